Source: an optimization exercise on an open RTL-to-GDS flow (aim: small area and a short achievable clock period). Production flows keep margins and buffers that such runs may drop. RTL that was checked went through simulation tests only; none was proved equivalent to the original. The runs stand in the order in which they began. Some may have run side by side, so a run need not build on the results above it, and the first need not be the original design. The series may have gaps, and a smaller design here may also do less where the tests do not look. Only the layout flow was run in runs 4 and 6 to 8; the RTL was not checked for function there. Power is estimated from default activity; no workload was simulated.

[flow/design.v]
module glyph_top (
    input            clk,
    input      [7:0] character_generator,
    input      [9:0] x,
    input      [9:0] y,
    input      [9:0] base_x,
    input      [9:0] base_y,
    output reg       pixel
);
    reg [7:0] ch_r;
    reg [9:0] x_r, y_r, bx_r, by_r;
    wire      pix;
    acelerometro_generator gen (
        .character_generator(ch_r),
        .x(x_r),
        .y(y_r),
        .base_x(bx_r),
        .base_y(by_r),
        .pixel(pix)
    );
    always @(posedge clk) begin
        ch_r  <= character_generator;
        x_r   <= x;
        y_r   <= y;
        bx_r  <= base_x;
        by_r  <= base_y;
        pixel <= pix;
    end
endmodule

module acelerometro_generator(
    input [7:0] character_generator,
    input [9:0] x,
    input [9:0] y,
    input [9:0] base_x,
    input [9:0] base_y,
    output pixel
);
    localparam LETTER_HEIGHT = 100;
    localparam LETTER_WIDTH  = 60;
    localparam LINE_WIDTH    = 20;
    reg pix;
    always @(*) begin
        pix = 1'b0;
        case(character_generator)
8'h58: if ((x - base_x) >= ((y - base_y) * (LETTER_WIDTH - LINE_WIDTH)) / LETTER_HEIGHT &&
            (x - base_x) <= ((y - base_y) * (LETTER_WIDTH - LINE_WIDTH)) / LETTER_HEIGHT + LINE_WIDTH &&
            (y >= base_y) && (y < base_y + LETTER_HEIGHT)) 
            pix = 1'b1;
        else if ((x - base_x) >= (((LETTER_HEIGHT - (y - base_y)) * (LETTER_WIDTH - LINE_WIDTH)) / LETTER_HEIGHT) &&
                 (x - base_x) <= (((LETTER_HEIGHT - (y - base_y)) * (LETTER_WIDTH - LINE_WIDTH)) / LETTER_HEIGHT + LINE_WIDTH) &&
                 (y >= base_y) && (y < base_y + LETTER_HEIGHT))
            pix = 1'b1;
				8'h59: begin
    if ((x >= base_x + (y - base_y) * (LETTER_WIDTH/2 - LINE_WIDTH/2) / (LETTER_HEIGHT/2)) &&
        (x < base_x + (y - base_y) * (LETTER_WIDTH/2 - LINE_WIDTH/2) / (LETTER_HEIGHT/2) + LINE_WIDTH) &&
        (y >= base_y) && (y < base_y + LETTER_HEIGHT/2))
        pix = 1'b1;
    else if ((x >= base_x + LETTER_WIDTH - (y - base_y) * (LETTER_WIDTH/2 - LINE_WIDTH/2) / (LETTER_HEIGHT/2) - LINE_WIDTH) &&
             (x < base_x + LETTER_WIDTH - (y - base_y) * (LETTER_WIDTH/2 - LINE_WIDTH/2) / (LETTER_HEIGHT/2)) &&
             (y >= base_y) && (y < base_y + LETTER_HEIGHT/2))
        pix = 1'b1;
    else if ((x >= base_x + LETTER_WIDTH/2 - LINE_WIDTH/2) &&
             (x < base_x + LETTER_WIDTH/2 + LINE_WIDTH/2) &&
             (y >= base_y + LETTER_HEIGHT/2) && (y < base_y + LETTER_HEIGHT))
        pix = 1'b1;
end
8'h5A: begin
    if ((x >= base_x) && (x < base_x + LETTER_WIDTH) && (y >= base_y) && (y < base_y + LINE_WIDTH))
        pix = 1'b1;
    else if ((x >= base_x) && (x < base_x + LETTER_WIDTH) &&
             (y >= base_y + LETTER_HEIGHT - LINE_WIDTH) && (y < base_y + LETTER_HEIGHT))
        pix = 1'b1;
    else if ((x >= base_x + LETTER_WIDTH - (y - base_y) * LETTER_WIDTH / LETTER_HEIGHT - LINE_WIDTH/2) &&
             (x < base_x + LETTER_WIDTH - (y - base_y) * LETTER_WIDTH / LETTER_HEIGHT + LINE_WIDTH/2) &&
             (y > base_y) && (y < base_y + LETTER_HEIGHT))
        pix = 1'b1;
end
    8'h3D: if (((x >= base_x) && (x < base_x + LETTER_WIDTH) &&
            (y >= base_y + LETTER_HEIGHT / 3) && (y < base_y + LETTER_HEIGHT / 3 + LINE_WIDTH)) ||                       ((x >= base_x) && (x < base_x + LETTER_WIDTH) &&
            (y >= base_y + 2 * LETTER_HEIGHT / 3) && (y < base_y + 2 * LETTER_HEIGHT / 3 + LINE_WIDTH)))
    pix = 1'b1;
	 8'h2D: if ((x >= base_x) && (x < base_x + LETTER_WIDTH) &&
           (y >= base_y + LETTER_HEIGHT / 2 - LINE_WIDTH / 2) && 
           (y < base_y + LETTER_HEIGHT / 2 + LINE_WIDTH / 2))
    pix = 1'b1;
    8'h30: if (((x >= base_x) && (x < base_x + LINE_WIDTH) && (y >= base_y) && (y < base_y + LETTER_HEIGHT)) ||   
               ((x >= base_x + LETTER_WIDTH - LINE_WIDTH) && (x < base_x + LETTER_WIDTH) && (y >= base_y) && (y < base_y + LETTER_HEIGHT)) ||  
               ((x >= base_x) && (x < base_x + LETTER_WIDTH) && (y >= base_y) && (y < base_y + LINE_WIDTH)) ||  
               ((x >= base_x) && (x < base_x + LETTER_WIDTH) && (y >= base_y + LETTER_HEIGHT - LINE_WIDTH) && (y < base_y + LETTER_HEIGHT)))  
        pix = 1'b1;
    8'h31: if (((x >= base_x + LETTER_WIDTH / 2 - LINE_WIDTH / 2) && (x < base_x + LETTER_WIDTH / 2 + LINE_WIDTH / 2) && (y >= base_y) && (y < base_y + LETTER_HEIGHT)) ||  
               ((y >= base_y + LETTER_HEIGHT - LINE_WIDTH) && (y < base_y + LETTER_HEIGHT) && (x >= base_x) && (x < base_x + LETTER_WIDTH)))  
        pix = 1'b1;
    8'h32: if (((y >= base_y) && (y < base_y + LINE_WIDTH) && (x >= base_x) && (x < base_x + LETTER_WIDTH)) ||   
               ((y >= base_y + LETTER_HEIGHT - LINE_WIDTH) && (y < base_y + LETTER_HEIGHT) && (x >= base_x) && (x < base_x + LETTER_WIDTH)) ||  
               ((x >= base_x + LETTER_WIDTH - LINE_WIDTH) && (x < base_x + LETTER_WIDTH) && (y >= base_y) && (y < base_y + LETTER_HEIGHT / 2)) ||  
               ((x >= base_x) && (x < base_x + LINE_WIDTH) && (y >= base_y + LETTER_HEIGHT / 2) && (y < base_y + LETTER_HEIGHT)))  
        pix = 1'b1;
    8'h33: if (((x >= base_x) && (x < base_x + LETTER_WIDTH) && (y >= base_y) && (y < base_y + LINE_WIDTH)) ||  
               ((x >= base_x) && (x < base_x + LETTER_WIDTH) && (y >= base_y + LETTER_HEIGHT / 2 - LINE_WIDTH / 2) && (y < base_y + LETTER_HEIGHT / 2 + LINE_WIDTH / 2)) ||  
               ((x >= base_x) && (x < base_x + LETTER_WIDTH) && (y >= base_y + LETTER_HEIGHT - LINE_WIDTH) && (y < base_y + LETTER_HEIGHT)) ||  
               ((x >= base_x + LETTER_WIDTH - LINE_WIDTH) && (x < base_x + LETTER_WIDTH) && (y >= base_y) && (y < base_y + LETTER_HEIGHT)))  
        pix = 1'b1;
    8'h34: if (((x >= base_x) && (x < base_x + LINE_WIDTH) && (y >= base_y) && (y < base_y + LETTER_HEIGHT / 2)) ||  
               ((x >= base_x) && (x < base_x + LETTER_WIDTH) && (y >= base_y + LETTER_HEIGHT / 2 - LINE_WIDTH / 2) && (y < base_y + LETTER_HEIGHT / 2 + LINE_WIDTH / 2)) ||  
               ((x >= base_x + LETTER_WIDTH - LINE_WIDTH) && (x < base_x + LETTER_WIDTH) && (y >= base_y) && (y < base_y + LETTER_HEIGHT)))  
        pix = 1'b1;
    8'h35: if (((x >= base_x) && (x < base_x + LETTER_WIDTH) && (y >= base_y) && (y < base_y + LINE_WIDTH)) ||  
               ((x >= base_x) && (x < base_x + LINE_WIDTH) && (y >= base_y) && (y < base_y + LETTER_HEIGHT / 2)) ||  
               ((x >= base_x) && (x < base_x + LETTER_WIDTH) && (y >= base_y + LETTER_HEIGHT / 2 - LINE_WIDTH / 2) && (y < base_y + LETTER_HEIGHT / 2 + LINE_WIDTH / 2)) ||  
               ((x >= base_x + LETTER_WIDTH - LINE_WIDTH) && (x < base_x + LETTER_WIDTH) && (y >= base_y + LETTER_HEIGHT / 2) && (y < base_y + LETTER_HEIGHT)) ||  
               ((x >= base_x) && (x < base_x + LETTER_WIDTH) && (y >= base_y + LETTER_HEIGHT - LINE_WIDTH) && (y < base_y + LETTER_HEIGHT)))  
        pix = 1'b1;
    8'h36: if (((x >= base_x) && (x < base_x + LINE_WIDTH) && (y >= base_y) && (y < base_y + LETTER_HEIGHT)) ||  
               ((x >= base_x + LETTER_WIDTH - LINE_WIDTH) && (x < base_x + LETTER_WIDTH) && (y >= base_y + LETTER_HEIGHT / 2) && (y < base_y + LETTER_HEIGHT)) ||  
               ((x >= base_x) && (x < base_x + LETTER_WIDTH) && (y >= base_y + LETTER_HEIGHT / 2 - LINE_WIDTH / 2) && (y < base_y + LETTER_HEIGHT / 2 + LINE_WIDTH / 2)) ||  
               ((x >= base_x) && (x < base_x + LETTER_WIDTH) && (y >= base_y + LETTER_HEIGHT - LINE_WIDTH) && (y < base_y + LETTER_HEIGHT)))  
        pix = 1'b1;
    8'h37: if (((x >= base_x) && (x < base_x + LETTER_WIDTH) && (y >= base_y) && (y < base_y + LINE_WIDTH)) ||  
               ((x >= base_x + LETTER_WIDTH - LINE_WIDTH) && (x < base_x + LETTER_WIDTH) && (y >= base_y) && (y < base_y + LETTER_HEIGHT)))  
        pix = 1'b1;
8'h38: if (((x >= base_x) && (x < base_x + LETTER_WIDTH) && (y >= base_y) && (y < base_y + LINE_WIDTH)) ||  
           ((x >= base_x) && (x < base_x + LETTER_WIDTH) && (y >= base_y + LETTER_HEIGHT - LINE_WIDTH) && (y < base_y + LETTER_HEIGHT)) ||  
           ((x >= base_x) && (x < base_x + LINE_WIDTH) && (y >= base_y) && (y < base_y + LETTER_HEIGHT)) ||  
           ((x >= base_x + LETTER_WIDTH - LINE_WIDTH) && (x < base_x + LETTER_WIDTH) && (y >= base_y) && (y < base_y + LETTER_HEIGHT)) ||  
           ((x >= base_x) && (x < base_x + LETTER_WIDTH) && (y >= base_y + LETTER_HEIGHT / 2 - LINE_WIDTH / 2) && (y < base_y + LETTER_HEIGHT / 2 + LINE_WIDTH / 2)))  
    pix = 1'b1;
8'h39: if (((x >= base_x + LETTER_WIDTH - LINE_WIDTH) && (x < base_x + LETTER_WIDTH) && (y >= base_y) && (y < base_y + LETTER_HEIGHT)) ||  
           ((x >= base_x) && (x < base_x + LINE_WIDTH) && (y >= base_y) && (y < base_y + LETTER_HEIGHT / 2)) ||  
           ((x >= base_x) && (x < base_x + LETTER_WIDTH) && (y >= base_y + LETTER_HEIGHT / 2 - LINE_WIDTH / 2) && (y < base_y + LETTER_HEIGHT / 2 + LINE_WIDTH / 2)) ||  
           ((x >= base_x) && (x < base_x + LETTER_WIDTH) && (y >= base_y && y < base_y + LINE_WIDTH)))  
    pix = 1'b1;
        endcase
    end
    assign pixel = pix;
endmodule
[flow/run.sh]
#!/bin/bash
# synth_recipe.tcl (not shown) runs the flow's synth.tcl, then flattens the netlist and writes it again
# the make line also repeats each setting of config.mk as NAME=value (left out here)
make -C /OpenROAD-flow-scripts/flow DESIGN_CONFIG=/design/flow/config.mk WORK_HOME=/design/flow/orfs CLKGATE_MAP_FILE= SYNTH_SCRIPT=/design/flow/synth_recipe.tcl finish
[flow/config.mk]
export PLATFORM = sky130hd
export DESIGN_NAME = glyph_top
export DESIGN_NICKNAME = glyph_top
export VERILOG_FILES = /design/flow/design.v
export SDC_FILE = /design/flow/constraint.sdc
export NUM_CORES = 4
export LEC_CHECK = 0
export CAP_MARGIN = 20
export CORE_MARGIN = 2
export CORE_UTILIZATION = 40
export SLEW_MARGIN = 20
[flow/constraint.sdc]
create_clock -name core_clock -period 80.0 [get_ports {clk}]
set_input_delay 16.0000 -clock core_clock [delete_from_list [all_inputs] [get_ports {clk}]]
set_output_delay 16.0000 -clock core_clock [all_outputs]
set_load 0.01 [all_outputs]
==> results of run 1 <==
==> metrics by stage <==
| step | area (sq um) | hold WS (ps) | setup WS [ps] | util (%) |
|---|---|---|---|---|
| after detailed placement | 39300 | 820 | 35650 | 42.2 |
| after global placement | 39300 | 832 | 36380 | 42.1 |
| after CTS | 39400 | 836 | 35420 | 42.3 |
| after global routing | 39400 | 897 | 30940 | 42.3 |
| after floorplan | 37500 | 637 | 45420 | - |
| final | 39400 | 845 | 34330 | 42.3 |
==> cell type report <==
type	instances	area, sq um	share of cell area (%)
flip-flops and latches	49	981	2.49
repair buffers	112	963	2.44
clock inverters	2	13.8	0.0349
inverters	253	957	2.43
well taps	1254	1570	3.98
multi-input cells	4860	34800	88.3
clock buffers	6	129	0.327
==> cell families (layout without fill, tap and decap cells) <==
family	count (synthesis)	in the layout	share of synthesized area, %
xor gates and xnor gates	593	593	14.1
muxes	94	94	2.65
buffers and inverters	447	373	4.86
adders and majority gates	489	489	16.6
and+or+nand+nor	2007	2007	28.1
AOI/OAI and AO/OA	1677	1677	31.1
DFF	49	49	2.61
==> state kept, by name, indices dropped and copies added, names as in the netlist <==
register	count
x_r	10
ch_r	8
by_r	10
pixel	1
bx_r	10
y_r	10
==> metal layers <==
| layer | vias to the layer above | GRT usage, % | routed length, um |
|---|---|---|---|
| li1 | 19800 | - | - |
| met1 | 19200 | 39.2 | 63600 |
| met2 | 1603 | 42.2 | 58000 |
| met3 | 208 | 3.41 | 10100 |
| met4 | 2 | 6.79 | 3520 |
| met5 | - | 0 | 12 |
==> path summary, 6_finish.rpt <==
check / depth (start not counted) / slack, ps / end
max: 140 / 34330 / pixel
min: 4 / 850 / pixel
max reg2reg: 140 / 34330 / pixel
min reg2reg: 4 / 850 / pixel
==> synth_stat cells, types with 99 or more instances <==
library cell and number:
inv_1 229, nor2b_1 104, ha_1 449, nor3_1 173
xor2_1 157, o21ai_0 279, nand2_1 436, xnor2_1 424
nor2_1 445, a21o_1 99, a21oi_1 434, clkbuf_1 123
nand2b_1 111, nand3_1 161
==> critical path, delay by kind of cell, from the launching register on <==
family	cells	cell delay [ps]
XOR/XNOR	10	3740
multiplexers	5	2210
flip-flops	1	560
AO/OA/AOI/OAI	65	19870
adder cells (fa/ha/maj)	6	1950
buffers and inverters	11	2440
AND/OR/NAND/NOR	43	14600
==> impl_metrics.env, run 1 <==
export IMPL_grt_pass1_vias=37500
export IMPL_clk_latency_ps=330
export IMPL_antenna_found_initial=1
export IMPL_cp_required_ps=80190
export IMPL_postCtsSetupBuffers=0
export IMPL_viasPerCell=6.25
export IMPL_grt_max_degree=60
export IMPL_wl_per_cell_um=20.7
export IMPL_first_pass_iters=7
export IMPL_syn_mean_instance_area_sq_um=7.01
export IMPL_cp_start_kind="register"
export IMPL_layout_drive_gt1_share_pct=6.21
export IMPL_synth_largest_area_cell="ha_1"
export IMPL_cts_hold_buf=0
export IMPL_synth_ff_type="dfxtp_1"
export IMPL_ys_seq_area_share_pct=2.61
export IMPL_rows=112
export IMPL_cts_sinks=49
export IMPL_clockBufferDepth=2
export IMPL_vias=40900
export IMPL_layout_cells_non_filler=6536
export IMPL_crit_type="reg -> reg"
export IMPL_reg2reg_from="by_r[1]"
export IMPL_cts_root_buf="clkbuf_16"
export IMPL_n_antenna_cell=0
export IMPL_fmax_mhz=21.9
export IMPL_end_kind="register"
export IMPL_die_w_um=310
export IMPL_synth_edf_count=0
export IMPL_critPathArrivalTime_ps=45870
export IMPL_synthTopCellsByArea="ha_1, xnor2_1, a21oi_1"
export IMPL_setup_tns_final_ps=0
export IMPL_syn_inst=5356
export IMPL_boundaryPins=50
export IMPL_cts_tree="yes"
export IMPL_start_util_pct=40.3
export IMPL_grt_first_pass_wirelength_um=212000
export IMPL_clkSlewWorstSetupHoldPaths_ps=80
export IMPL_max_stage_delay_ps=890
export IMPL_slew_violations=0
export IMPL_post_place_cells=6528
export IMPL_antenna_left=0
export IMPL_dpl_hpwl_um=110000
export IMPL_synth_warnings=2
export IMPL_grt_usage_pct=27.1
export IMPL_min_from="ch_r[6]"
export IMPL_synth_async_sr_flop_share_pct=0
export IMPL_crit_slowest_cell="a21oi_1"
export IMPL_tightest_slew_ps=1190
export IMPL_cts_resized=0
export IMPL_hold_viol=0
export IMPL_synth_top_area_share_pct=15.0
export IMPL_grt_overflow=0
export IMPL_syn_nets=5875
export IMPL_finalClockSkew_ps=5.73
export IMPL_cts_made_buffers=5
export IMPL_h_tree_depth=2
export IMPL_status="finished clean"
export IMPL_die_h_um=310
export IMPL_period_share_pct=57.1
export IMPL_min_path_type="reg -> reg"
export IMPL_maxCapViolations=0
export IMPL_drt_total_wl_um=135000
export IMPL_coreArea_sq_um=93200
export IMPL_area_growth_pct=5.03
export IMPL_critPathMostFrequentCell="a21oi_1"
export IMPL_drc=0
export IMPL_place_congestion=0.999
export IMPL_period_minus_slack_ps=45670
export IMPL_setup_viol=0
export IMPL_grt_setup_unrepaired="false"
export IMPL_yosysUniqueCellTypes=150
export IMPL_slew_headroom_pct=20.0
export IMPL_synth_seq_cells=49
export IMPL_startpoint="by_r[1]"
export IMPL_die_area_sq_um=96300
export IMPL_layout_nets=5800
export IMPL_place_port_buffers=49
export IMPL_final_cell_mix="ha_1, nor2_1, nand2_1"
export IMPL_mostFrequentLayoutCell="ha_1"
export IMPL_syn_area_sq_um=37500
export IMPL_cp_max_fo=32
export IMPL_drtIter0Drc=4085
export IMPL_nFillCells=9825
Power of run 1 is not shown: default switching activity piles up to over one toggle a cycle in this logic, so the estimate is an artifact.
==> inputs of run 2 (changes only) <==
==> flow/design.v (replaced) <==
module glyph_top (
    input            clk,
    input      [7:0] character_generator,
    input      [9:0] x,
    input      [9:0] y,
    input      [9:0] base_x,
    input      [9:0] base_y,
    output reg       pixel
);
    reg [7:0] ch_r;
    reg [9:0] x_r, y_r, bx_r, by_r;
    wire      pix;
    acelerometro_generator gen (
        .character_generator(ch_r),
        .x(x_r),
        .y(y_r),
        .base_x(bx_r),
        .base_y(by_r),
        .pixel(pix)
    );
    always @(posedge clk) begin
        ch_r  <= character_generator;
        x_r   <= x;
        y_r   <= y;
        bx_r  <= base_x;
        by_r  <= base_y;
        pixel <= pix;
    end
endmodule

module acelerometro_generator(
    input [7:0] character_generator,
    input [9:0] x,
    input [9:0] y,
    input [9:0] base_x,
    input [9:0] base_y,
    output pixel
);
    function [10:0] sub10(input [9:0] a, input [9:0] b);
        integer i;
        reg bw;
        begin
            bw = 1'b0;
            for (i = 0; i < 10; i = i + 1) begin
                sub10[i] = a[i] ^ b[i] ^ bw;
                bw = (~a[i] & b[i]) | (~(a[i] ^ b[i]) & bw);
            end
            sub10[10] = bw;
        end
    endfunction
    function [6:0] add7(input [6:0] a, input [6:0] b, input c);
        integer i;
        reg cy;
        begin
            cy = c;
            for (i = 0; i < 7; i = i + 1) begin
                add7[i] = a[i] ^ b[i] ^ cy;
                cy = (a[i] & b[i]) | ((a[i] ^ b[i]) & cy);
            end
        end
    endfunction
    function ge7(input [6:0] a, input [6:0] k);
        integer i;
        reg g;
        begin
            g = 1'b1;
            for (i = 0; i < 7; i = i + 1)
                g = k[i] ? (a[i] & g) : (a[i] | g);
            ge7 = g;
        end
    endfunction
    wire [10:0] sx_ = sub10(x, base_x);
    wire [10:0] sy_ = sub10(y, base_y);
    wire [6:0] ux = sx_[6:0];
    wire [6:0] uy = sy_[6:0];
    wire xin = ~sx_[10] & ~|sx_[9:7];               
    wire xneg = sx_[10] & (&sx_[9:4]);              
    wire yin = ~sy_[10] & ~|sy_[9:7] & ~ge7(uy, 7'd100);
    wire x20 = ge7(ux, 7'd20), x40 = ge7(ux, 7'd40), x60 = ge7(ux, 7'd60);
    wire cL = xin & ~x20;
    wire cM = xin & x20 & ~x40;
    wire cR = xin & x40 & ~x60;
    wire cW = xin & ~x60;
    wire rT = ~ge7(uy, 7'd20);
    wire rB = ge7(uy, 7'd80);
    wire rU = ~ge7(uy, 7'd50);
    wire rD = ~rU;
    wire rM = ge7(uy, 7'd40) & ~ge7(uy, 7'd60);
    wire rE1 = ge7(uy, 7'd33) & ~ge7(uy, 7'd53);
    wire rE2 = ge7(uy, 7'd66) & ~ge7(uy, 7'd86);
    reg [4:0] q;
    reg [2:0] r;
    always @(*) begin
        q = 5'd0;
        r = 3'd0;
        case (uy)
            7'd0: begin q = 5'd0; r = 3'd0; end
            7'd1: begin q = 5'd0; r = 3'd1; end
            7'd2: begin q = 5'd0; r = 3'd2; end
            7'd3: begin q = 5'd0; r = 3'd3; end
            7'd4: begin q = 5'd0; r = 3'd4; end
            7'd5: begin q = 5'd1; r = 3'd0; end
            7'd6: begin q = 5'd1; r = 3'd1; end
            7'd7: begin q = 5'd1; r = 3'd2; end
            7'd8: begin q = 5'd1; r = 3'd3; end
            7'd9: begin q = 5'd1; r = 3'd4; end
            7'd10: begin q = 5'd2; r = 3'd0; end
            7'd11: begin q = 5'd2; r = 3'd1; end
            7'd12: begin q = 5'd2; r = 3'd2; end
            7'd13: begin q = 5'd2; r = 3'd3; end
            7'd14: begin q = 5'd2; r = 3'd4; end
            7'd15: begin q = 5'd3; r = 3'd0; end
            7'd16: begin q = 5'd3; r = 3'd1; end
            7'd17: begin q = 5'd3; r = 3'd2; end
            7'd18: begin q = 5'd3; r = 3'd3; end
            7'd19: begin q = 5'd3; r = 3'd4; end
            7'd20: begin q = 5'd4; r = 3'd0; end
            7'd21: begin q = 5'd4; r = 3'd1; end
            7'd22: begin q = 5'd4; r = 3'd2; end
            7'd23: begin q = 5'd4; r = 3'd3; end
            7'd24: begin q = 5'd4; r = 3'd4; end
            7'd25: begin q = 5'd5; r = 3'd0; end
            7'd26: begin q = 5'd5; r = 3'd1; end
            7'd27: begin q = 5'd5; r = 3'd2; end
            7'd28: begin q = 5'd5; r = 3'd3; end
            7'd29: begin q = 5'd5; r = 3'd4; end
            7'd30: begin q = 5'd6; r = 3'd0; end
            7'd31: begin q = 5'd6; r = 3'd1; end
            7'd32: begin q = 5'd6; r = 3'd2; end
            7'd33: begin q = 5'd6; r = 3'd3; end
            7'd34: begin q = 5'd6; r = 3'd4; end
            7'd35: begin q = 5'd7; r = 3'd0; end
            7'd36: begin q = 5'd7; r = 3'd1; end
            7'd37: begin q = 5'd7; r = 3'd2; end
            7'd38: begin q = 5'd7; r = 3'd3; end
            7'd39: begin q = 5'd7; r = 3'd4; end
            7'd40: begin q = 5'd8; r = 3'd0; end
            7'd41: begin q = 5'd8; r = 3'd1; end
            7'd42: begin q = 5'd8; r = 3'd2; end
            7'd43: begin q = 5'd8; r = 3'd3; end
            7'd44: begin q = 5'd8; r = 3'd4; end
            7'd45: begin q = 5'd9; r = 3'd0; end
            7'd46: begin q = 5'd9; r = 3'd1; end
            7'd47: begin q = 5'd9; r = 3'd2; end
            7'd48: begin q = 5'd9; r = 3'd3; end
            7'd49: begin q = 5'd9; r = 3'd4; end
            7'd50: begin q = 5'd10; r = 3'd0; end
            7'd51: begin q = 5'd10; r = 3'd1; end
            7'd52: begin q = 5'd10; r = 3'd2; end
            7'd53: begin q = 5'd10; r = 3'd3; end
            7'd54: begin q = 5'd10; r = 3'd4; end
            7'd55: begin q = 5'd11; r = 3'd0; end
            7'd56: begin q = 5'd11; r = 3'd1; end
            7'd57: begin q = 5'd11; r = 3'd2; end
            7'd58: begin q = 5'd11; r = 3'd3; end
            7'd59: begin q = 5'd11; r = 3'd4; end
            7'd60: begin q = 5'd12; r = 3'd0; end
            7'd61: begin q = 5'd12; r = 3'd1; end
            7'd62: begin q = 5'd12; r = 3'd2; end
            7'd63: begin q = 5'd12; r = 3'd3; end
            7'd64: begin q = 5'd12; r = 3'd4; end
            7'd65: begin q = 5'd13; r = 3'd0; end
            7'd66: begin q = 5'd13; r = 3'd1; end
            7'd67: begin q = 5'd13; r = 3'd2; end
            7'd68: begin q = 5'd13; r = 3'd3; end
            7'd69: begin q = 5'd13; r = 3'd4; end
            7'd70: begin q = 5'd14; r = 3'd0; end
            7'd71: begin q = 5'd14; r = 3'd1; end
            7'd72: begin q = 5'd14; r = 3'd2; end
            7'd73: begin q = 5'd14; r = 3'd3; end
            7'd74: begin q = 5'd14; r = 3'd4; end
            7'd75: begin q = 5'd15; r = 3'd0; end
            7'd76: begin q = 5'd15; r = 3'd1; end
            7'd77: begin q = 5'd15; r = 3'd2; end
            7'd78: begin q = 5'd15; r = 3'd3; end
            7'd79: begin q = 5'd15; r = 3'd4; end
            7'd80: begin q = 5'd16; r = 3'd0; end
            7'd81: begin q = 5'd16; r = 3'd1; end
            7'd82: begin q = 5'd16; r = 3'd2; end
            7'd83: begin q = 5'd16; r = 3'd3; end
            7'd84: begin q = 5'd16; r = 3'd4; end
            7'd85: begin q = 5'd17; r = 3'd0; end
            7'd86: begin q = 5'd17; r = 3'd1; end
            7'd87: begin q = 5'd17; r = 3'd2; end
            7'd88: begin q = 5'd17; r = 3'd3; end
            7'd89: begin q = 5'd17; r = 3'd4; end
            7'd90: begin q = 5'd18; r = 3'd0; end
            7'd91: begin q = 5'd18; r = 3'd1; end
            7'd92: begin q = 5'd18; r = 3'd2; end
            7'd93: begin q = 5'd18; r = 3'd3; end
            7'd94: begin q = 5'd18; r = 3'd4; end
            7'd95: begin q = 5'd19; r = 3'd0; end
            7'd96: begin q = 5'd19; r = 3'd1; end
            7'd97: begin q = 5'd19; r = 3'd2; end
            7'd98: begin q = 5'd19; r = 3'd3; end
            7'd99: begin q = 5'd19; r = 3'd4; end
            default: begin q = 5'd0; r = 3'd0; end
        endcase
    end
    wire r0 = (r == 3'd0), r1 = (r == 3'd1), r2 = (r == 3'd2), r3 = (r == 3'd3), r4 = (r == 3'd4);
    wire r34 = r3 | r4;
    wire [6:0] q2 = {1'b0, q, 1'b0};
    wire [6:0] q3 = add7(q2, {2'b00, q}, 1'b0);
    wire [6:0] am = add7(ux, ~q2, 1'b1);            
    wire [6:0] ap = add7(ux, q2, 1'b0);             
    wire xz = (xin & ~ge7(ux, 7'd70)) | xneg;       
    wire [6:0] az = add7(ux, q3, 1'b0);             
    wire dX1 = xin & (r34 ? (ge7(am, 7'd1) & ~ge7(am, 7'd22)) : ~ge7(am, 7'd21));
    wire dY1 = xin & (r34 ? (ge7(am, 7'd1) & ~ge7(am, 7'd21)) : ~ge7(am, 7'd20));
    wire dX2 = xin & (r0 ? (ge7(ap, 7'd40) & ~ge7(ap, 7'd61)) :
                     r34 ? (ge7(ap, 7'd38) & ~ge7(ap, 7'd59)) :
                           (ge7(ap, 7'd39) & ~ge7(ap, 7'd60)));
    wire dY2 = xin & (r34 ? (ge7(ap, 7'd39) & ~ge7(ap, 7'd59)) :
                           (ge7(ap, 7'd40) & ~ge7(ap, 7'd60)));
    reg [3:0] kk;
    always @(*) begin
        case (uy)
            85, 86: kk = 1;  87, 88: kk = 2;  89: kk = 3;  90, 91: kk = 4;
            92, 93: kk = 5;  94: kk = 6;  95, 96: kk = 7;  97, 98: kk = 8;
            99: kk = 9;
            default: kk = 0;
        endcase
    end
    wire zwrap = ~|base_x[9:4] & ~ge7({3'b000, base_x[3:0]}, {3'b000, kk});
    wire dZ = xz & (|uy) & ~zwrap &
              ((r0 | r1) ? (ge7(az, 7'd50) & ~ge7(az, 7'd70)) :
               r4        ? (ge7(az, 7'd48) & ~ge7(az, 7'd68)) :
                           (ge7(az, 7'd49) & ~ge7(az, 7'd69)));
    reg pix;
    always @(*) begin
        case (character_generator)
            8'h58: pix = dX1 | dX2;
            8'h59: pix = (rU & (dY1 | dY2)) | (rD & cM);
            8'h5A: pix = (cW & (rT | rB)) | dZ;
            8'h3D: pix = cW & (rE1 | rE2);
            8'h2D: pix = cW & rM;
            8'h30: pix = cL | cR | (cW & (rT | rB));
            8'h31: pix = cM | (cW & rB);
            8'h32: pix = (cW & (rT | rB)) | (cR & rU) | (cL & rD);
            8'h33: pix = (cW & (rT | rM | rB)) | cR;
            8'h34: pix = (cL & rU) | (cW & rM) | cR;
            8'h35: pix = (cW & (rT | rM | rB)) | (cL & rU) | (cR & rD);
            8'h36: pix = cL | (cR & rD) | (cW & (rM | rB));
            8'h37: pix = (cW & rT) | cR;
            8'h38: pix = (cW & (rT | rM | rB)) | cL | cR;
            8'h39: pix = cR | (cL & rU) | (cW & (rM | rT));
            default: pix = 1'b0;
        endcase
    end
    assign pixel = pix & yin;
endmodule
==> impl_metrics.env, run 2 <==
export IMPL_period_share_pct=21.4
export IMPL_max_stage_delay_ps=520
export IMPL_tightest_slew_ps=977
export IMPL_syn_nets=592
export IMPL_slew_headroom_pct=34.8
export IMPL_viasPerCell=5.75
export IMPL_period_minus_slack_ps=17160
export IMPL_synth_commonest_cells="inv_1, dfxtp_1, nand2_1, a21oi_1, fa_1"
export IMPL_syn_mean_instance_area_sq_um=8.48
export IMPL_pwr_share_comb_pct=66.2
export IMPL_syn_inst=496
export IMPL_slew_violations=0
export IMPL_cts_tree="yes"
export IMPL_cp_depth=1
export IMPL_setup_tns_final_ps=0
export IMPL_grt_overflow=0
export IMPL_internal_power_uw=70.9
export IMPL_r2r_cells=30
export IMPL_layout_nets=621
export IMPL_crit_type="reg -> out"
export IMPL_hold_viol=0
export IMPL_start_util_pct=40.9
export IMPL_cts_sinks=49
export IMPL_clk_latency_ps=310
export IMPL_grt_max_degree=37
export IMPL_place_worst_setup_slack_ps=63190
export IMPL_place_area_sq_um=4740
export IMPL_p_leak_uw=0.00191
export IMPL_coreArea_sq_um=10300
export IMPL_h_tree_depth=2
export IMPL_power_frac_clock_pct=14.1
export IMPL_timing_final_ws_setup_ps=62840
export IMPL_crit_family="buffers and inverters"
export IMPL_clockBufferDepth=2
export IMPL_min_path_type="reg -> reg"
export IMPL_cp_start_kind="register"
export IMPL_cts_hold_buf=0
export IMPL_rows=37
export IMPL_status="finished clean"
export IMPL_setup_viol=0
export IMPL_synth_largest_area_cell="dfxtp_1"
export IMPL_clkSlewWorstSetupHoldPaths_ps=110
export IMPL_die_w_um=107
export IMPL_antenna_left=0
export IMPL_end_kind="output port"
export IMPL_p_sw_share_pct=47.2
export IMPL_crit_slowest_cell="clkdlybuf4s50_1"
export IMPL_nFillCells=1052
export IMPL_path_buf_inv=1
export IMPL_ys_seq_area_share_pct=23.3
export IMPL_synth_async_sr_flop_share_pct=0
export IMPL_mostFrequentLayoutCell="inv_1"
export IMPL_syn_area_sq_um=4200
export IMPL_maxCapViolations=0
export IMPL_final_area_sq_um=4860
export IMPL_fmax_mhz=58.3
export IMPL_first_pass_iters=5
export IMPL_cts_resized=0
export IMPL_p_per_area_nw_per_um2=27.6
export IMPL_vias=3808
export IMPL_synth_edf_count=0
export IMPL_place_port_buffers=49
export IMPL_pwr_share_seq_pct=19.7
export IMPL_drtIter0Drc=442
export IMPL_die_area_sq_um=11300
export IMPL_layout_drive_gt1_share_pct=5.32
export IMPL_irDropWorstVdd_mv=0.0139
export IMPL_holdPathStages=4
export IMPL_synth_top_area_share_pct=23.3
export IMPL_p_switching_uw=63.3
export IMPL_dpl_hpwl_um=8550
export IMPL_crit_chain="clkdlybuf4s50_1"
export IMPL_critPathArrivalTime_ps=1160
export IMPL_utilization_pct=47.3
export IMPL_grt_pass1_vias=3790
export IMPL_cts_root_buf="clkbuf_8"
export IMPL_synth_most_common_cell="inv_1"
export IMPL_finalClockSkew_ps=21.0
export IMPL_n_antenna_cell=0
export IMPL_yosysUniqueCellTypes=83
export IMPL_drc=0
export IMPL_cp_max_fo=1
export IMPL_grt_setup_unrepaired="false"
export IMPL_cp_required_ps=64000
export IMPL_antenna_found_initial=0
export IMPL_grt_first_pass_wirelength_um=18900
export IMPL_place_congestion=0.943
export IMPL_postCtsSetupBuffers=0
export IMPL_synth_ff_type="dfxtp_1"
export IMPL_die_h_um=107
export IMPL_cts_made_buffers=5
export IMPL_final_cell_mix="inv_1, dfxtp_1, clkdlybuf4s50_1"
export IMPL_boundaryPins=50
export IMPL_grt_usage_pct=20.7
export IMPL_area_growth_pct=15.6
export IMPL_synth_warnings=2
export IMPL_synth_seq_cells=49
export IMPL_wl_per_cell_um=16.7
export IMPL_synthTopCellsByArea="dfxtp_1, fa_1, inv_1"
export IMPL_drt_total_wl_um=11100
run 2: cell types whose count changed after synthesis, sizes merged, moves of 148 or more:
cell   previous run  this run
nor2            445        32
ha              449        13
o21ai           327        29
nand2           441        38
xor2            159         2
a21oi           440        34
xnor2           434         4
nor3            183         7
inv             247        59
nand3           163        15
run 2: logic make-up after synthesis:
family / Yosys count / synth area share, %
simple gates: 142 / 17.6
mux: 5 / 1.79
compound gates: 152 / 25.9
xor+xnor: 6 / 1.25
buf+inv: 90 / 8.90
fa+ha+maj: 52 / 21.3
flops: 49 / 23.3
run 2: power groups by stage:
| stage | clock network (uW) | registers [uW] | logic, uW |
|---|---|---|---|
| global placement | 0 | 27.0 | 84.7 |
| floorplan | 0 | 26.7 | 68.2 |
| global route | 20.5 | 26.6 | 100 |
| detailed placement | 0 | 27.0 | 88.0 |
| CTS | 19.4 | 26.4 | 88.3 |
| finish | 18.9 | 26.4 | 88.9 |
run 2: per-stage QoR:
step | power [uW] | std cells | hold WS, ps
after floorplan | 94.9 | 496 | 708
after global placement | 112 | 654 | 914
after detailed placement | 115 | 654 | 901
after CTS | 134 | 662 | 896
after global routing | 147 | 662 | 941
final | 134 | 662 | 910
run 2: final timing paths:
kind	slack (ps)	to	from
max	62840	pixel	pixel
min	910	pixel	y_r[9]
max reg2reg	71430	pixel	y_r[0]
min reg2reg	910	pixel	y_r[9]
run 2: cell type report:
type | instances | area [sq um] | area share (%)
multi-input cells | 357 | 2850 | 58.6
inverters | 60 | 225 | 4.64
flip-flops and latches | 49 | 981 | 20.2
clock buffers | 6 | 82.6 | 1.70
clock inverters | 2 | 37.5 | 0.773
well taps | 136 | 170 | 3.50
repair buffers | 52 | 513 | 10.6
run 2: metal layers:
layer	up-vias	share of wire, %	track usage (%)
li1	1834	-	-
met1	1819	46	29.5
met2	145	47	34.4
met3	10	5.7	2.21
met4	0	1.0	3.53
met5	-	0	0
run 2: worst min-delay path, stage by stage (launching register included):
cell and delay, ps:
dfxtp_1 330, fa_1 140, and4b_1 190, o211ai_1 140
a31oi_1 70
==> inputs of run 3 (changes only) <==
==> flow/flow/run.sh (new file) <==
#!/bin/bash
set -e
export BUFFER_PORTS_ARGS="-buffer_cell sky130_fd_sc_hd__buf_1"
bash standard.sh > standard.log 2>&1
==> flow/standard.sh (new file) <==
#!/bin/bash
# synth_recipe.tcl (not shown) runs the flow's synth.tcl, then flattens the netlist and writes it again
# the make line also repeats each setting of config.mk as NAME=value (left out here)
make -C /OpenROAD-flow-scripts/flow DESIGN_CONFIG=/design/flow/config.mk WORK_HOME=/design/flow/orfs CLKGATE_MAP_FILE= SYNTH_SCRIPT=/design/flow/synth_recipe.tcl "${@:-finish}"
--- a/flow/config.mk
+++ b/flow/config.mk
@@ -7,2 +7,3 @@
 export LEC_CHECK = 0
+export ABC_AREA = 1
 export CAP_MARGIN = 20
removed: flow/run.sh
==> impl_metrics.env, run 3 <==
export IMPL_synthTopCellsByArea="dfxtp_1, fa_1, nand2_1"
export IMPL_start_util_pct=41.4
export IMPL_synth_top_area_share_pct=24.1
export IMPL_drt_total_wl_um=9710
export IMPL_period_share_pct=20.9
export IMPL_crit_chain="buf_1"
export IMPL_setup_viol=0
export IMPL_cts_resized=0
export IMPL_cp_max_fo=1
export IMPL_clockBufferDepth=2
export IMPL_layout_drive_gt1_share_pct=5.03
export IMPL_cts_hold_buf=0
export IMPL_grt_usage_pct=18.2
export IMPL_synth_warnings=2
export IMPL_vias=3918
export IMPL_synth_ff_type="dfxtp_1"
export IMPL_viasPerCell=5.09
export IMPL_crit_family="flip-flops"
export IMPL_finalClockSkew_ps=3.96
export IMPL_slew_violations=0
export IMPL_clkSlewWorstSetupHoldPaths_ps=90
export IMPL_drtIter0Drc=272
export IMPL_path_buf_inv=1
export IMPL_cts_made_buffers=5
export IMPL_nFillCells=1047
export IMPL_setup_tns_final_ps=0
export IMPL_rows=36
export IMPL_irDropWorstVdd_mv=0.0132
export IMPL_die_w_um=105
export IMPL_cts_tree="yes"
export IMPL_clk_latency_ps=300
export IMPL_min_path_type="reg -> reg"
export IMPL_drc=0
export IMPL_dpl_hpwl_um=7860
export IMPL_status="finished clean"
export IMPL_crit_slowest_cell="dfxtp_1"
export IMPL_hold_viol=0
export IMPL_h_tree_depth=2
export IMPL_grt_first_pass_wirelength_um=16400
export IMPL_boundaryPins=50
export IMPL_syn_mean_instance_area_sq_um=6.88
export IMPL_grt_overflow=0
export IMPL_place_port_buffers=49
export IMPL_cp_required_ps=64000
export IMPL_fmax_mhz=59.7
export IMPL_holdWs_ps=698
export IMPL_ys_seq_area_share_pct=24.1
export IMPL_syn_nets=687
export IMPL_coreArea_sq_um=9820
export IMPL_die_h_um=105
export IMPL_final_cell_mix="nand2_1, inv_1, nor2_1"
export IMPL_p_leak_uw=0.00215
export IMPL_crit_type="reg -> out"
export IMPL_syn_inst=591
export IMPL_cts_root_buf="clkbuf_8"
export IMPL_syn_area_sq_um=4070
export IMPL_mostFrequentLayoutCell="nand2_1"
export IMPL_grt_setup_unrepaired="false"
export IMPL_die_area_sq_um=11000
export IMPL_synth_largest_area_cell="dfxtp_1"
export IMPL_p_per_area_nw_per_um2=29.5
export IMPL_synth_most_common_cell="nand2_1"
export IMPL_wl_per_cell_um=12.6
export IMPL_slew_headroom_pct=41.7
export IMPL_area_growth_pct=9.17
export IMPL_postCtsSetupBuffers=0
export IMPL_synth_async_sr_flop_share_pct=0
export IMPL_end_kind="output port"
export IMPL_layout_nets=731
export IMPL_grt_max_degree=27
export IMPL_cts_sinks=49
export IMPL_max_stage_delay_ps=310
export IMPL_maxCapViolations=0
export IMPL_place_congestion=0.952
export IMPL_synth_seq_cells=49
export IMPL_antenna_found_initial=0
export IMPL_tightest_slew_ps=873
export IMPL_first_pass_iters=5
export IMPL_synth_commonest_cells="nand2_1, inv_1, nor2_1, nand3_1, dfxtp_1"
export IMPL_n_antenna_cell=0
export IMPL_cp_start_kind="register"
export IMPL_synth_edf_count=0
export IMPL_antenna_left=0
export IMPL_period_minus_slack_ps=16750
export IMPL_yosysUniqueCellTypes=33
export IMPL_critPathArrivalTime_ps=750
export IMPL_grt_pass1_vias=3588
==> run 3: cell types whose count changed after synthesis, moves of 12 or more <==
cell	change
nand3_1	+51
inv_1	+36
clkbuf_1	-12
a21oi_1	-16
nand2_1	+103
nor2_1	+44
==> run 3: logic make-up after synthesis <==
kind of cell,after synthesis,synth area share [%]
fa+ha+maj,47,20.7
flops,49,24.1
compound gates,58,8.31
simple gates,323,34.9
xor+xnor,3,0.646
buf+inv,111,11.3
==> run 3: final timing paths <==
kind / from / end / slack [ps] / depth (start not counted)
setup / recovery: pixel / pixel / 63250 / 1
hold / removal: y_r[9] / pixel / 700 / 4
setup reg to reg: y_r[0] / pixel / 71800 / 34
hold reg to reg: y_r[9] / pixel / 700 / 4
==> run 3: layer usage <==
layer	global-route usage, %	vias up	wire length [um]
met2	28.8	160	4470
met3	2.81	22	647
met5	0	-	0
met1	25.0	1779	4350
met4	7.14	0	234
li1	-	1957	-
==> run 3: through the flow <==
step	power (uW)	instance area [sq um]	setup slack [ps]	util [%]	cells
after floorplan	93.9	4070	63670	-	591
after global placement	111	4330	63570	44.1	761
after detailed placement	113	4330	63580	44.1	761
after CTS	131	4440	63230	45.2	769
after global routing	144	4440	63220	45.2	769
final	131	4440	63250	45.2	769
==> run 3: worst min-delay path, cell delays in order, from the launching register on <==
cell	delay, ps
dfxtp_1	340
fa_1	150
nor2_1	40
o211ai_1	70
nor2_1	60
==> run 3: cell type report <==
type / instances / area [sq um] / share of cell area (%)
sequential: 49 / 981 / 22.1
clock buffer: 6 / 72.6 / 1.63
multi-input combinational: 431 / 2630 / 59.1
tap: 133 / 166 / 3.75
clock inverter: 2 / 38.8 / 0.874
timing repair buffer: 49 / 184 / 4.14
inverter: 99 / 372 / 8.37
==> run 3: where the power goes <==
group | internal, uW | switching (uW) | total (uW) | leakage [uW]
Clock | 9.38 | 7.96 | 17.3 | 0.0000554
Combinational | 30.6 | 56.6 | 87.2 | 0.00168
Sequential | 25.7 | 0.596 | 26.3 | 0.000413
Total | 65.7 | 65.1 | 131 | 0.00215
==> inputs of run 4 (changes only) <==
==> flow/design.v (replaced) <==
module glyph_top (
    input            clk,
    input      [7:0] character_generator,
    input      [9:0] x,
    input      [9:0] y,
    input      [9:0] base_x,
    input      [9:0] base_y,
    output reg       pixel
);
    reg [7:0] ch_r;
    reg [9:0] x_r, y_r, bx_r, by_r;
    wire      pix;
    acelerometro_generator gen (
        .character_generator(ch_r),
        .x(x_r),
        .y(y_r),
        .base_x(bx_r),
        .base_y(by_r),
        .pixel(pix)
    );
    always @(posedge clk) begin
        ch_r  <= character_generator;
        x_r   <= x;
        y_r   <= y;
        bx_r  <= base_x;
        by_r  <= base_y;
        pixel <= pix;
    end
endmodule

module acelerometro_generator(
    input [7:0] character_generator,
    input [9:0] x,
    input [9:0] y,
    input [9:0] base_x,
    input [9:0] base_y,
    output pixel
);
    wire new_n50;
    wire new_n51;
    wire new_n52;
    wire new_n53;
    wire new_n54;
    wire new_n55;
    wire new_n56;
    wire new_n57;
    wire new_n58;
    wire new_n59;
    wire new_n60;
    wire new_n61;
    wire new_n62;
    wire new_n63;
    wire new_n64;
    wire new_n65;
    wire new_n66;
    wire new_n67;
    wire new_n68;
    wire new_n69;
    wire new_n70;
    wire new_n71;
    wire new_n72;
    wire new_n73;
    wire new_n74;
    wire new_n75;
    wire new_n76;
    wire new_n77;
    wire new_n78;
    wire new_n79;
    wire new_n80;
    wire new_n81;
    wire new_n82;
    wire new_n83;
    wire new_n84;
    wire new_n85;
    wire new_n86;
    wire new_n87;
    wire new_n88;
    wire new_n89;
    wire new_n90;
    wire new_n91;
    wire new_n92;
    wire new_n93;
    wire new_n94;
    wire new_n95;
    wire new_n96;
    wire new_n97;
    wire new_n98;
    wire new_n99;
    wire new_n100;
    wire new_n101;
    wire new_n102;
    wire new_n103;
    wire new_n104;
    wire new_n105;
    wire new_n106;
    wire new_n107;
    wire new_n108;
    wire new_n109;
    wire new_n110;
    wire new_n111;
    wire new_n112;
    wire new_n113;
    wire new_n114;
    wire new_n115;
    wire new_n116;
    wire new_n117;
    wire new_n118;
    wire new_n119;
    wire new_n120;
    wire new_n121;
    wire new_n122;
    wire new_n123;
    wire new_n124;
    wire new_n125;
    wire new_n126;
    wire new_n127;
    wire new_n128;
    wire new_n129;
    wire new_n130;
    wire new_n131;
    wire new_n132;
    wire new_n133;
    wire new_n134;
    wire new_n135;
    wire new_n136;
    wire new_n137;
    wire new_n138;
    wire new_n139;
    wire new_n140;
    wire new_n141;
    wire new_n142;
    wire new_n143;
    wire new_n144;
    wire new_n145;
    wire new_n146;
    wire new_n147;
    wire new_n148;
    wire new_n149;
    wire new_n150;
    wire new_n151;
    wire new_n152;
    wire new_n153;
    wire new_n154;
    wire new_n155;
    wire new_n156;
    wire new_n157;
    wire new_n158;
    wire new_n159;
    wire new_n160;
    wire new_n161;
    wire new_n162;
    wire new_n163;
    wire new_n164;
    wire new_n165;
    wire new_n166;
    wire new_n167;
    wire new_n168;
    wire new_n169;
    wire new_n170;
    wire new_n171;
    wire new_n172;
    wire new_n173;
    wire new_n174;
    wire new_n175;
    wire new_n176;
    wire new_n177;
    wire new_n178;
    wire new_n179;
    wire new_n180;
    wire new_n181;
    wire new_n182;
    wire new_n183;
    wire new_n184;
    wire new_n185;
    wire new_n186;
    wire new_n187;
    wire new_n188;
    wire new_n189;
    wire new_n190;
    wire new_n191;
    wire new_n192;
    wire new_n193;
    wire new_n194;
    wire new_n195;
    wire new_n196;
    wire new_n197;
    wire new_n198;
    wire new_n199;
    wire new_n200;
    wire new_n201;
    wire new_n202;
    wire new_n203;
    wire new_n204;
    wire new_n205;
    wire new_n206;
    wire new_n207;
    wire new_n208;
    wire new_n209;
    wire new_n210;
    wire new_n211;
    wire new_n212;
    wire new_n213;
    wire new_n214;
    wire new_n215;
    wire new_n216;
    wire new_n217;
    wire new_n218;
    wire new_n219;
    wire new_n220;
    wire new_n221;
    wire new_n222;
    wire new_n223;
    wire new_n224;
    wire new_n225;
    wire new_n226;
    wire new_n227;
    wire new_n228;
    wire new_n229;
    wire new_n230;
    wire new_n231;
    wire new_n232;
    wire new_n233;
    wire new_n234;
    wire new_n235;
    wire new_n236;
    wire new_n237;
    wire new_n238;
    wire new_n239;
    wire new_n240;
    wire new_n241;
    wire new_n242;
    wire new_n243;
    wire new_n244;
    wire new_n245;
    wire new_n246;
    wire new_n247;
    wire new_n248;
    wire new_n249;
    wire new_n250;
    wire new_n251;
    wire new_n252;
    wire new_n253;
    wire new_n254;
    wire new_n255;
    wire new_n256;
    wire new_n257;
    wire new_n258;
    wire new_n259;
    wire new_n260;
    wire new_n261;
    wire new_n262;
    wire new_n263;
    wire new_n264;
    wire new_n265;
    wire new_n266;
    wire new_n267;
    wire new_n268;
    wire new_n269;
    wire new_n270;
    wire new_n271;
    wire new_n272;
    wire new_n273;
    wire new_n274;
    wire new_n275;
    wire new_n276;
    wire new_n277;
    wire new_n278;
    wire new_n279;
    wire new_n280;
    wire new_n281;
    wire new_n282;
    wire new_n283;
    wire new_n284;
    wire new_n285;
    wire new_n286;
    wire new_n287;
    wire new_n288;
    wire new_n289;
    wire new_n290;
    wire new_n291;
    wire new_n292;
    wire new_n293;
    wire new_n294;
    wire new_n295;
    wire new_n296;
    wire new_n297;
    wire new_n298;
    wire new_n299;
    wire new_n300;
    wire new_n301;
    wire new_n302;
    wire new_n303;
    wire new_n304;
    wire new_n305;
    wire new_n306;
    wire new_n307;
    wire new_n308;
    wire new_n309;
    wire new_n310;
    wire new_n311;
    wire new_n312;
    wire new_n313;
    wire new_n314;
    wire new_n315;
    wire new_n316;
    wire new_n317;
    wire new_n318;
    wire new_n319;
    wire new_n320;
    wire new_n321;
    wire new_n322;
    wire new_n323;
    wire new_n324;
    wire new_n325;
    wire new_n326;
    wire new_n327;
    wire new_n328;
    wire new_n329;
    wire new_n330;
    wire new_n331;
    wire new_n332;
    wire new_n333;
    wire new_n334;
    wire new_n335;
    wire new_n336;
    wire new_n337;
    wire new_n338;
    wire new_n339;
    wire new_n340;
    wire new_n341;
    wire new_n342;
    wire new_n343;
    wire new_n344;
    wire new_n345;
    wire new_n346;
    wire new_n347;
    wire new_n348;
    wire new_n349;
    wire new_n350;
    wire new_n351;
    wire new_n352;
    wire new_n353;
    wire new_n354;
    wire new_n355;
    wire new_n356;
    wire new_n357;
    wire new_n358;
    wire new_n359;
    wire new_n360;
    wire new_n361;
    wire new_n362;
    wire new_n363;
    wire new_n364;
    wire new_n365;
    wire new_n366;
    wire new_n367;
    wire new_n368;
    wire new_n369;
    wire new_n370;
    wire new_n371;
    wire new_n372;
    wire new_n373;
    wire new_n374;
    wire new_n375;
    wire new_n376;
    wire new_n377;
    wire new_n378;
    wire new_n379;
    wire new_n380;
    wire new_n381;
    wire new_n382;
    wire new_n383;
    wire new_n384;
    wire new_n385;
    wire new_n386;
    wire new_n387;
    wire new_n388;
    wire new_n389;
    wire new_n390;
    wire new_n391;
    wire new_n392;
    wire new_n393;
    wire new_n394;
    wire new_n395;
    wire new_n396;
    wire new_n397;
    wire new_n398;
    wire new_n399;
    wire new_n400;
    wire new_n401;
    wire new_n402;
    wire new_n403;
    wire new_n404;
    wire new_n405;
    wire new_n406;
    wire new_n407;
    wire new_n408;
    wire new_n409;
    wire new_n410;
    wire new_n411;
    wire new_n412;
    wire new_n413;
    wire new_n414;
    wire new_n415;
    wire new_n416;
    wire new_n417;
    wire new_n418;
    wire new_n419;
    wire new_n420;
    wire new_n421;
    wire new_n422;
    wire new_n423;
    wire new_n424;
    wire new_n425;
    wire new_n426;
    wire new_n427;
    wire new_n428;
    wire new_n429;
    wire new_n430;
    wire new_n431;
    wire new_n432;
    wire new_n433;
    wire new_n434;
    wire new_n435;
    wire new_n436;
    wire new_n437;
    wire new_n438;
    wire new_n439;
    wire new_n440;
    wire new_n441;
    wire new_n442;
    wire new_n443;
    wire new_n444;
    wire new_n445;
    wire new_n446;
    wire new_n447;
    wire new_n448;
    wire new_n449;
    wire new_n450;
    wire new_n451;
    wire new_n452;
    wire new_n453;
    wire new_n454;
    wire new_n455;
    wire new_n456;
    wire new_n457;
    wire new_n458;
    wire new_n459;
    wire new_n460;
    wire new_n461;
    wire new_n462;
    wire new_n463;
    wire new_n464;
    wire new_n465;
    wire new_n466;
    wire new_n467;
    wire new_n468;
    wire new_n469;
    wire new_n470;
    wire new_n471;
    wire new_n472;
    wire new_n473;
    wire new_n474;
    wire new_n475;
    wire new_n476;
    wire new_n477;
    wire new_n478;
    wire new_n479;
    wire new_n480;
    wire new_n481;
    wire new_n482;
    wire new_n483;
    wire new_n484;
    wire new_n485;
    wire new_n486;
    wire new_n487;
    wire new_n488;
    wire new_n489;
    wire new_n490;
    wire new_n491;
    wire new_n492;
    wire new_n493;
    wire new_n494;
    wire new_n495;
    wire new_n496;
    wire new_n497;
    wire new_n498;
    wire new_n499;
    wire new_n500;
    wire new_n501;
    wire new_n502;
    wire new_n503;
    wire new_n504;
    wire new_n505;
    wire new_n506;
    wire new_n507;
    wire new_n508;
    wire new_n509;
    wire new_n510;
    wire new_n511;
    wire new_n512;
    wire new_n513;
    wire new_n514;
    wire new_n515;
    wire new_n516;
    wire new_n517;
    wire new_n518;
    wire new_n519;
    wire new_n520;
    wire new_n521;
    wire new_n522;
    wire new_n523;
    wire new_n524;
    wire new_n525;
    wire new_n526;
    wire new_n527;
    wire new_n528;
    wire new_n529;
    wire new_n530;
    wire new_n531;
    wire new_n532;
    wire new_n533;
    wire new_n534;
    wire new_n535;
    wire new_n536;
    wire new_n537;
    wire new_n538;
    wire new_n539;
    wire new_n540;
    wire new_n541;
    wire new_n542;
    wire new_n543;
    wire new_n544;
    wire new_n545;
    wire new_n546;
    wire new_n547;
    wire new_n548;
    wire new_n549;
    wire new_n550;
    wire new_n551;
    wire new_n552;
    wire new_n553;
    wire new_n554;
    wire new_n555;
    wire new_n556;
    wire new_n557;
    wire new_n558;
    wire new_n559;
    wire new_n560;
    wire new_n561;
    wire new_n562;
    wire new_n563;
    wire new_n564;
    wire new_n565;
    wire new_n566;
    wire new_n567;
    wire new_n568;
    wire new_n569;
    wire new_n570;
    wire new_n571;
    wire new_n572;
    wire new_n573;
    wire new_n574;
    wire new_n575;
    wire new_n576;
    wire new_n577;
    wire new_n578;
    wire new_n579;
    wire new_n580;
    wire new_n581;
    wire new_n582;
    wire new_n583;
    wire new_n584;
    wire new_n585;
    wire new_n586;
    wire new_n587;
    wire new_n588;
    wire new_n589;
    wire new_n590;
    wire new_n591;
    wire new_n592;
    wire new_n593;
    wire new_n594;
    wire new_n595;
    wire new_n596;
    wire new_n597;
    wire new_n598;
    wire new_n599;
    wire new_n600;
    wire new_n601;
    wire new_n602;
    wire new_n603;
    wire new_n604;
    wire new_n605;
    wire new_n606;
    wire new_n607;
    wire new_n608;
    wire new_n609;
    wire new_n610;
    wire new_n611;
    wire new_n612;
    wire new_n613;
    wire new_n614;
    wire new_n615;
    wire new_n616;
    wire new_n617;
    wire new_n618;
    wire new_n619;
    wire new_n620;
    wire new_n621;
    wire new_n622;
    wire new_n623;
    wire new_n624;
    wire new_n625;
    wire new_n626;
    wire new_n627;
    wire new_n628;
    wire new_n629;
    wire new_n630;
    wire new_n631;
    wire new_n632;
    wire new_n633;
    wire new_n634;
    wire new_n635;
    wire new_n636;
    wire new_n637;
    wire new_n638;
    wire new_n639;
    wire new_n640;
    assign new_n50 = x[5] & ~base_x[5];
    assign new_n51 = ~x[5] & base_x[5];
    assign new_n52 = ~new_n50 & ~new_n51;
    assign new_n53 = ~x[4] & base_x[4];
    assign new_n54 = x[4] & ~base_x[4];
    assign new_n55 = ~new_n53 & ~new_n54;
    assign new_n56 = ~x[3] & base_x[3];
    assign new_n57 = ~x[2] & base_x[2];
    assign new_n58 = x[2] & ~base_x[2];
    assign new_n59 = ~new_n57 & ~new_n58;
    assign new_n60 = x[1] & ~base_x[1];
    assign new_n61 = ~x[1] & base_x[1];
    assign new_n62 = ~x[0] & base_x[0];
    assign new_n63 = ~new_n61 & ~new_n62;
    assign new_n64 = ~new_n60 & ~new_n63;
    assign new_n65 = new_n59 & new_n64;
    assign new_n66 = ~new_n57 & ~new_n65;
    assign new_n67 = x[3] & ~base_x[3];
    assign new_n68 = ~new_n56 & ~new_n67;
    assign new_n69 = ~new_n66 & new_n68;
    assign new_n70 = ~new_n56 & ~new_n69;
    assign new_n71 = new_n55 & ~new_n70;
    assign new_n72 = ~new_n53 & ~new_n71;
    assign new_n73 = ~new_n52 & new_n72;
    assign new_n74 = new_n52 & ~new_n72;
    assign new_n75 = ~new_n73 & ~new_n74;
    assign new_n76 = ~new_n55 & new_n70;
    assign new_n77 = ~new_n71 & ~new_n76;
    assign new_n78 = new_n66 & ~new_n68;
    assign new_n79 = ~new_n69 & ~new_n78;
    assign new_n80 = ~new_n59 & ~new_n64;
    assign new_n81 = ~new_n65 & ~new_n80;
    assign new_n82 = new_n79 & new_n81;
    assign new_n83 = ~new_n77 & ~new_n82;
    assign new_n84 = new_n75 & ~new_n83;
    assign new_n85 = ~new_n75 & ~new_n77;
    assign new_n86 = ~new_n75 & ~new_n79;
    assign new_n87 = ~new_n85 & ~new_n86;
    assign new_n88 = ~new_n84 & new_n87;
    assign new_n89 = ~character_generator[1] & ~new_n88;
    assign new_n90 = y[6] & ~base_y[6];
    assign new_n91 = ~y[6] & base_y[6];
    assign new_n92 = ~new_n90 & ~new_n91;
    assign new_n93 = y[5] & ~base_y[5];
    assign new_n94 = ~y[5] & base_y[5];
    assign new_n95 = ~new_n93 & ~new_n94;
    assign new_n96 = y[4] & ~base_y[4];
    assign new_n97 = ~y[4] & base_y[4];
    assign new_n98 = ~new_n96 & ~new_n97;
    assign new_n99 = ~y[3] & base_y[3];
    assign new_n100 = y[3] & ~base_y[3];
    assign new_n101 = ~new_n99 & ~new_n100;
    assign new_n102 = ~y[2] & base_y[2];
    assign new_n103 = ~y[1] & base_y[1];
    assign new_n104 = ~y[0] & base_y[0];
    assign new_n105 = y[1] & ~base_y[1];
    assign new_n106 = ~new_n103 & ~new_n105;
    assign new_n107 = new_n104 & new_n106;
    assign new_n108 = ~new_n103 & ~new_n107;
    assign new_n109 = y[2] & ~base_y[2];
    assign new_n110 = ~new_n102 & ~new_n109;
    assign new_n111 = ~new_n108 & new_n110;
    assign new_n112 = ~new_n102 & ~new_n111;
    assign new_n113 = new_n101 & ~new_n112;
    assign new_n114 = ~new_n99 & ~new_n113;
    assign new_n115 = new_n98 & new_n114;
    assign new_n116 = ~new_n96 & ~new_n115;
    assign new_n117 = new_n95 & ~new_n116;
    assign new_n118 = ~new_n93 & ~new_n117;
    assign new_n119 = new_n92 & ~new_n118;
    assign new_n120 = ~new_n92 & new_n118;
    assign new_n121 = ~new_n119 & ~new_n120;
    assign new_n122 = ~new_n95 & new_n116;
    assign new_n123 = ~new_n117 & ~new_n122;
    assign new_n124 = ~new_n98 & ~new_n114;
    assign new_n125 = ~new_n115 & ~new_n124;
    assign new_n126 = ~new_n101 & new_n112;
    assign new_n127 = ~new_n113 & ~new_n126;
    assign new_n128 = new_n108 & ~new_n110;
    assign new_n129 = ~new_n111 & ~new_n128;
    assign new_n130 = new_n127 & new_n129;
    assign new_n131 = new_n125 & ~new_n130;
    assign new_n132 = ~new_n123 & ~new_n131;
    assign new_n133 = ~new_n121 & ~new_n132;
    assign new_n134 = ~new_n123 & ~new_n125;
    assign new_n135 = new_n121 & new_n134;
    assign new_n136 = ~new_n133 & ~new_n135;
    assign new_n137 = ~new_n89 & ~new_n136;
    assign new_n138 = x[6] & ~base_x[6];
    assign new_n139 = ~x[6] & base_x[6];
    assign new_n140 = ~new_n138 & ~new_n139;
    assign new_n141 = ~new_n51 & ~new_n74;
    assign new_n142 = new_n140 & ~new_n141;
    assign new_n143 = ~new_n140 & new_n141;
    assign new_n144 = ~new_n142 & ~new_n143;
    assign new_n145 = ~new_n139 & ~new_n142;
    assign new_n146 = x[8] & ~base_x[8];
    assign new_n147 = ~x[8] & base_x[8];
    assign new_n148 = ~new_n146 & ~new_n147;
    assign new_n149 = ~x[9] & base_x[9];
    assign new_n150 = x[9] & ~base_x[9];
    assign new_n151 = ~new_n149 & ~new_n150;
    assign new_n152 = new_n148 & new_n151;
    assign new_n153 = x[7] & ~base_x[7];
    assign new_n154 = ~x[7] & base_x[7];
    assign new_n155 = ~new_n153 & ~new_n154;
    assign new_n156 = new_n152 & new_n155;
    assign new_n157 = new_n145 & ~new_n156;
    assign new_n158 = ~new_n147 & new_n151;
    assign new_n159 = ~new_n146 & ~new_n151;
    assign new_n160 = ~new_n158 & ~new_n159;
    assign new_n161 = ~new_n149 & new_n154;
    assign new_n162 = ~new_n148 & new_n161;
    assign new_n163 = ~new_n160 & new_n162;
    assign new_n164 = new_n152 & new_n153;
    assign new_n165 = ~new_n163 & ~new_n164;
    assign new_n166 = ~new_n145 & new_n165;
    assign new_n167 = ~new_n157 & ~new_n166;
    assign new_n168 = new_n144 & new_n167;
    assign new_n169 = ~new_n77 & ~new_n81;
    assign new_n170 = new_n86 & new_n169;
    assign new_n171 = new_n168 & ~new_n170;
    assign new_n172 = ~new_n137 & new_n171;
    assign new_n173 = new_n123 & new_n125;
    assign new_n174 = ~new_n125 & new_n127;
    assign new_n175 = new_n123 & ~new_n174;
    assign new_n176 = ~new_n127 & ~new_n129;
    assign new_n177 = new_n125 & new_n176;
    assign new_n178 = new_n175 & ~new_n177;
    assign new_n179 = ~new_n136 & ~new_n178;
    assign new_n180 = ~new_n104 & ~new_n106;
    assign new_n181 = ~new_n107 & ~new_n180;
    assign new_n182 = ~new_n129 & ~new_n181;
    assign new_n183 = new_n127 & ~new_n182;
    assign new_n184 = y[0] & ~base_y[0];
    assign new_n185 = new_n106 & new_n184;
    assign new_n186 = ~new_n106 & ~new_n184;
    assign new_n187 = ~new_n185 & ~new_n186;
    assign new_n188 = new_n183 & new_n187;
    assign new_n189 = ~new_n104 & ~new_n184;
    assign new_n190 = new_n129 & ~new_n189;
    assign new_n191 = ~new_n129 & new_n189;
    assign new_n192 = ~new_n190 & ~new_n191;
    assign new_n193 = new_n187 & ~new_n192;
    assign new_n194 = ~new_n127 & ~new_n193;
    assign new_n195 = ~new_n188 & ~new_n194;
    assign new_n196 = ~new_n127 & ~new_n181;
    assign new_n197 = new_n127 & new_n181;
    assign new_n198 = ~new_n196 & ~new_n197;
    assign new_n199 = new_n192 & ~new_n198;
    assign new_n200 = ~new_n195 & ~new_n199;
    assign new_n201 = ~new_n125 & ~new_n200;
    assign new_n202 = ~new_n187 & ~new_n192;
    assign new_n203 = new_n198 & ~new_n202;
    assign new_n204 = new_n125 & new_n203;
    assign new_n205 = new_n176 & new_n204;
    assign new_n206 = new_n125 & ~new_n203;
    assign new_n207 = new_n129 & new_n206;
    assign new_n208 = ~new_n132 & ~new_n207;
    assign new_n209 = ~new_n205 & new_n208;
    assign new_n210 = ~new_n201 & ~new_n209;
    assign new_n211 = ~new_n195 & new_n203;
    assign new_n212 = ~new_n121 & new_n199;
    assign new_n213 = ~new_n211 & ~new_n212;
    assign new_n214 = new_n125 & ~new_n213;
    assign new_n215 = ~new_n125 & ~new_n203;
    assign new_n216 = ~new_n192 & new_n215;
    assign new_n217 = ~new_n204 & ~new_n211;
    assign new_n218 = ~new_n123 & ~new_n217;
    assign new_n219 = ~new_n216 & ~new_n218;
    assign new_n220 = ~new_n121 & ~new_n219;
    assign new_n221 = new_n195 & ~new_n199;
    assign new_n222 = new_n206 & new_n221;
    assign new_n223 = new_n195 & ~new_n203;
    assign new_n224 = ~new_n125 & ~new_n211;
    assign new_n225 = ~new_n223 & new_n224;
    assign new_n226 = ~new_n222 & ~new_n225;
    assign new_n227 = new_n121 & ~new_n226;
    assign new_n228 = ~new_n220 & ~new_n227;
    assign new_n229 = ~new_n214 & new_n228;
    assign new_n230 = new_n121 & ~new_n195;
    assign new_n231 = ~new_n201 & ~new_n206;
    assign new_n232 = ~new_n230 & ~new_n231;
    assign new_n233 = new_n123 & ~new_n232;
    assign new_n234 = ~new_n121 & ~new_n199;
    assign new_n235 = ~new_n226 & new_n234;
    assign new_n236 = ~new_n123 & ~new_n231;
    assign new_n237 = ~new_n235 & new_n236;
    assign new_n238 = ~new_n233 & ~new_n237;
    assign new_n239 = new_n229 & ~new_n238;
    assign new_n240 = ~new_n134 & ~new_n199;
    assign new_n241 = new_n239 & new_n240;
    assign new_n242 = new_n134 & new_n199;
    assign new_n243 = new_n121 & ~new_n242;
    assign new_n244 = ~new_n241 & new_n243;
    assign new_n245 = new_n174 & new_n193;
    assign new_n246 = new_n125 & ~new_n127;
    assign new_n247 = new_n106 & new_n189;
    assign new_n248 = ~new_n129 & ~new_n247;
    assign new_n249 = ~new_n246 & ~new_n248;
    assign new_n250 = ~new_n245 & new_n249;
    assign new_n251 = ~new_n123 & new_n125;
    assign new_n252 = ~new_n206 & ~new_n251;
    assign new_n253 = ~new_n250 & new_n252;
    assign new_n254 = ~new_n244 & new_n253;
    assign new_n255 = new_n244 & ~new_n253;
    assign new_n256 = ~new_n254 & ~new_n255;
    assign new_n257 = new_n210 & new_n256;
    assign new_n258 = ~new_n210 & ~new_n256;
    assign new_n259 = ~new_n257 & ~new_n258;
    assign new_n260 = ~new_n179 & new_n259;
    assign new_n261 = new_n123 & new_n127;
    assign new_n262 = new_n125 & ~new_n182;
    assign new_n263 = ~new_n121 & new_n262;
    assign new_n264 = ~new_n261 & new_n263;
    assign new_n265 = ~new_n179 & new_n264;
    assign new_n266 = new_n129 & new_n181;
    assign new_n267 = new_n174 & new_n266;
    assign new_n268 = new_n125 & ~new_n183;
    assign new_n269 = ~new_n267 & ~new_n268;
    assign new_n270 = new_n121 & new_n269;
    assign new_n271 = ~new_n183 & new_n270;
    assign new_n272 = ~new_n207 & new_n261;
    assign new_n273 = ~new_n127 & ~new_n266;
    assign new_n274 = ~new_n123 & new_n273;
    assign new_n275 = ~new_n263 & new_n274;
    assign new_n276 = ~new_n272 & ~new_n275;
    assign new_n277 = ~new_n271 & new_n276;
    assign new_n278 = ~new_n265 & new_n277;
    assign new_n279 = ~new_n260 & ~new_n278;
    assign new_n280 = new_n127 & ~new_n279;
    assign new_n281 = new_n173 & ~new_n280;
    assign new_n282 = new_n123 & ~new_n281;
    assign new_n283 = ~new_n127 & new_n279;
    assign new_n284 = ~new_n121 & ~new_n283;
    assign new_n285 = new_n251 & ~new_n284;
    assign new_n286 = ~new_n282 & ~new_n285;
    assign new_n287 = x[0] & ~base_x[0];
    assign new_n288 = ~new_n62 & ~new_n287;
    assign new_n289 = ~new_n60 & ~new_n61;
    assign new_n290 = new_n62 & ~new_n289;
    assign new_n291 = ~new_n62 & new_n289;
    assign new_n292 = ~new_n290 & ~new_n291;
    assign new_n293 = ~new_n278 & ~new_n292;
    assign new_n294 = new_n278 & new_n292;
    assign new_n295 = ~new_n293 & ~new_n294;
    assign new_n296 = ~new_n259 & new_n288;
    assign new_n297 = new_n295 & new_n296;
    assign new_n298 = ~new_n295 & ~new_n296;
    assign new_n299 = ~new_n297 & ~new_n298;
    assign new_n300 = new_n288 & ~new_n299;
    assign new_n301 = new_n179 & ~new_n293;
    assign new_n302 = ~new_n179 & new_n293;
    assign new_n303 = ~new_n301 & ~new_n302;
    assign new_n304 = new_n81 & ~new_n303;
    assign new_n305 = ~new_n81 & new_n303;
    assign new_n306 = ~new_n304 & ~new_n305;
    assign new_n307 = new_n300 & ~new_n306;
    assign new_n308 = ~new_n179 & ~new_n278;
    assign new_n309 = new_n259 & ~new_n308;
    assign new_n310 = ~new_n293 & ~new_n309;
    assign new_n311 = new_n81 & ~new_n310;
    assign new_n312 = ~new_n301 & new_n309;
    assign new_n313 = ~new_n81 & ~new_n293;
    assign new_n314 = ~new_n278 & new_n288;
    assign new_n315 = new_n313 & ~new_n314;
    assign new_n316 = ~new_n179 & ~new_n315;
    assign new_n317 = ~new_n259 & new_n316;
    assign new_n318 = ~new_n312 & ~new_n317;
    assign new_n319 = ~new_n311 & new_n318;
    assign new_n320 = ~new_n307 & new_n319;
    assign new_n321 = ~new_n79 & new_n320;
    assign new_n322 = new_n79 & ~new_n320;
    assign new_n323 = ~new_n321 & ~new_n322;
    assign new_n324 = ~new_n133 & new_n279;
    assign new_n325 = new_n133 & ~new_n279;
    assign new_n326 = ~new_n281 & new_n325;
    assign new_n327 = ~new_n324 & ~new_n326;
    assign new_n328 = new_n323 & ~new_n327;
    assign new_n329 = ~new_n321 & ~new_n328;
    assign new_n330 = new_n286 & new_n329;
    assign new_n331 = ~new_n286 & ~new_n329;
    assign new_n332 = ~new_n77 & new_n331;
    assign new_n333 = ~new_n330 & ~new_n332;
    assign new_n334 = new_n75 & ~new_n333;
    assign new_n335 = new_n77 & new_n330;
    assign new_n336 = new_n77 & ~new_n331;
    assign new_n337 = ~new_n330 & ~new_n336;
    assign new_n338 = ~new_n335 & ~new_n337;
    assign new_n339 = ~new_n334 & ~new_n338;
    assign new_n340 = new_n144 & ~new_n339;
    assign new_n341 = ~new_n144 & new_n339;
    assign new_n342 = ~new_n340 & ~new_n341;
    assign new_n343 = new_n75 & ~new_n121;
    assign new_n344 = ~new_n75 & new_n121;
    assign new_n345 = ~new_n343 & ~new_n344;
    assign new_n346 = new_n281 & new_n345;
    assign new_n347 = ~new_n281 & ~new_n345;
    assign new_n348 = ~new_n346 & ~new_n347;
    assign new_n349 = ~new_n338 & new_n348;
    assign new_n350 = new_n333 & new_n349;
    assign new_n351 = new_n335 & ~new_n348;
    assign new_n352 = ~new_n350 & ~new_n351;
    assign new_n353 = ~new_n323 & new_n327;
    assign new_n354 = ~new_n328 & ~new_n353;
    assign new_n355 = ~new_n259 & ~new_n300;
    assign new_n356 = new_n306 & new_n355;
    assign new_n357 = ~new_n306 & ~new_n355;
    assign new_n358 = ~new_n356 & ~new_n357;
    assign new_n359 = new_n259 & ~new_n288;
    assign new_n360 = ~new_n296 & ~new_n359;
    assign new_n361 = new_n238 & ~new_n360;
    assign new_n362 = new_n123 & new_n221;
    assign new_n363 = ~new_n226 & new_n362;
    assign new_n364 = ~new_n204 & ~new_n215;
    assign new_n365 = ~new_n123 & new_n200;
    assign new_n366 = ~new_n364 & new_n365;
    assign new_n367 = ~new_n121 & ~new_n366;
    assign new_n368 = ~new_n363 & new_n367;
    assign new_n369 = ~new_n244 & ~new_n368;
    assign new_n370 = new_n299 & ~new_n369;
    assign new_n371 = ~new_n361 & new_n370;
    assign new_n372 = ~new_n358 & ~new_n371;
    assign new_n373 = ~new_n354 & ~new_n372;
    assign new_n374 = ~new_n352 & new_n373;
    assign new_n375 = new_n342 & ~new_n374;
    assign new_n376 = ~new_n332 & ~new_n348;
    assign new_n377 = new_n358 & new_n371;
    assign new_n378 = ~new_n354 & new_n377;
    assign new_n379 = ~new_n376 & ~new_n378;
    assign new_n380 = ~new_n349 & new_n379;
    assign new_n381 = ~new_n342 & ~new_n380;
    assign new_n382 = ~new_n127 & ~new_n192;
    assign new_n383 = ~new_n187 & ~new_n382;
    assign new_n384 = ~new_n193 & ~new_n383;
    assign new_n385 = ~new_n130 & ~new_n196;
    assign new_n386 = ~new_n187 & ~new_n385;
    assign new_n387 = ~new_n176 & new_n187;
    assign new_n388 = ~new_n183 & new_n387;
    assign new_n389 = ~base_x[0] & ~new_n388;
    assign new_n390 = ~new_n386 & new_n389;
    assign new_n391 = new_n384 & new_n390;
    assign new_n392 = base_x[1] & ~new_n391;
    assign new_n393 = ~new_n384 & ~new_n390;
    assign new_n394 = new_n121 & ~new_n134;
    assign new_n395 = ~new_n393 & new_n394;
    assign new_n396 = ~new_n392 & new_n395;
    assign new_n397 = ~base_x[2] & new_n121;
    assign new_n398 = ~new_n396 & ~new_n397;
    assign new_n399 = new_n131 & ~new_n188;
    assign new_n400 = ~new_n125 & new_n130;
    assign new_n401 = new_n247 & new_n400;
    assign new_n402 = new_n123 & ~new_n401;
    assign new_n403 = ~new_n399 & new_n402;
    assign new_n404 = ~new_n270 & ~new_n403;
    assign new_n405 = ~new_n276 & new_n404;
    assign new_n406 = ~new_n398 & new_n405;
    assign new_n407 = new_n121 & new_n123;
    assign new_n408 = ~new_n247 & new_n407;
    assign new_n409 = ~base_x[3] & new_n408;
    assign new_n410 = ~base_x[2] & new_n396;
    assign new_n411 = ~new_n409 & ~new_n410;
    assign new_n412 = ~new_n406 & new_n411;
    assign new_n413 = base_x[3] & ~new_n408;
    assign new_n414 = ~base_x[4] & ~base_x[5];
    assign new_n415 = ~base_x[6] & ~base_x[7];
    assign new_n416 = ~base_x[8] & ~base_x[9];
    assign new_n417 = new_n415 & new_n416;
    assign new_n418 = new_n414 & new_n417;
    assign new_n419 = ~new_n413 & new_n418;
    assign new_n420 = ~new_n412 & new_n419;
    assign new_n421 = ~new_n75 & ~new_n144;
    assign new_n422 = new_n167 & new_n421;
    assign new_n423 = character_generator[1] & ~new_n422;
    assign new_n424 = ~new_n121 & new_n132;
    assign new_n425 = new_n401 & new_n424;
    assign new_n426 = ~base_x[7] & ~new_n160;
    assign new_n427 = new_n138 & ~new_n426;
    assign new_n428 = ~new_n155 & ~new_n427;
    assign new_n429 = ~new_n152 & ~new_n153;
    assign new_n430 = ~new_n428 & ~new_n429;
    assign new_n431 = new_n421 & new_n430;
    assign new_n432 = ~new_n167 & ~new_n431;
    assign new_n433 = ~new_n425 & ~new_n432;
    assign new_n434 = new_n423 & new_n433;
    assign new_n435 = ~new_n420 & new_n434;
    assign new_n436 = ~new_n381 & new_n435;
    assign new_n437 = ~new_n375 & new_n436;
    assign new_n438 = ~new_n172 & ~new_n437;
    assign new_n439 = character_generator[5] & ~character_generator[6];
    assign new_n440 = ~character_generator[7] & new_n439;
    assign new_n441 = character_generator[4] & new_n440;
    assign new_n442 = ~character_generator[3] & new_n441;
    assign new_n443 = ~character_generator[2] & new_n442;
    assign new_n444 = ~character_generator[1] & ~new_n443;
    assign new_n445 = ~character_generator[2] & character_generator[3];
    assign new_n446 = character_generator[4] & new_n445;
    assign new_n447 = ~character_generator[5] & character_generator[6];
    assign new_n448 = ~character_generator[7] & new_n447;
    assign new_n449 = new_n446 & new_n448;
    assign new_n450 = character_generator[1] & ~new_n449;
    assign new_n451 = ~character_generator[0] & ~new_n450;
    assign new_n452 = ~new_n444 & new_n451;
    assign new_n453 = ~new_n438 & new_n452;
    assign new_n454 = character_generator[1] & new_n442;
    assign new_n455 = new_n130 & ~new_n203;
    assign new_n456 = new_n173 & ~new_n455;
    assign new_n457 = ~new_n121 & ~new_n456;
    assign new_n458 = character_generator[2] & new_n457;
    assign new_n459 = new_n136 & ~new_n458;
    assign new_n460 = ~new_n84 & ~new_n178;
    assign new_n461 = character_generator[2] & ~new_n460;
    assign new_n462 = character_generator[2] & ~new_n87;
    assign new_n463 = ~new_n84 & ~new_n462;
    assign new_n464 = ~new_n457 & ~new_n463;
    assign new_n465 = ~new_n461 & ~new_n464;
    assign new_n466 = ~new_n459 & new_n465;
    assign new_n467 = ~character_generator[0] & ~new_n466;
    assign new_n468 = ~character_generator[2] & ~new_n87;
    assign new_n469 = new_n457 & new_n468;
    assign new_n470 = ~new_n467 & ~new_n469;
    assign new_n471 = new_n454 & ~new_n470;
    assign new_n472 = ~new_n178 & ~new_n457;
    assign new_n473 = character_generator[2] & character_generator[3];
    assign new_n474 = new_n441 & ~new_n473;
    assign new_n475 = ~new_n443 & new_n474;
    assign new_n476 = ~character_generator[1] & new_n475;
    assign new_n477 = ~new_n460 & new_n476;
    assign new_n478 = ~new_n472 & new_n477;
    assign new_n479 = ~new_n471 & ~new_n478;
    assign new_n480 = ~character_generator[1] & new_n84;
    assign new_n481 = new_n179 & ~new_n480;
    assign new_n482 = ~character_generator[2] & ~new_n481;
    assign new_n483 = character_generator[1] & new_n424;
    assign new_n484 = new_n87 & ~new_n483;
    assign new_n485 = ~new_n482 & new_n484;
    assign new_n486 = character_generator[0] & ~new_n454;
    assign new_n487 = ~character_generator[0] & ~new_n476;
    assign new_n488 = ~new_n486 & ~new_n487;
    assign new_n489 = ~new_n485 & new_n488;
    assign new_n490 = ~new_n404 & ~new_n407;
    assign new_n491 = character_generator[4] & ~new_n490;
    assign new_n492 = ~character_generator[4] & ~new_n178;
    assign new_n493 = new_n440 & new_n473;
    assign new_n494 = ~new_n492 & new_n493;
    assign new_n495 = ~new_n491 & new_n494;
    assign new_n496 = new_n449 & ~new_n457;
    assign new_n497 = ~new_n443 & ~new_n496;
    assign new_n498 = new_n88 & ~new_n497;
    assign new_n499 = ~new_n87 & new_n446;
    assign new_n500 = ~new_n424 & ~new_n499;
    assign new_n501 = new_n475 & ~new_n500;
    assign new_n502 = ~new_n134 & ~new_n173;
    assign new_n503 = ~new_n462 & ~new_n502;
    assign new_n504 = new_n442 & ~new_n457;
    assign new_n505 = ~new_n503 & new_n504;
    assign new_n506 = ~new_n501 & ~new_n505;
    assign new_n507 = ~new_n498 & new_n506;
    assign new_n508 = ~new_n495 & new_n507;
    assign new_n509 = character_generator[0] & ~character_generator[1];
    assign new_n510 = ~new_n508 & new_n509;
    assign new_n511 = ~new_n489 & ~new_n510;
    assign new_n512 = new_n479 & new_n511;
    assign new_n513 = new_n171 & ~new_n512;
    assign new_n514 = new_n81 & new_n278;
    assign new_n515 = ~new_n259 & new_n292;
    assign new_n516 = ~new_n81 & ~new_n278;
    assign new_n517 = ~new_n514 & ~new_n516;
    assign new_n518 = ~new_n515 & new_n517;
    assign new_n519 = ~new_n514 & ~new_n518;
    assign new_n520 = ~new_n79 & ~new_n179;
    assign new_n521 = new_n79 & new_n179;
    assign new_n522 = ~new_n520 & ~new_n521;
    assign new_n523 = ~new_n135 & ~new_n175;
    assign new_n524 = new_n77 & ~new_n523;
    assign new_n525 = ~new_n77 & new_n523;
    assign new_n526 = ~new_n524 & ~new_n525;
    assign new_n527 = ~new_n522 & ~new_n526;
    assign new_n528 = new_n519 & new_n527;
    assign new_n529 = new_n79 & new_n526;
    assign new_n530 = ~new_n79 & ~new_n526;
    assign new_n531 = ~new_n529 & ~new_n530;
    assign new_n532 = new_n522 & ~new_n531;
    assign new_n533 = ~new_n519 & new_n532;
    assign new_n534 = new_n75 & ~new_n394;
    assign new_n535 = ~new_n75 & new_n394;
    assign new_n536 = ~new_n534 & ~new_n535;
    assign new_n537 = new_n77 & ~new_n532;
    assign new_n538 = ~new_n523 & ~new_n537;
    assign new_n539 = ~new_n77 & new_n532;
    assign new_n540 = ~new_n538 & ~new_n539;
    assign new_n541 = new_n536 & ~new_n540;
    assign new_n542 = ~new_n536 & new_n540;
    assign new_n543 = ~new_n541 & ~new_n542;
    assign new_n544 = ~new_n533 & new_n543;
    assign new_n545 = ~new_n528 & new_n544;
    assign new_n546 = ~new_n259 & ~new_n292;
    assign new_n547 = new_n259 & new_n292;
    assign new_n548 = ~new_n546 & ~new_n547;
    assign new_n549 = ~new_n545 & new_n548;
    assign new_n550 = new_n515 & ~new_n517;
    assign new_n551 = ~new_n518 & ~new_n550;
    assign new_n552 = ~new_n519 & new_n527;
    assign new_n553 = new_n522 & new_n531;
    assign new_n554 = new_n519 & new_n553;
    assign new_n555 = ~new_n552 & ~new_n554;
    assign new_n556 = ~new_n551 & ~new_n555;
    assign new_n557 = new_n517 & new_n543;
    assign new_n558 = ~new_n548 & ~new_n557;
    assign new_n559 = ~new_n556 & ~new_n558;
    assign new_n560 = ~new_n549 & new_n559;
    assign new_n561 = new_n288 & new_n548;
    assign new_n562 = new_n239 & ~new_n369;
    assign new_n563 = new_n561 & new_n562;
    assign new_n564 = ~new_n560 & ~new_n563;
    assign new_n565 = ~new_n239 & ~new_n288;
    assign new_n566 = ~new_n229 & new_n238;
    assign new_n567 = ~new_n369 & ~new_n566;
    assign new_n568 = ~new_n565 & new_n567;
    assign new_n569 = ~new_n545 & new_n568;
    assign new_n570 = ~character_generator[0] & ~new_n569;
    assign new_n571 = ~new_n564 & new_n570;
    assign new_n572 = ~new_n288 & ~new_n567;
    assign new_n573 = new_n560 & new_n572;
    assign new_n574 = ~new_n555 & new_n572;
    assign new_n575 = new_n545 & ~new_n556;
    assign new_n576 = ~new_n574 & new_n575;
    assign new_n577 = ~new_n525 & ~new_n536;
    assign new_n578 = ~new_n524 & new_n536;
    assign new_n579 = ~new_n577 & ~new_n578;
    assign new_n580 = ~new_n520 & new_n579;
    assign new_n581 = ~new_n517 & ~new_n546;
    assign new_n582 = ~new_n313 & ~new_n581;
    assign new_n583 = ~new_n521 & ~new_n582;
    assign new_n584 = ~new_n581 & new_n583;
    assign new_n585 = new_n580 & ~new_n584;
    assign new_n586 = new_n517 & new_n546;
    assign new_n587 = ~character_generator[0] & new_n288;
    assign new_n588 = new_n567 & ~new_n587;
    assign new_n589 = character_generator[0] & ~new_n288;
    assign new_n590 = ~new_n588 & ~new_n589;
    assign new_n591 = new_n548 & new_n590;
    assign new_n592 = ~new_n586 & ~new_n591;
    assign new_n593 = ~new_n75 & new_n179;
    assign new_n594 = new_n529 & new_n593;
    assign new_n595 = ~new_n579 & ~new_n594;
    assign new_n596 = new_n582 & ~new_n595;
    assign new_n597 = ~new_n580 & ~new_n596;
    assign new_n598 = ~new_n592 & ~new_n597;
    assign new_n599 = ~new_n520 & ~new_n583;
    assign new_n600 = new_n526 & ~new_n536;
    assign new_n601 = ~new_n599 & new_n600;
    assign new_n602 = ~new_n598 & ~new_n601;
    assign new_n603 = ~new_n585 & new_n602;
    assign new_n604 = ~new_n576 & new_n603;
    assign new_n605 = ~new_n573 & new_n604;
    assign new_n606 = character_generator[0] & ~new_n457;
    assign new_n607 = new_n522 & new_n600;
    assign new_n608 = ~new_n517 & new_n607;
    assign new_n609 = ~new_n567 & new_n608;
    assign new_n610 = new_n561 & new_n609;
    assign new_n611 = ~new_n606 & ~new_n610;
    assign new_n612 = ~new_n605 & new_n611;
    assign new_n613 = ~new_n571 & ~new_n612;
    assign new_n614 = ~character_generator[1] & new_n449;
    assign new_n615 = new_n168 & new_n614;
    assign new_n616 = ~new_n613 & new_n615;
    assign new_n617 = ~new_n513 & ~new_n616;
    assign new_n618 = ~new_n453 & new_n617;
    assign new_n619 = ~new_n400 & new_n407;
    assign new_n620 = ~y[7] & base_y[7];
    assign new_n621 = y[7] & ~base_y[7];
    assign new_n622 = ~new_n620 & ~new_n621;
    assign new_n623 = ~new_n90 & ~new_n119;
    assign new_n624 = ~new_n622 & ~new_n623;
    assign new_n625 = new_n622 & new_n623;
    assign new_n626 = y[8] & ~new_n620;
    assign new_n627 = ~y[8] & new_n620;
    assign new_n628 = ~new_n626 & ~new_n627;
    assign new_n629 = ~base_y[8] & ~new_n628;
    assign new_n630 = y[9] & ~base_y[9];
    assign new_n631 = base_y[8] & ~new_n630;
    assign new_n632 = ~new_n626 & new_n631;
    assign new_n633 = ~new_n627 & new_n630;
    assign new_n634 = ~y[9] & base_y[9];
    assign new_n635 = ~new_n633 & ~new_n634;
    assign new_n636 = ~new_n632 & new_n635;
    assign new_n637 = ~new_n629 & new_n636;
    assign new_n638 = ~new_n625 & new_n637;
    assign new_n639 = ~new_n624 & new_n638;
    assign new_n640 = ~new_n619 & new_n639;
    assign pixel = ~new_n618 & new_n640;
endmodule
==> impl_metrics.env, run 4 <==
export IMPL_synth_top_area_share_pct=27.5
export IMPL_place_congestion=0.890
export IMPL_cp_start_kind="register"
export IMPL_min_path_type="reg -> reg"
export IMPL_cts_hold_buf=0
export IMPL_dr_wl_met2_um=3560
export IMPL_cts_sinks=49
export IMPL_antenna_left=0
export IMPL_reg2reg_from="y_r[0]"
export IMPL_layout_nets=613
export IMPL_drt_total_wl_um=7640
export IMPL_start_util_pct=41.1
export IMPL_maxCapViolations=0
export IMPL_holdPathStages=3
export IMPL_postCtsSetupBuffers=0
export IMPL_clkSlewWorstSetupHoldPaths_ps=90
export IMPL_cts_made_buffers=5
export IMPL_p_per_area_nw_per_um2=27.4
export IMPL_viasPerCell=4.86
export IMPL_cp_max_fo=1
export IMPL_grt_overflow=0
export IMPL_vias=3060
export IMPL_antenna_found_initial=0
export IMPL_syn_mean_instance_area_sq_um=7.61
export IMPL_n_antenna_cell=0
export IMPL_hold_viol=0
export IMPL_tightest_slew_ps=492
export IMPL_synthTopCellsByArea="dfxtp_1, ha_1, nand2_1"
export IMPL_first_pass_iters=5
export IMPL_timing_final_ws_setup_ps=63250
export IMPL_cts_resized=0
export IMPL_die_w_um=98.5
export IMPL_slew_headroom_pct=67.2
export IMPL_max_stage_delay_ps=310
export IMPL_die_h_um=98.5
export IMPL_period_minus_slack_ps=16750
export IMPL_wl_per_cell_um=12.1
export IMPL_cp_required_ps=64000
export IMPL_p_sw_share_pct=47.7
export IMPL_syn_inst=469
export IMPL_dpl_hpwl_um=6500
export IMPL_rows=34
export IMPL_crit_slowest_cell="dfxtp_1"
export IMPL_slew_violations=0
export IMPL_crit_type="reg -> out"
export IMPL_pwr_share_seq_pct=24.4
export IMPL_p_switching_uw=51.7
export IMPL_p_leak_uw=0.00190
export IMPL_internal_power_uw=56.7
export IMPL_crit_chain="buf_1"
export IMPL_setup_viol=0
export IMPL_irDropWorstVdd_mv=0.0157
export IMPL_crit_family="flip-flops"
export IMPL_top_layer_used="met4"
export IMPL_yosysUniqueCellTypes=49
export IMPL_fmax_mhz=59.7
export IMPL_power_frac_clock_pct=13.9
export IMPL_min_from="by_r[9]"
export IMPL_synth_most_common_cell="nand2_1"
export IMPL_synth_async_sr_flop_share_pct=0
export IMPL_cts_root_buf="clkbuf_8"
export IMPL_clockBufferDepth=2
export IMPL_mostFrequentLayoutCell="nand2_1"
export IMPL_synth_seq_cells=49
export IMPL_drc=0
export IMPL_syn_nets=562
export IMPL_grt_usage_pct=16.8
export IMPL_synth_warnings=1
export IMPL_status="finished clean"
export IMPL_critPathArrivalTime_ps=750
export IMPL_period_share_pct=20.9
export IMPL_synth_edf_count=0
export IMPL_grt_setup_unrepaired="false"
export IMPL_synth_largest_area_cell="dfxtp_1"
export IMPL_coreArea_sq_um=8680
export IMPL_synth_ff_type="dfxtp_1"
export IMPL_grt_pass1_vias=3091
export IMPL_whs_endpoint="pixel"
export IMPL_wl_met1_um=3690
export IMPL_path_buf_inv=1
export IMPL_layout_drive_gt1_share_pct=12.1
export IMPL_grt_max_degree=19
export IMPL_h_tree_depth=2
export IMPL_area_growth_pct=10.7
export IMPL_drtIter0Drc=170
export IMPL_clk_latency_ps=300
export IMPL_synth_commonest_cells="nand2_1, inv_1, dfxtp_1, nor2_1, ha_1"
export IMPL_place_port_buffers=49
export IMPL_boundaryPins=50
export IMPL_place_worst_setup_slack_ps=63580
export IMPL_syn_area_sq_um=3570
export IMPL_grt_first_pass_wirelength_um=13600
export IMPL_end_kind="output port"
export IMPL_final_cell_mix="nand2_1, inv_1, dfxtp_1, buf_1, nor2_1"
export IMPL_cts_tree="yes"
export IMPL_pwr_share_comb_pct=61.7
export IMPL_die_area_sq_um=9700
export IMPL_holdWs_ps=639
export IMPL_finalClockSkew_ps=2.31
export IMPL_r2r_cells=36
export IMPL_regToRegSetupSlack_ps=73350
export IMPL_wl_met3_um=295
export IMPL_ys_seq_area_share_pct=27.5
export IMPL_setup_tns_final_ps=0
export IMPL_critical_path_reg2reg_endpoint="pixel"
export IMPL_p_total_uw=108
==> run 4: how the worst max path moves through the flow <==
stage           from     to  slack (ps)  cells past startpoint
2_1_floorplan  pixel  pixel       63670                      0
3_3_place_gp   pixel  pixel       63570                      1
3_5_place_dp   pixel  pixel       63580                      1
4_1_cts        pixel  pixel       63230                      1
5_1_grt        pixel  pixel       63220                      1
6_report       pixel  pixel       63250                      1
==> run 4: kinds of logic (layout without fill, tap and decap cells) <==
family	after synthesis	count (layout)	synth area share, %
AND/OR/NAND/NOR	194	194	26.7
buffers and inverters	93	145	10.5
AO/OA/AOI/OAI	77	77	13.8
flip-flops	49	49	27.5
adder cells (fa/ha/maj)	45	45	18.6
XOR/XNOR	9	9	2.42
multiplexers	2	2	0.561
==> run 4: final cells by class <==
type,count,area (sq um)
clock inverter,3,28.8
timing repair buffer,49,184
tap,108,135
sequential,49,981
multi-input combinational,327,2220
inverter,88,338
fill,948,4730
clock buffer,5,68.8
==> run 4: per-stage QoR <==
stage          utilization, %  std cells  instance area [sq um]
2_1_floorplan               -        469                   3570
3_3_place_gp             44.4        621                   3850
3_5_place_dp             44.4        621                   3850
4_1_cts                  45.5        629                   3950
5_1_grt                  45.5        629                   3950
6_report                 45.5        629                   3950
==> run 4: per-layer routing <==
| metal | vias up | track usage [%] |
|---|---|---|
| met5 | - | 0 |
| met4 | 0 | 4.64 |
| met3 | 8 | 1.91 |
| met2 | 67 | 28.6 |
| met1 | 1368 | 22.8 |
| li1 | 1617 | - |
==> run 4: power groups by stage <==
stage	registers [uW]	clock network [uW]	logic, uW
3_3_place_gp	27.0	0	65.0
6_report	26.4	15.1	66.9
4_1_cts	26.4	15.8	66.4
2_1_floorplan	26.8	0	52.9
5_1_grt	26.6	17.1	77.1
3_5_place_dp	27.0	0	66.0
==> inputs of run 5 (changes only) <==
==> flow/design.v: back to that of run 2 <==
--- a/flow/config.mk
+++ b/flow/config.mk
@@ -11,2 +11,4 @@
 export CORE_UTILIZATION = 40
+export CTS_CLUSTER_DIAMETER = 500
+export CTS_CLUSTER_SIZE = 64
 export SLEW_MARGIN = 20
==> impl_metrics.env, run 5 <==
export IMPL_synthTopCellsByArea="dfxtp_1, fa_1, nand2_1"
export IMPL_layout_drive_gt1_share_pct=5.03
export IMPL_layout_nets=731
export IMPL_die_h_um=105
export IMPL_maxCapViolations=0
export IMPL_clockBufferDepth=2
export IMPL_holdPathStages=4
export IMPL_end_kind="output port"
export IMPL_place_congestion=0.952
export IMPL_synth_largest_area_cell="dfxtp_1"
export IMPL_dpl_hpwl_um=7860
export IMPL_synth_most_common_cell="nand2_1"
export IMPL_cts_resized=0
export IMPL_p_total_uw=131
export IMPL_synth_commonest_cells="nand2_1, inv_1, nor2_1, nand3_1, dfxtp_1"
export IMPL_start_util_pct=41.4
export IMPL_n_antenna_cell=0
export IMPL_place_worst_setup_slack_ps=63580
export IMPL_area_growth_pct=9.17
export IMPL_antenna_found_initial=0
export IMPL_place_port_buffers=49
export IMPL_post_place_cells=761
export IMPL_final_cell_mix="nand2_1, inv_1, nor2_1"
export IMPL_synth_ff_type="dfxtp_1"
export IMPL_critPathArrivalTime_ps=750
export IMPL_first_pass_iters=5
export IMPL_p_per_area_nw_per_um2=29.5
export IMPL_grt_pass1_vias=3588
export IMPL_drt_total_wl_um=9710
export IMPL_r2r_cells=34
export IMPL_status="finished clean"
export IMPL_die_w_um=105
export IMPL_min_path_type="reg -> reg"
export IMPL_cp_required_ps=64000
export IMPL_viasPerCell=5.09
export IMPL_final_area_sq_um=4440
export IMPL_irDropWorstVdd_mv=0.0132
export IMPL_synth_top_area_share_pct=24.1
export IMPL_grt_overflow=0
export IMPL_drc=0
export IMPL_cts_made_buffers=5
export IMPL_wl_per_cell_um=12.6
export IMPL_vias=3918
export IMPL_slew_violations=0
export IMPL_antenna_left=0
export IMPL_tightest_slew_ps=873
export IMPL_setup_viol=0
export IMPL_reg2reg_from="y_r[0]"
export IMPL_hold_viol=0
export IMPL_slew_headroom_pct=41.7
export IMPL_cts_sinks=49
export IMPL_syn_mean_instance_area_sq_um=6.88
export IMPL_boundaryPins=50
export IMPL_synth_edf_count=0
export IMPL_finalClockSkew_ps=3.96
export IMPL_coreArea_sq_um=9820
export IMPL_rows=36
export IMPL_period_minus_slack_ps=16750
export IMPL_drtIter0Drc=272
export IMPL_clk_latency_ps=300
export IMPL_crit_slowest_cell="dfxtp_1"
export IMPL_cp_max_fo=1
export IMPL_syn_nets=687
export IMPL_cp_start_kind="register"
export IMPL_cts_root_buf="clkbuf_8"
export IMPL_syn_area_sq_um=4070
export IMPL_synth_async_sr_flop_share_pct=0
export IMPL_h_tree_depth=2
export IMPL_postCtsSetupBuffers=0
export IMPL_clkSlewWorstSetupHoldPaths_ps=90
export IMPL_min_from="y_r[9]"
export IMPL_setup_tns_final_ps=0
export IMPL_cts_tree="yes"
export IMPL_regArea_sq_um=981
export IMPL_crit_type="reg -> out"
export IMPL_yosysUniqueCellTypes=33
export IMPL_grt_setup_unrepaired="false"
export IMPL_place_area_sq_um=4330
export IMPL_whs_endpoint="pixel"
export IMPL_mostFrequentLayoutCell="nand2_1"
export IMPL_nFillCells=1047
export IMPL_synth_seq_cells=49
export IMPL_layout_cells_non_filler=769
export IMPL_regToRegSetupSlack_ps=71800
export IMPL_crit_chain="buf_1"
export IMPL_grt_usage_pct=18.2
export IMPL_multi_input_area_sq_um=2630
export IMPL_syn_inst=591
export IMPL_cts_hold_buf=0
export IMPL_path_buf_inv=1
export IMPL_synth_warnings=2
export IMPL_grt_first_pass_wirelength_um=16400
export IMPL_critical_path_reg2reg_endpoint="pixel"
export IMPL_die_area_sq_um=11000
export IMPL_timing_final_ws_setup_ps=63250
export IMPL_p_leak_uw=0.00215
export IMPL_max_stage_delay_ps=310
export IMPL_period_share_pct=20.9
export IMPL_ys_seq_area_share_pct=24.1
export IMPL_fmax_mhz=59.7
export IMPL_grt_max_degree=27
export IMPL_crit_family="flip-flops"
-- run 5: cell types whose count changed after synthesis, moves of 5 or more --
cell     before  now
nand2_1      76  140
nand3_1      23   66
nor2_1       43   75
inv_1        70   92
fa_1         14   34
ha_1         30   13
nand2_4       8    0
inv_2        14    7
nand2_2      12    7
-- run 5: worst max path at each step --
stage | from | to | slack [ps] | cells after the start
3_5_place_dp | pixel | pixel | 63580 | 1
3_3_place_gp | pixel | pixel | 63570 | 1
5_1_grt | pixel | pixel | 63220 | 1
6_report | pixel | pixel | 63250 | 1
2_1_floorplan | pixel | pixel | 63670 | 0
4_1_cts | pixel | pixel | 63230 | 1
-- run 5: stage by stage --
step / hold slack (ps) / utilization (%)
after floorplan: 642 / -
after global placement: 674 / 44.1
after detailed placement: 696 / 44.1
after CTS: 711 / 45.2
after global routing: 755 / 45.2
final: 698 / 45.2
-- run 5: area by class of cell --
type | count | share of cell area [%]
clock buffer | 6 | 1.63
clock inverter | 2 | 0.874
inverter | 99 | 8.37
multi-input combinational | 431 | 59.1
sequential | 49 | 22.1
tap | 133 | 3.75
timing repair buffer | 49 | 4.14
-- run 5: where the power goes --
group / total, uW / internal [uW] / switching [uW]
clock: 17.3 / 9.38 / 7.96
sequential: 26.3 / 25.7 / 0.596
combinational: 87.2 / 30.6 / 56.6
-- run 5: metal layers --
layer  track usage (%)  wire, um  up-vias
li1                  -         -     1957
met1              25.0      4350     1779
met2              28.8      4470      160
met3              2.81       647       22
met4              7.14       234        0
met5                 0         0        -
-- run 5: logic make-up (layout without fill, tap and decap cells) --
family	count (synthesis)	in the layout	synth area share, %
AO/OA/AOI/OAI	58	58	8.31
XOR/XNOR	3	3	0.646
flip-flops	49	49	24.1
AND/OR/NAND/NOR	323	323	34.9
buffers and inverters	111	156	11.3
adder cells (fa/ha/maj)	47	47	20.7
==> inputs of run 6 (changes only) <==
==> flow/design.v: back to that of run 4 <==
==> flow/flow/run.sh (replaced) <==
#!/bin/bash
set -e
export BUFFER_PORTS_ARGS="-buffer_cell sky130_fd_sc_hd__buf_1"
export CTS_ARGS="-sink_clustering_enable -repair_clock_nets -dont_use_dummy_load"
bash standard.sh > standard.log 2>&1
--- a/flow/config.mk
+++ b/flow/config.mk
@@ -11,4 +11,2 @@
 export CORE_UTILIZATION = 40
-export CTS_CLUSTER_DIAMETER = 500
-export CTS_CLUSTER_SIZE = 64
 export SLEW_MARGIN = 20
==> impl_metrics.env, run 6 <==
export IMPL_status="finished clean"
export IMPL_antenna_left=0
export IMPL_synth_warnings=1
export IMPL_vias=3057
export IMPL_p_leak_uw=0.00189
export IMPL_setup_tns_final_ps=0
export IMPL_crit_chain="buf_1"
export IMPL_tightest_slew_ps=506
export IMPL_p_total_uw=106
export IMPL_dpl_hpwl_um=6500
export IMPL_syn_area_sq_um=3570
export IMPL_boundaryPins=50
export IMPL_yosysUniqueCellTypes=49
export IMPL_nFillCells=952
export IMPL_max_stage_delay_ps=300
export IMPL_critPathArrivalTime_ps=720
export IMPL_cp_start_kind="register"
export IMPL_grt_usage_pct=16.9
export IMPL_area_growth_pct=9.85
export IMPL_coreArea_sq_um=8680
export IMPL_synth_largest_area_cell="dfxtp_1"
export IMPL_grt_setup_unrepaired="false"
export IMPL_synth_ff_type="dfxtp_1"
export IMPL_syn_mean_instance_area_sq_um=7.61
export IMPL_start_util_pct=41.1
export IMPL_final_cell_mix="nand2_1, inv_1, dfxtp_1, buf_1, nor2_1"
export IMPL_die_w_um=98.5
export IMPL_slew_violations=0
export IMPL_drt_total_wl_um=7620
export IMPL_synth_seq_cells=49
export IMPL_layout_cells_non_filler=626
export IMPL_period_minus_slack_ps=16720
export IMPL_fmax_mhz=59.8
export IMPL_drtIter0Drc=131
export IMPL_cts_root_buf="clkbuf_8"
export IMPL_clk_latency_ps=300
export IMPL_clkSlewWorstSetupHoldPaths_ps=90
export IMPL_cts_made_buffers=5
export IMPL_crit_family="flip-flops"
export IMPL_postCtsSetupBuffers=0
export IMPL_grt_first_pass_wirelength_um=13600
export IMPL_antenna_found_initial=0
export IMPL_die_h_um=98.5
export IMPL_ys_seq_area_share_pct=27.5
export IMPL_first_pass_iters=4
export IMPL_h_tree_depth=2
export IMPL_path_buf_inv=1
export IMPL_layout_nets=613
export IMPL_cts_tree="yes"
export IMPL_rows=34
export IMPL_period_share_pct=20.9
export IMPL_utilization_pct=45.2
export IMPL_synth_top_area_share_pct=27.5
export IMPL_hold_viol=0
export IMPL_wl_per_cell_um=12.2
export IMPL_synth_edf_count=0
export IMPL_grt_pass1_vias=3086
export IMPL_setup_viol=0
export IMPL_drc=0
export IMPL_min_path_type="reg -> reg"
export IMPL_irDropWorstVdd_mv=0.0139
export IMPL_crit_type="reg -> out"
export IMPL_p_per_area_nw_per_um2=26.9
export IMPL_layout_drive_gt1_share_pct=11.6
export IMPL_place_port_buffers=49
export IMPL_cp_max_fo=1
export IMPL_synth_commonest_cells="nand2_1, inv_1, dfxtp_1, nor2_1, ha_1"
export IMPL_finalClockSkew_ps=24.1
export IMPL_syn_inst=469
export IMPL_cp_required_ps=64000
export IMPL_cts_sinks=49
export IMPL_regToRegSetupSlack_ps=73340
export IMPL_post_place_cells=621
export IMPL_end_kind="output port"
export IMPL_place_congestion=0.890
export IMPL_crit_slowest_cell="dfxtp_1"
export IMPL_grt_overflow=0
export IMPL_n_antenna_cell=0
export IMPL_place_area_sq_um=3850
export IMPL_mostFrequentLayoutCell="nand2_1"
export IMPL_cts_hold_buf=0
export IMPL_grt_max_degree=19
export IMPL_maxCapViolations=0
export IMPL_syn_nets=562
export IMPL_clockBufferDepth=2
export IMPL_synth_async_sr_flop_share_pct=0
export IMPL_final_area_sq_um=3920
export IMPL_slew_headroom_pct=66.2
export IMPL_synthTopCellsByArea="dfxtp_1, ha_1, nand2_1"
export IMPL_synth_most_common_cell="nand2_1"
export IMPL_cts_resized=0
export IMPL_die_area_sq_um=9700
export IMPL_viasPerCell=4.88
[run 6: cell types whose count changed in the layout (fill, tap and decap cells not counted), sizes merged, moves of 4 or more]
cell and change:
nand2 -51, nand3 -40, nor2 -34, fa -20
ha +17, inv -12, xor2 +5, a21oi +4
nand3b -4, nand4 -4, nor3 -4, o211ai +4
[run 6: final cells by class]
class	instances	area (sq um)	area share, %
Multi-Input combinational cell	327	2220	56.5
Sequential cell	49	981	25.0
Inverter	88	338	8.61
Timing Repair Buffer	49	184	4.69
Tap cell	108	135	3.44
Clock buffer	5	68.8	1.75
[run 6: per-layer routing]
| metal | part of all wire, % | track usage, % | vias to the layer above |
|---|---|---|---|
| met2 | 47 | 28.7 | 66 |
| met5 | 0 | 0 | - |
| li1 | - | - | 1613 |
| met4 | 1.4 | 4.64 | 0 |
| met3 | 3.9 | 2.13 | 10 |
| met1 | 48 | 22.8 | 1368 |
[run 6: power by group]
| group | total [uW] | switching (uW) | internal (uW) |
|---|---|---|---|
| Clock | 12.3 | 6.71 | 5.64 |
| Combinational | 66.9 | 42.4 | 24.5 |
| Sequential | 26.4 | 0.727 | 25.7 |
| Total | 106 | 49.8 | 55.8 |
[run 6: final timing paths]
path,startpoint,end,cells after the start
worst max-delay path,pixel,pixel,1
worst max register to register,y_r[0],pixel,36
worst min-delay path,by_r[9],pixel,3
worst min register to register,by_r[9],pixel,3
[run 6: cell families after synthesis]
family	count (synthesis)	share of synthesized area, %
buffers and inverters	93	10.5
multiplexers	2	0.561
XOR/XNOR	9	2.42
adder cells (fa/ha/maj)	45	18.6
AND/OR/NAND/NOR	194	26.7
AO/OA/AOI/OAI	77	13.8
flip-flops	49	27.5
[run 6: stage by stage]
stage	worst slack (ps)	hold slack (ps)
3_3_place_gp	63570	631
5_1_grt	63250	723
3_5_place_dp	63580	632
4_1_cts	63270	679
2_1_floorplan	63670	530
6_report	63280	668
==> inputs of run 7 (changes only) <==
==> flow/flow/run.sh (replaced) <==
#!/bin/bash
set -e
export BUFFER_PORTS_ARGS="-buffer_cell sky130_fd_sc_hd__buf_1"
export CTS_ARGS="-sink_clustering_enable -repair_clock_nets -dont_use_dummy_load -root_buf sky130_fd_sc_hd__clkbuf_16 -buf_list sky130_fd_sc_hd__clkbuf_16 -sink_clustering_size 64 -sink_clustering_max_diameter 500"
bash standard.sh > standard.log 2>&1
==> impl_metrics.env, run 7 <==
export IMPL_grt_first_pass_wirelength_um=13700
export IMPL_slew_violations=0
export IMPL_grt_pass1_vias=3092
export IMPL_cts_tree="yes"
export IMPL_finalClockSkew_ps=14.9
export IMPL_mostFrequentLayoutCell="nand2_1"
export IMPL_clkSlewWorstSetupHoldPaths_ps=70
export IMPL_p_leak_uw=0.00191
export IMPL_setup_tns_final_ps=0
export IMPL_slew_headroom_pct=66.9
export IMPL_cp_start_kind="register"
export IMPL_cts_resized=0
export IMPL_utilization_pct=45.8
export IMPL_syn_nets=562
export IMPL_final_cell_mix="nand2_1, inv_1, dfxtp_1, buf_1, nor2_1"
export IMPL_die_area_sq_um=9700
export IMPL_viasPerCell=4.87
export IMPL_place_port_buffers=49
export IMPL_tightest_slew_ps=497
export IMPL_layout_cells_non_filler=626
export IMPL_synthTopCellsByArea="dfxtp_1, ha_1, nand2_1"
export IMPL_cp_max_fo=1
export IMPL_postCtsSetupBuffers=0
export IMPL_max_stage_delay_ps=300
export IMPL_cp_required_ps=64000
export IMPL_post_place_cells=621
export IMPL_syn_mean_instance_area_sq_um=7.61
export IMPL_vias=3048
export IMPL_area_growth_pct=11.4
export IMPL_n_antenna_cell=0
export IMPL_synth_warnings=1
export IMPL_crit_family="flip-flops"
export IMPL_synth_compound_area_share_pct=13.8
export IMPL_synth_mux_area_share_pct=0.561
export IMPL_period_share_pct=20.9
export IMPL_antenna_found_initial=0
export IMPL_wl_per_cell_um=12.3
export IMPL_layout_nets=613
export IMPL_grt_overflow=0
export IMPL_grt_setup_unrepaired="false"
export IMPL_synth_top_family_by_area="simple AND/OR/NAND/NOR gates"
export IMPL_synthXorXnorAreaFrac_pct=2.42
export IMPL_crit_type="reg -> out"
export IMPL_start_util_pct=41.1
export IMPL_grt_usage_pct=17.0
export IMPL_hold_viol=0
export IMPL_path_buf_inv=1
export IMPL_place_congestion=0.890
export IMPL_h_tree_depth=2
export IMPL_cts_sinks=49
export IMPL_status="finished clean"
export IMPL_min_from="by_r[9]"
export IMPL_drc=0
export IMPL_cts_hold_buf=0
export IMPL_synth_seq_cells=49
export IMPL_grt_max_degree=19
export IMPL_synth_edf_count=0
export IMPL_dpl_hpwl_um=6500
export IMPL_holdWs_ps=653
export IMPL_startpoint="pixel"
export IMPL_syn_area_sq_um=3570
export IMPL_cts_root_buf="clkbuf_16"
export IMPL_drt_total_wl_um=7670
export IMPL_first_pass_iters=4
export IMPL_setup_viol=0
export IMPL_die_h_um=98.5
export IMPL_min_path_type="reg -> reg"
export IMPL_cts_made_buffers=5
export IMPL_clk_latency_ps=290
export IMPL_boundaryPins=50
export IMPL_crit_chain="buf_1"
export IMPL_synthSimpleGateAreaFrac_pct=26.7
export IMPL_synth_commonest_cells="nand2_1, inv_1, dfxtp_1, nor2_1, ha_1"
export IMPL_fmax_mhz=59.8
export IMPL_p_per_area_nw_per_um2=28.1
export IMPL_layout_drive_gt1_share_pct=11.6
export IMPL_drtIter0Drc=164
export IMPL_period_minus_slack_ps=16710
export IMPL_coreArea_sq_um=8680
export IMPL_crit_slowest_cell="dfxtp_1"
export IMPL_synth_top_area_share_pct=27.5
export IMPL_irDropWorstVdd_mv=0.0155
export IMPL_ys_seq_area_share_pct=27.5
export IMPL_reg2reg_from="y_r[0]"
export IMPL_maxCapViolations=0
export IMPL_die_w_um=98.5
export IMPL_yosysUniqueCellTypes=49
export IMPL_end_kind="output port"
export IMPL_rows=34
export IMPL_synth_largest_area_cell="dfxtp_1"
export IMPL_clockBufferDepth=2
export IMPL_synth_ff_type="dfxtp_1"
export IMPL_synth_async_sr_flop_share_pct=0
export IMPL_antenna_left=0
export IMPL_nFillCells=945
export IMPL_syn_inst=469
export IMPL_synthAdderAreaFrac_pct=18.6
export IMPL_synth_most_common_cell="nand2_1"
export IMPL_critPathArrivalTime_ps=710
## run 7: cell counts after synthesis
No cell type changed its count.
## run 7: layer usage
layer / routed length, um / track usage, % / part of all wire [%]
met5: 0 / 0 / 0
met4: 125 / 4.95 / 1.6
met3: 331 / 2.34 / 4.3
met2: 3520 / 28.9 / 46
met1: 3700 / 22.7 / 48
## run 7: kinds of logic after synthesis
logic type / Yosys count
AND/OR/NAND/NOR: 194
adder cells (fa/ha/maj): 45
buffers and inverters: 93
XOR/XNOR: 9
flip-flops: 49
AO/OA/AOI/OAI: 77
multiplexers: 2
## run 7: cell type report
cell class / count / area (sq um) / area share (%)
repair buffers: 49 / 184 / 4.62
well taps: 108 / 135 / 3.40
clock buffers: 5 / 125 / 3.14
flip-flops and latches: 49 / 981 / 24.7
multi-input cells: 327 / 2220 / 55.7
inverters: 88 / 338 / 8.49
## run 7: path summary, 6_finish.rpt
| kind | endpoint | slack (ps) | cells past startpoint |
|---|---|---|---|
| setup / recovery | pixel | 63290 | 1 |
| hold / removal | pixel | 650 | 3 |
| setup reg to reg | pixel | 73350 | 36 |
| hold reg to reg | pixel | 650 | 3 |
## run 7: report_power, final
group | switching [uW] | leakage [uW] | internal [uW]
clock | 7.47 | 0.0000616 | 11.0
sequential | 0.728 | 0.000413 | 25.7
combinational | 42.5 | 0.00144 | 24.5
total | 50.7 | 0.00191 | 61.2
## run 7: per-stage QoR
stage / worst slack, ps / area [sq um] / total power [uW]
after global placement: 63570 / 3850 / 92.0
after floorplan: 63670 / 3570 / 79.8
final: 63290 / 3980 / 112
after global routing: 63270 / 3980 / 124
after CTS: 63280 / 3980 / 112
after detailed placement: 63580 / 3850 / 93.0
==> inputs of run 8 (changes only) <==
==> flow/design.v (replaced) <==
module glyph_top (
    input            clk,
    input      [7:0] character_generator,
    input      [9:0] x,
    input      [9:0] y,
    input      [9:0] base_x,
    input      [9:0] base_y,
    output reg       pixel
);
    reg [7:0] ch_r;
    reg [9:0] x_r, y_r, bx_r, by_r;
    wire      pix;
    acelerometro_generator gen (
        .character_generator(ch_r),
        .x(x_r),
        .y(y_r),
        .base_x(bx_r),
        .base_y(by_r),
        .pixel(pix)
    );
    always @(posedge clk) begin
        ch_r  <= character_generator;
        x_r   <= x;
        y_r   <= y;
        bx_r  <= base_x;
        by_r  <= base_y;
        pixel <= pix;
    end
endmodule

module acelerometro_generator(
    input [7:0] character_generator,
    input [9:0] x,
    input [9:0] y,
    input [9:0] base_x,
    input [9:0] base_y,
    output pixel
);
    wire new_n50;
    wire new_n51;
    wire new_n52;
    wire new_n53;
    wire new_n54;
    wire new_n55;
    wire new_n56;
    wire new_n57;
    wire new_n58;
    wire new_n59;
    wire new_n60;
    wire new_n61;
    wire new_n62;
    wire new_n63;
    wire new_n64;
    wire new_n65;
    wire new_n66;
    wire new_n67;
    wire new_n68;
    wire new_n69;
    wire new_n70;
    wire new_n71;
    wire new_n72;
    wire new_n73;
    wire new_n74;
    wire new_n75;
    wire new_n76;
    wire new_n77;
    wire new_n78;
    wire new_n79;
    wire new_n80;
    wire new_n81;
    wire new_n82;
    wire new_n83;
    wire new_n84;
    wire new_n85;
    wire new_n86;
    wire new_n87;
    wire new_n88;
    wire new_n89;
    wire new_n90;
    wire new_n91;
    wire new_n92;
    wire new_n93;
    wire new_n94;
    wire new_n95;
    wire new_n96;
    wire new_n97;
    wire new_n98;
    wire new_n99;
    wire new_n100;
    wire new_n101;
    wire new_n102;
    wire new_n103;
    wire new_n104;
    wire new_n105;
    wire new_n106;
    wire new_n107;
    wire new_n108;
    wire new_n109;
    wire new_n110;
    wire new_n111;
    wire new_n112;
    wire new_n113;
    wire new_n114;
    wire new_n115;
    wire new_n116;
    wire new_n117;
    wire new_n118;
    wire new_n119;
    wire new_n120;
    wire new_n121;
    wire new_n122;
    wire new_n123;
    wire new_n124;
    wire new_n125;
    wire new_n126;
    wire new_n127;
    wire new_n128;
    wire new_n129;
    wire new_n130;
    wire new_n131;
    wire new_n132;
    wire new_n133;
    wire new_n134;
    wire new_n135;
    wire new_n136;
    wire new_n137;
    wire new_n138;
    wire new_n139;
    wire new_n140;
    wire new_n141;
    wire new_n142;
    wire new_n143;
    wire new_n144;
    wire new_n145;
    wire new_n146;
    wire new_n147;
    wire new_n148;
    wire new_n149;
    wire new_n150;
    wire new_n151;
    wire new_n152;
    wire new_n153;
    wire new_n154;
    wire new_n155;
    wire new_n156;
    wire new_n157;
    wire new_n158;
    wire new_n159;
    wire new_n160;
    wire new_n161;
    wire new_n162;
    wire new_n163;
    wire new_n164;
    wire new_n165;
    wire new_n166;
    wire new_n167;
    wire new_n168;
    wire new_n169;
    wire new_n170;
    wire new_n171;
    wire new_n172;
    wire new_n173;
    wire new_n174;
    wire new_n175;
    wire new_n176;
    wire new_n177;
    wire new_n178;
    wire new_n179;
    wire new_n180;
    wire new_n181;
    wire new_n182;
    wire new_n183;
    wire new_n184;
    wire new_n185;
    wire new_n186;
    wire new_n187;
    wire new_n188;
    wire new_n189;
    wire new_n190;
    wire new_n191;
    wire new_n192;
    wire new_n193;
    wire new_n194;
    wire new_n195;
    wire new_n196;
    wire new_n197;
    wire new_n198;
    wire new_n199;
    wire new_n200;
    wire new_n201;
    wire new_n202;
    wire new_n203;
    wire new_n204;
    wire new_n205;
    wire new_n206;
    wire new_n207;
    wire new_n208;
    wire new_n209;
    wire new_n210;
    wire new_n211;
    wire new_n212;
    wire new_n213;
    wire new_n214;
    wire new_n215;
    wire new_n216;
    wire new_n217;
    wire new_n218;
    wire new_n219;
    wire new_n220;
    wire new_n221;
    wire new_n222;
    wire new_n223;
    wire new_n224;
    wire new_n225;
    wire new_n226;
    wire new_n227;
    wire new_n228;
    wire new_n229;
    wire new_n230;
    wire new_n231;
    wire new_n232;
    wire new_n233;
    wire new_n234;
    wire new_n235;
    wire new_n236;
    wire new_n237;
    wire new_n238;
    wire new_n239;
    wire new_n240;
    wire new_n241;
    wire new_n242;
    wire new_n243;
    wire new_n244;
    wire new_n245;
    wire new_n246;
    wire new_n247;
    wire new_n248;
    wire new_n249;
    wire new_n250;
    wire new_n251;
    wire new_n252;
    wire new_n253;
    wire new_n254;
    wire new_n255;
    wire new_n256;
    wire new_n257;
    wire new_n258;
    wire new_n259;
    wire new_n260;
    wire new_n261;
    wire new_n262;
    wire new_n263;
    wire new_n264;
    wire new_n265;
    wire new_n266;
    wire new_n267;
    wire new_n268;
    wire new_n269;
    wire new_n270;
    wire new_n271;
    wire new_n272;
    wire new_n273;
    wire new_n274;
    wire new_n275;
    wire new_n276;
    wire new_n277;
    wire new_n278;
    wire new_n279;
    wire new_n280;
    wire new_n281;
    wire new_n282;
    wire new_n283;
    wire new_n284;
    wire new_n285;
    wire new_n286;
    wire new_n287;
    wire new_n288;
    wire new_n289;
    wire new_n290;
    wire new_n291;
    wire new_n292;
    wire new_n293;
    wire new_n294;
    wire new_n295;
    wire new_n296;
    wire new_n297;
    wire new_n298;
    wire new_n299;
    wire new_n300;
    wire new_n301;
    wire new_n302;
    wire new_n303;
    wire new_n304;
    wire new_n305;
    wire new_n306;
    wire new_n307;
    wire new_n308;
    wire new_n309;
    wire new_n310;
    wire new_n311;
    wire new_n312;
    wire new_n313;
    wire new_n314;
    wire new_n315;
    wire new_n316;
    wire new_n317;
    wire new_n318;
    wire new_n319;
    wire new_n320;
    wire new_n321;
    wire new_n322;
    wire new_n323;
    wire new_n324;
    wire new_n325;
    wire new_n326;
    wire new_n327;
    wire new_n328;
    wire new_n329;
    wire new_n330;
    wire new_n331;
    wire new_n332;
    wire new_n333;
    wire new_n334;
    wire new_n335;
    wire new_n336;
    wire new_n337;
    wire new_n338;
    wire new_n339;
    wire new_n340;
    wire new_n341;
    wire new_n342;
    wire new_n343;
    wire new_n344;
    wire new_n345;
    wire new_n346;
    wire new_n347;
    wire new_n348;
    wire new_n349;
    wire new_n350;
    wire new_n351;
    wire new_n352;
    wire new_n353;
    wire new_n354;
    wire new_n355;
    wire new_n356;
    wire new_n357;
    wire new_n358;
    wire new_n359;
    wire new_n360;
    wire new_n361;
    wire new_n362;
    wire new_n363;
    wire new_n364;
    wire new_n365;
    wire new_n366;
    wire new_n367;
    wire new_n368;
    wire new_n369;
    wire new_n370;
    wire new_n371;
    wire new_n372;
    wire new_n373;
    wire new_n374;
    wire new_n375;
    wire new_n376;
    wire new_n377;
    wire new_n378;
    wire new_n379;
    wire new_n380;
    wire new_n381;
    wire new_n382;
    wire new_n383;
    wire new_n384;
    wire new_n385;
    wire new_n386;
    wire new_n387;
    wire new_n388;
    wire new_n389;
    wire new_n390;
    wire new_n391;
    wire new_n392;
    wire new_n393;
    wire new_n394;
    wire new_n395;
    wire new_n396;
    wire new_n397;
    wire new_n398;
    wire new_n399;
    wire new_n400;
    wire new_n401;
    wire new_n402;
    wire new_n403;
    wire new_n404;
    wire new_n405;
    wire new_n406;
    wire new_n407;
    wire new_n408;
    wire new_n409;
    wire new_n410;
    wire new_n411;
    wire new_n412;
    wire new_n413;
    wire new_n414;
    wire new_n415;
    wire new_n416;
    wire new_n417;
    wire new_n418;
    wire new_n419;
    wire new_n420;
    wire new_n421;
    wire new_n422;
    wire new_n423;
    wire new_n424;
    wire new_n425;
    wire new_n426;
    wire new_n427;
    wire new_n428;
    wire new_n429;
    wire new_n430;
    wire new_n431;
    wire new_n432;
    wire new_n433;
    wire new_n434;
    wire new_n435;
    wire new_n436;
    wire new_n437;
    wire new_n438;
    wire new_n439;
    wire new_n440;
    wire new_n441;
    wire new_n442;
    wire new_n443;
    wire new_n444;
    wire new_n445;
    wire new_n446;
    wire new_n447;
    wire new_n448;
    wire new_n449;
    wire new_n450;
    wire new_n451;
    wire new_n452;
    wire new_n453;
    wire new_n454;
    wire new_n455;
    wire new_n456;
    wire new_n457;
    wire new_n458;
    wire new_n459;
    wire new_n460;
    wire new_n461;
    wire new_n462;
    wire new_n463;
    wire new_n464;
    wire new_n465;
    wire new_n466;
    wire new_n467;
    wire new_n468;
    wire new_n469;
    wire new_n470;
    wire new_n471;
    wire new_n472;
    wire new_n473;
    wire new_n474;
    wire new_n475;
    wire new_n476;
    wire new_n477;
    wire new_n478;
    wire new_n479;
    wire new_n480;
    wire new_n481;
    wire new_n482;
    wire new_n483;
    wire new_n484;
    wire new_n485;
    wire new_n486;
    wire new_n487;
    wire new_n488;
    wire new_n489;
    wire new_n490;
    wire new_n491;
    wire new_n492;
    wire new_n493;
    wire new_n494;
    wire new_n495;
    wire new_n496;
    wire new_n497;
    wire new_n498;
    wire new_n499;
    wire new_n500;
    wire new_n501;
    wire new_n502;
    wire new_n503;
    wire new_n504;
    wire new_n505;
    wire new_n506;
    wire new_n507;
    wire new_n508;
    wire new_n509;
    wire new_n510;
    wire new_n511;
    wire new_n512;
    wire new_n513;
    wire new_n514;
    wire new_n515;
    wire new_n516;
    wire new_n517;
    wire new_n518;
    wire new_n519;
    wire new_n520;
    wire new_n521;
    wire new_n522;
    wire new_n523;
    wire new_n524;
    wire new_n525;
    wire new_n526;
    wire new_n527;
    wire new_n528;
    wire new_n529;
    wire new_n530;
    wire new_n531;
    wire new_n532;
    wire new_n533;
    wire new_n534;
    wire new_n535;
    wire new_n536;
    wire new_n537;
    wire new_n538;
    wire new_n539;
    wire new_n540;
    wire new_n541;
    wire new_n542;
    wire new_n543;
    wire new_n544;
    wire new_n545;
    wire new_n546;
    wire new_n547;
    wire new_n548;
    wire new_n549;
    wire new_n550;
    wire new_n551;
    wire new_n552;
    wire new_n553;
    wire new_n554;
    wire new_n555;
    wire new_n556;
    wire new_n557;
    wire new_n558;
    wire new_n559;
    wire new_n560;
    wire new_n561;
    wire new_n562;
    wire new_n563;
    wire new_n564;
    wire new_n565;
    wire new_n566;
    wire new_n567;
    wire new_n568;
    wire new_n569;
    wire new_n570;
    wire new_n571;
    wire new_n572;
    wire new_n573;
    assign new_n50 = character_generator[4] & ~character_generator[7];
    assign new_n51 = ~character_generator[2] & character_generator[3];
    assign new_n52 = ~character_generator[5] & character_generator[6];
    assign new_n53 = new_n51 & new_n52;
    assign new_n54 = new_n50 & new_n53;
    assign new_n55 = ~character_generator[0] & character_generator[1];
    assign new_n56 = new_n54 & new_n55;
    assign new_n57 = ~x[1] & base_x[1];
    assign new_n58 = ~x[0] & base_x[0];
    assign new_n59 = x[1] & ~base_x[1];
    assign new_n60 = ~new_n57 & ~new_n59;
    assign new_n61 = new_n58 & new_n60;
    assign new_n62 = ~new_n57 & ~new_n61;
    assign new_n63 = ~x[2] & base_x[2];
    assign new_n64 = x[2] & ~base_x[2];
    assign new_n65 = ~new_n63 & ~new_n64;
    assign new_n66 = ~new_n62 & new_n65;
    assign new_n67 = new_n62 & ~new_n65;
    assign new_n68 = ~new_n66 & ~new_n67;
    assign new_n69 = ~y[2] & base_y[2];
    assign new_n70 = y[2] & ~base_y[2];
    assign new_n71 = ~new_n69 & ~new_n70;
    assign new_n72 = ~y[1] & base_y[1];
    assign new_n73 = y[1] & ~base_y[1];
    assign new_n74 = ~y[0] & base_y[0];
    assign new_n75 = ~new_n73 & new_n74;
    assign new_n76 = ~new_n72 & ~new_n75;
    assign new_n77 = new_n71 & ~new_n76;
    assign new_n78 = ~new_n71 & new_n76;
    assign new_n79 = ~new_n77 & ~new_n78;
    assign new_n80 = ~new_n72 & ~new_n73;
    assign new_n81 = new_n74 & ~new_n80;
    assign new_n82 = ~new_n74 & new_n80;
    assign new_n83 = ~new_n81 & ~new_n82;
    assign new_n84 = y[0] & ~base_y[0];
    assign new_n85 = ~new_n74 & ~new_n84;
    assign new_n86 = x[0] & ~base_x[0];
    assign new_n87 = ~new_n58 & ~new_n86;
    assign new_n88 = ~new_n85 & ~new_n87;
    assign new_n89 = new_n83 & new_n88;
    assign new_n90 = ~new_n83 & ~new_n88;
    assign new_n91 = ~new_n58 & ~new_n60;
    assign new_n92 = ~new_n61 & ~new_n91;
    assign new_n93 = ~new_n90 & ~new_n92;
    assign new_n94 = ~new_n89 & ~new_n93;
    assign new_n95 = new_n79 & new_n94;
    assign new_n96 = ~new_n79 & ~new_n94;
    assign new_n97 = new_n56 & ~new_n96;
    assign new_n98 = ~new_n95 & new_n97;
    assign new_n99 = new_n68 & ~new_n98;
    assign new_n100 = ~new_n68 & new_n98;
    assign new_n101 = ~new_n99 & ~new_n100;
    assign new_n102 = ~new_n69 & ~new_n77;
    assign new_n103 = ~y[3] & base_y[3];
    assign new_n104 = y[3] & ~base_y[3];
    assign new_n105 = ~new_n103 & ~new_n104;
    assign new_n106 = ~new_n102 & new_n105;
    assign new_n107 = new_n102 & ~new_n105;
    assign new_n108 = ~new_n106 & ~new_n107;
    assign new_n109 = ~new_n103 & ~new_n106;
    assign new_n110 = ~y[4] & base_y[4];
    assign new_n111 = y[4] & ~base_y[4];
    assign new_n112 = ~new_n110 & ~new_n111;
    assign new_n113 = ~new_n109 & new_n112;
    assign new_n114 = new_n109 & ~new_n112;
    assign new_n115 = ~new_n113 & ~new_n114;
    assign new_n116 = ~new_n79 & new_n115;
    assign new_n117 = new_n108 & ~new_n116;
    assign new_n118 = ~new_n83 & new_n108;
    assign new_n119 = new_n79 & ~new_n83;
    assign new_n120 = ~new_n115 & new_n119;
    assign new_n121 = ~new_n118 & ~new_n120;
    assign new_n122 = ~new_n117 & new_n121;
    assign new_n123 = new_n83 & new_n108;
    assign new_n124 = new_n79 & ~new_n115;
    assign new_n125 = ~new_n85 & new_n124;
    assign new_n126 = ~new_n85 & ~new_n116;
    assign new_n127 = ~new_n124 & ~new_n126;
    assign new_n128 = ~new_n125 & ~new_n127;
    assign new_n129 = new_n123 & new_n128;
    assign new_n130 = new_n85 & new_n116;
    assign new_n131 = ~new_n83 & ~new_n108;
    assign new_n132 = ~new_n130 & new_n131;
    assign new_n133 = new_n127 & new_n132;
    assign new_n134 = ~new_n129 & ~new_n133;
    assign new_n135 = ~new_n110 & ~new_n113;
    assign new_n136 = y[5] & ~base_y[5];
    assign new_n137 = ~y[5] & base_y[5];
    assign new_n138 = ~new_n136 & ~new_n137;
    assign new_n139 = new_n135 & ~new_n138;
    assign new_n140 = ~new_n135 & new_n138;
    assign new_n141 = ~new_n139 & ~new_n140;
    assign new_n142 = ~new_n79 & ~new_n131;
    assign new_n143 = ~new_n85 & ~new_n142;
    assign new_n144 = ~new_n123 & ~new_n131;
    assign new_n145 = ~new_n119 & ~new_n144;
    assign new_n146 = ~new_n143 & new_n145;
    assign new_n147 = new_n141 & ~new_n146;
    assign new_n148 = ~new_n127 & new_n144;
    assign new_n149 = new_n147 & ~new_n148;
    assign new_n150 = new_n134 & new_n149;
    assign new_n151 = ~y[6] & base_y[6];
    assign new_n152 = y[6] & ~base_y[6];
    assign new_n153 = ~new_n151 & ~new_n152;
    assign new_n154 = new_n135 & ~new_n137;
    assign new_n155 = ~new_n136 & ~new_n154;
    assign new_n156 = new_n153 & new_n155;
    assign new_n157 = ~new_n153 & ~new_n155;
    assign new_n158 = ~new_n156 & ~new_n157;
    assign new_n159 = new_n141 & new_n144;
    assign new_n160 = new_n128 & new_n159;
    assign new_n161 = new_n123 & new_n130;
    assign new_n162 = ~new_n160 & ~new_n161;
    assign new_n163 = ~new_n158 & ~new_n162;
    assign new_n164 = ~new_n134 & ~new_n141;
    assign new_n165 = ~new_n123 & ~new_n128;
    assign new_n166 = new_n150 & new_n165;
    assign new_n167 = ~new_n164 & ~new_n166;
    assign new_n168 = new_n158 & ~new_n167;
    assign new_n169 = ~new_n130 & new_n168;
    assign new_n170 = ~new_n163 & ~new_n169;
    assign new_n171 = new_n150 & new_n170;
    assign new_n172 = new_n148 & new_n158;
    assign new_n173 = new_n134 & new_n146;
    assign new_n174 = ~new_n172 & ~new_n173;
    assign new_n175 = ~new_n141 & ~new_n174;
    assign new_n176 = ~new_n171 & ~new_n175;
    assign new_n177 = ~new_n116 & ~new_n124;
    assign new_n178 = ~new_n119 & ~new_n142;
    assign new_n179 = ~new_n147 & ~new_n178;
    assign new_n180 = new_n123 & ~new_n141;
    assign new_n181 = ~new_n115 & ~new_n131;
    assign new_n182 = ~new_n180 & new_n181;
    assign new_n183 = ~new_n179 & ~new_n182;
    assign new_n184 = ~new_n177 & ~new_n183;
    assign new_n185 = ~new_n141 & new_n184;
    assign new_n186 = ~new_n176 & new_n185;
    assign new_n187 = new_n131 & new_n141;
    assign new_n188 = new_n177 & new_n187;
    assign new_n189 = ~new_n184 & ~new_n188;
    assign new_n190 = new_n158 & ~new_n189;
    assign new_n191 = new_n141 & ~new_n190;
    assign new_n192 = ~new_n186 & ~new_n191;
    assign new_n193 = ~new_n122 & new_n192;
    assign new_n194 = new_n122 & ~new_n192;
    assign new_n195 = ~new_n193 & ~new_n194;
    assign new_n196 = new_n101 & new_n195;
    assign new_n197 = ~new_n63 & ~new_n66;
    assign new_n198 = ~x[3] & base_x[3];
    assign new_n199 = x[3] & ~base_x[3];
    assign new_n200 = ~new_n198 & ~new_n199;
    assign new_n201 = ~new_n197 & new_n200;
    assign new_n202 = new_n197 & ~new_n200;
    assign new_n203 = ~new_n201 & ~new_n202;
    assign new_n204 = new_n115 & new_n141;
    assign new_n205 = ~new_n158 & ~new_n204;
    assign new_n206 = new_n141 & new_n158;
    assign new_n207 = ~new_n79 & ~new_n115;
    assign new_n208 = ~new_n108 & ~new_n115;
    assign new_n209 = ~new_n207 & ~new_n208;
    assign new_n210 = new_n206 & new_n209;
    assign new_n211 = ~new_n205 & ~new_n210;
    assign new_n212 = new_n108 & new_n115;
    assign new_n213 = ~new_n141 & ~new_n212;
    assign new_n214 = ~new_n108 & new_n207;
    assign new_n215 = new_n213 & ~new_n214;
    assign new_n216 = new_n211 & ~new_n215;
    assign new_n217 = ~new_n203 & new_n216;
    assign new_n218 = new_n203 & ~new_n216;
    assign new_n219 = ~new_n217 & ~new_n218;
    assign new_n220 = ~new_n68 & ~new_n95;
    assign new_n221 = ~new_n96 & ~new_n220;
    assign new_n222 = new_n108 & new_n221;
    assign new_n223 = ~new_n108 & ~new_n221;
    assign new_n224 = new_n56 & ~new_n223;
    assign new_n225 = ~new_n222 & new_n224;
    assign new_n226 = new_n219 & new_n225;
    assign new_n227 = ~new_n219 & ~new_n225;
    assign new_n228 = ~new_n226 & ~new_n227;
    assign new_n229 = ~new_n196 & ~new_n228;
    assign new_n230 = ~new_n141 & ~new_n158;
    assign new_n231 = ~new_n206 & ~new_n230;
    assign new_n232 = ~new_n134 & ~new_n231;
    assign new_n233 = new_n176 & ~new_n232;
    assign new_n234 = ~new_n85 & ~new_n167;
    assign new_n235 = ~new_n158 & new_n189;
    assign new_n236 = ~new_n190 & ~new_n235;
    assign new_n237 = ~new_n116 & ~new_n167;
    assign new_n238 = ~new_n236 & ~new_n237;
    assign new_n239 = ~new_n234 & ~new_n238;
    assign new_n240 = character_generator[1] & ~new_n89;
    assign new_n241 = ~new_n90 & new_n240;
    assign new_n242 = new_n60 & ~new_n241;
    assign new_n243 = ~new_n60 & new_n241;
    assign new_n244 = ~new_n242 & ~new_n243;
    assign new_n245 = new_n239 & new_n244;
    assign new_n246 = ~new_n239 & ~new_n244;
    assign new_n247 = ~new_n245 & ~new_n246;
    assign new_n248 = new_n87 & new_n247;
    assign new_n249 = ~new_n233 & new_n248;
    assign new_n250 = ~new_n101 & ~new_n195;
    assign new_n251 = ~new_n58 & ~new_n247;
    assign new_n252 = new_n58 & new_n247;
    assign new_n253 = ~new_n251 & ~new_n252;
    assign new_n254 = ~new_n239 & ~new_n253;
    assign new_n255 = ~new_n250 & ~new_n254;
    assign new_n256 = ~new_n249 & new_n255;
    assign new_n257 = new_n229 & ~new_n256;
    assign new_n258 = new_n216 & new_n228;
    assign new_n259 = ~new_n257 & ~new_n258;
    assign new_n260 = ~new_n158 & new_n204;
    assign new_n261 = ~new_n213 & ~new_n260;
    assign new_n262 = ~new_n198 & ~new_n201;
    assign new_n263 = ~x[4] & base_x[4];
    assign new_n264 = x[4] & ~base_x[4];
    assign new_n265 = ~new_n263 & ~new_n264;
    assign new_n266 = ~new_n262 & new_n265;
    assign new_n267 = new_n262 & ~new_n265;
    assign new_n268 = ~new_n266 & ~new_n267;
    assign new_n269 = ~new_n203 & ~new_n222;
    assign new_n270 = ~new_n223 & ~new_n269;
    assign new_n271 = ~new_n115 & ~new_n270;
    assign new_n272 = new_n115 & new_n270;
    assign new_n273 = new_n56 & ~new_n272;
    assign new_n274 = ~new_n271 & new_n273;
    assign new_n275 = new_n268 & new_n274;
    assign new_n276 = ~new_n268 & ~new_n274;
    assign new_n277 = ~new_n275 & ~new_n276;
    assign new_n278 = ~new_n261 & new_n277;
    assign new_n279 = new_n261 & ~new_n277;
    assign new_n280 = ~new_n278 & ~new_n279;
    assign new_n281 = ~new_n259 & new_n280;
    assign new_n282 = new_n259 & ~new_n280;
    assign new_n283 = ~new_n281 & ~new_n282;
    assign new_n284 = ~new_n263 & ~new_n266;
    assign new_n285 = ~x[5] & base_x[5];
    assign new_n286 = x[5] & ~base_x[5];
    assign new_n287 = ~new_n285 & ~new_n286;
    assign new_n288 = ~new_n284 & new_n287;
    assign new_n289 = new_n284 & ~new_n287;
    assign new_n290 = ~new_n288 & ~new_n289;
    assign new_n291 = ~new_n158 & ~new_n290;
    assign new_n292 = ~new_n283 & ~new_n291;
    assign new_n293 = new_n56 & ~new_n292;
    assign new_n294 = ~new_n285 & ~new_n288;
    assign new_n295 = ~x[6] & base_x[6];
    assign new_n296 = x[6] & ~base_x[6];
    assign new_n297 = ~new_n295 & ~new_n296;
    assign new_n298 = new_n294 & new_n297;
    assign new_n299 = ~new_n294 & ~new_n297;
    assign new_n300 = ~new_n298 & ~new_n299;
    assign new_n301 = ~new_n293 & new_n300;
    assign new_n302 = new_n56 & ~new_n211;
    assign new_n303 = new_n268 & new_n302;
    assign new_n304 = new_n293 & ~new_n300;
    assign new_n305 = ~new_n303 & ~new_n304;
    assign new_n306 = ~new_n301 & new_n305;
    assign new_n307 = new_n268 & ~new_n271;
    assign new_n308 = ~new_n272 & ~new_n307;
    assign new_n309 = new_n141 & ~new_n308;
    assign new_n310 = ~new_n141 & new_n308;
    assign new_n311 = character_generator[1] & ~new_n310;
    assign new_n312 = ~new_n309 & new_n311;
    assign new_n313 = ~new_n205 & ~new_n290;
    assign new_n314 = new_n312 & ~new_n313;
    assign new_n315 = ~new_n312 & new_n313;
    assign new_n316 = new_n205 & new_n290;
    assign new_n317 = ~new_n315 & ~new_n316;
    assign new_n318 = ~new_n314 & new_n317;
    assign new_n319 = ~new_n278 & ~new_n281;
    assign new_n320 = ~new_n318 & new_n319;
    assign new_n321 = new_n318 & ~new_n319;
    assign new_n322 = ~new_n320 & ~new_n321;
    assign new_n323 = new_n306 & new_n322;
    assign new_n324 = ~new_n229 & ~new_n249;
    assign new_n325 = ~new_n254 & new_n324;
    assign new_n326 = new_n228 & ~new_n250;
    assign new_n327 = ~new_n257 & ~new_n326;
    assign new_n328 = ~new_n325 & new_n327;
    assign new_n329 = ~new_n196 & ~new_n255;
    assign new_n330 = new_n228 & ~new_n329;
    assign new_n331 = ~new_n256 & ~new_n324;
    assign new_n332 = ~new_n330 & ~new_n331;
    assign new_n333 = ~new_n87 & new_n233;
    assign new_n334 = ~character_generator[0] & new_n253;
    assign new_n335 = ~new_n333 & new_n334;
    assign new_n336 = new_n332 & new_n335;
    assign new_n337 = ~new_n328 & ~new_n336;
    assign new_n338 = ~new_n283 & new_n337;
    assign new_n339 = new_n323 & ~new_n338;
    assign new_n340 = new_n79 & new_n118;
    assign new_n341 = ~new_n115 & ~new_n340;
    assign new_n342 = ~new_n141 & new_n341;
    assign new_n343 = new_n158 & ~new_n342;
    assign new_n344 = character_generator[0] & ~new_n343;
    assign new_n345 = ~new_n261 & ~new_n268;
    assign new_n346 = new_n261 & new_n268;
    assign new_n347 = ~new_n345 & ~new_n346;
    assign new_n348 = ~new_n217 & ~new_n347;
    assign new_n349 = new_n217 & new_n347;
    assign new_n350 = ~new_n348 & ~new_n349;
    assign new_n351 = ~new_n68 & ~new_n195;
    assign new_n352 = ~new_n92 & ~new_n239;
    assign new_n353 = new_n92 & new_n239;
    assign new_n354 = ~new_n87 & ~new_n353;
    assign new_n355 = ~new_n233 & new_n354;
    assign new_n356 = ~new_n352 & ~new_n355;
    assign new_n357 = ~character_generator[0] & ~new_n170;
    assign new_n358 = new_n248 & new_n357;
    assign new_n359 = new_n356 & new_n358;
    assign new_n360 = ~new_n351 & new_n359;
    assign new_n361 = new_n68 & new_n195;
    assign new_n362 = new_n219 & ~new_n361;
    assign new_n363 = ~new_n360 & new_n362;
    assign new_n364 = ~new_n219 & ~new_n351;
    assign new_n365 = ~new_n356 & ~new_n358;
    assign new_n366 = ~new_n364 & new_n365;
    assign new_n367 = ~new_n363 & ~new_n366;
    assign new_n368 = new_n350 & ~new_n367;
    assign new_n369 = new_n87 & new_n233;
    assign new_n370 = ~character_generator[0] & new_n170;
    assign new_n371 = ~new_n253 & new_n370;
    assign new_n372 = ~new_n369 & new_n371;
    assign new_n373 = new_n356 & ~new_n372;
    assign new_n374 = ~new_n361 & ~new_n373;
    assign new_n375 = ~new_n350 & ~new_n374;
    assign new_n376 = new_n364 & new_n375;
    assign new_n377 = ~new_n345 & ~new_n349;
    assign new_n378 = new_n318 & new_n377;
    assign new_n379 = ~new_n318 & ~new_n377;
    assign new_n380 = ~new_n300 & ~new_n379;
    assign new_n381 = ~new_n378 & new_n380;
    assign new_n382 = ~new_n376 & new_n381;
    assign new_n383 = ~new_n368 & new_n382;
    assign new_n384 = ~new_n344 & ~new_n383;
    assign new_n385 = ~new_n339 & new_n384;
    assign new_n386 = new_n68 & new_n203;
    assign new_n387 = ~new_n268 & ~new_n386;
    assign new_n388 = new_n290 & ~new_n387;
    assign new_n389 = ~new_n203 & ~new_n290;
    assign new_n390 = ~new_n268 & ~new_n290;
    assign new_n391 = ~new_n389 & ~new_n390;
    assign new_n392 = ~new_n388 & new_n391;
    assign new_n393 = ~new_n300 & new_n392;
    assign new_n394 = new_n344 & ~new_n393;
    assign new_n395 = ~character_generator[1] & new_n54;
    assign new_n396 = ~new_n394 & new_n395;
    assign new_n397 = ~new_n385 & new_n396;
    assign new_n398 = new_n85 & new_n87;
    assign new_n399 = ~new_n88 & ~new_n398;
    assign new_n400 = new_n233 & new_n399;
    assign new_n401 = new_n170 & ~new_n400;
    assign new_n402 = ~new_n253 & ~new_n401;
    assign new_n403 = new_n332 & ~new_n402;
    assign new_n404 = new_n328 & new_n403;
    assign new_n405 = new_n306 & ~new_n404;
    assign new_n406 = ~new_n283 & ~new_n405;
    assign new_n407 = ~new_n328 & ~new_n403;
    assign new_n408 = new_n322 & ~new_n407;
    assign new_n409 = new_n283 & ~new_n408;
    assign new_n410 = new_n80 & new_n85;
    assign new_n411 = new_n79 & new_n212;
    assign new_n412 = new_n410 & new_n411;
    assign new_n413 = new_n207 & ~new_n410;
    assign new_n414 = ~new_n208 & ~new_n413;
    assign new_n415 = ~new_n412 & new_n414;
    assign new_n416 = base_x[3] & ~new_n415;
    assign new_n417 = new_n85 & ~new_n108;
    assign new_n418 = ~base_x[0] & ~new_n417;
    assign new_n419 = base_x[1] & ~new_n418;
    assign new_n420 = ~base_x[0] & ~new_n79;
    assign new_n421 = ~new_n85 & new_n123;
    assign new_n422 = ~new_n420 & ~new_n421;
    assign new_n423 = base_x[0] & new_n79;
    assign new_n424 = ~base_x[1] & ~new_n423;
    assign new_n425 = ~new_n422 & new_n424;
    assign new_n426 = new_n108 & ~new_n410;
    assign new_n427 = ~new_n178 & ~new_n426;
    assign new_n428 = ~new_n425 & ~new_n427;
    assign new_n429 = ~new_n419 & ~new_n428;
    assign new_n430 = ~base_x[2] & new_n429;
    assign new_n431 = ~new_n416 & new_n430;
    assign new_n432 = base_x[2] & ~new_n415;
    assign new_n433 = ~new_n429 & new_n432;
    assign new_n434 = ~base_x[3] & ~new_n433;
    assign new_n435 = ~new_n195 & new_n434;
    assign new_n436 = ~new_n431 & ~new_n435;
    assign new_n437 = ~base_x[4] & ~base_x[5];
    assign new_n438 = ~base_x[6] & ~base_x[7];
    assign new_n439 = ~base_x[8] & ~base_x[9];
    assign new_n440 = new_n438 & new_n439;
    assign new_n441 = new_n437 & new_n440;
    assign new_n442 = new_n205 & new_n441;
    assign new_n443 = ~new_n436 & new_n442;
    assign new_n444 = new_n168 & new_n340;
    assign new_n445 = x[7] & ~base_x[7];
    assign new_n446 = ~x[7] & base_x[7];
    assign new_n447 = ~new_n445 & ~new_n446;
    assign new_n448 = ~new_n296 & new_n447;
    assign new_n449 = new_n296 & ~new_n447;
    assign new_n450 = ~new_n448 & ~new_n449;
    assign new_n451 = ~new_n268 & new_n450;
    assign new_n452 = new_n300 & new_n451;
    assign new_n453 = new_n56 & ~new_n452;
    assign new_n454 = ~new_n444 & new_n453;
    assign new_n455 = ~new_n443 & new_n454;
    assign new_n456 = ~new_n409 & new_n455;
    assign new_n457 = ~new_n323 & new_n456;
    assign new_n458 = ~new_n406 & new_n457;
    assign new_n459 = new_n211 & new_n391;
    assign new_n460 = new_n343 & ~new_n459;
    assign new_n461 = character_generator[0] & new_n215;
    assign new_n462 = ~new_n460 & ~new_n461;
    assign new_n463 = ~character_generator[2] & ~new_n462;
    assign new_n464 = ~new_n205 & ~new_n388;
    assign new_n465 = ~character_generator[0] & ~new_n464;
    assign new_n466 = ~new_n343 & new_n465;
    assign new_n467 = ~new_n463 & ~new_n466;
    assign new_n468 = character_generator[1] & ~new_n467;
    assign new_n469 = new_n343 & new_n388;
    assign new_n470 = ~new_n215 & ~new_n469;
    assign new_n471 = character_generator[0] & character_generator[1];
    assign new_n472 = character_generator[2] & ~new_n471;
    assign new_n473 = ~new_n470 & new_n472;
    assign new_n474 = character_generator[0] & ~character_generator[1];
    assign new_n475 = ~new_n55 & ~new_n474;
    assign new_n476 = character_generator[2] & ~new_n343;
    assign new_n477 = ~new_n475 & ~new_n476;
    assign new_n478 = ~new_n391 & ~new_n477;
    assign new_n479 = character_generator[2] & ~new_n474;
    assign new_n480 = new_n205 & ~new_n479;
    assign new_n481 = character_generator[0] & character_generator[2];
    assign new_n482 = new_n210 & new_n481;
    assign new_n483 = ~new_n480 & ~new_n482;
    assign new_n484 = ~new_n478 & new_n483;
    assign new_n485 = ~new_n473 & new_n484;
    assign new_n486 = ~new_n468 & new_n485;
    assign new_n487 = ~character_generator[3] & ~new_n486;
    assign new_n488 = new_n391 & new_n470;
    assign new_n489 = character_generator[3] & ~new_n488;
    assign new_n490 = character_generator[0] & ~character_generator[3];
    assign new_n491 = ~new_n210 & ~new_n490;
    assign new_n492 = new_n392 & ~new_n491;
    assign new_n493 = ~new_n465 & ~new_n492;
    assign new_n494 = ~new_n489 & new_n493;
    assign new_n495 = ~character_generator[1] & ~character_generator[2];
    assign new_n496 = ~new_n494 & new_n495;
    assign new_n497 = ~new_n487 & ~new_n496;
    assign new_n498 = character_generator[5] & ~character_generator[6];
    assign new_n499 = new_n50 & new_n498;
    assign new_n500 = ~new_n497 & new_n499;
    assign new_n501 = character_generator[4] & new_n231;
    assign new_n502 = ~new_n215 & ~new_n501;
    assign new_n503 = new_n118 & new_n205;
    assign new_n504 = character_generator[4] & ~new_n415;
    assign new_n505 = ~new_n503 & new_n504;
    assign new_n506 = new_n159 & new_n411;
    assign new_n507 = ~character_generator[1] & character_generator[3];
    assign new_n508 = ~character_generator[7] & new_n507;
    assign new_n509 = new_n481 & new_n498;
    assign new_n510 = new_n508 & new_n509;
    assign new_n511 = ~new_n506 & new_n510;
    assign new_n512 = ~new_n505 & new_n511;
    assign new_n513 = ~new_n502 & new_n512;
    assign new_n514 = ~new_n302 & ~new_n513;
    assign new_n515 = ~new_n500 & new_n514;
    assign new_n516 = ~new_n68 & ~new_n203;
    assign new_n517 = new_n390 & new_n516;
    assign new_n518 = ~new_n300 & ~new_n517;
    assign new_n519 = ~new_n515 & new_n518;
    assign new_n520 = ~new_n458 & ~new_n519;
    assign new_n521 = ~new_n397 & new_n520;
    assign new_n522 = ~new_n158 & new_n300;
    assign new_n523 = x[9] & ~base_x[9];
    assign new_n524 = ~x[9] & base_x[9];
    assign new_n525 = ~new_n523 & ~new_n524;
    assign new_n526 = x[8] & ~new_n446;
    assign new_n527 = base_x[8] & ~new_n526;
    assign new_n528 = new_n525 & ~new_n527;
    assign new_n529 = ~x[8] & new_n446;
    assign new_n530 = new_n523 & new_n529;
    assign new_n531 = ~new_n528 & ~new_n530;
    assign new_n532 = new_n445 & ~new_n531;
    assign new_n533 = x[8] & ~base_x[8];
    assign new_n534 = ~new_n525 & ~new_n533;
    assign new_n535 = ~x[8] & base_x[8];
    assign new_n536 = ~new_n533 & ~new_n535;
    assign new_n537 = ~new_n445 & ~new_n536;
    assign new_n538 = ~new_n534 & ~new_n537;
    assign new_n539 = ~new_n532 & new_n538;
    assign new_n540 = ~new_n526 & ~new_n529;
    assign new_n541 = ~base_x[8] & ~new_n540;
    assign new_n542 = ~new_n531 & ~new_n541;
    assign new_n543 = new_n285 & ~new_n296;
    assign new_n544 = ~new_n295 & ~new_n543;
    assign new_n545 = new_n542 & new_n544;
    assign new_n546 = new_n539 & ~new_n545;
    assign new_n547 = ~new_n522 & new_n546;
    assign new_n548 = new_n230 & ~new_n411;
    assign new_n549 = ~new_n151 & ~new_n156;
    assign new_n550 = ~y[7] & base_y[7];
    assign new_n551 = y[7] & ~base_y[7];
    assign new_n552 = ~new_n550 & ~new_n551;
    assign new_n553 = ~new_n549 & new_n552;
    assign new_n554 = new_n549 & ~new_n552;
    assign new_n555 = new_n542 & ~new_n544;
    assign new_n556 = ~new_n539 & ~new_n555;
    assign new_n557 = y[9] & ~base_y[9];
    assign new_n558 = y[8] & ~new_n550;
    assign new_n559 = base_y[8] & ~new_n558;
    assign new_n560 = ~y[9] & base_y[9];
    assign new_n561 = ~new_n559 & ~new_n560;
    assign new_n562 = ~new_n557 & ~new_n561;
    assign new_n563 = ~y[8] & new_n550;
    assign new_n564 = ~new_n558 & ~new_n563;
    assign new_n565 = ~base_y[8] & ~new_n564;
    assign new_n566 = new_n557 & ~new_n563;
    assign new_n567 = ~new_n565 & ~new_n566;
    assign new_n568 = ~new_n562 & new_n567;
    assign new_n569 = ~new_n556 & new_n568;
    assign new_n570 = ~new_n554 & new_n569;
    assign new_n571 = ~new_n553 & new_n570;
    assign new_n572 = ~new_n548 & new_n571;
    assign new_n573 = ~new_n547 & new_n572;
    assign pixel = ~new_n521 & new_n573;
endmodule
==> flow/flow/run.sh (replaced) <==
#!/bin/bash
set -e
export BUFFER_PORTS_ARGS="-buffer_cell sky130_fd_sc_hd__buf_1"
export CTS_ARGS="-sink_clustering_enable -repair_clock_nets -dont_use_dummy_load"
bash standard.sh synth > synth.log 2>&1
DOWNSIZE_ODB=orfs/results/sky130hd/glyph_top/base/1_synth.odb openroad -no_init -exit -threads 1 flow/downsize.tcl > downsize.log 2>&1 || true
sed -n '/downsize:/p' downsize.log
bash standard.sh > standard.log 2>&1
==> flow/flow/downsize.tcl (new file) <==
# Swap every combinational cell of the synthesized netlist to the smallest
# drive strength of its family (same function and pins). Registers keep their
# cells. Timing has tens of ns of slack here; repair_design restores slew and
# capacitance limits later in the flow.
set odb $::env(DOWNSIZE_ODB)
read_db $odb
set db [ord::get_db]
set block [ord::get_db_block]
set masters {}
foreach lib [$db getLibs] {
  foreach m [$lib getMasters] {
    dict set masters [$m getName] $m
  }
}
proc pins {m} {
  set l {}
  foreach t [$m getMTerms] { lappend l [$t getName] }
  return [lsort $l]
}
set swapped 0
set saved 0
foreach inst [$block getInsts] {
  set m [$inst getMaster]
  set name [$m getName]
  if {![regexp {^(sky130_fd_sc_hd__[a-z0-9]+)_([0-9]+)$} $name -> base size]} { continue }
  if {[regexp {df|dl|sdf|edf|clk|bufinv|bufbuf|conb|tap|fill|decap|probe|lpflow} $base]} { continue }
  set best $m
  set barea [expr {[$m getWidth] * [$m getHeight]}]
  dict for {n cand} $masters {
    if {![regexp "^${base}_\[0-9\]+\$" $n]} { continue }
    if {[pins $cand] ne [pins $m]} { continue }
    set a [expr {[$cand getWidth] * [$cand getHeight]}]
    if {$a < $barea} { set best $cand; set barea $a }
  }
  if {$best ne $m} {
    set saved [expr {$saved + [$m getWidth] * [$m getHeight] - $barea}]
    $inst swapMaster $best
    incr swapped
  }
}
puts "downsize: swapped $swapped cells, saved [expr {$saved / 1e6}] um2"
write_db $odb
==> impl_metrics.env, run 8 <==
export IMPL_period_share_pct=20.9
export IMPL_clkSlewWorstSetupHoldPaths_ps=60
export IMPL_antenna_found_initial=0
export IMPL_end_kind="output port"
export IMPL_min_path_type="reg -> reg"
export IMPL_viasPerCell=4.88
export IMPL_grt_pass1_vias=2734
export IMPL_grt_util_met1_pct=22.0
export IMPL_cts_hold_buf=0
export IMPL_dpl_hpwl_um=5840
export IMPL_maxCapViolations=0
export IMPL_grt_max_degree=17
export IMPL_syn_nets=525
export IMPL_critPathArrivalTime_ps=720
export IMPL_final_area_sq_um=3540
export IMPL_drtIter0Drc=210
export IMPL_irDropWorstVdd_mv=0.0122
export IMPL_holdWs_ps=824
export IMPL_mostFrequentLayoutCell="nand2_1"
export IMPL_grt_first_pass_wirelength_um=11900
export IMPL_grt_busiest_layer="met2"
export IMPL_antenna_left=0
export IMPL_synth_warnings=1
export IMPL_hold_viol=0
export IMPL_p_total_uw=83.4
export IMPL_grtUsageMet2_pct=29.9
export IMPL_syn_area_sq_um=3170
export IMPL_cp_max_fo=1
export IMPL_cts_resized=0
export IMPL_cp_start_kind="register"
export IMPL_n_antenna_cell=0
export IMPL_path_buf_inv=1
export IMPL_cts_tree="yes"
export IMPL_die_area_sq_um=8640
export IMPL_start_util_pct=41.2
export IMPL_vias=2861
export IMPL_layout_nets=579
export IMPL_place_worst_setup_slack_ps=63580
export IMPL_cts_made_buffers=5
export IMPL_drc=0
export IMPL_crit_slowest_cell="dfxtp_1"
export IMPL_met3_usage_pct=2.50
export IMPL_crit_chain="buf_1"
export IMPL_period_minus_slack_ps=16720
export IMPL_crit_family="flip-flops"
export IMPL_place_area_sq_um=3470
export IMPL_drt_total_wl_um=6990
export IMPL_coreArea_sq_um=7690
export IMPL_multi_input_area_sq_um=1850
export IMPL_grt_setup_unrepaired="false"
export IMPL_setup_viol=0
export IMPL_status="finished clean"
export IMPL_max_stage_delay_ps=300
export IMPL_cts_sinks=49
export IMPL_regArea_sq_um=981
export IMPL_setup_tns_final_ps=0
export IMPL_grt_overflow=0
export IMPL_place_port_buffers=49
export IMPL_clk_latency_ps=300
export IMPL_h_tree_depth=2
export IMPL_cts_root_buf="clkbuf_8"
export IMPL_first_pass_iters=5
export IMPL_rows=32
export IMPL_syn_inst=432
export IMPL_grt_usage_pct=17.2
export IMPL_slew_headroom_pct=66.3
export IMPL_p_leak_uw=0.00180
export IMPL_slew_violations=0
export IMPL_layout_drive_gt1_share_pct=1.86
export IMPL_tightest_slew_ps=504
export IMPL_wl_per_cell_um=11.9
export IMPL_postCtsSetupBuffers=0
export IMPL_place_congestion=0.948
export IMPL_die_h_um=93.0
export IMPL_boundaryPins=50
export IMPL_p_per_area_nw_per_um2=23.5
export IMPL_final_cell_mix="nand2_1, inv_1, dfxtp_1, buf_1, nand3_1"
export IMPL_crit_type="reg -> out"
export IMPL_die_w_um=93.0
export IMPL_timing_final_ws_setup_ps=63280
export IMPL_syn_mean_instance_area_sq_um=7.33
export IMPL_cp_required_ps=64000
export IMPL_fmax_mhz=59.8
export IMPL_nFillCells=811
export IMPL_clockBufferDepth=2
export IMPL_finalClockSkew_ps=24.4
export IMPL_area_growth_pct=11.8
run 8: cell count changes in the layout (fill, tap and decap cells not counted), sizes merged, moves of 3 or more:
cell | before | now
nand2 | 96 | 105
nor2 | 46 | 19
o221ai | 0 | 3
nand3 | 29 | 39
o2111ai | 3 | 0
a21oi | 24 | 13
nor4 | 4 | 0
run 8: final timing paths:
check | startpoint | to | slack (ps) | cells after the start
worst min register to register | ch_r[7] | pixel | 820 | 7
worst max-delay path | pixel | pixel | 63280 | 1
worst min-delay path | ch_r[7] | pixel | 820 | 7
worst max register to register | y_r[0] | pixel | 73390 | 38
run 8: per-stage QoR:
stage          std cells  util (%)
2_1_floorplan        432         -
3_3_place_gp         581      45.1
3_5_place_dp         581      45.1
4_1_cts              586      46.0
5_1_grt              586      46.0
6_report             586      46.0
run 8: worst register-to-register path, delay by kind of cell, from the launching register on:
family / cells / cell delay [ps]
compound gates: 4 / 580
fa+ha+maj: 8 / 3100
buf+inv: 7 / 660
flops: 1 / 320
simple gates: 19 / 1810
run 8: power by group:
part | total, uW | leakage [uW] | internal, uW | switching [uW]
clock network | 12.7 | 0.0000359 | 5.64 | 7.09
registers | 26.4 | 0.000413 | 25.7 | 0.707
logic | 44.2 | 0.00135 | 14.9 | 29.4
run 8: layer usage:
metal	part of all wire, %	wire length, um
met5	0	0
met4	1.8	123
met3	4.4	311
met2	46	3250
met1	47	3310
run 8: cell type report:
type,instances,area share [%]
multi-input cells,293,52.2
repair buffers,49,5.20
flip-flops and latches,49,27.7
inverters,88,9.33
clock buffers,5,1.94
well taps,102,3.61

## port drivers added, routing unchanged
No port has a modelled driver above. Below, the same layouts with a new extraction and two added sets of constraints. Step 1 assumes that a clkbuf_16 drives the clock port and a buf_2 every other input. Step 2 moves the port delays by t, midway between the first and last clock arrival at a register: inputs arrive t later, outputs are due t later. That takes back most of the time a late clock gives input paths. Three values: ideal ports, drivers, drivers and shift; two values: the first two.
| run | shift t [ns] | setup slack, ns | latest minus earliest clock arrival (ns) |
|---|---|---|---|
| run 1 | 0.381 | 34.325 / 34.325 / 34.325 | 0.011 / 0.011 |
| run 2 | 0.334 | 62.841 / 62.809 / 63.143 | 0.022 / 0.023 |
| run 3 | 0.332 | 63.247 / 63.217 / 63.548 | 0.005 / 0.005 |
| run 4 | 0.324 | 63.247 / 63.221 / 63.545 | 0.004 / 0.005 |
| run 5 | 0.332 | 63.247 / 63.217 / 63.548 | 0.005 / 0.005 |
| run 6 | 0.314 | 63.280 / 63.253 / 63.567 | 0.025 / 0.025 |
| run 7 | 0.313 | 63.290 / 63.254 / 63.567 | 0.016 / 0.016 |
| run 8 | 0.319 | 63.279 / 63.251 / 63.570 | 0.025 / 0.025 |
After both steps every run listed still meets setup and hold.
